This is an optimization exercise on Yosys and OpenROAD, whose aim is small area, not a production implementation.
At most, simulation tests tie the RTL to the original design; equivalence was not proved.
Runs are listed by start time; runs that overlapped did not see each other's results, and the first one shown may already differ from the original design.
Not every run is shown, and edits may drop behaviour that the tests do not exercise.
No functional check of the RTL was part of runs 5 and 6.

$ cat design/flow/design.v
module freq(input clkin,output reg clkout,output reg tick,input rst);
	parameter cycle = 500;
	parameter size = 30;
	reg[size-1:0] cyc;
	always @(posedge clkin) begin
		if(~rst) begin
			clkout <= 1'b1;
			tick <= 1'b0;
			cyc <= cycle;
		end
		else begin
			if(cyc == 1) begin
				clkout <= ~clkout;
				tick <= ~clkout;
				cyc <= cycle;
			end
			else begin
				cyc <= cyc - 1;
				tick <= 1'b0;
			end
		end
	end
endmodule
module cyc_counter5_rl(clk,en,rst_n,out,rst);
	parameter cycle2one = 10;
	parameter size_cyc = 30;
	parameter count = 5;
	parameter size_cnt = 3;
	input clk;
	input en;      
	input rst_n;   
	input rst;
	output reg[size_cnt-1:0] out;
	reg [size_cyc-1:0] cyc;
	always @(posedge clk) begin
		if(~rst_n) begin
			out <= 0;
			cyc <= cycle2one;
		end
		else if(en) begin
			if(~rst) begin
				out <= 0;
				cyc <= cycle2one;
			end
			else begin
				if(cyc == 1) begin
					if(out == count - 1) out <= 0;
					else out <= out + 1;
					cyc <= cycle2one;
				end
				else begin
					cyc <= cyc - 1;
				end
			end
		end
	end
endmodule
module player(act,state,led_ctrl,clk,rst);
	input wire[1:0] act;
	output reg[1:0] state;
	output reg[2:0] led_ctrl;
	input clk,rst;
	parameter atk_pre_cyc = 10; 
	parameter atk_rec_cyc = 2; 
	parameter def_hld_cyc = 20;
	parameter def_rec_cyc = 1; 
	parameter freq_base_time = 1000000;
	wire clk_act;
	wire tick;
	freq #(.cycle(freq_base_time)) fq_act(.clkin(clk),.clkout(clk_act),.tick(tick),.rst(rst));
	wire [2:0] led_apt,led_art,led_drt,led_dht;
	reg [3:0] led_sel;
	reg rst_apt,rst_art,rst_drt,rst_dht;
	reg ct5;
	reg ct5_rec;
	cyc_counter5_rl #(.cycle2one(atk_pre_cyc)) ct_apt(.clk(clk),.en(tick),.rst_n(rst),.out(led_apt),.rst(rst_apt));
	cyc_counter5_rl #(.cycle2one(atk_rec_cyc)) ct_art(.clk(clk),.en(tick),.rst_n(rst),.out(led_art),.rst(rst_art));
	cyc_counter5_rl #(.cycle2one(def_rec_cyc)) ct_drt(.clk(clk),.en(tick),.rst_n(rst),.out(led_drt),.rst(rst_drt));
	cyc_counter5_rl #(.cycle2one(def_hld_cyc)) ct_dht(.clk(clk),.en(tick),.rst_n(rst),.out(led_dht),.rst(rst_dht));
	reg acting;
	parameter atk = 2'b10;
	parameter def = 2'b01;
	parameter nothing = 2'b00;
	parameter punching = 2'b11;
	always @(posedge clk) begin
		if(~rst) begin
			rst_apt <= 1'b0;
			rst_art <= 1'b0;
			rst_dht <= 1'b0;
			rst_drt <= 1'b0;
			led_ctrl <= 3'b000;
			state <= nothing;
			acting <= 1'b0;
			ct5 <= 1'b0;
			ct5_rec <= 1'b1;
			led_sel <= 4'b0000;
		end
		else if(tick) begin
			if(acting) begin
				if(ct5 && ct5_rec)begin 
					case(led_sel)
						4'b0001 : begin 
							rst_drt <= 1'b0;
							acting <= 1'b0;
								 end
						4'b0010 : begin 
							rst_dht <= 1'b0;
							rst_drt <= 1'b1;
							state <= nothing;
								 end
						4'b0100 : begin 
							rst_art <= 1'b0;
							acting <= 1'b0;
							state <= nothing;
								 end
						4'b1000 : begin 
							rst_apt <= 1'b0;
							rst_art <= 1'b1;
							state <= punching;
								 end
						default :  begin
							rst_apt <= 1'b0;
							rst_art <= 1'b0;
							rst_dht <= 1'b0;
							rst_drt <= 1'b0;
							acting <= 1'b0;
									  end
					endcase
					ct5_rec <= 1'b0;
				end
				else begin  
					if(state == def && act == nothing) begin
						state <= nothing;
						rst_dht <= 1'b0;
						rst_drt <= 1'b1;
					end
					else	acting <= acting;
					ct5_rec <= (led_apt[2] | led_art[2] |led_drt[2] | led_dht[2]) & ~ct5;
					ct5 <= led_apt[2] | led_art[2] |led_drt[2] | led_dht[2];
				end
			end
			else begin
				case(act)
				2'b00 : begin  
					state <= nothing;
					acting <= 1'b0;
					end
				2'b01,2'b11 : begin  
					state <= def; 
					rst_dht <= 1'b1;
					acting <= 1'b1;
					end
				2'b10 : 	begin  
					state <= atk;
					rst_apt <= 1'b1;
					acting <= 1'b1;
					end
				default : begin
					state <= nothing;
					acting <= 1'b0;
					end
				endcase
			end
			led_sel[0] <= rst_drt;
			led_sel[1] <= rst_dht;
			led_sel[2] <= rst_art;
			led_sel[3] <= rst_apt;
			case(led_sel)
				4'b0001 : led_ctrl <= led_drt;
				4'b0010 : led_ctrl <= led_dht;
				4'b0100 : led_ctrl <= led_art;
				4'b1000 : led_ctrl <= led_apt;
				default : led_ctrl <= 3'b0;
			endcase
		end
	end
endmodule
module ps2_keyboard_driver(clk,rst_n,ps2k_clk,ps2k_data,ps2_byte,ps2_state);
input clk;		 
input rst_n;	 
input ps2k_clk;	 
input ps2k_data;	 
output wire [7:0] ps2_byte;	 
output ps2_state;		 
reg ps2k_clk_r0,ps2k_clk_r1,ps2k_clk_r2;	 
wire neg_ps2k_clk;	 
always @ (posedge clk) begin
	if(!rst_n) begin
			ps2k_clk_r0 <= 1'b0;
			ps2k_clk_r1 <= 1'b0;
			ps2k_clk_r2 <= 1'b0;
		end
	else begin
			ps2k_clk_r0 <= ps2k_clk;
			ps2k_clk_r1 <= ps2k_clk_r0;
			ps2k_clk_r2 <= ps2k_clk_r1;
		end
end
assign neg_ps2k_clk = ~ps2k_clk_r1 & ps2k_clk_r2;	 
reg[7:0] ps2_byte_r;
reg[3:0] num;				 
reg[7:0] temp_data;			 
always @ (posedge clk) begin
	if(!rst_n) begin
			num <= 4'd0;
			temp_data <= 8'd0;
		end
	else if(neg_ps2k_clk) begin
			case (num)
				4'd0:	num <= num+1'b1;
				4'd1:	begin
							num <= num+1'b1;
							temp_data[0] <= ps2k_data;	 
						end
				4'd2:	begin
							num <= num+1'b1;
							temp_data[1] <= ps2k_data;	 
						end
				4'd3:	begin
							num <= num+1'b1;
							temp_data[2] <= ps2k_data;	 
						end
				4'd4:	begin
							num <= num+1'b1;
							temp_data[3] <= ps2k_data;	 
						end
				4'd5:	begin
							num <= num+1'b1;
							temp_data[4] <= ps2k_data;	 
						end
				4'd6:	begin
							num <= num+1'b1;
							temp_data[5] <= ps2k_data;	 
						end
				4'd7:	begin
							num <= num+1'b1;
							temp_data[6] <= ps2k_data;	 
						end
				4'd8:	begin
							num <= num+1'b1;
							temp_data[7] <= ps2k_data;	 
						end
				4'd9:	begin
							num <= num+1'b1;	 
						end
				4'd10: begin
							num <= 4'd0;
						end
				default: ;
				endcase
		end
end
reg key_f0;		 
reg ps2_state_r;	 
reg[7:0] ps2_asci;	 
always @ (posedge clk) begin
	if(!rst_n) begin
			key_f0 <= 1'b0;
			ps2_asci <= 1'b0;
			ps2_state_r <= 1'b0;
		end
	else if(num==4'd10) begin	 
			case (temp_data)
				8'h1c,8'h1b,8'h3b,8'h42,8'hf0: begin
					ps2_asci <= temp_data;	 
					ps2_state_r <= 1'b1;
				end
			default:
				ps2_state_r <= 1'b0;
			endcase
		end
	else begin
		ps2_state_r <= 1'b0;
	end
end
assign ps2_byte[7] = ps2_asci[7] & ps2_state;
assign ps2_byte[6] = ps2_asci[6] & ps2_state;
assign ps2_byte[5] = ps2_asci[5] & ps2_state;
assign ps2_byte[4] = ps2_asci[4] & ps2_state;
assign ps2_byte[3] = ps2_asci[3] & ps2_state;
assign ps2_byte[2] = ps2_asci[2] & ps2_state;
assign ps2_byte[1] = ps2_asci[1] & ps2_state;
assign ps2_byte[0] = ps2_asci[0] & ps2_state;
assign ps2_state = ps2_state_r;
endmodule
module get_act(in,out1,out2,clk,rst);
	input [7:0] in;
	output reg[1:0] out1;
	output reg[1:0] out2;
	input rst;
	input clk;
	reg [7:0] bufin1;
	reg [7:0] bufin2;
	reg access;
	parameter opt_freq = 50_000; 
	reg [20:0] num;
	reg [3:0] tmp;
	reg brk;
	always @(posedge clk) begin
		if(~rst) begin
			bufin1 <= 8'd0;
			bufin2 <= 8'd0;
			access <= 1'b0;
		end
		else begin
			bufin1 <= in;
			bufin2 <= bufin1;
			if(bufin1 == bufin2) access <= 1'b0;
			else access <= 1'b1;
		end
	end
	always @(posedge clk) begin
		if(~rst)  begin
			brk <= 0;
			tmp <= 0;
		end
		else begin
			if(access) begin
				if(brk) begin
					case (in)
					8'h1c: begin
							tmp[3] <= 1'b0;	 
							brk <= 1'b0;
						end
					8'h1b: begin
							tmp[2] <= 1'b0;	 
							brk <= 1'b0;
						end
					8'h3b: begin
							tmp[1] <= 1'b0;	 
							brk <= 1'b0;
						end
					8'h42: begin
							tmp[0] <= 1'b0;	 
							brk <= 1'b0;
						end
					8'h00: begin
							tmp <= tmp;
						end
					default: begin
							tmp <= tmp;
							brk <= 1'b1;
						end
					endcase
				end
				else begin
					case (in)
						8'h1c: tmp[3] <= 1'b1; 
						8'h1b: tmp[2] <= 1'b1; 
						8'h3b: tmp[1] <= 1'b1; 
						8'h42: tmp[0] <= 1'b1; 
						8'hf0: brk <= 1'b1;
						default:	tmp <= tmp;
					endcase
				end
			end
			else tmp <= tmp;
		end
	end
	always @(posedge clk) begin
		if(~rst)  begin
				num <= opt_freq;
				out1 <= 0;
				out2 <= 0;
			end
		else if(num == 0) begin
				out1[1] <= tmp[3];
				out1[0] <= tmp[2];
				out2[1] <= tmp[1];
				out2[0] <= tmp[0];
				num <= opt_freq;
			end
		else begin
				num <= num - 1;
		end
	end
endmodule
module fight_sys(state1,state2,clk,rst,point1_1,point1_0,point2_1,point2_0,win );
	input [1:0] state1,state2;
	input clk,rst;
	output reg[3:0] point1_1,point1_0,point2_1,point2_0;
	output reg win;
	parameter inipoint1 = 10;
	parameter inipoint2 = 10;
	reg [4:0] point1,point2;
	reg st1_buf1,st1_buf2;
	reg ph_access1;
	always @(posedge clk) begin
		if(~rst) begin
			st1_buf1 <= 1'b0;
			st1_buf2 <= 1'b0;
			ph_access1 <= 1'b0;
		end
		else begin
			st1_buf1 <= state1;
			st1_buf2 <= st1_buf1;
			if(st1_buf1 == st1_buf2) ph_access1 <= 1'b0;
			else begin
				if(state1 == 2'b11) ph_access1 <= 1'b1;
			end
		end
	end
	reg st2_buf1,st2_buf2;
	reg ph_access2;
	always @(posedge clk) begin
		if(~rst) begin
			st2_buf1 <= 1'b0;
			st2_buf2 <= 1'b0;
			ph_access2 <= 1'b0;
		end
		else begin
			st2_buf1 <= state2;
			st2_buf2 <= st2_buf1;
			if(st2_buf1 == st2_buf2) ph_access2 <= 1'b0;
			else begin
				if(state2 == 2'b11) ph_access2 <= 1'b1;
			end
		end
	end
	always @(posedge clk) begin
		if(~rst) begin
			point1 <= inipoint1;
			point2 <= inipoint2;
			win <= 0;
		end
		else if(win)win <= win;
		else if(ph_access1)begin
			case (state2)
				2'b00: begin
					if(point2 > 5'd2) begin
						point2 <= point2 - 5'd2;
						point1 <= point1 + 5'd2;
					end
					else begin
						win <= 1'b1;
						point2 <= 0;
						point1 <= 5'd20;
					end
				end
				2'b01: begin
					if(point2 > 5'd1) begin
						point2 <= point2 - 5'd1;
						point1 <= point1 + 5'd1;
					end
					else begin
						win <= 1'b1;
						point2 <= 0;
						point1 <= 5'd20;
					end
				end
				2'b10,2'b11: begin
					if(point2 > 5'd3) begin
						point2 <= point2 - 5'd3;
						point1 <= point1 + 5'd3;
					end
					else begin
						win <= 1'b1;
						point2 <= 0;
						point1 <= 5'd20;
					end
				end
				default: begin
					point1 <= point1;
					point2 <= point2;
				end
			endcase
		end
		else if(ph_access2) begin
			case (state1)
				2'b00: begin
					if(point1 > 5'd2) begin
						point1 <= point1 - 5'd2;
						point2 <= point2 + 5'd2;
					end
					else begin
						win <= 1'b1;
						point1 <= 0;
						point2 <= 5'd20;
					end
				end
				2'b10,2'b11: begin
					if(point1 > 5'd3) begin
						point1 <= point1 - 5'd3;
						point2 <= point2 + 5'd3;
					end
					else begin
						win <= 1'b1;
						point1 <= 0;
						point2 <= 5'd20;
					end
				end
				2'b01: begin
					if(point1 > 5'd1) begin
						point1 <= point1 - 5'd1;
						point2 <= point2 + 5'd1;
					end
					else begin
						win <= 1'b1;
						point1 <= 0;
						point2 <= 5'd20;
					end
				end
				default: begin
					point1 <= point1;
					point2 <= point2;
				end
			endcase
		end
		else point1 <= point1;
	end
	always @(*) begin
		if(point1 == 5'd20) begin
			point1_1 = 4'b0010;
			point1_0 = 0;
		end
		else if (point1 > 5'd10)begin
			point1_1 = 4'd1;
			point1_0 = point1[3:0] + 4'd6;
		end
		else if(point1 == 5'd10) begin
			point1_1 = 4'd1;
			point1_0 = 0;
		end
		else begin
			point1_1 = 0;
			point1_0 = point1[3:0];
		end
		if(point2 == 5'd20) begin
			point2_1 = 4'd2;
			point2_0 = 0;
		end
		else if (point2 > 5'd10)begin
			point2_1 = 4'd1;
			point2_0 = point2[3:0] + 4'd6;
		end
		else if(point2 == 5'd10) begin
			point2_1 = 4'd1;
			point2_0 = 0;
		end
		else begin
			point2_1 = 0;
			point2_0 = point2[3:0];
		end
	end
endmodule
module led_display(state,in,out,clk,rst);
	input wire[2:0] in;
	input wire[1:0] state;
	output reg[4:0] out;
	input rst;
	input clk;
	always @(posedge clk) begin
		if(~rst) out <= 5'b11111;
		else begin
			case(state)
				2'b10 : begin  
					case (in)
						3'd0: out <= 5'b00001;
						3'd1: out <= 5'b00011;
						3'd2: out <= 5'b00111;
						3'd3: out <= 5'b01111;
						3'd4: out <= 5'b11111;
						default: ;
					endcase
					end
				2'b11 : begin  
					case (in)
						3'd0: out <= 5'b10000;
						3'd1: out <= 5'b01000;
						3'd2: out <= 5'b00100;
						3'd3: out <= 5'b00010;
						3'd4: out <= 5'b00001;
						default: ;
					endcase
					end
				2'b01 : begin  
					case (in)
						3'd0: out <= 5'b11111;
						3'd1: out <= 5'b10111;
						3'd2: out <= 5'b10011;
						3'd3: out <= 5'b10001;
						3'd4: out <= 5'b00000;
						default: ;
					endcase
					end
				2'b00 : begin  
						out <= 5'b00000;
					end
				default :;
			endcase
		end
	end
endmodule
module boxing_top(
	input  wire       clk,
	input  wire       rst_n,
	input  wire       ps2k_clk,
	input  wire       ps2k_data,
	output wire [1:0] state1,
	output wire [1:0] state2,
	output wire [4:0] led1,
	output wire [4:0] led2,
	output wire [3:0] p1_tens,
	output wire [3:0] p1_ones,
	output wire [3:0] p2_tens,
	output wire [3:0] p2_ones,
	output wire       win
);
	wire [7:0] ps2_byte;
	wire       ps2_state;
	wire [1:0] act1, act2;
	wire [2:0] led_ctrl1, led_ctrl2;
	ps2_keyboard_driver u_kbd(
		.clk(clk), .rst_n(rst_n), .ps2k_clk(ps2k_clk), .ps2k_data(ps2k_data),
		.ps2_byte(ps2_byte), .ps2_state(ps2_state));
	get_act #(.opt_freq(12)) u_act(
		.in(ps2_byte), .out1(act1), .out2(act2), .clk(clk), .rst(rst_n));
	player #(.atk_pre_cyc(10), .atk_rec_cyc(2), .def_hld_cyc(20), .def_rec_cyc(1),
	         .freq_base_time(4)) u_p1(
		.act(act1), .state(state1), .led_ctrl(led_ctrl1), .clk(clk), .rst(rst_n));
	player #(.atk_pre_cyc(10), .atk_rec_cyc(2), .def_hld_cyc(20), .def_rec_cyc(1),
	         .freq_base_time(4)) u_p2(
		.act(act2), .state(state2), .led_ctrl(led_ctrl2), .clk(clk), .rst(rst_n));
	fight_sys u_fight(
		.state1(state1), .state2(state2), .clk(clk), .rst(rst_n),
		.point1_1(p1_tens), .point1_0(p1_ones), .point2_1(p2_tens), .point2_0(p2_ones),
		.win(win));
	led_display u_led1(.state(state1), .in(led_ctrl1), .out(led1), .clk(clk), .rst(rst_n));
	led_display u_led2(.state(state2), .in(led_ctrl2), .out(led2), .clk(clk), .rst(rst_n));
endmodule
$ cat design/flow/constraint.sdc
create_clock -name core_clock -period 10.0 [get_ports {clk}]
set_input_delay 2.0000 -clock core_clock [delete_from_list [all_inputs] [get_ports {clk}]]
set_output_delay 2.0000 -clock core_clock [all_outputs]
set_load 0.01 [all_outputs]
$ cat design/flow/run.sh
#!/bin/bash
# synth_recipe.tcl (not shown) runs the flow's synth.tcl, then flattens the netlist and writes it again
# the make line also repeats each setting of config.mk as NAME=value (left out here)
make -C /OpenROAD-flow-scripts/flow DESIGN_CONFIG=/design/flow/config.mk WORK_HOME=/design/flow/orfs CLKGATE_MAP_FILE= SYNTH_SCRIPT=/design/flow/synth_recipe.tcl finish
$ cat design/flow/config.mk
export PLATFORM = sky130hd
export DESIGN_NAME = boxing_top
export DESIGN_NICKNAME = boxing_top
export VERILOG_FILES = /design/flow/design.v
export SDC_FILE = /design/flow/constraint.sdc
export NUM_CORES = 4
export LEC_CHECK = 0
export CAP_MARGIN = 20
export CORE_MARGIN = 2
export CORE_UTILIZATION = 40
export SLEW_MARGIN = 20
==> results by group, run 1 <==
STA
  • Tcrit/Tclk final: 51.6%
  • Hold Violations, Final: 0
  • Fmax: 194 MHz
  • Skew final: 0.0246 ns
  • Tightest Pin Transition: 0.955 ns
  • Max-slew violation count: 0
  • TNS Setup: 0 ns
  • RSZ-0062 raised after global routing: no
  • Final setup vio count: 0
  • Final Critical Period: 5.16 ns
  • Max-slew headroom: 36.2%

Logic synthesis
  • Ranking of synthesized cells by area: dfxtp_1 42%, nor2_1 8.6%, xnor2_1 7.9%, xor2_1 4.4%, ha_1 3.2%
  • EDFF count, synth: 0
  • Synthesized area: 22000 µm²
  • Post-synth top area cell: dfxtp_1
  • Register bit count reported by yosys: 458
  • Distinct cells, synth: 82
  • Sequential-to-total area share from yosys stat: 41.7%
  • Mean post-synth cell area: 8.34 µm²
  • Most frequent cells after synthesis: 504 x nor2_1, 458 x dfxtp_1, 198 x xnor2_1
  • Top FF cell, synth: dfxtp_1
  • Yosys warns: 10
  • Synth async-reset ratio: 0%
  • Cell count after synthesis: 2637
  • Most common cell in the synthesized netlist: nor2_1
  • Yosys top cell area share: 41.7%

Floorplanning
  • I/O Pins: 35
  • Die Wd: 239 µm
  • Initial core utilization: 40.6%
  • Die Ht: 239 µm
  • Core footprint: 54100 µm²
  • Die area: 56900 µm²
  • Site row count: 85

Route
  • Antenna-violating nets left: 0
  • Wire length on met2: 20300 µm
  • DRT iter0 DRCs: 1079
  • Initial DRT Pass Iterations: 6
  • Via count: 17700
  • Top Layer Used: met4
  • Met3 wire length: 1660 µm
  • M1 wire length: 21900 µm
  • DRC viols: 0
  • Drt via density: 5.29
  • WL final: 44700 µm
  • Wire length per cell: 13.4 µm

Worst setup path
  • Crit-path max FO: 18
  • Crit-path leading delay family: buffers and inverters
  • Arrival time at the worst endpoint: 3.16 ns
  • Worst path cell trace: inv_1 -> ha_1 -> nor2b_1 -> a21oi_1 -> nor2_1 -> a21oi_1 -> nor2_1 -> clkdlybuf4s50_1
  • FF-to-FF path depth: 6
  • CP Depth: 8
  • Critical Path RT: 8.00 ns
  • Critical path's slowest cell: dfxtp_1
  • Critical path class: flip-flop to primary output
  • CP Capture Type: primary output
  • Setup crit start kind: flip-flop
  • Buf/Inv on CP: 2
  • R2R setup slack: 6.68 ns
  • Delay of the slowest cell on the worst path: 0.71 ns

Clock network
  • CTS buffer count: 49
  • Clock H-tree levels: 2
  • Clock latency on the worst-skew pair: 0.58 ns
  • Clock root cell: clkbuf_16
  • CTS hold repair buffers: 0
  • Clk buf depth: 3
  • PostCTS Resize Cnt: 0
  • Clk sinks: 458
  • CTS tree: built
  • Clock transition at path regs: 0.06 ns
  • Post-CTS Repair Setup Buffers: 0

Global routing
  • Overall Global Routing Usage: 15.7%
  • Grt total ovfl: 0
  • Global-route wire length before repair: 77700 µm
  • Vias in the first global route: 16700
  • Initial antenna violation count: 0
  • Largest net degree at the start of global routing: 55

Finish
  • Fillers: 5248
  • Final #Nets: 2674
  • Layout cells sized above 1: 5.09%
  • Ant. Diodes: 0
  • Area growth syn-to-layout: 11.1%

Placement
  • Gpl congestion: 0.847
  • IO buf count: 30
  • Hpwl dp: 30100 µm

Min path
  • Hold WC Path Type: flip-flop to flip-flop
  • Hold path cells: 1

Job
  • Maxcap violations: 0

Run status
  • Status: no timing/DRC/antenna violations
==> stage by stage <==
step                std cells  hold WS [ns]  instance area, µm²  worst slack [ns]  utilization (%)
detailed placement       3258         0.424               22800              5.02             42.1
global route             3347         0.455               24500              4.58             45.2
CTS                      3347         0.439               24400              4.84             45.1
finish                   3347         0.432               24500              4.84             45.2
global placement         3258         0.420               22800              5.09             42.1
floorplan                2640         0.412               22000              6.22                -
==> routing by layer <==
metal / up-vias / global-route usage [%]
met5: - / 0
met4: 0 / 4.85
met3: 65 / 2.38
met2: 270 / 25.8
met1: 8288 / 21.2
li1: 9095 / -
==> area by class of cell <==
class | instances | area [µm²] | area share [%]
Clock inverter | 20 | 206 | 0.844
Sequential cell | 458 | 9170 | 37.5
Tap cell | 696 | 871 | 3.56
Inverter | 79 | 298 | 1.22
Clock buffer | 69 | 1450 | 5.95
Timing Repair Buffer | 41 | 380 | 1.56
Multi-Input combinational cell | 1984 | 12100 | 49.4
==> logic make-up (layout without fill, tap and decap cells) <==
group,Yosys count,count (layout),synth area share [%]
flops,458,458,41.7
buf+inv,198,209,3.61
simple gates,1249,1249,28.0
xor+xnor,308,308,12.3
compound gates,337,337,9.79
fa+ha+maj,57,57,3.24
mux,29,29,1.44
other cells,1,4,0.0170
==> cells in the final DEF (no fill, tap or decap), types with 67 or more instances in the layout <==
| cell | count |
|---|---|
| xor2_1 | 110 |
| nand2_1 | 190 |
| nor4_1 | 86 |
| inv_1 | 74 |
| nor3_1 | 107 |
| nand3_1 | 67 |
| o21ai_0 | 79 |
| a21oi_1 | 106 |
| xnor2_1 | 198 |
| dfxtp_1 | 458 |
| nor2_1 | 504 |
==> worst paths after layout <==
path                            start                  end
setup / recovery    u_fight.point1[2]           p1_ones[2]
hold / removal      u_kbd.ps2k_clk_r0    u_kbd.ps2k_clk_r1
setup reg to reg  u_p1.ct_apt.cyc[11]  u_p1.ct_apt.cyc[25]
hold reg to reg     u_kbd.ps2k_clk_r0    u_kbd.ps2k_clk_r1
Power of run 1 is not shown: the default activity estimate is doubtful for this run.
==> run 2, diff against run 1 <==
==> design/flow/design.v (replaced) <==
module boxing_top(
	input  wire       clk,
	input  wire       rst_n,
	input  wire       ps2k_clk,
	input  wire       ps2k_data,
	output wire [1:0] state1,
	output wire [1:0] state2,
	output wire [4:0] led1,
	output wire [4:0] led2,
	output wire [3:0] p1_tens,
	output wire [3:0] p1_ones,
	output wire [3:0] p2_tens,
	output wire [3:0] p2_ones,
	output wire       win
);
	reg r0, r1, r2;
	reg [3:0] num;
	reg [7:0] sh;
	reg vs;
	wire neg = ~r1 & r2;
	wire n10 = num[3] & num[1];
	wire isA  = sh == 8'h1c;
	wire isS  = sh == 8'h1b;
	wire isJ  = sh == 8'h3b;
	wire isK  = sh == 8'h42;
	wire isF0 = sh == 8'hf0;
	wire valid = isA | isS | isJ | isK | isF0;
	always @(posedge clk) begin
		if (!rst_n) begin
			r0 <= 1'b0; r1 <= 1'b0; r2 <= 1'b0;
			num <= 4'd0;
			vs <= 1'b0;
		end else begin
			r0 <= ps2k_clk; r1 <= r0; r2 <= r1;
			if (neg) num <= n10 ? 4'd0 : num + 4'd1;
			vs <= n10 & valid;
		end
	end
	always @(posedge clk)
		if (neg && num != 4'd0 && !num[3] | (num == 4'd8))
			sh <= {ps2k_data, sh[7:1]};
	reg x1, x2, acc, brk;
	reg [3:0] tmp;
	reg [3:0] cnt;
	reg [1:0] act1, act2;
	always @(posedge clk) begin
		if (!rst_n) begin
			x1 <= 1'b0; x2 <= 1'b0; acc <= 1'b0; brk <= 1'b0;
			tmp <= 4'd0; cnt <= 4'd12; act1 <= 2'd0; act2 <= 2'd0;
		end else begin
			x1 <= vs; x2 <= vs ^ x1; acc <= x2;
			if (acc & vs) begin
				if (isA | isS | isJ | isK) brk <= 1'b0;
				else brk <= 1'b1;
				if (isA) tmp[3] <= ~brk;
				if (isS) tmp[2] <= ~brk;
				if (isJ) tmp[1] <= ~brk;
				if (isK) tmp[0] <= ~brk;
			end
			if (cnt == 4'd0) begin
				cnt <= 4'd12;
				act1 <= tmp[3:2];
				act2 <= tmp[1:0];
			end else cnt <= cnt - 4'd1;
		end
	end
	reg [2:0] ph;
	always @(posedge clk)
		if (!rst_n) ph <= 3'd0; else ph <= ph + 3'd1;
	wire tick = ph == 3'd0;
	wire [2:0] lc1, lc2;
	wire en1, en2;
	player u_p1(.clk(clk), .rst_n(rst_n), .tick(tick), .act(act1), .state(state1), .lc(lc1), .entry(en1));
	player u_p2(.clk(clk), .rst_n(rst_n), .tick(tick), .act(act2), .state(state2), .lc(lc2), .entry(en2));
	wire pa1 = (ph == 3'd3) & en1;
	wire pa2 = (ph == 3'd3) & en2;
	reg [4:0] pt;
	assign win = (pt == 5'd0) | (pt == 5'd20);
	wire [1:0] k2 = state2[1] ? 2'd3 : state2[0] ? 2'd1 : 2'd2;
	wire [1:0] k1 = state1[1] ? 2'd3 : state1[0] ? 2'd1 : 2'd2;
	wire [4:0] q2 = 5'd20 - pt;
	always @(posedge clk) begin
		if (!rst_n) pt <= 5'd10;
		else if (!win) begin
			if (pa1) pt <= (q2 > {3'd0, k2}) ? pt + {3'd0, k2} : 5'd20;
			else if (pa2) pt <= (pt > {3'd0, k1}) ? pt - {3'd0, k1} : 5'd0;
		end
	end
	bcd u_b1(.v(pt), .tens(p1_tens), .ones(p1_ones));
	bcd u_b2(.v(q2), .tens(p2_tens), .ones(p2_ones));
	ledpat u_l1(.clk(clk), .rst_n(rst_n), .state(state1), .lc(lc1), .out(led1));
	ledpat u_l2(.clk(clk), .rst_n(rst_n), .state(state2), .lc(lc2), .out(led2));
endmodule
module bcd(input wire [4:0] v, output wire [3:0] tens, output wire [3:0] ones);
	assign tens = (v >= 5'd20) ? 4'd2 : (v >= 5'd10) ? 4'd1 : 4'd0;
	assign ones = (v >= 5'd20) ? 4'd0 : (v >= 5'd10) ? v[3:0] - 4'd10 : v[3:0];
endmodule
module ledpat(input wire clk, input wire rst_n, input wire [1:0] state, input wire [2:0] lc, output reg [4:0] out);
	always @(posedge clk) begin
		if (!rst_n) out <= 5'b11111;
		else case (state)
			2'b10: out <= lc[2] ? 5'b11111 : lc[1] ? (lc[0] ? 5'b01111 : 5'b00111) : (lc[0] ? 5'b00011 : 5'b00001);
			2'b11: out <= lc[2] ? 5'b00001 : lc[1] ? (lc[0] ? 5'b00010 : 5'b00100) : (lc[0] ? 5'b01000 : 5'b10000);
			2'b01: out <= lc[2] ? 5'b00000 : lc[1] ? (lc[0] ? 5'b10001 : 5'b10011) : (lc[0] ? 5'b10111 : 5'b11111);
			default: out <= 5'b00000;
		endcase
	end
endmodule
module player(input wire clk, input wire rst_n, input wire tick, input wire [1:0] act,
	output wire [1:0] state, output reg [2:0] lc, output wire entry);
	reg [2:0] f;
	reg nw;
	reg [2:0] o;
	reg [4:0] e;
	reg trig;
	assign state = f[2:1];
	assign entry = f[2] & f[1] & nw;
	wire f_apt = f == 3'b100;
	wire f_art = f == 3'b110;
	wire f_dht = f == 3'b010;
	wire f_drt = f == 3'b001;
	wire acting = |f;
	wire [2:0] co = nw ? 3'd0 : o;
	wire [4:0] ce = nw ? 5'd0 : e;
	wire [4:0] lim = f_apt ? 5'd9 : f_art ? 5'd1 : f_dht ? 5'd19 : 5'd0;
	reg [2:0] fn;
	always @(*) begin
		fn = f;
		if (acting) begin
			if (trig) begin
				if (!nw) begin
					if (f_drt | f_art) fn = 3'b000;
					else if (f_dht) fn = 3'b001;
					else fn = 3'b110;
				end
			end else if (f_dht && act == 2'b00) fn = 3'b001;
		end else begin
			case (act)
				2'b00: fn = 3'b000;
				2'b10: fn = 3'b100;
				default: fn = 3'b010;
			endcase
		end
	end
	always @(posedge clk) begin
		if (!rst_n) begin
			f <= 0; nw <= 0; o <= 0; e <= 0; lc <= 0; trig <= 0;
		end else if (tick) begin
			if (!acting) begin o <= 0; e <= 0; end
			else if (ce == lim) begin o <= co[2] ? 3'd0 : co + 3'd1; e <= 0; end
			else begin o <= co; e <= ce + 5'd1; end
			f <= fn;
			nw <= fn != f;
			lc <= o;
			if (acting) trig <= trig ? 1'b0 : (o[2] & ~lc[2]);
		end
	end
endmodule
==> results by group, run 2 <==
Route
  • DRT iter0 DRCs: 234 (-78%)
  • Via count: 4052 (-77%)
  • WL final: 10500 µm (-76%)
  • Initial DRT Pass Iterations: 7 (+1)
  • Drt via density: 5.48 (+3.6%)
  • DRC viols: 0 (unchanged)
  • Wire length per cell: 14.2 µm (+6.5%)
  • Antenna-violating nets left: 0 (unchanged)

Clock network
  • CTS tree: built
  • PostCTS Resize Cnt: 0 (unchanged)
  • CTS hold repair buffers: 0 (unchanged)
  • Clk sinks: 82 (-82%)
  • Post-CTS Repair Setup Buffers: 0 (unchanged)
  • Clock H-tree levels: 3 (+1)
  • Clock latency on the worst-skew pair: 0.35 ns (-0.23 ns)
  • Clk buf depth: 2 (-1)
  • Clock transition at path regs: 0.07 ns (about the same)
  • Clock root cell: clkbuf_16
  • CTS buffer count: 9 (-82%)

Finish
  • Layout cells sized above 1: 6.76% (+1.7 points)
  • Fillers: 1153 (-78%)
  • Most common cell after layout, fill and taps aside: dfxtp_1
  • Final #Nets: 616 (-77%)
  • Ant. Diodes: 0 (unchanged)
  • Biggest register: sh
  • Area growth syn-to-layout: 12.0%
  • Most frequent cells in the layout: 74 x dfxtp_1, 52 x nor2_1, 45 x nand2_1, 39 x a21oi_1, 35 x inv_1
  • Max reg flops: 8

Logic synthesis
  • Mean post-synth cell area: 8.39 µm² (+0.50%)
  • Synth async-reset ratio: 0% (unchanged)
  • Cell count after synthesis: 584 (-78%)
  • Yosys top cell area share: 30.3% (-11 points)
  • Most common cell in the synthesized netlist: dfxtp_1
  • Yosys warns: 3 (-7)
  • EDFF count, synth: 8 (+8)
  • Post-synth top area cell: dfxtp_1
  • Top FF cell, synth: dfxtp_1
  • Synthesized area: 4900 µm² (-78%)
  • Register bit count reported by yosys: 82 (-82%)
  • Distinct cells, synth: 81 (-1.2%)
  • Ranking of synthesized cells by area: dfxtp_1 30%, ha_1 5.9%, edfxtp_1 4.9%, a21oi_1 4.0%, nor2_1 4.0%
  • Most frequent cells after synthesis: 74 x dfxtp_1, 52 x nor2_1, 45 x nand2_1
  • Sequential-to-total area share from yosys stat: 35.2% (-6.5 points)

Floorplanning
  • I/O Pins: 35 (unchanged)
  • Initial core utilization: 40.9% (+0.29 points)
  • Site row count: 40 (-53%)
  • Die Wd: 115 µm (-52%)
  • Die area: 13100 µm² (-77%)
  • Die Ht: 115 µm (-52%)
  • Core footprint: 12000 µm² (-78%)

Placement
  • Hpwl dp: 7410 µm (-75%)
  • Gpl congestion: 0.823 (-2.9%)
  • IO buf count: 30 (unchanged)

Worst setup path
  • CP Capture Type: primary output
  • R2R setup slack: 7.14 ns (+0.46 ns)
  • Setup crit start: pt[0]
  • Setup crit start kind: flip-flop
  • R2r startpoint: u_p1.f[2]
  • Crit-path max FO: 9 (-9)
  • Arrival time at the worst endpoint: 3.37 ns (+0.21 ns)
  • Critical Path RT: 8.00 ns (about the same)
  • FF-to-FF path depth: 9 (+3)
  • Critical path class: flip-flop to primary output
  • Worst Setup EP: p2_ones[1]
  • Crit Reg-Reg Endpoint: pt[1]

Min path
  • Hold WC Path Type: flip-flop to flip-flop

STA
  • Fmax: 186 MHz (-3.9%)
  • Tcrit/Tclk final: 53.7% (+2.1 points)
  • Min Hold Slack: 0.431 ns (-0.00126 ns)
  • Max-slew headroom: 28.7% (-7.5 points)
  • Tightest Pin Transition: 1.07 ns (+0.110 ns)
  • Hold Violations, Final: 0 (unchanged)
  • Final setup vio count: 0 (unchanged)
  • RSZ-0062 raised after global routing: no
  • Final Critical Period: 5.37 ns (+0.208 ns)
  • Skew final: 0.0129 ns (-0.0117 ns)
  • Max-slew violation count: 0 (unchanged)
  • TNS Setup: 0 ns (unchanged)

Global routing
  • Grt total ovfl: 0 (unchanged)
  • Vias in the first global route: 3717 (-78%)
  • Initial antenna violation count: 0 (unchanged)
  • Overall Global Routing Usage: 16.5% (+0.81 points)
  • Largest net degree at the start of global routing: 35 (-36%)
  • Global-route wire length before repair: 17600 µm (-77%)

Run status
  • Status: no timing/DRC/antenna violations

Job
  • Maxcap violations: 0 (unchanged)
-- run 2: cell types whose count changed in the layout (fill, tap and decap cells not counted), moves of 42 or more --
cell       delta
nor2_1      -452
dfxtp_1     -384
xnor2_1     -190
nand2_1     -145
xor2_1      -106
nor3_1       -92
nor4_1       -83
a21oi_1      -67
nand3_1      -50
o21ai_0      -45
or4_1        -45
clkbuf_16    -42
-- run 2: layout make-up --
class	count	area [µm²]	share of cell area [%]
clock inverters	7	76.3	1.39
multi-input cells	424	2820	51.3
inverters	37	139	2.53
well taps	147	184	3.35
flip-flops and latches	82	1720	31.4
repair buffers	33	323	5.89
clock buffers	9	225	4.11
-- run 2: kinds of logic (layout without fill, tap and decap cells) --
family                   count (synthesis)  after routing  synth area share (%)
AND/OR/NAND/NOR                        222            222                  24.6
AO/OA/AOI/OAI                          144            144                  20.2
flip-flops                              82             82                  35.2
buffers and inverters                   81             86                  7.59
adder cells (fa/ha/maj)                 25             25                  6.69
multiplexers                            17             17                  3.53
XOR/XNOR                                12             12                  2.15
other                                    1              4                0.0766
-- run 2: worst min path at each step --
stage          cells after the start  slack, ns  from  end
2_1_floorplan                      1       0.41    x2  acc
3_3_place_gp                       1       0.41    x2  acc
3_5_place_dp                       1       0.42    r0   r1
4_1_cts                            1       0.43    r0   r1
5_1_grt                            1       0.44    r0   r1
6_report                           1       0.43    r0   r1
-- run 2: metrics by stage --
| stage | instances | instance area, µm² | setup slack (ns) | utilization, % |
|---|---|---|---|---|
| 2_1_floorplan | 587 | 4910 | 5.66 | - |
| 3_3_place_gp | 723 | 5180 | 5.11 | 43.3 |
| 3_5_place_dp | 723 | 5180 | 5.01 | 43.3 |
| 4_1_cts | 739 | 5480 | 4.63 | 45.8 |
| 5_1_grt | 739 | 5480 | 4.39 | 45.8 |
| 6_report | 739 | 5480 | 4.63 | 45.8 |
-- run 2: worst max-delay path: stages (launching register included) --
cell,delay [ns]
dfxtp_1,0.45
inv_1,0.22
ha_1,0.36
xnor2_1,0.20
ha_1,0.35
a22o_1,0.23
a2bb2oi_1,0.18
a2bb2oi_2,0.20
mux2_2,0.35
clkdlybuf4s50_1,0.47
-- run 2: layer usage --
metal / up-vias / part of all wire (%) / track usage (%)
met1: 1906 / 47 / 21.1
met3: 11 / 3.3 / 4.29
met4: 0 / 1.5 / 5.28
met5: - / 0 / 0
li1: 2069 / - / -
met2: 66 / 49 / 27.2
Power of run 2 is not shown: the default activity estimate is doubtful for this run.
==> run 3, diff against run 2 <==
--- a/design/flow/config.mk
+++ b/design/flow/config.mk
@@ -7,5 +7,9 @@
 export LEC_CHECK = 0
+export ABC_AREA = 1
 export CAP_MARGIN = 20
 export CORE_MARGIN = 2
-export CORE_UTILIZATION = 40
+export CORE_UTILIZATION = 60
+export CTS_BUF_LIST = sky130_fd_sc_hd__clkbuf_8
+export CTS_CLUSTER_DIAMETER = 200
+export CTS_CLUSTER_SIZE = 50
 export SLEW_MARGIN = 20
==> results by group, run 3 <==
Finish
  • Fillers: 687 (-40%)
  • Max reg flops: 8 (unchanged)
  • Layout cells sized above 1: 6.23% (-0.52 points)
  • Most frequent cells in the layout: 154 x nand2_1, 87 x inv_1, 74 x dfxtp_1, 63 x a21oi_1, 58 x nand3_1
  • Post-layout util: 68.1% (+22 points)
  • Ant. Diodes: 0 (unchanged)
  • Storage cell area: 1720 µm² (unchanged)
  • Biggest register: sh
  • Final #Nets: 730 (+19%)
  • Most common cell after layout, fill and taps aside: nand2_1
  • Area growth syn-to-layout: 11.1%
  • Multi-input gate area: 2500 µm² (-11%)

Worst setup path
  • R2R setup slack: 7.64 ns (+0.50 ns)
  • Critical Path RT: 8.00 ns (about the same)
  • R2r startpoint: pt[1]
  • Critical path class: flip-flop to primary output
  • Setup crit start kind: flip-flop
  • Crit Reg-Reg Endpoint: pt[2]
  • Arrival time at the worst endpoint: 2.85 ns (-0.52 ns)
  • Setup crit start: pt[1]
  • Crit-path max FO: 6 (-3)
  • CP Capture Type: primary output
  • Worst Setup EP: p2_ones[2]
  • FF-to-FF path depth: 10 (+1)

Logic synthesis
  • Synthesized area: 4710 µm² (-3.8%)
  • Yosys top cell area share: 31.4% (+1.2 points)
  • Ranking of synthesized cells by area: dfxtp_1 31%, nand2_1 12%, inv_1 6.9%, a21oi_1 6.7%, nand3_1 6.2%
  • Mean post-synth cell area: 6.91 µm² (-18%)
  • Cell count after synthesis: 682 (+17%)
  • Sequential-to-total area share from yosys stat: 36.5% (+1.4 points)
  • Top FF cell, synth: dfxtp_1
  • Most frequent cells after synthesis: 154 x nand2_1, 87 x inv_1, 74 x dfxtp_1
  • Yosys warns: 3 (unchanged)
  • Register bit count reported by yosys: 82 (unchanged)
  • EDFF count, synth: 8 (unchanged)
  • Distinct cells, synth: 39 (-52%)
  • Post-synth top area cell: dfxtp_1
  • Synth async-reset ratio: 0% (unchanged)
  • Most common cell in the synthesized netlist: nand2_1

STA
  • Tcrit/Tclk final: 48.5% (-5.2 points)
  • Final Critical Period: 4.85 ns (-0.517 ns)
  • Final setup vio count: 0 (unchanged)
  • Skew final: 0.0132 ns (+0.000317 ns)
  • Max-slew headroom: 51.1% (+22 points)
  • Tightest Pin Transition: 0.733 ns (-0.333 ns)
  • TNS Setup: 0 ns (unchanged)
  • Hold Violations, Final: 0 (unchanged)
  • Fmax: 206 MHz (+11%)
  • RSZ-0062 raised after global routing: no
  • Max-slew violation count: 0 (unchanged)

Clock network
  • Clock H-tree levels: 3 (unchanged)
  • CTS hold repair buffers: 0 (unchanged)
  • Clock transition at path regs: 0.09 ns (+0.02 ns)
  • CTS buffer count: 9 (unchanged)
  • CTS tree: built
  • Clock latency on the worst-skew pair: 0.36 ns (about the same)
  • Clock root cell: clkbuf_8
  • PostCTS Resize Cnt: 0 (unchanged)
  • Clk buf depth: 2 (unchanged)
  • Post-CTS Repair Setup Buffers: 0 (unchanged)
  • Clk sinks: 82 (unchanged)

Global routing
  • Global routing met1 resource utilization: 30.8% (+9.7 points)
  • Initial antenna violation count: 0 (unchanged)
  • Met2 Use GR: 42.6% (+15 points)
  • GRT met3 Usage: 4.96% (+0.68 points)
  • Largest net degree at the start of global routing: 44 (+26%)
  • Overall Global Routing Usage: 24.4% (+7.9 points)
  • Vias in the first global route: 4005 (+7.7%)
  • Grt total ovfl: 0 (unchanged)
  • GR peak layer: met2
  • Global-route wire length before repair: 17200 µm (-2.6%)

Route
  • Drt via density: 5.39 (-1.7%)
  • DRC viols: 0 (unchanged)
  • DRT iter0 DRCs: 187 (-20%)
  • Initial DRT Pass Iterations: 5 (-2)
  • Antenna-violating nets left: 0 (unchanged)
  • Via count: 4356 (+7.5%)
  • WL final: 9980 µm (-5.1%)
  • Wire length per cell: 12.4 µm (-13%)

Floorplanning
  • Die area: 8580 µm² (-35%)
  • Die Wd: 92.6 µm (-19%)
  • Site row count: 32 (-20%)
  • Initial core utilization: 61.3% (+20 points)
  • Die Ht: 92.6 µm (-19%)
  • Core footprint: 7690 µm² (-36%)
  • I/O Pins: 35 (unchanged)

Min path
  • Hold_sp: cnt[0]
  • Hold WC Path Type: flip-flop to flip-flop

Run status
  • Status: no timing/DRC/antenna violations

Job
  • Maxcap violations: 0 (unchanged)

Placement
  • Gpl congestion: 0.918 (+12%)
  • IO buf count: 30 (unchanged)
  • Hpwl dp: 7190 µm (-3.0%)
## run 3: changes by cell type after synthesis, moves of 8 or more
cell | before | now
buf_2 | 15 | 7
inv_1 | 35 | 87
nor2b_1 | 20 | 0
a21oi_1 | 39 | 63
nand2b_1 | 15 | 0
nand2_1 | 45 | 154
nand3_1 | 17 | 58
mux2i_1 | 15 | 0
## run 3: worst min-delay path by stage
stage | endpoint | slack (ns) | depth (start not counted)
3_5_place_dp | acc | 0.40 | 2
2_1_floorplan | acc | 0.39 | 2
6_report | cnt[0] | 0.42 | 1
3_3_place_gp | acc | 0.40 | 2
4_1_cts | cnt[0] | 0.42 | 1
5_1_grt | cnt[0] | 0.44 | 1
## run 3: area by class of cell
class                           count  area share [%]
Timing Repair Buffer               32            6.02
Sequential cell                    82            32.9
Clock inverter                      7            1.60
Multi-Input combinational cell    479            47.7
Inverter                           97            7.00
Tap cell                          102            2.44
Clock buffer                        9            2.37
## run 3: critical path, stage by stage, from the launching register on
cell             delay [ns]
dfxtp_1                0.44
inv_1                  0.19
ha_1                   0.28
inv_1                  0.09
nand2_1                0.05
nand2_1                0.14
ha_1                   0.17
nand2_1                0.05
nand2_1                0.07
nand3_1                0.08
nand2_1                0.10
nand2_1                0.06
inv_1                  0.08
nand2_1                0.05
o21ai_0                0.07
clkdlybuf4s50_1        0.56
## run 3: cells by family after synthesis
kind of cell               share of synthesized area (%)
AOI/OAI and AO/OA                                   15.1
xor gates and xnor gates                            2.04
adders and majority gates                           6.96
buffers and inverters                               10.8
DFF                                                 36.5
other                                             0.0796
and+or+nand+nor                                     28.5
## run 3: through the flow
step | hold slack (ns) | std cells | area, µm² | worst slack, ns
2_1_floorplan | 0.390 | 685 | 4720 | 6.24
3_3_place_gp | 0.396 | 792 | 5030 | 5.67
3_5_place_dp | 0.403 | 792 | 5030 | 5.53
4_1_cts | 0.418 | 808 | 5240 | 5.13
5_1_grt | 0.440 | 808 | 5240 | 4.87
6_report | 0.419 | 808 | 5240 | 5.15
## run 3: routing by layer
layer	vias up	share of wire, %
met3	8	4.9
met2	112	46
met1	1974	48
met4	0	0.82
met5	-	0
li1	2262	-
Power of run 3 is not shown: the default activity estimate is doubtful for this run.
==> run 4, diff against run 3 <==
--- a/design/flow/design.v
+++ b/design/flow/design.v
@@ -39,5 +39,5 @@
 	always @(posedge clk)
-		if (neg && num != 4'd0 && !num[3] | (num == 4'd8))
+		if (neg && num != 4'd0 && (!num[3] || num == 4'd8))
 			sh <= {ps2k_data, sh[7:1]};
-	reg x1, x2, acc, brk;
+	reg x1, x2, acc, accd, brk;
 	reg [3:0] tmp;
@@ -47,7 +47,7 @@
 		if (!rst_n) begin
-			x1 <= 1'b0; x2 <= 1'b0; acc <= 1'b0; brk <= 1'b0;
-			tmp <= 4'd0; cnt <= 4'd12; act1 <= 2'd0; act2 <= 2'd0;
+			x1 <= 1'b0; x2 <= 1'b0; acc <= 1'b0; accd <= 1'b0; brk <= 1'b0;
+			tmp <= 4'd0; cnt <= 4'd13; act1 <= 2'd0; act2 <= 2'd0;
 		end else begin
-			x1 <= vs; x2 <= vs ^ x1; acc <= x2;
-			if (acc & vs) begin
+			x1 <= vs; x2 <= vs ^ x1; acc <= x2; accd <= acc;
+			if (accd & x1) begin
 				if (isA | isS | isJ | isK) brk <= 1'b0;
@@ -69,7 +69,12 @@
 		if (!rst_n) ph <= 3'd0; else ph <= ph + 3'd1;
-	wire tick = ph == 3'd0;
+	wire tick = ph == 3'd1;
+	reg jr;		 
+	always @(posedge clk) jr <= ~rst_n;
+	wire [1:0] sd1, sd2;
 	wire [2:0] lc1, lc2;
 	wire en1, en2;
-	player u_p1(.clk(clk), .rst_n(rst_n), .tick(tick), .act(act1), .state(state1), .lc(lc1), .entry(en1));
-	player u_p2(.clk(clk), .rst_n(rst_n), .tick(tick), .act(act2), .state(state2), .lc(lc2), .entry(en2));
+	player u_p1(.clk(clk), .rst_n(rst_n), .tick(tick), .act(act1), .state_out(state1),
+		.state(sd1), .lc(lc1), .entry(en1));
+	player u_p2(.clk(clk), .rst_n(rst_n), .tick(tick), .act(act2), .state_out(state2),
+		.state(sd2), .lc(lc2), .entry(en2));
 	wire pa1 = (ph == 3'd3) & en1;
@@ -78,4 +83,4 @@
 	assign win = (pt == 5'd0) | (pt == 5'd20);
-	wire [1:0] k2 = state2[1] ? 2'd3 : state2[0] ? 2'd1 : 2'd2;
-	wire [1:0] k1 = state1[1] ? 2'd3 : state1[0] ? 2'd1 : 2'd2;
+	wire [1:0] k2 = sd2[1] ? 2'd3 : sd2[0] ? 2'd1 : 2'd2;
+	wire [1:0] k1 = sd1[1] ? 2'd3 : sd1[0] ? 2'd1 : 2'd2;
 	wire [4:0] q2 = 5'd20 - pt;
@@ -90,4 +95,4 @@
 	bcd u_b2(.v(q2), .tens(p2_tens), .ones(p2_ones));
-	ledpat u_l1(.clk(clk), .rst_n(rst_n), .state(state1), .lc(lc1), .out(led1));
-	ledpat u_l2(.clk(clk), .rst_n(rst_n), .state(state2), .lc(lc2), .out(led2));
+	ledpat u_l1(.jr(jr), .state(sd1), .lc(lc1), .out(led1));
+	ledpat u_l2(.jr(jr), .state(sd2), .lc(lc2), .out(led2));
 endmodule
@@ -97,10 +102,10 @@
 endmodule
-module ledpat(input wire clk, input wire rst_n, input wire [1:0] state, input wire [2:0] lc, output reg [4:0] out);
-	always @(posedge clk) begin
-		if (!rst_n) out <= 5'b11111;
+module ledpat(input wire jr, input wire [1:0] state, input wire [2:0] lc, output reg [4:0] out);
+	always @(*) begin
+		if (jr) out = 5'b11111;
 		else case (state)
-			2'b10: out <= lc[2] ? 5'b11111 : lc[1] ? (lc[0] ? 5'b01111 : 5'b00111) : (lc[0] ? 5'b00011 : 5'b00001);
-			2'b11: out <= lc[2] ? 5'b00001 : lc[1] ? (lc[0] ? 5'b00010 : 5'b00100) : (lc[0] ? 5'b01000 : 5'b10000);
-			2'b01: out <= lc[2] ? 5'b00000 : lc[1] ? (lc[0] ? 5'b10001 : 5'b10011) : (lc[0] ? 5'b10111 : 5'b11111);
-			default: out <= 5'b00000;
+			2'b10: out = lc[2] ? 5'b11111 : lc[1] ? (lc[0] ? 5'b01111 : 5'b00111) : (lc[0] ? 5'b00011 : 5'b00001);
+			2'b11: out = lc[2] ? 5'b00001 : lc[1] ? (lc[0] ? 5'b00010 : 5'b00100) : (lc[0] ? 5'b01000 : 5'b10000);
+			2'b01: out = lc[2] ? 5'b00000 : lc[1] ? (lc[0] ? 5'b10001 : 5'b10011) : (lc[0] ? 5'b10111 : 5'b11111);
+			default: out = 5'b00000;
 		endcase
@@ -109,3 +114,3 @@
 module player(input wire clk, input wire rst_n, input wire tick, input wire [1:0] act,
-	output wire [1:0] state, output reg [2:0] lc, output wire entry);
+	output wire [1:0] state_out, output wire [1:0] state, output reg [2:0] lc, output wire entry);
 	reg [2:0] f;
@@ -113,3 +118,3 @@
 	reg [2:0] o;
-	reg [4:0] e;
+	reg [4:0] d;
 	reg trig;
@@ -122,5 +127,2 @@
 	wire acting = |f;
-	wire [2:0] co = nw ? 3'd0 : o;
-	wire [4:0] ce = nw ? 5'd0 : e;
-	wire [4:0] lim = f_apt ? 5'd9 : f_art ? 5'd1 : f_dht ? 5'd19 : 5'd0;
 	reg [2:0] fn;
@@ -144,12 +146,13 @@
 	end
+	wire chg = fn != f;
+	wire [4:0] lim = (fn == 3'b100) ? 5'b10111 : (fn == 3'b110) ? 5'b10000 : (fn == 3'b010) ? 5'b01111 : 5'b00001;
+	wire wrap = d == 5'b00001;
+	wire [2:0] co = nw ? 3'd0 : o;
+	assign state_out = tick ? fn[2:1] : f[2:1];
 	always @(posedge clk) begin
 		if (!rst_n) begin
-			f <= 0; nw <= 0; o <= 0; e <= 0; lc <= 0; trig <= 0;
+			f <= 3'b000;
+			trig <= 1'b0;
 		end else if (tick) begin
-			if (!acting) begin o <= 0; e <= 0; end
-			else if (ce == lim) begin o <= co[2] ? 3'd0 : co + 3'd1; e <= 0; end
-			else begin o <= co; e <= ce + 5'd1; end
 			f <= fn;
-			nw <= fn != f;
-			lc <= o;
 			if (acting) trig <= trig ? 1'b0 : (o[2] & ~lc[2]);
@@ -157,2 +160,12 @@
 	end
+	always @(posedge clk) begin
+		if (tick) begin
+			if (!acting) o <= 3'd0;
+			else if (wrap) o <= co[2] ? 3'd0 : co + 3'd1;
+			else o <= co;
+			d <= (chg | wrap) ? lim : {d[3:0], d[4] ^ d[2]};
+			nw <= chg;
+			lc <= o;
+		end
+	end
 endmodule
==> results by group, run 4 <==
Run status
  • Status: no timing/DRC/antenna violations

Route
  • Via count: 3909 (-10%)
  • WL final: 9090 µm (-8.9%)
  • Drt via density: 5.41 (+0.29%)
  • Wire length per cell: 12.6 µm (+1.8%)
  • DRT iter0 DRCs: 155 (-17%)
  • DRC viols: 0 (unchanged)
  • Initial DRT Pass Iterations: 5 (unchanged)
  • Antenna-violating nets left: 0 (unchanged)

Clock network
  • CTS tree: built
  • Clock latency on the worst-skew pair: 0.35 ns (about the same)
  • Clock H-tree levels: 3 (unchanged)
  • Clk buf depth: 2 (unchanged)
  • Post-CTS Repair Setup Buffers: 0 (unchanged)
  • PostCTS Resize Cnt: 0 (unchanged)
  • Clk sinks: 74 (-9.8%)
  • CTS buffer count: 9 (unchanged)
  • Clock transition at path regs: 0.07 ns (-0.02 ns)
  • Clock root cell: clkbuf_8
  • CTS hold repair buffers: 0 (unchanged)

Worst setup path
  • FF-to-FF path depth: 6 (-4)
  • Critical path's slowest cell: clkinv_1
  • Worst path cell trace: inv_1 -> ha_1 -> nand2_1 -> clkinv_1 -> nand3_1 -> nand2_1 -> clkdlybuf4s50_1
  • Most frequent cell on the critical path: nand2_1
  • Critical path class: flip-flop to primary output
  • Arrival time at the worst endpoint: 3.00 ns (+0.15 ns)
  • CP Capture Type: primary output
  • Crit-path max FO: 28 (+22)
  • Setup crit start kind: flip-flop
  • Delay of the slowest cell on the worst path: 0.86 ns (+0.30 ns)
  • Critical Path RT: 8.00 ns (about the same)

Global routing
  • Grt total ovfl: 0 (unchanged)
  • Largest net degree at the start of global routing: 29 (-34%)
  • Global-route wire length before repair: 15900 µm (-7.1%)
  • Initial antenna violation count: 0 (unchanged)
  • Overall Global Routing Usage: 23.8% (-0.62 points)
  • Vias in the first global route: 3682 (-8.1%)

Logic synthesis
  • Yosys top cell area share: 21.6% (-9.8 points)
  • Synth async-reset ratio: 0% (unchanged)
  • Ranking of synthesized cells by area: edfxtp_1 22%, dfxtp_1 19%, nand2_1 11%, inv_1 7.4%, ha_1 5.9%
  • Post-synth top area cell: edfxtp_1
  • Sequential-to-total area share from yosys stat: 40.6% (+4.0 points)
  • Register bit count reported by yosys: 74 (-9.8%)
  • EDFF count, synth: 32 (+24)
  • Cell count after synthesis: 586 (-14%)
  • Most common cell in the synthesized netlist: nand2_1
  • Mean post-synth cell area: 7.58 µm² (+9.7%)
  • Top FF cell, synth: dfxtp_1
  • Yosys warns: 3 (unchanged)
  • Distinct cells, synth: 44 (+13%)
  • Synthesized area: 4440 µm² (-5.7%)
  • Most frequent cells after synthesis: 126 x nand2_1, 87 x inv_1, 65 x nor2_1

Min path
  • Hold path cells: 2 (+1)
  • Hold WC Path Type: flip-flop to flip-flop

Floorplanning
  • Die area: 8110 µm² (-5.5%)
  • I/O Pins: 35 (unchanged)
  • Initial core utilization: 61.6% (+0.27 points)
  • Site row count: 31 (-3.1%)
  • Die Ht: 90.1 µm (-2.8%)
  • Die Wd: 90.1 µm (-2.8%)
  • Core footprint: 7210 µm² (-6.2%)

Placement
  • IO buf count: 30 (unchanged)
  • Hpwl dp: 6770 µm (-5.8%)
  • Gpl congestion: 0.893 (-2.7%)

Finish
  • Final #Nets: 646 (-12%)
  • Layout cells sized above 1: 7.85% (+1.6 points)
  • Fillers: 626 (-8.9%)
  • Max reg flops: 8 (unchanged)
  • Ant. Diodes: 0 (unchanged)
  • Most frequent cells in the layout: 126 x nand2_1, 88 x inv_1, 65 x nor2_1, 42 x dfxtp_1, 38 x a21oi_1
  • Most common cell after layout, fill and taps aside: nand2_1
  • Biggest register: sh
  • Area growth syn-to-layout: 12.9%

STA
  • Max-slew violation count: 0 (unchanged)
  • Hold Violations, Final: 0 (unchanged)
  • TNS Setup: 0 ns (unchanged)
  • Tcrit/Tclk final: 50.0% (+1.4 points)
  • Final setup vio count: 0 (unchanged)
  • Skew final: 0.0100 ns (-0.00317 ns)
  • Max-slew headroom: 34.6% (-17 points)
  • Fmax: 200 MHz (-2.9%)
  • RSZ-0062 raised after global routing: no
  • Tightest Pin Transition: 0.975 ns (+0.242 ns)
  • Final Critical Period: 5.00 ns (+0.145 ns)

Job
  • Maxcap violations: 0 (unchanged)
run 4: worst max-delay path: cells and delay by family (launching register included):
kind | cells | cell delay [ns]
AND/OR/NAND/NOR | 3 | 0.76
flip-flops | 1 | 0.33
buffers and inverters | 3 | 1.39
adder cells (fa/ha/maj) | 1 | 0.17
run 4: through the flow:
stage          worst slack, ns  std cells  util, %  area, µm²  hold WS (ns)
4_1_cts                   5.14        723     69.5       5020         0.429
6_report                  5.00        723     69.5       5020         0.423
5_1_grt                   4.77        723     69.5       5020         0.446
3_3_place_gp              5.63        707     66.7       4810         0.393
3_5_place_dp              5.54        707     66.7       4810         0.411
2_1_floorplan             6.17        589        -       4450         0.390
run 4: cells by family after synthesis:
group	synth area share, %
AO/OA/AOI/OAI	12.9
XOR/XNOR	1.97
adder cells (fa/ha/maj)	6.81
buffers and inverters	9.91
flip-flops	40.6
other	0.0844
AND/OR/NAND/NOR	27.7
run 4: area by class of cell:
| cell class | count | area (µm²) | share of cell area [%] |
|---|---|---|---|
| clock buffer | 12 | 165 | 3.29 |
| clock inverter | 4 | 42.5 | 0.848 |
| inverter | 99 | 372 | 7.41 |
| multi-input combinational | 405 | 2210 | 44.1 |
| sequential | 74 | 1800 | 35.9 |
| tap | 99 | 124 | 2.47 |
| timing repair buffer | 30 | 300 | 5.99 |
run 4: routing by layer:
metal / GRT usage, % / wire, µm / vias to the layer above / part of all wire [%]
met2: 41.2 / 4450 / 104 / 49
li1: - / - / 1975 / -
met4: 8.33 / 152 / 0 / 1.7
met5: 0 / 0 / - / 0
met3: 4.95 / 439 / 19 / 4.8
met1: 29.4 / 4050 / 1811 / 45
run 4: path summary, 6_finish.rpt:
check	start	end	slack, ns
setup / recovery	ph[1]	state1[0]	5.00
hold / removal	x2	acc	0.42
setup reg to reg	ph[1]	u_p1.f[1]	7.68
hold reg to reg	x2	acc	0.42
Power of run 4 is not shown: the default activity estimate is doubtful for this run.
==> run 5, diff against run 4 <==
--- a/design/flow/design.v
+++ b/design/flow/design.v
@@ -17,12 +17,13 @@
 	reg [3:0] num;
-	reg [7:0] sh;
 	reg vs;
+	localparam [2:0] CN = 3'd0, CA = 3'd1, CF = 3'd2, CK = 3'd3, CS = 3'd4, CJ = 3'd5;
+	reg [2:0] cd;
 	wire neg = ~r1 & r2;
 	wire n10 = num[3] & num[1];
-	wire isA  = sh == 8'h1c;
-	wire isS  = sh == 8'h1b;
-	wire isJ  = sh == 8'h3b;
-	wire isK  = sh == 8'h42;
-	wire isF0 = sh == 8'hf0;
-	wire valid = isA | isS | isJ | isK | isF0;
+	wire isA  = cd == CA;
+	wire isS  = cd == CS;
+	wire isJ  = cd == CJ;
+	wire isK  = cd == CK;
+	wire isF0 = cd == CF;
+	wire valid = cd != CN;
 	always @(posedge clk) begin
@@ -38,5 +39,26 @@
 	end
+	wire d = ps2k_data;
+	reg [7:0] ex;
+	always @(*) begin
+		case (cd)
+			CA: ex = 8'b00111000;
+			CF: ex = 8'b11100001;
+			CK: ex = 8'b10000100;
+			CS: ex = 8'b00110110;
+			CJ: ex = 8'b01110110;
+			default: ex = 8'b00000000;
+		endcase
+	end
+	wire hit = (d == ex[num[2:0]]) & (cd != CN);
+	reg [2:0] cn;
+	always @(*) begin
+		if (num[2:0] == 3'd1) cn = d ? CS : CA;
+		else if (num[2:0] == 3'd2 && cd == CA && d) cn = CK;
+		else if (num[2:0] == 3'd3 && cd == CA && !d) cn = CF;
+		else if (num[2:0] == 3'd6 && cd == CS && d) cn = CJ;
+		else cn = hit ? cd : CN;
+	end
 	always @(posedge clk)
 		if (neg && num != 4'd0 && (!num[3] || num == 4'd8))
-			sh <= {ps2k_data, sh[7:1]};
+			cd <= cn;
 	reg x1, x2, acc, accd, brk;
@@ -81,16 +103,28 @@
 	wire pa2 = (ph == 3'd3) & en2;
-	reg [4:0] pt;
-	assign win = (pt == 5'd0) | (pt == 5'd20);
+	reg [1:0] t1;
+	reg [3:0] o1;
+	wire z1 = o1 == 4'd0;
+	assign win = t1[1] | (~t1[0] & z1);
 	wire [1:0] k2 = sd2[1] ? 2'd3 : sd2[0] ? 2'd1 : 2'd2;
 	wire [1:0] k1 = sd1[1] ? 2'd3 : sd1[0] ? 2'd1 : 2'd2;
-	wire [4:0] q2 = 5'd20 - pt;
-	always @(posedge clk) begin
-		if (!rst_n) pt <= 5'd10;
+	wire [4:0] up = {1'b0, o1} + {3'd0, k2};
+	wire [4:0] dn = {1'b0, o1} - {3'd0, k1};
+	always @(posedge clk) begin
+		if (!rst_n) begin t1 <= 2'd1; o1 <= 4'd0; end
 		else if (!win) begin
-			if (pa1) pt <= (q2 > {3'd0, k2}) ? pt + {3'd0, k2} : 5'd20;
-			else if (pa2) pt <= (pt > {3'd0, k1}) ? pt - {3'd0, k1} : 5'd0;
-		end
-	end
-	bcd u_b1(.v(pt), .tens(p1_tens), .ones(p1_ones));
-	bcd u_b2(.v(q2), .tens(p2_tens), .ones(p2_ones));
+			if (pa1) begin
+				if (t1[0] & (up >= 5'd10)) begin t1 <= 2'd2; o1 <= 4'd0; end
+				else if (up >= 5'd10) begin t1 <= 2'd1; o1 <= up[3:0] - 4'd10; end
+				else o1 <= up[3:0];
+			end else if (pa2) begin
+				if (~t1[0] & (o1 <= {2'd0, k1})) begin t1 <= 2'd0; o1 <= 4'd0; end
+				else if (dn[4]) begin t1 <= 2'd0; o1 <= dn[3:0] + 4'd10; end
+				else o1 <= dn[3:0];
+			end
+		end
+	end
+	assign p1_tens = {2'd0, t1};
+	assign p1_ones = o1;
+	assign p2_tens = {2'd0, z1 ? ~t1[0] & ~t1[1] : 1'b0, z1 ? t1[0] : ~t1[0] & ~t1[1]};
+	assign p2_ones = z1 ? 4'd0 : 4'd10 - o1;
 	ledpat u_l1(.jr(jr), .state(sd1), .lc(lc1), .out(led1));
==> design/flow/flow/run.sh (new file) <==
#!/bin/bash
# Standard ORFS layout with two changes: the port buffers are buf_1 cells
# and clock tree synthesis adds no dummy loads.
set -euo pipefail
cat >> config.mk <<'EOC'
export BUFFER_PORTS_ARGS = -buffer_cell sky130_fd_sc_hd__buf_1
export CTS_ARGS = -sink_clustering_enable -repair_clock_nets -dont_use_dummy_load -buf_list sky130_fd_sc_hd__clkbuf_8 -sink_clustering_size 50 -sink_clustering_max_diameter 200
EOC
bash standard.sh finish > standard_flow.log 2>&1
==> design/flow/standard.sh (new file) <==
#!/bin/bash
# synth_recipe.tcl (not shown) runs the flow's synth.tcl, then flattens the netlist and writes it again
# the make line also repeats each setting of config.mk as NAME=value (left out here)
make -C /OpenROAD-flow-scripts/flow DESIGN_CONFIG=/design/flow/config.mk WORK_HOME=/design/flow/orfs CLKGATE_MAP_FILE= SYNTH_SCRIPT=/design/flow/synth_recipe.tcl "${@:-finish}"
--- a/design/flow/config.mk
+++ b/design/flow/config.mk
@@ -11,5 +11,4 @@
 export CORE_UTILIZATION = 60
-export CTS_BUF_LIST = sky130_fd_sc_hd__clkbuf_8
-export CTS_CLUSTER_DIAMETER = 200
-export CTS_CLUSTER_SIZE = 50
 export SLEW_MARGIN = 20
+export BUFFER_PORTS_ARGS = -buffer_cell sky130_fd_sc_hd__buf_1
+export CTS_ARGS = -sink_clustering_enable -repair_clock_nets -dont_use_dummy_load -buf_list sky130_fd_sc_hd__clkbuf_8 -sink_clustering_size 50 -sink_clustering_max_diameter 200
removed: design/flow/run.sh
==> results by group, run 5 <==
Run status
  • Status: no timing/DRC/antenna violations

Global routing
  • Grt total ovfl: 0 (unchanged)
  • Global-route wire length before repair: 14800 µm (-6.9%)
  • Initial antenna violation count: 0 (unchanged)
  • Largest net degree at the start of global routing: 29 (unchanged)
  • Vias in the first global route: 3467 (-5.8%)
  • Overall Global Routing Usage: 23.9% (+0.15 points)

Logic synthesis
  • Mean post-synth cell area: 7.15 µm² (-5.7%)
  • Synthesized area: 4260 µm² (-4.1%)
  • Sequential-to-total area share from yosys stat: 39.2% (-1.3 points)
  • Synth async-reset ratio: 0% (unchanged)
  • EDFF count, synth: 27 (-16%)
  • Cell count after synthesis: 596 (+1.7%)
  • Distinct cells, synth: 40 (-9.1%)
  • Post-synth top area cell: dfxtp_1
  • Register bit count reported by yosys: 70 (-5.4%)
  • Most frequent cells after synthesis: 150 x nand2_1, 90 x inv_1, 57 x nor2_1
  • Ranking of synthesized cells by area: dfxtp_1 20%, edfxtp_1 19%, nand2_1 13%, inv_1 7.9%, ha_1 5.9%
  • Yosys warns: 3 (unchanged)
  • Most common cell in the synthesized netlist: nand2_1
  • Yosys top cell area share: 20.2% (-1.4 points)
  • Top FF cell, synth: dfxtp_1

Worst setup path
  • Setup crit start: ph[0]
  • Setup crit start kind: flip-flop
  • R2R setup slack: 7.38 ns (-0.30 ns)
  • R2r startpoint: u_p2.f[1]
  • Crit-path max FO: 28 (unchanged)
  • Arrival time at the worst endpoint: 1.95 ns (-1.05 ns)
  • Critical path class: flip-flop to primary output
  • CP Capture Type: primary output
  • Critical Path RT: 8.00 ns (about the same)

Clock network
  • PostCTS Resize Cnt: 0 (unchanged)
  • Clock transition at path regs: 0.07 ns (about the same)
  • Clk buf depth: 2 (unchanged)
  • Clock latency on the worst-skew pair: 0.34 ns (about the same)
  • CTS hold repair buffers: 0 (unchanged)
  • Clock H-tree levels: 3 (unchanged)
  • CTS buffer count: 9 (unchanged)
  • CTS tree: built
  • Clock root cell: clkbuf_8
  • Post-CTS Repair Setup Buffers: 0 (unchanged)
  • Clk sinks: 70 (-5.4%)

Floorplanning
  • I/O Pins: 35 (unchanged)
  • Site row count: 30 (-3.2%)
  • Die Wd: 88.3 µm (-2.0%)
  • Initial core utilization: 62.4% (+0.81 points)
  • Die Ht: 88.3 µm (-2.0%)
  • Die area: 7800 µm² (-3.9%)
  • Core footprint: 6830 µm² (-5.3%)

STA
  • Final Critical Period: 3.95 ns (-1.05 ns)
  • Max-slew violation count: 0 (unchanged)
  • Skew final: 0.0184 ns (+0.00837 ns)
  • Post-route setup slack: 6.05 ns (+1.05 ns)
  • RSZ-0062 raised after global routing: no
  • Hold Violations, Final: 0 (unchanged)
  • Max-slew headroom: 64.3% (+30 points)
  • TNS Setup: 0 ns (unchanged)
  • Final setup vio count: 0 (unchanged)
  • Fmax: 253 MHz (+27%)
  • Tcrit/Tclk final: 39.5% (-11 points)
  • Tightest Pin Transition: 0.535 ns (-0.440 ns)

Placement
  • Hpwl dp: 6580 µm (-2.9%)
  • IO buf count: 30 (unchanged)
  • Placed Area: 4460 µm² (-7.3%)
  • Pre-CTS setup slack: 6.42 ns (+0.879 ns)
  • Gpl congestion: 0.966 (+8.2%)

Finish
  • Area growth syn-to-layout: 7.46%
  • Most common cell after layout, fill and taps aside: nand2_1
  • Fillers: 628 (+0.32%)
  • Ant. Diodes: 0 (unchanged)
  • Most frequent cells in the layout: 150 x nand2_1, 90 x inv_1, 57 x nor2_1, 44 x nand3_1
  • Storage cell area: 1670 µm² (-7.2%)
  • Design Area, Final: 4580 µm² (-8.7%)
  • Layout cells sized above 1: 5.57% (-2.3 points)
  • Largest regs: u_p1.d: 5 flops, u_p2.d: 5 flops
  • Final #Nets: 656 (+1.5%)
  • Multi-input gate area: 2170 µm² (-1.7%)
  • Post-layout util: 67.1% (-2.5 points)

Route
  • DRT iter0 DRCs: 169 (+9.0%)
  • DRC viols: 0 (unchanged)
  • Drt via density: 5.33 (-1.4%)
  • Antenna-violating nets left: 0 (unchanged)
  • Via count: 3860 (-1.3%)
  • WL final: 8710 µm (-4.2%)
  • Wire length per cell: 12.0 µm (-4.4%)
  • Initial DRT Pass Iterations: 4 (-1)

Min path
  • Hold_sp: x2
  • Hold WC Path Type: flip-flop to flip-flop

Job
  • Maxcap violations: 0 (unchanged)
==> run 5: final timing paths <==
| path | to | cells past startpoint |
|---|---|---|
| max | state2[0] | 7 |
| min | acc | 2 |
| max reg2reg | o1[0] | 13 |
| min reg2reg | acc | 2 |
==> run 5: routing by layer <==
metal / vias to the layer above / part of all wire, % / routed length, µm / global-route usage, %
li1: 1992 / - / - / -
met1: 1770 / 47 / 4090 / 31.0
met2: 86 / 48 / 4150 / 40.6
met3: 12 / 4.0 / 346 / 4.01
met4: 0 / 1.3 / 115 / 8.26
met5: - / 0 / 0 / 0
==> run 5: through the flow <==
| stage | std cells | hold WS [ns] |
|---|---|---|
| after floorplan | 599 | 0.390 |
| after global placement | 715 | 0.395 |
| after detailed placement | 715 | 0.404 |
| after CTS | 724 | 0.429 |
| after global routing | 724 | 0.452 |
| final | 724 | 0.424 |
==> run 5: logic make-up (layout without fill, tap and decap cells) <==
logic type,count (synthesis),after routing,share of synthesized area [%]
simple gates,286,286,29.2
buf+inv,108,137,10.0
compound gates,101,101,13.0
flops,70,70,39.2
fa+ha+maj,22,22,6.81
xor+xnor,8,8,1.64
other cells,1,4,0.0880
==> run 5: final cells by class <==
| type | count | area share (%) |
|---|---|---|
| Multi-Input combinational cell | 421 | 47.5 |
| Sequential cell | 70 | 36.5 |
| Inverter | 96 | 7.92 |
| Timing Repair Buffer | 32 | 2.79 |
| Clock buffer | 9 | 2.70 |
| Tap cell | 96 | 2.62 |
==> run 5: critical path, cell delays in order (launching register included) <==
cell     delay (ns)
dfxtp_1        0.36
ha_1           0.16
nand2_1        0.24
inv_1          0.12
buf_4          0.34
nand3_1        0.16
nand2_1        0.08
buf_1          0.15
Power of run 5 is not shown: the default activity estimate is doubtful for this run.
==> run 6, diff against run 5 <==
==> design/flow/flow/run.sh (replaced) <==
#!/bin/bash
# Standard ORFS layout with two changes: the port buffers are buf_1 cells
# and clock tree synthesis adds no dummy loads.
set -euo pipefail
cat >> config.mk <<'EOC'
export BUFFER_PORTS_ARGS = -buffer_cell sky130_fd_sc_hd__buf_1
export CTS_ARGS = -sink_clustering_enable -repair_clock_nets -dont_use_dummy_load -buf_list sky130_fd_sc_hd__clkbuf_4 -sink_clustering_size 16 -sink_clustering_max_diameter 100
EOC
bash standard.sh finish > standard_flow.log 2>&1
--- a/design/flow/config.mk
+++ b/design/flow/config.mk
@@ -13,2 +13,2 @@
 export BUFFER_PORTS_ARGS = -buffer_cell sky130_fd_sc_hd__buf_1
-export CTS_ARGS = -sink_clustering_enable -repair_clock_nets -dont_use_dummy_load -buf_list sky130_fd_sc_hd__clkbuf_8 -sink_clustering_size 50 -sink_clustering_max_diameter 200
+export CTS_ARGS = -sink_clustering_enable -repair_clock_nets -dont_use_dummy_load -buf_list sky130_fd_sc_hd__clkbuf_4 -sink_clustering_size 16 -sink_clustering_max_diameter 100
==> results by group, run 6 <==
Run status
  • Status: no timing/DRC/antenna violations

Worst setup path
  • R2r startpoint: u_p2.f[1]
  • Crit-path max FO: 28 (unchanged)
  • Critical path class: flip-flop to primary output
  • FF-to-FF path depth: 13 (unchanged)
  • Crit-path leading delay family: buffers and inverters
  • Buf/Inv on CP: 3 (unchanged)
  • Worst path cell trace: ha_1 -> nand2_1 -> inv_1 -> buf_4 -> nand3_1 -> nand2_1 -> buf_1
  • Critical path's slowest cell: dfxtp_1
  • Delay of the slowest cell on the worst path: 0.38 ns (+0.02 ns)
  • R2R setup slack: 7.34 ns (-0.04 ns)
  • Arrival time at the worst endpoint: 2.01 ns (+0.06 ns)
  • CP Capture Type: primary output
  • Most frequent cell on the critical path: nand2_1
  • Setup crit start kind: flip-flop
  • Setup crit start: ph[0]
  • Crit Reg-Reg Endpoint: o1[0]
  • Critical Path RT: 8.00 ns (about the same)

Finish
  • Most frequent cells in the layout: 150 x nand2_1, 90 x inv_1, 57 x nor2_1, 44 x nand3_1
  • Layout cells sized above 1: 5.57% (unchanged)
  • Fillers: 639 (+1.8%)
  • Most common cell after layout, fill and taps aside: nand2_1
  • Area growth syn-to-layout: 6.13%
  • Storage cell area: 1670 µm² (unchanged)
  • Largest regs: u_p1.d: 5 flops, u_p2.d: 5 flops
  • Ant. Diodes: 0 (unchanged)
  • Final #Nets: 656 (unchanged)
  • Multi-input gate area: 2170 µm² (unchanged)

Logic synthesis
  • Yosys top cell area share: 20.2% (unchanged)
  • Cell count after synthesis: 596 (unchanged)
  • Yosys warns: 3 (unchanged)
  • Register bit count reported by yosys: 70 (unchanged)
  • Post-synth top area cell: dfxtp_1
  • Most common cell in the synthesized netlist: nand2_1
  • Top FF cell, synth: dfxtp_1
  • Most frequent cells after synthesis: 150 x nand2_1, 90 x inv_1, 57 x nor2_1
  • Mean post-synth cell area: 7.15 µm² (unchanged)
  • Synthesized area: 4260 µm² (unchanged)
  • Synth async-reset ratio: 0% (unchanged)
  • Distinct cells, synth: 40 (unchanged)
  • EDFF count, synth: 27 (unchanged)
  • Ranking of synthesized cells by area: dfxtp_1 20%, edfxtp_1 19%, nand2_1 13%, inv_1 7.9%, ha_1 5.9%
  • Sequential-to-total area share from yosys stat: 39.2% (unchanged)

STA
  • Hold Violations, Final: 0 (unchanged)
  • Final Critical Period: 4.01 ns (+0.0614 ns)
  • Max-slew violation count: 0 (unchanged)
  • RSZ-0062 raised after global routing: no
  • TNS Setup: 0 ns (unchanged)
  • Post-route setup slack: 5.99 ns (-0.0614 ns)
  • Skew final: 0.0331 ns (+0.0147 ns)
  • Tightest Pin Transition: 0.537 ns (+0.00168 ns)
  • Fmax: 249 MHz (-1.5%)
  • Final setup vio count: 0 (unchanged)
  • Tcrit/Tclk final: 40.1% (+0.61 points)
  • Max-slew headroom: 64.2% (-0.11 points)

Floorplanning
  • Core footprint: 6830 µm² (unchanged)
  • Die Wd: 88.3 µm (unchanged)
  • Site row count: 30 (unchanged)
  • Die area: 7800 µm² (unchanged)
  • I/O Pins: 35 (unchanged)
  • Initial core utilization: 62.4% (unchanged)
  • Die Ht: 88.3 µm (unchanged)

Route
  • Wire length per cell: 12.0 µm (-0.51%)
  • DRC viols: 0 (unchanged)
  • WL final: 8660 µm (-0.51%)
  • Initial DRT Pass Iterations: 4 (unchanged)
  • DRT iter0 DRCs: 195 (+15%)
  • Via count: 3884 (+0.62%)
  • Drt via density: 5.36 (+0.62%)
  • Antenna-violating nets left: 0 (unchanged)

Global routing
  • Grt total ovfl: 0 (unchanged)
  • Largest net degree at the start of global routing: 29 (unchanged)
  • Global-route wire length before repair: 14800 µm (about the same)
  • Vias in the first global route: 3465 (-0.058%)
  • Overall Global Routing Usage: 23.9% (unchanged)
  • Initial antenna violation count: 0 (unchanged)

Clock network
  • CTS tree: built
  • Post-CTS Repair Setup Buffers: 0 (unchanged)
  • Clock latency on the worst-skew pair: 0.40 ns (+0.06 ns)
  • CTS buffer count: 9 (unchanged)
  • Clock root cell: clkbuf_4
  • CTS hold repair buffers: 0 (unchanged)
  • Clk buf depth: 2 (unchanged)
  • PostCTS Resize Cnt: 0 (unchanged)
  • Clk sinks: 70 (unchanged)
  • Clock transition at path regs: 0.10 ns (+0.03 ns)
  • Clock H-tree levels: 3 (unchanged)

Min path
  • Hold path cells: 2 (unchanged)
  • Worst Hold Path EP: accd
  • Hold WC Path Type: flip-flop to flip-flop
  • Hold_sp: acc

Placement
  • Hpwl dp: 6580 µm (unchanged)
  • Pre-CTS setup slack: 6.42 ns (unchanged)
  • IO buf count: 30 (unchanged)
  • Gpl congestion: 0.966 (unchanged)

Job
  • Maxcap violations: 0 (unchanged)
[run 6: cell counts after synthesis]
Identical to the previous run, type by type.
[run 6: how the worst max path moves through the flow]
stage	endpoint	slack (ns)	depth (start not counted)
2_1_floorplan	state1[0]	6.61	5
3_3_place_gp	state1[0]	6.52	7
3_5_place_dp	state2[0]	6.42	7
4_1_cts	state2[0]	5.97	7
5_1_grt	state1[0]	5.78	8
6_report	state2[0]	5.99	7
[run 6: cell families after synthesis]
kind of cell	share of synthesized area (%)
simple gates	29.2
fa+ha+maj	6.81
flops	39.2
xor+xnor	1.64
compound gates	13.0
buf+inv	10.0
other cells	0.0880
[run 6: area by class of cell]
type                       instances  area share (%)
timing repair buffer              32            2.82
sequential                        70            36.9
tap                               96            2.65
inverter                          96            8.02
multi-input combinational        421            48.1
clock buffer                       9            1.49
[run 6: worst reg2reg max path: cells and delay by family (launching register included)]
family                   cells  cell delay [ns]
AO/OA/AOI/OAI                2             0.37
XOR/XNOR                     1             0.24
adder cells (fa/ha/maj)      3             0.79
buffers and inverters        2             0.16
flip-flops                   1             0.52
AND/OR/NAND/NOR              5             0.47
[run 6: per-layer routing]
layer	routed length (µm)	vias up	GRT usage, %
li1	-	1990	-
met2	4110	93	40.4
met4	138	0	9.64
met3	328	14	3.26
met5	0	-	0
met1	4090	1787	31.1
[run 6: per-stage QoR]
stage / utilization, % / cells / hold WS [ns] / instance area [µm²]
6_report: 66.2 / 724 / 0.431 / 4520
5_1_grt: 66.2 / 724 / 0.458 / 4520
4_1_cts: 66.2 / 724 / 0.435 / 4520
3_5_place_dp: 65.2 / 715 / 0.404 / 4460
3_3_place_gp: 65.2 / 715 / 0.395 / 4460
2_1_floorplan: - / 599 / 0.390 / 4270
Power of run 6 is not shown: the default activity estimate is doubtful for this run.
==> run 7, diff against run 6 <==
==> design/flow/design.v (replaced) <==
module boxing_top(clk, rst_n, ps2k_clk, ps2k_data, state1, state2, led1, led2, p1_tens, p1_ones, p2_tens, p2_ones, win);
  input clk;
  wire clk;
  input rst_n;
  wire rst_n;
  input ps2k_clk;
  wire ps2k_clk;
  input ps2k_data;
  wire ps2k_data;
  output [1:0] state1;
  wire [1:0] state1;
  output [1:0] state2;
  wire [1:0] state2;
  output [4:0] led1;
  wire [4:0] led1;
  output [4:0] led2;
  wire [4:0] led2;
  output [3:0] p1_tens;
  wire [3:0] p1_tens;
  output [3:0] p1_ones;
  wire [3:0] p1_ones;
  output [3:0] p2_tens;
  wire [3:0] p2_tens;
  output [3:0] p2_ones;
  wire [3:0] p2_ones;
  output win;
  wire win;
  reg [1:0] act1;
  reg [1:0] act2;
  reg brk;
  reg [2:0] cd;
  reg [3:0] cnt;
  reg [2:0] lc1;
  reg [2:0] lc2;
  reg [3:0] num;
  reg [2:0] ph;
  reg [4:0] pt;
  reg r0;
  reg r1;
  reg r2;
  reg [2:0] rl;
  reg [1:0] sd1;
  reg [1:0] sd2;
  reg [3:0] tmp;
  reg [4:0] \u_p1.d ;
  wire [2:0] \u_p1.f ;
  reg \u_p1.nw ;
  reg [2:0] \u_p1.o ;
  reg \u_p1.trig ;
  reg [4:0] \u_p2.d ;
  wire [2:0] \u_p2.f ;
  reg \u_p2.nw ;
  reg [2:0] \u_p2.o ;
  reg \u_p2.trig ;
  reg vs;
  wire xg0;
  wire xg1;
  wire xg10;
  wire xg100;
  wire xg101;
  wire xg102;
  wire xg103;
  wire xg104;
  wire xg105;
  wire xg106;
  wire xg107;
  wire xg108;
  wire xg109;
  wire xg11;
  wire xg110;
  wire xg111;
  wire xg112;
  wire xg113;
  wire xg114;
  wire xg115;
  wire xg116;
  wire xg117;
  wire xg118;
  wire xg119;
  wire xg12;
  wire xg120;
  wire xg121;
  wire xg122;
  wire xg123;
  wire xg124;
  wire xg125;
  wire xg126;
  wire xg127;
  wire xg128;
  wire xg129;
  wire xg13;
  wire xg130;
  wire xg131;
  wire xg132;
  wire xg133;
  wire xg134;
  wire xg135;
  wire xg136;
  wire xg137;
  wire xg138;
  wire xg139;
  wire xg14;
  wire xg140;
  wire xg141;
  wire xg142;
  wire xg143;
  wire xg144;
  wire xg145;
  wire xg146;
  wire xg147;
  wire xg148;
  wire xg149;
  wire xg15;
  wire xg150;
  wire xg151;
  wire xg152;
  wire xg153;
  wire xg154;
  wire xg155;
  wire xg156;
  wire xg157;
  wire xg158;
  wire xg159;
  wire xg16;
  wire xg160;
  wire xg161;
  wire xg162;
  wire xg163;
  wire xg164;
  wire xg165;
  wire xg166;
  wire xg167;
  wire xg168;
  wire xg169;
  wire xg17;
  wire xg170;
  wire xg171;
  wire xg172;
  wire xg173;
  wire xg174;
  wire xg175;
  wire xg176;
  wire xg177;
  wire xg178;
  wire xg179;
  wire xg18;
  wire xg180;
  wire xg181;
  wire xg182;
  wire xg183;
  wire xg184;
  wire xg185;
  wire xg186;
  wire xg187;
  wire xg188;
  wire xg189;
  wire xg19;
  wire xg190;
  wire xg191;
  wire xg192;
  wire xg193;
  wire xg194;
  wire xg195;
  wire xg196;
  wire xg197;
  wire xg198;
  wire xg199;
  wire xg2;
  wire xg20;
  wire xg200;
  wire xg201;
  wire xg202;
  wire xg203;
  wire xg204;
  wire xg205;
  wire xg206;
  wire xg207;
  wire xg208;
  wire xg209;
  wire xg21;
  wire xg210;
  wire xg211;
  wire xg212;
  wire xg213;
  wire xg214;
  wire xg215;
  wire xg216;
  wire xg217;
  wire xg218;
  wire xg219;
  wire xg22;
  wire xg220;
  wire xg221;
  wire xg222;
  wire xg223;
  wire xg224;
  wire xg225;
  wire xg226;
  wire xg227;
  wire xg228;
  wire xg229;
  wire xg23;
  wire xg230;
  wire xg231;
  wire xg232;
  wire xg233;
  wire xg234;
  wire xg235;
  wire xg236;
  wire xg237;
  wire xg238;
  wire xg239;
  wire xg24;
  wire xg240;
  wire xg241;
  wire xg242;
  wire xg243;
  wire xg244;
  wire xg245;
  wire xg246;
  wire xg247;
  wire xg248;
  wire xg249;
  wire xg25;
  wire xg250;
  wire xg251;
  wire xg252;
  wire xg253;
  wire xg254;
  wire xg255;
  wire xg256;
  wire xg257;
  wire xg258;
  wire xg259;
  wire xg26;
  wire xg260;
  wire xg261;
  wire xg262;
  wire xg263;
  wire xg264;
  wire xg265;
  wire xg266;
  wire xg267;
  wire xg268;
  wire xg269;
  wire xg27;
  wire xg270;
  wire xg271;
  wire xg272;
  wire xg273;
  wire xg274;
  wire xg275;
  wire xg276;
  wire xg277;
  wire xg278;
  wire xg279;
  wire xg28;
  wire xg280;
  wire xg281;
  wire xg282;
  wire xg283;
  wire xg284;
  wire xg285;
  wire xg286;
  wire xg287;
  wire xg288;
  wire xg289;
  wire xg29;
  wire xg290;
  wire xg291;
  wire xg292;
  wire xg293;
  wire xg294;
  wire xg295;
  wire xg296;
  wire xg297;
  wire xg298;
  wire xg299;
  wire xg3;
  wire xg30;
  wire xg300;
  wire xg301;
  wire xg302;
  wire xg303;
  wire xg304;
  wire xg305;
  wire xg306;
  wire xg307;
  wire xg308;
  wire xg309;
  wire xg31;
  wire xg310;
  wire xg311;
  wire xg312;
  wire xg313;
  wire xg314;
  wire xg315;
  wire xg316;
  wire xg317;
  wire xg318;
  wire xg319;
  wire xg32;
  wire xg320;
  wire xg321;
  wire xg322;
  wire xg323;
  wire xg324;
  wire xg325;
  wire xg326;
  wire xg327;
  wire xg328;
  wire xg329;
  wire xg33;
  wire xg330;
  wire xg331;
  wire xg332;
  wire xg333;
  wire xg334;
  wire xg335;
  wire xg336;
  wire xg337;
  wire xg338;
  wire xg339;
  wire xg34;
  wire xg340;
  wire xg341;
  wire xg342;
  wire xg343;
  wire xg344;
  wire xg345;
  wire xg346;
  wire xg347;
  wire xg348;
  wire xg349;
  wire xg35;
  wire xg350;
  wire xg351;
  wire xg352;
  wire xg353;
  wire xg354;
  wire xg355;
  wire xg356;
  wire xg357;
  wire xg358;
  wire xg359;
  wire xg36;
  wire xg360;
  wire xg361;
  wire xg362;
  wire xg363;
  wire xg364;
  wire xg365;
  wire xg366;
  wire xg367;
  wire xg368;
  wire xg369;
  wire xg37;
  wire xg370;
  wire xg371;
  wire xg372;
  wire xg373;
  wire xg374;
  wire xg375;
  wire xg376;
  wire xg377;
  wire xg378;
  wire xg379;
  wire xg38;
  wire xg380;
  wire xg381;
  wire xg382;
  wire xg383;
  wire xg384;
  wire xg385;
  wire xg386;
  wire xg387;
  wire xg388;
  wire xg389;
  wire xg39;
  wire xg390;
  wire xg391;
  wire xg392;
  wire xg393;
  wire xg394;
  wire xg395;
  wire xg396;
  wire xg397;
  wire xg398;
  wire xg399;
  wire xg4;
  wire xg40;
  wire xg400;
  wire xg401;
  wire xg402;
  wire xg403;
  wire xg404;
  wire xg405;
  wire xg406;
  wire xg407;
  wire xg408;
  wire xg409;
  wire xg41;
  wire xg410;
  wire xg411;
  wire xg412;
  wire xg413;
  wire xg414;
  wire xg415;
  wire xg416;
  wire xg417;
  wire xg418;
  wire xg419;
  wire xg42;
  wire xg420;
  wire xg421;
  wire xg422;
  wire xg423;
  wire xg424;
  wire xg425;
  wire xg426;
  wire xg427;
  wire xg428;
  wire xg429;
  wire xg43;
  wire xg430;
  wire xg431;
  wire xg432;
  wire xg433;
  wire xg434;
  wire xg435;
  wire xg436;
  wire xg437;
  wire xg438;
  wire xg439;
  wire xg44;
  wire xg440;
  wire xg441;
  wire xg442;
  wire xg443;
  wire xg444;
  wire xg445;
  wire xg446;
  wire xg447;
  wire xg448;
  wire xg449;
  wire xg45;
  wire xg450;
  wire xg451;
  wire xg452;
  wire xg453;
  wire xg454;
  wire xg455;
  wire xg456;
  wire xg457;
  wire xg458;
  wire xg459;
  wire xg46;
  wire xg460;
  wire xg461;
  wire xg462;
  wire xg463;
  wire xg464;
  wire xg465;
  wire xg466;
  wire xg467;
  wire xg468;
  wire xg469;
  wire xg47;
  wire xg470;
  wire xg471;
  wire xg472;
  wire xg473;
  wire xg474;
  wire xg475;
  wire xg476;
  wire xg477;
  wire xg478;
  wire xg479;
  wire xg48;
  wire xg480;
  wire xg481;
  wire xg482;
  wire xg483;
  wire xg484;
  wire xg485;
  wire xg486;
  wire xg487;
  wire xg488;
  wire xg489;
  wire xg49;
  wire xg490;
  wire xg491;
  wire xg492;
  wire xg493;
  wire xg494;
  wire xg495;
  wire xg496;
  wire xg497;
  wire xg498;
  wire xg499;
  wire xg5;
  wire xg50;
  wire xg500;
  wire xg501;
  wire xg502;
  wire xg503;
  wire xg504;
  wire xg505;
  wire xg506;
  wire xg507;
  wire xg508;
  wire xg509;
  wire xg51;
  wire xg510;
  wire xg511;
  wire xg512;
  wire xg513;
  wire xg514;
  wire xg515;
  wire xg516;
  wire xg517;
  wire xg518;
  wire xg519;
  wire xg52;
  wire xg520;
  wire xg521;
  wire xg522;
  wire xg523;
  wire xg524;
  wire xg525;
  wire xg526;
  wire xg527;
  wire xg528;
  wire xg529;
  wire xg53;
  wire xg530;
  wire xg531;
  wire xg532;
  wire xg533;
  wire xg534;
  wire xg535;
  wire xg536;
  wire xg537;
  wire xg538;
  wire xg539;
  wire xg54;
  wire xg55;
  wire xg56;
  wire xg57;
  wire xg58;
  wire xg59;
  wire xg6;
  wire xg60;
  wire xg61;
  wire xg62;
  wire xg63;
  wire xg64;
  wire xg65;
  wire xg66;
  wire xg67;
  wire xg68;
  wire xg69;
  wire xg7;
  wire xg70;
  wire xg71;
  wire xg72;
  wire xg73;
  wire xg74;
  wire xg75;
  wire xg76;
  wire xg77;
  wire xg78;
  wire xg79;
  wire xg8;
  wire xg80;
  wire xg81;
  wire xg82;
  wire xg83;
  wire xg84;
  wire xg85;
  wire xg86;
  wire xg87;
  wire xg88;
  wire xg89;
  wire xg9;
  wire xg90;
  wire xg91;
  wire xg92;
  wire xg93;
  wire xg94;
  wire xg95;
  wire xg96;
  wire xg97;
  wire xg98;
  wire xg99;
  assign xg519 = 4'h1 >> { xg147, xg248 };
  assign xg518 = 4'h2 >> { xg247, xg288 };
  assign xg517 = 4'h1 >> { xg518, xg144 };
  assign xg516 = 4'h4 >> { xg517, xg519 };
  assign xg515 = 4'h8 >> { xg516, xg533 };
  assign xg514 = 4'h1 >> { xg515, xg520 };
  assign xg513 = 4'h4 >> { xg514, xg523 };
  assign xg398 = 4'hd >> { xg513, rst_n };
  assign xg512 = 4'h8 >> { xg169, xg183 };
  assign xg511 = 4'h8 >> { xg512, brk };
  assign xg510 = 4'h1 >> { xg512, tmp[3] };
  assign xg509 = 4'h2 >> { xg510, rst_n };
  assign xg397 = 4'h4 >> { xg509, xg511 };
  assign xg508 = 4'h1 >> { xg185, cd[0] };
  assign xg507 = 4'h1 >> { xg182, xg209 };
  assign xg506 = 4'h1 >> { xg507, xg206 };
  assign xg505 = 4'h2 >> { xg506, xg185 };
  assign xg504 = 4'h4 >> { xg222, ps2k_data };
  assign xg503 = 4'h2 >> { xg504, xg505 };
  assign xg396 = 4'h1 >> { xg503, xg508 };
  assign xg502 = 4'h4 >> { xg161, cd[0] };
  assign xg501 = 4'h8 >> { xg502, brk };
  assign xg443 = 4'h1 >> { xg502, tmp[2] };
  assign xg444 = 4'h2 >> { xg443, rst_n };
  assign xg395 = 4'h4 >> { xg444, xg501 };
  assign xg445 = 4'h2 >> { xg505, cd[2] };
  assign xg446 = 4'h8 >> { xg503, xg222 };
  assign xg394 = 4'he >> { xg446, xg445 };
  assign xg447 = 4'h8 >> { xg161, cd[0] };
  assign xg448 = 4'h8 >> { xg447, brk };
  assign xg449 = 4'h1 >> { xg447, tmp[1] };
  assign xg450 = 4'h2 >> { xg449, rst_n };
  assign xg393 = 4'h4 >> { xg450, xg448 };
  assign xg451 = 4'h1 >> { xg178, cnt[0] };
  assign xg392 = 4'hd >> { xg451, rst_n };
  assign xg452 = 4'h4 >> { xg248, pt[1] };
  assign xg453 = 4'h2 >> { xg452, xg149 };
  assign xg454 = 4'h1 >> { xg453, xg355 };
  assign xg455 = 4'h8 >> { xg454, xg533 };
  assign xg456 = 4'h1 >> { xg455, pt[0] };
  assign xg457 = 4'h8 >> { xg530, sd1[1] };
  assign xg458 = 4'h1 >> { xg457, pt[0] };
  assign xg459 = 4'h2 >> { xg458, xg455 };
  assign xg460 = 4'h8 >> { xg131, xg308 };
  assign xg461 = 4'h2 >> { xg460, rst_n };
  assign xg462 = 4'h4 >> { xg461, xg459 };
  assign xg391 = 4'h4 >> { xg462, xg456 };
  assign xg463 = 4'h1 >> { ph[0], ph[1] };
  assign xg464 = 4'h2 >> { xg153, rst_n };
  assign xg390 = 4'h4 >> { xg464, xg463 };
  assign xg389 = 4'h4 >> { rst_n, ph[0] };
  assign xg465 = 4'h4 >> { rl[2], rl[0] };
  assign xg466 = 4'h4 >> { xg157, xg159 };
  assign xg388 = 4'h4 >> { xg466, xg465 };
  assign xg467 = 4'h2 >> { xg361, rst_n };
  assign xg387 = 4'hb >> { xg467, xg179 };
  assign xg468 = 4'h8 >> { xg187, num[1] };
  assign xg469 = 4'h2 >> { xg468, rst_n };
  assign xg470 = 4'h8 >> { num[1], num[3] };
  assign xg471 = 4'h2 >> { xg470, xg187 };
  assign xg472 = 4'h1 >> { xg471, num[0] };
  assign xg473 = 4'h8 >> { xg187, num[0] };
  assign xg474 = 4'h2 >> { xg473, rst_n };
  assign xg384 = 4'h4 >> { xg474, xg472 };
  assign xg475 = 4'h1 >> { xg384, xg469 };
  assign xg476 = 4'h4 >> { rst_n, num[3] };
  assign xg477 = 4'h8 >> { xg476, xg475 };
  assign xg478 = 4'h1 >> { xg477, num[2] };
  assign xg479 = 4'h8 >> { xg475, num[2] };
  assign xg386 = 4'h1 >> { xg479, xg478 };
  assign xg480 = 4'h1 >> { xg473, num[1] };
  assign xg385 = 4'h1 >> { xg480, xg475 };
  assign xg481 = 4'h1 >> { xg82, \u_p1.o [2] };
  assign xg383 = 4'h2 >> { xg481, xg78 };
  assign xg482 = 4'h4 >> { xg109, \u_p1.f [0] };
  assign xg483 = 4'h1 >> { xg482, xg316 };
  assign xg484 = 4'h1 >> { xg483, xg324 };
  assign xg485 = 4'h8 >> { xg99, \u_p1.d [3] };
  assign xg486 = 4'h2 >> { xg357, \u_p1.d [4] };
  assign xg487 = 4'h1 >> { xg486, xg485 };
  assign xg382 = 4'hb >> { xg487, xg484 };
  assign xg488 = 4'h2 >> { xg357, lc1[2] };
  assign xg489 = 4'h8 >> { xg357, \u_p1.o [2] };
  assign xg381 = 4'he >> { xg489, xg488 };
  assign xg490 = 4'h2 >> { xg357, \u_p1.nw  };
  assign xg380 = 4'he >> { xg490, xg316 };
  assign xg379 = 4'h8 >> { state1[1], rst_n };
  assign xg491 = 4'h2 >> { xg120, \u_p1.trig  };
  assign xg492 = 4'h4 >> { \u_p1.o [2], \u_p1.trig  };
  assign xg493 = 4'h4 >> { xg492, lc1[2] };
  assign xg494 = 4'h8 >> { xg493, xg120 };
  assign xg495 = 4'h1 >> { xg494, xg491 };
  assign xg378 = 4'h2 >> { xg495, rst_n };
  assign xg496 = 4'h1 >> { cd[0], cd[1] };
  assign xg497 = 4'h4 >> { xg496, cd[2] };
  assign xg498 = 4'h8 >> { xg470, rst_n };
  assign xg377 = 4'h4 >> { xg498, xg497 };
  assign xg499 = 4'h8 >> { xg469, num[3] };
  assign xg500 = 4'h8 >> { xg477, num[2] };
  assign xg376 = 4'he >> { xg500, xg499 };
  always @(posedge clk)
    sd2[1] <= xg407;
  always @(posedge clk)
    rl[0] <= xg388;
  always @(posedge clk)
    \u_p2.nw  <= xg408;
  always @(posedge clk)
    lc2[2] <= xg409;
  always @(posedge clk)
    \u_p2.d [4] <= xg410;
  always @(posedge clk)
    \u_p2.o [2] <= xg411;
  always @(posedge clk)
    \u_p1.nw  <= xg380;
  always @(posedge clk)
    \u_p2.o [1] <= xg412;
  always @(posedge clk)
    ph[0] <= xg389;
  always @(posedge clk)
    \u_p2.d [0] <= xg413;
  always @(posedge clk)
    \u_p2.d [1] <= xg414;
  always @(posedge clk)
    \u_p2.d [2] <= xg415;
  always @(posedge clk)
    \u_p2.d [3] <= xg416;
  always @(posedge clk)
    lc2[0] <= xg417;
  always @(posedge clk)
    lc2[1] <= xg418;
  reg xg1115;
  always @(posedge clk)
    xg1115 <= xg419;
  assign \u_p2.f [0] = xg1115;
  always @(posedge clk)
    ph[1] <= xg390;
  assign xg372 = 4'h2 >> { sd2[0], sd2[1] };
  always @(posedge clk)
    sd2[0] <= xg420;
  always @(posedge clk)
    pt[0] <= xg391;
  always @(posedge clk)
    \u_p1.o [0] <= xg421;
  always @(posedge clk)
    lc1[2] <= xg381;
  always @(posedge clk)
    \u_p1.o [1] <= xg422;
  always @(posedge clk)
    cnt[0] <= xg392;
  always @(posedge clk)
    \u_p1.d [0] <= xg423;
  always @(posedge clk)
    \u_p1.d [1] <= xg424;
  always @(posedge clk)
    \u_p1.d [2] <= xg425;
  always @(posedge clk)
    \u_p1.d [3] <= xg426;
  always @(posedge clk)
    lc1[0] <= xg427;
  assign xg373 = 4'h4 >> { xg374, lc2[1] };
  always @(posedge clk)
    lc1[1] <= xg428;
  reg xg1131;
  always @(posedge clk)
    xg1131 <= xg429;
  assign \u_p1.f [0] = xg1131;
  always @(posedge clk)
    tmp[1] <= xg393;
  always @(posedge clk)
    sd1[0] <= xg430;
  always @(posedge clk)
    \u_p1.d [4] <= xg382;
  always @(posedge clk)
    pt[4] <= xg431;
  always @(posedge clk)
    cd[2] <= xg394;
  always @(posedge clk)
    ph[2] <= xg432;
  always @(posedge clk)
    rl[1] <= xg433;
  assign xg375 = 4'h2 >> { lc2[2], sd2[0] };
  always @(posedge clk)
    tmp[2] <= xg395;
  always @(posedge clk)
    brk <= xg434;
  always @(posedge clk)
    \u_p1.o [2] <= xg383;
  always @(posedge clk)
    tmp[0] <= xg435;
  always @(posedge clk)
    cd[0] <= xg396;
  always @(posedge clk)
    cnt[3] <= xg436;
  always @(posedge clk)
    act1[1] <= xg437;
  always @(posedge clk)
    tmp[3] <= xg397;
  always @(posedge clk)
    act2[1] <= xg438;
  always @(posedge clk)
    \u_p1.trig  <= xg378;
  always @(posedge clk)
    cd[1] <= xg439;
  always @(posedge clk)
    pt[1] <= xg398;
  always @(posedge clk)
    r0 <= xg440;
  assign xg374 = 4'h1 >> { lc2[0], lc2[2] };
  always @(posedge clk)
    r1 <= xg441;
  always @(posedge clk)
    r2 <= xg442;
  always @(posedge clk)
    num[0] <= xg384;
  always @(posedge clk)
    rl[2] <= xg399;
  always @(posedge clk)
    pt[2] <= xg400;
  always @(posedge clk)
    num[3] <= xg376;
  always @(posedge clk)
    pt[3] <= xg401;
  always @(posedge clk)
    num[1] <= xg385;
  always @(posedge clk)
    act2[0] <= xg402;
  always @(posedge clk)
    sd1[1] <= xg379;
  assign xg371 = 4'h4 >> { xg372, xg373 };
  assign xg370 = 4'h1 >> { xg371, xg375 };
  always @(posedge clk)
    act1[0] <= xg403;
  always @(posedge clk)
    num[2] <= xg386;
  always @(posedge clk)
    cnt[1] <= xg404;
  always @(posedge clk)
    \u_p2.o [0] <= xg405;
  always @(posedge clk)
    vs <= xg377;
  always @(posedge clk)
    \u_p2.trig  <= xg406;
  always @(posedge clk)
    cnt[2] <= xg387;
  assign xg369 = 4'h4 >> { lc2[1], sd2[1] };
  assign xg368 = 4'h8 >> { xg369, lc2[0] };
  assign xg367 = 4'h8 >> lc2[1:0];
  assign xg366 = 4'h8 >> { sd2[0], sd2[1] };
  assign xg365 = 4'h4 >> { xg366, xg367 };
  assign xg364 = 4'h1 >> { xg365, xg368 };
  assign xg363 = 4'h4 >> { xg364, xg370 };
  assign xg362 = 4'h1 >> cnt[1:0];
  assign xg361 = 4'h2 >> { xg362, cnt[2] };
  assign xg360 = 4'h4 >> { cnt[3], cnt[1] };
  assign xg359 = 4'h8 >> { xg360, xg361 };
  assign led2[1] = 4'he >> { xg359, xg363 };
  assign xg358 = 4'h2 >> { ph[2], ph[0] };
  assign xg357 = 4'h4 >> { xg358, ph[1] };
  assign xg356 = 4'h4 >> { sd2[0], \u_p2.f [0] };
  assign xg355 = 4'h1 >> { sd2[0], sd2[1] };
  assign xg354 = 4'h4 >> { xg355, \u_p2.f [0] };
  assign xg353 = 4'h1 >> { xg354, \u_p2.nw  };
  assign xg352 = 4'h8 >> { xg353, \u_p2.trig  };
  assign xg351 = 4'h1 >> act2;
  assign xg350 = 4'h2 >> { xg351, xg354 };
  assign xg349 = 4'h1 >> { sd2[1], \u_p2.trig  };
  assign xg348 = 4'h8 >> { xg349, xg356 };
  assign xg347 = 4'h8 >> { xg348, xg351 };
  assign xg346 = 4'h1 >> { xg347, xg350 };
  assign xg345 = 4'h4 >> { xg346, xg352 };
  assign xg344 = 4'h2 >> { xg345, xg356 };
  assign xg343 = 4'h8 >> { xg344, xg357 };
  assign xg342 = 4'h2 >> { \u_p2.nw , \u_p2.trig  };
  assign xg341 = 4'h8 >> { xg342, xg357 };
  assign xg340 = 4'h8 >> { xg341, sd2[1] };
  assign xg339 = 4'h4 >> { xg357, sd2[1] };
  assign xg338 = 4'h2 >> { \u_p2.f [0], act2[0] };
  assign xg337 = 4'h8 >> { xg338, xg339 };
  assign xg336 = 4'h1 >> { xg337, sd2[0] };
  assign xg335 = 4'h4 >> { xg336, xg340 };
  assign state2[0] = 4'h1 >> { xg335, xg343 };
  assign xg334 = 4'h1 >> { act1[1], \u_p1.trig  };
  assign xg333 = 4'h2 >> { xg334, sd1[0] };
  assign xg332 = 4'h1 >> { \u_p1.f [0], act1[0] };
  assign xg331 = 4'h4 >> { xg332, xg333 };
  assign xg330 = 4'h8 >> { xg331, act1[1] };
  assign xg329 = 4'h2 >> { \u_p1.nw , \u_p1.trig  };
  assign xg328 = 4'h8 >> { xg329, sd1[0] };
  assign xg327 = 4'h2 >> { xg328, sd1[1] };
  assign xg326 = 4'h8 >> { xg328, \u_p1.f [0] };
  assign xg325 = 4'h1 >> { xg326, xg327 };
  assign xg324 = 4'h4 >> { xg325, xg330 };
  assign xg323 = 4'h8 >> { xg324, xg331 };
  assign xg322 = 4'h1 >> { \u_p1.f [0], sd1[1] };
  assign xg321 = 4'h4 >> { xg322, sd1[0] };
  assign xg320 = 4'h1 >> { xg321, xg329 };
  assign xg319 = 4'h2 >> { xg320, xg323 };
  assign xg318 = 4'h4 >> { xg320, xg323 };
  assign xg317 = 4'h1 >> { xg318, xg319 };
  assign xg316 = 4'h8 >> { xg317, xg357 };
  assign xg315 = 4'h2 >> { sd1[0], sd1[1] };
  assign xg314 = 4'h8 >> { xg321, act1[0] };
  assign xg313 = 4'h1 >> { xg314, xg315 };
  assign xg312 = 4'h2 >> { xg313, xg316 };
  assign xg311 = 4'h8 >> { xg316, xg325 };
  assign xg310 = 4'h2 >> { xg311, sd1[0] };
  assign state1[0] = 4'he >> { xg310, xg312 };
  assign xg309 = 4'h4 >> pt[4:3];
  assign xg308 = 4'h4 >> { xg309, pt[2] };
  assign p1_tens[1] = 4'h2 >> { xg308, pt[4] };
  assign xg307 = 4'h1 >> pt[2:1];
  assign xg306 = 4'h8 >> { xg307, xg309 };
  assign xg305 = 4'h2 >> pt[4:3];
  assign xg304 = 4'h4 >> { xg305, pt[1] };
  assign xg303 = 4'h2 >> { pt[4], pt[2] };
  assign xg302 = 4'h4 >> { xg303, xg304 };
  assign p1_ones[2] = 4'he >> { xg302, xg306 };
  assign p1_ones[0] = 4'h2 >> { p1_tens[1], pt[0] };
  assign xg301 = 4'h4 >> { xg375, lc2[1] };
  assign xg300 = 4'h2 >> { xg374, sd2[0] };
  assign xg299 = 4'h2 >> { xg300, lc2[1] };
  assign xg298 = 4'h1 >> { xg299, xg301 };
  assign xg297 = 4'h8 >> { lc2[0], sd2[1] };
  assign xg296 = 4'h4 >> { xg297, xg298 };
  assign xg295 = 4'h8 >> { xg372, lc2[2] };
  assign xg294 = 4'h1 >> { xg295, xg359 };
  assign xg293 = 4'h4 >> { xg375, sd2[1] };
  assign xg292 = 4'h8 >> { xg293, xg373 };
  assign xg291 = 4'h2 >> { xg292, xg294 };
  assign led2[3] = 4'hb >> { xg291, xg296 };
  assign xg290 = 4'h8 >> { xg315, lc1[2] };
  assign xg289 = 4'h1 >> { xg290, xg359 };
  assign xg288 = 4'h4 >> { sd1[0], sd1[1] };
  assign xg287 = 4'h4 >> { xg288, lc1[2] };
  assign xg286 = 4'h4 >> { xg287, lc1[1] };
  assign xg285 = 4'h1 >> { lc1[0], lc1[2] };
  assign xg284 = 4'h2 >> { xg285, sd1[0] };
  assign xg283 = 4'h2 >> { xg284, sd1[1] };
  assign xg282 = 4'h8 >> { xg283, lc1[1] };
  assign xg281 = 4'h1 >> { xg282, xg286 };
  assign led1[2] = 4'h7 >> { xg281, xg289 };
  assign xg280 = 4'h4 >> { lc1[0], sd1[1] };
  assign xg279 = 4'h2 >> { lc1[2], sd1[0] };
  assign xg278 = 4'h4 >> { xg279, lc1[1] };
  assign xg277 = 4'h4 >> { xg278, xg280 };
  assign xg276 = 4'h4 >> { xg277, xg283 };
  assign xg275 = 4'h8 >> { lc1[0], lc1[1] };
  assign xg274 = 4'h8 >> { xg275, xg315 };
  assign xg273 = 4'h2 >> { xg274, xg289 };
  assign led1[3] = 4'hb >> { xg273, xg276 };
  assign xg272 = 4'h2 >> { xg375, sd2[1] };
  assign xg271 = 4'h2 >> { xg293, xg294 };
  assign led2[0] = 4'hb >> { xg271, xg272 };
  assign xg270 = 4'h4 >> { xg285, lc1[1] };
  assign xg269 = 4'h2 >> { xg270, xg315 };
  assign xg268 = 4'h1 >> { xg269, xg279 };
  assign xg267 = 4'h4 >> { xg275, sd1[1] };
  assign xg266 = 4'h8 >> { sd1[0], sd1[1] };
  assign xg265 = 4'h4 >> { xg266, xg275 };
  assign xg264 = 4'h1 >> { xg265, xg267 };
  assign xg263 = 4'h4 >> { xg264, xg268 };
  assign led1[1] = 4'he >> { xg263, xg359 };
  assign xg262 = 4'h2 >> { xg279, sd1[1] };
  assign xg261 = 4'h2 >> { xg287, xg289 };
  assign led1[0] = 4'hb >> { xg261, xg262 };
  assign xg260 = 4'h1 >> { xg293, xg299 };
  assign xg259 = 4'h1 >> { xg260, xg369 };
  assign led2[2] = 4'hd >> { xg259, xg294 };
  assign xg258 = 4'h1 >> pt[1:0];
  assign xg257 = 4'h4 >> { xg258, pt[3] };
  assign xg256 = 4'h2 >> { xg257, p1_tens[1] };
  assign win = 4'h4 >> { xg257, p1_ones[2] };
  assign xg255 = 4'h4 >> { win, pt[2] };
  assign p2_tens[1] = 4'he >> { xg255, xg256 };
  assign xg254 = 4'h8 >> pt[1:0];
  assign xg253 = 4'h1 >> { xg254, pt[2] };
  assign xg252 = 4'h2 >> { xg253, pt[3] };
  assign xg251 = 4'h1 >> { xg252, pt[4] };
  assign p2_tens[0] = 4'h4 >> { xg251, p2_tens[1] };
  assign xg250 = 4'h8 >> { xg270, sd1[0] };
  assign led1[4] = 4'hd >> { xg250, xg261 };
  assign xg249 = 4'h1 >> pt[4:3];
  assign xg248 = 4'h4 >> { xg249, pt[2] };
  assign xg247 = 4'h1 >> { xg254, xg258 };
  assign xg246 = 4'h8 >> { xg247, xg248 };
  assign xg245 = 4'h8 >> { xg249, pt[1] };
  assign xg244 = 4'h4 >> { xg305, xg307 };
  assign p1_tens[0] = 4'he >> { xg244, xg308 };
  assign xg243 = 4'h4 >> { p1_tens[0], pt[1] };
  assign p1_ones[1] = 4'he >> { xg243, xg245 };
  assign xg242 = 4'h8 >> { p1_ones[1], pt[0] };
  assign xg241 = 4'h1 >> { xg242, p1_ones[2] };
  assign xg240 = 4'h1 >> { xg253, pt[4] };
  assign xg239 = 4'h8 >> { xg240, xg241 };
  assign p2_ones[3] = 4'he >> { xg239, xg246 };
  assign xg238 = 4'h8 >> { xg242, p1_ones[2] };
  assign p2_ones[2] = 4'h1 >> { xg238, xg241 };
  assign xg237 = 4'h2 >> { xg324, xg357 };
  assign xg236 = 4'h2 >> { xg357, sd1[1] };
  assign state1[1] = 4'he >> { xg236, xg237 };
  assign xg235 = 4'h2 >> { xg247, p2_tens[0] };
  assign xg234 = 4'h4 >> { xg247, p2_tens[1] };
  assign xg233 = 4'h4 >> { xg234, p2_tens[0] };
  assign p2_ones[1] = 4'he >> { xg233, xg235 };
  assign xg232 = 4'h4 >> { xg301, lc2[0] };
  assign led2[4] = 4'hd >> { xg232, xg271 };
  assign xg231 = 4'h1 >> { xg304, xg308 };
  assign p1_ones[3] = 4'h1 >> { xg231, xg243 };
  assign xg230 = 4'h2 >> { xg357, sd2[1] };
  assign xg229 = 4'h1 >> { \u_p2.f [0], act2[0] };
  assign xg228 = 4'h1 >> { xg229, sd2[0] };
  assign xg227 = 4'h1 >> { xg228, xg345 };
  assign xg226 = 4'h1 >> { xg227, sd2[1] };
  assign xg225 = 4'h1 >> { xg226, xg344 };
  assign xg224 = 4'h8 >> { xg225, xg357 };
  assign state2[1] = 4'he >> { xg224, xg230 };
  assign xg442 = 4'h8 >> { r1, rst_n };
  assign xg441 = 4'h8 >> { r0, rst_n };
  assign xg440 = 4'h8 >> { ps2k_clk, rst_n };
  assign xg223 = 4'h1 >> num[2:1];
  assign xg222 = 4'h8 >> { xg223, num[0] };
  assign xg221 = 4'h4 >> { xg222, num[3] };
  assign xg220 = 4'h4 >> { cd[0], num[0] };
  assign xg219 = 4'h8 >> { xg220, cd[2] };
  assign xg218 = 4'h2 >> { xg219, num[1] };
  assign xg217 = 4'h1 >> { xg218, cd[1] };
  assign xg216 = 4'h2 >> { xg217, num[2] };
  assign xg215 = 4'h1 >> { cd[0], num[1] };
  assign xg214 = 4'h2 >> { cd[1], num[0] };
  assign xg213 = 4'h1 >> { xg214, xg215 };
  assign xg212 = 4'h1 >> { xg213, cd[2] };
  assign xg211 = 4'h4 >> cd[2:1];
  assign xg210 = 4'h4 >> num[1:0];
  assign xg209 = 4'h8 >> { xg210, xg211 };
  assign xg208 = 4'h1 >> { xg209, num[2] };
  assign xg207 = 4'h4 >> { xg208, xg212 };
  assign xg206 = 4'h1 >> { xg207, xg216 };
  assign xg205 = 4'h2 >> num[2:1];
  assign xg204 = 4'h8 >> { xg205, xg220 };
  assign xg203 = 4'h2 >> { cd[0], num[0] };
  assign xg202 = 4'h1 >> { xg203, num[1] };
  assign xg201 = 4'h2 >> { xg220, num[2] };
  assign xg200 = 4'h4 >> { xg201, xg202 };
  assign xg199 = 4'h1 >> { xg200, xg204 };
  assign xg198 = 4'h2 >> cd[2:1];
  assign xg197 = 4'h4 >> { xg198, xg199 };
  assign xg196 = 4'h1 >> { xg197, xg206 };
  assign xg195 = 4'h4 >> { xg196, ps2k_data };
  assign xg194 = 4'h2 >> { num[0], num[3] };
  assign xg193 = 4'h2 >> { xg194, xg223 };
  assign xg192 = 4'h2 >> { xg196, ps2k_data };
  assign xg191 = 4'h1 >> { xg192, xg193 };
  assign xg190 = 4'h4 >> { xg191, xg195 };
  assign xg189 = 4'h1 >> { xg190, xg221 };
  assign xg188 = 4'h2 >> { xg223, num[3] };
  assign xg187 = 4'h2 >> { r1, r2 };
  assign xg186 = 4'h4 >> { xg187, xg188 };
  assign xg185 = 4'h4 >> { xg186, xg189 };
  assign xg184 = 4'h2 >> { cd[2], cd[0] };
  assign xg183 = 4'h4 >> { xg184, cd[1] };
  assign xg182 = 4'h8 >> { xg183, xg205 };
  assign xg181 = 4'h2 >> { xg182, xg185 };
  assign xg180 = 4'h1 >> { xg185, cd[1] };
  assign xg439 = 4'h1 >> { xg180, xg181 };
  assign xg179 = 4'h4 >> { xg362, cnt[2] };
  assign xg178 = 4'h4 >> { xg179, cnt[3] };
  assign xg177 = 4'h4 >> { xg178, tmp[1] };
  assign xg176 = 4'h1 >> { xg178, act2[1] };
  assign xg175 = 4'h2 >> { xg176, rst_n };
  assign xg438 = 4'h4 >> { xg175, xg177 };
  assign xg174 = 4'h4 >> { xg178, tmp[3] };
  assign xg173 = 4'h1 >> { xg178, act1[1] };
  assign xg172 = 4'h2 >> { xg173, rst_n };
  assign xg437 = 4'h4 >> { xg172, xg174 };
  assign xg171 = 4'h2 >> { xg178, rst_n };
  assign xg170 = 4'h2 >> { xg179, cnt[3] };
  assign xg436 = 4'hd >> { xg170, xg171 };
  assign xg169 = 4'h8 >> rl[1:0];
  assign xg168 = 4'h8 >> { xg169, xg184 };
  assign xg167 = 4'h8 >> { xg168, cd[1] };
  assign xg166 = 4'h8 >> { xg167, brk };
  assign xg165 = 4'h1 >> { xg167, tmp[0] };
  assign xg164 = 4'h2 >> { xg165, rst_n };
  assign xg435 = 4'h4 >> { xg164, xg166 };
  assign xg163 = 4'h2 >> { xg168, rst_n };
  assign xg162 = 4'h1 >> { xg169, brk };
  assign xg161 = 4'h8 >> { xg169, xg211 };
  assign xg160 = 4'h1 >> { xg161, xg162 };
  assign xg434 = 4'h8 >> { xg160, xg163 };
  assign xg159 = 4'h2 >> { rl[2], rl[0] };
  assign xg158 = 4'h8 >> { xg159, rl[1] };
  assign xg157 = 4'h8 >> { rst_n, vs };
  assign xg156 = 4'h1 >> { xg159, rl[1] };
  assign xg155 = 4'h2 >> { xg156, xg157 };
  assign xg433 = 4'h4 >> { xg155, xg158 };
  assign xg154 = 4'h8 >> { xg358, ph[1] };
  assign xg153 = 4'h8 >> { ph[0], ph[1] };
  assign xg152 = 4'h2 >> { xg153, ph[2] };
  assign xg151 = 4'h1 >> { xg152, xg154 };
  assign xg432 = 4'h2 >> { xg151, rst_n };
  assign xg150 = 4'h8 >> { xg247, sd1[1] };
  assign xg149 = 4'h1 >> { sd1[0], sd1[1] };
  assign xg148 = 4'h4 >> { xg149, pt[1] };
  assign xg147 = 4'h1 >> { xg148, xg150 };
  assign xg146 = 4'h4 >> { xg147, xg258 };
  assign xg145 = 4'h8 >> { xg266, \u_p1.nw  };
  assign xg144 = 4'h8 >> { xg145, xg154 };
  assign xg143 = 4'h1 >> { xg144, xg146 };
  assign xg142 = 4'h8 >> { xg366, \u_p2.nw  };
  assign xg141 = 4'h8 >> { xg142, xg154 };
  assign xg140 = 4'h4 >> { xg141, pt[2] };
  assign xg139 = 4'h8 >> { xg140, xg143 };
  assign xg138 = 4'h8 >> { xg139, xg309 };
  assign xg137 = 4'h2 >> { xg138, rst_n };
  assign xg136 = 4'h8 >> { sd2[1], pt[0] };
  assign xg135 = 4'h1 >> { xg136, pt[1] };
  assign xg134 = 4'h1 >> { sd2[1], pt[0] };
  assign xg133 = 4'h8 >> { xg134, sd2[0] };
  assign xg132 = 4'h1 >> { xg133, xg135 };
  assign xg131 = 4'h8 >> { xg132, xg144 };
  assign xg130 = 4'h8 >> { xg131, pt[2] };
  assign xg129 = 4'h8 >> { xg130, pt[3] };
  assign xg128 = 4'h1 >> { xg129, pt[4] };
  assign xg127 = 4'h8 >> { xg129, pt[4] };
  assign xg126 = 4'h1 >> { xg127, xg128 };
  assign xg431 = 4'h8 >> { xg126, xg137 };
  assign xg430 = 4'h8 >> { state1[0], rst_n };
  assign xg125 = 4'h2 >> { xg322, xg357 };
  assign xg124 = 4'h2 >> { xg125, xg329 };
  assign xg123 = 4'h2 >> { xg329, \u_p1.f [0] };
  assign xg122 = 4'h1 >> { xg123, xg124 };
  assign xg121 = 4'h4 >> { xg122, xg323 };
  assign xg120 = 4'h2 >> { xg321, xg357 };
  assign xg119 = 4'h1 >> { xg120, \u_p1.f [0] };
  assign xg118 = 4'h2 >> { xg119, rst_n };
  assign xg429 = 4'h4 >> { xg118, xg121 };
  assign xg117 = 4'h2 >> { xg357, lc1[1] };
  assign xg116 = 4'h8 >> { xg357, \u_p1.o [1] };
  assign xg428 = 4'he >> { xg116, xg117 };
  assign xg115 = 4'h2 >> { xg357, lc1[0] };
  assign xg114 = 4'h8 >> { xg357, \u_p1.o [0] };
  assign xg427 = 4'he >> { xg114, xg115 };
  assign xg113 = 4'h1 >> { \u_p1.d [4], \u_p1.d [2] };
  assign xg112 = 4'h1 >> { \u_p1.d [3], \u_p1.d [1] };
  assign xg111 = 4'h8 >> { xg112, xg113 };
  assign xg110 = 4'h8 >> { xg111, \u_p1.d [0] };
  assign xg109 = 4'h8 >> { xg110, xg357 };
  assign xg108 = 4'h4 >> { xg266, \u_p1.f [0] };
  assign xg107 = 4'h2 >> { xg108, xg109 };
  assign xg106 = 4'h4 >> { xg107, xg317 };
  assign xg105 = 4'h1 >> { xg106, xg311 };
  assign xg104 = 4'h1 >> { xg328, \u_p1.f [0] };
  assign xg103 = 4'h4 >> { xg104, xg323 };
  assign xg102 = 4'h4 >> { xg103, xg105 };
  assign xg101 = 4'h8 >> { xg102, xg324 };
  assign xg100 = 4'h2 >> { xg357, \u_p1.d [3] };
  assign xg99 = 4'h2 >> { xg317, xg357 };
  assign xg98 = 4'h8 >> { xg99, \u_p1.d [2] };
  assign xg97 = 4'h1 >> { xg98, xg100 };
  assign xg426 = 4'hb >> { xg97, xg101 };
  assign xg96 = 4'h2 >> { xg357, \u_p1.d [2] };
  assign xg95 = 4'h8 >> { xg99, \u_p1.d [1] };
  assign xg94 = 4'h1 >> { xg95, xg96 };
  assign xg425 = 4'hb >> { xg94, xg102 };
  assign xg93 = 4'h2 >> { xg111, \u_p1.d [0] };
  assign xg92 = 4'h8 >> { xg93, xg99 };
  assign xg91 = 4'h2 >> { xg357, \u_p1.d [1] };
  assign xg90 = 4'h1 >> { xg91, xg92 };
  assign xg424 = 4'hb >> { xg90, xg102 };
  assign xg89 = 4'h8 >> { \u_p1.d [4], \u_p1.d [2] };
  assign xg88 = 4'h1 >> { xg89, xg113 };
  assign xg87 = 4'h8 >> { xg88, xg99 };
  assign xg86 = 4'h2 >> { xg357, \u_p1.d [0] };
  assign xg85 = 4'h1 >> { xg86, xg87 };
  assign xg423 = 4'h7 >> { xg85, xg105 };
  assign xg84 = 4'h8 >> { xg109, \u_p1.o [0] };
  assign xg83 = 4'h1 >> { xg84, \u_p1.o [1] };
  assign xg82 = 4'h8 >> { xg84, \u_p1.o [1] };
  assign xg81 = 4'h1 >> { xg321, \u_p1.nw  };
  assign xg80 = 4'h2 >> { xg81, xg357 };
  assign xg79 = 4'h8 >> { xg109, \u_p1.o [2] };
  assign xg78 = 4'h1 >> { xg79, xg80 };
  assign xg77 = 4'h4 >> { xg78, xg82 };
  assign xg422 = 4'h4 >> { xg77, xg83 };
  assign xg76 = 4'h1 >> { \u_p1.o [2], \u_p1.o [0] };
  assign xg75 = 4'h1 >> { xg76, \u_p1.nw  };
  assign xg74 = 4'h2 >> { xg75, xg120 };
  assign xg73 = 4'h8 >> { xg74, xg110 };
  assign xg72 = 4'h2 >> { xg109, \u_p1.o [0] };
  assign xg71 = 4'h4 >> { xg72, xg80 };
  assign xg421 = 4'he >> { xg71, xg73 };
  assign xg420 = 4'h8 >> { state2[0], rst_n };
  assign xg70 = 4'h2 >> { xg341, \u_p2.f [0] };
  assign xg69 = 4'h8 >> { xg339, xg344 };
  assign xg68 = 4'h1 >> { xg69, xg70 };
  assign xg419 = 4'h2 >> { xg68, rst_n };
  assign xg67 = 4'h2 >> { xg357, lc2[1] };
  assign xg66 = 4'h8 >> { xg357, \u_p2.o [1] };
  assign xg418 = 4'he >> { xg66, xg67 };
  assign xg65 = 4'h8 >> { xg357, \u_p2.o [0] };
  assign xg64 = 4'h2 >> { xg357, lc2[0] };
  assign xg417 = 4'he >> { xg64, xg65 };
  assign xg63 = 4'h4 >> { \u_p2.d [0], \u_p2.d [1] };
  assign xg62 = 4'h4 >> { xg63, \u_p2.d [3] };
  assign xg61 = 4'h1 >> { \u_p2.d [4], \u_p2.d [2] };
  assign xg60 = 4'h8 >> { xg61, xg62 };
  assign xg59 = 4'h4 >> { xg60, \u_p2.f [0] };
  assign xg58 = 4'h2 >> { xg59, xg345 };
  assign xg57 = 4'h2 >> { xg58, xg357 };
  assign xg56 = 4'h8 >> { xg57, state2[0] };
  assign xg55 = 4'h4 >> { xg56, xg225 };
  assign xg54 = 4'h2 >> { xg357, \u_p2.d [3] };
  assign xg53 = 4'h8 >> { xg345, xg357 };
  assign xg52 = 4'h8 >> { xg53, \u_p2.d [2] };
  assign xg51 = 4'h1 >> { xg52, xg54 };
  assign xg416 = 4'hb >> { xg51, xg55 };
  assign xg50 = 4'h8 >> { xg57, xg225 };
  assign xg49 = 4'h8 >> { xg50, xg335 };
  assign xg48 = 4'h1 >> { xg49, xg55 };
  assign xg47 = 4'h8 >> { xg53, \u_p2.d [1] };
  assign xg46 = 4'h2 >> { xg357, \u_p2.d [2] };
  assign xg45 = 4'h1 >> { xg46, xg47 };
  assign xg415 = 4'h7 >> { xg45, xg48 };
  assign xg44 = 4'h2 >> { xg60, \u_p2.d [0] };
  assign xg43 = 4'h8 >> { xg44, xg53 };
  assign xg42 = 4'h2 >> { xg357, \u_p2.d [1] };
  assign xg41 = 4'h1 >> { xg42, xg43 };
  assign xg414 = 4'h7 >> { xg41, xg48 };
  assign xg40 = 4'h8 >> { xg50, state2[0] };
  assign xg39 = 4'h1 >> { xg357, \u_p2.d [0] };
  assign xg38 = 4'h8 >> { \u_p2.d [4], \u_p2.d [2] };
  assign xg37 = 4'h4 >> { xg61, xg62 };
  assign xg36 = 4'h1 >> { xg37, xg38 };
  assign xg35 = 4'h2 >> { xg36, xg53 };
  assign xg34 = 4'h1 >> { xg35, xg39 };
  assign xg413 = 4'h4 >> { xg34, xg40 };
  assign xg33 = 4'h2 >> { xg60, xg353 };
  assign xg32 = 4'h2 >> { xg33, xg357 };
  assign xg31 = 4'h2 >> { xg32, \u_p2.o [1] };
  assign xg30 = 4'h8 >> { \u_p2.o [0], \u_p2.o [1] };
  assign xg29 = 4'h8 >> { xg60, xg65 };
  assign xg28 = 4'h1 >> { xg29, \u_p2.o [1] };
  assign xg27 = 4'h4 >> { xg353, \u_p2.o [2] };
  assign xg26 = 4'h4 >> { xg27, xg28 };
  assign xg25 = 4'h4 >> { xg26, xg30 };
  assign xg412 = 4'he >> { xg25, xg31 };
  assign xg24 = 4'h2 >> { xg32, \u_p2.o [2] };
  assign xg23 = 4'h2 >> { xg412, xg26 };
  assign xg411 = 4'he >> { xg23, xg24 };
  assign xg22 = 4'h8 >> { xg53, \u_p2.d [3] };
  assign xg21 = 4'h2 >> { xg357, \u_p2.d [4] };
  assign xg20 = 4'h1 >> { xg21, xg22 };
  assign xg410 = 4'hb >> { xg20, xg50 };
  assign xg19 = 4'h2 >> { xg357, lc2[2] };
  assign xg18 = 4'h8 >> { xg357, \u_p2.o [2] };
  assign xg409 = 4'he >> { xg18, xg19 };
  assign xg17 = 4'h1 >> { xg357, \u_p2.nw  };
  assign xg408 = 4'h1 >> { xg17, xg53 };
  assign xg407 = 4'h8 >> { state2[1], rst_n };
  assign xg16 = 4'h2 >> { xg354, xg357 };
  assign xg15 = 4'h2 >> { xg16, \u_p2.trig  };
  assign xg14 = 4'h1 >> { lc2[2], \u_p2.trig  };
  assign xg13 = 4'h8 >> { xg14, \u_p2.o [2] };
  assign xg12 = 4'h8 >> { xg13, xg16 };
  assign xg11 = 4'h1 >> { xg12, xg15 };
  assign xg406 = 4'h2 >> { xg11, rst_n };
  assign xg10 = 4'h2 >> { xg32, \u_p2.o [0] };
  assign xg9 = 4'h1 >> { \u_p2.o [2], \u_p2.o [0] };
  assign xg8 = 4'h1 >> { xg9, \u_p2.nw  };
  assign xg7 = 4'h2 >> { xg8, xg60 };
  assign xg6 = 4'h8 >> { xg7, xg16 };
  assign xg405 = 4'he >> { xg6, xg10 };
  assign xg5 = 4'h8 >> cnt[1:0];
  assign xg4 = 4'h1 >> { xg5, xg362 };
  assign xg404 = 4'h2 >> { xg4, xg171 };
  assign xg3 = 4'h4 >> { xg178, tmp[2] };
  assign xg2 = 4'h1 >> { xg178, act1[0] };
  assign xg1 = 4'h2 >> { xg2, rst_n };
  assign xg403 = 4'h4 >> { xg1, xg3 };
  assign xg0 = 4'h4 >> { xg178, tmp[0] };
  assign xg539 = 4'h1 >> { xg178, act2[0] };
  assign xg538 = 4'h2 >> { xg539, rst_n };
  assign xg402 = 4'h4 >> { xg538, xg0 };
  assign xg537 = 4'h1 >> { xg130, pt[3] };
  assign xg536 = 4'h1 >> { xg537, xg129 };
  assign xg535 = 4'h4 >> { xg536, xg139 };
  assign xg401 = 4'hd >> { xg535, xg137 };
  assign xg534 = 4'h1 >> { xg141, xg144 };
  assign xg533 = 4'h1 >> { xg534, win };
  assign xg532 = 4'h1 >> { xg131, xg143 };
  assign xg531 = 4'h2 >> { xg532, xg533 };
  assign xg530 = 4'h2 >> { xg144, xg248 };
  assign xg529 = 4'h1 >> { xg530, pt[2] };
  assign xg528 = 4'h2 >> { xg529, xg531 };
  assign xg527 = 4'h1 >> { xg531, pt[2] };
  assign xg526 = 4'h2 >> { xg527, rst_n };
  assign xg400 = 4'h4 >> { xg526, xg528 };
  assign xg525 = 4'h1 >> { xg169, rl[2] };
  assign xg399 = 4'h2 >> { xg525, xg157 };
  assign xg524 = 4'h4 >> { xg533, xg133 };
  assign xg523 = 4'h1 >> { xg524, pt[1] };
  assign xg522 = 4'h2 >> { xg308, sd2[1] };
  assign xg521 = 4'h4 >> { xg522, xg247 };
  assign xg520 = 4'h2 >> { xg521, xg131 };
  assign \u_p2.f [2:1] = sd2;
  assign \u_p1.f [2:1] = sd1;
  assign p2_ones[0] = p1_ones[0];
  assign p2_tens[3:2] = 2'h0;
  assign p1_tens[3:2] = 2'h0;
endmodule
==> results by group, run 7 <==
Logic synthesis
  • Register bit count reported by yosys: 67 (-4.3%)
  • Yosys warns: 1 (-2)
  • Most frequent cells after synthesis: 109 x nand2_1, 74 x inv_1, 67 x dfxtp_1
  • Synth async-reset ratio: 0% (unchanged)
  • Most common cell in the synthesized netlist: nand2_1
  • Synth Area in Compound Gates: 19.2% (+6.2 points)
  • Synth Area in Simple Gates: 29.0% (-0.20 points)
  • Top FF cell, synth: dfxtp_1
  • Yosys top cell area share: 36.2% (+16 points)
  • Area share of fa/ha/maj cells after synthesis: 2.03% (-4.8 points)
  • Cell count after synthesis: 536 (-10%)
  • Main combinational cell family by area after synthesis: simple AND/OR/NAND/NOR gates
  • XOR/XNOR share of the synthesized area: 1.59% (-0.055 points)
  • Sequential-to-total area share from yosys stat: 36.2% (-3.0 points)
  • Distinct cells, synth: 48 (+20%)
  • Synthesized area: 3700 µm² (-13%)
  • Ranking of synthesized cells by area: dfxtp_1 36%, nand2_1 11%, inv_1 7.5%, o21ai_0 6.9%, nor2_1 4.4%
  • Post-synth top area cell: dfxtp_1
  • EDFF count, synth: 0 (-100%)
  • Mean post-synth cell area: 6.91 µm² (-3.4%)
  • Mux cell area share after synthesis: 0% (unchanged)

Floorplanning
  • I/O Pins: 35 (unchanged)
  • Core footprint: 5960 µm² (-13%)
  • Die Wd: 82.6 µm (-6.5%)
  • Die Ht: 82.6 µm (-6.5%)
  • Initial core utilization: 62.2% (-0.24 points)
  • Die area: 6810 µm² (-13%)
  • Site row count: 28 (-6.7%)

Placement
  • Hpwl dp: 6030 µm (-8.3%)
  • Pre-CTS setup slack: 6.00 ns (-0.417 ns)
  • IO buf count: 30 (unchanged)
  • Post-Place Cells: 630 (-12%)
  • Gpl congestion: 0.880 (-8.9%)

Finish
  • Finished Layout Cells: 639 (-12%)
  • Area growth syn-to-layout: 5.31%
  • Largest regs: pt: 5 flops, u_p1.d: 5 flops, u_p2.d: 5 flops
  • Ant. Diodes: 0 (unchanged)
  • Layout cells sized above 1: 9.22% (+3.6 points)
  • Final #Nets: 576 (-12%)
  • Most common cell after layout, fill and taps aside: nand2_1
  • Most frequent cells in the layout: 109 x nand2_1, 74 x inv_1, 67 x dfxtp_1, 51 x o21ai_0, 43 x nor2_1

Clock network
  • Clock latency on the worst-skew pair: 0.42 ns (+0.02 ns)
  • PostCTS Resize Cnt: 0 (unchanged)
  • Clk buf depth: 2 (unchanged)
  • Clock root cell: clkbuf_4
  • CTS buffer count: 9 (unchanged)
  • Clock transition at path regs: 0.10 ns (about the same)
  • Clock H-tree levels: 3 (unchanged)
  • CTS hold repair buffers: 0 (unchanged)
  • Clk sinks: 67 (-4.3%)
  • CTS tree: built
  • Post-CTS Repair Setup Buffers: 0 (unchanged)

STA
  • Final setup vio count: 0 (unchanged)
  • Final Critical Period: 4.45 ns (+0.444 ns)
  • Max-slew headroom: 36.6% (-28 points)
  • Tightest Pin Transition: 0.951 ns (+0.414 ns)
  • Tcrit/Tclk final: 44.5% (+4.4 points)
  • Skew final: 0.0238 ns (-0.00925 ns)
  • Max-slew violation count: 0 (unchanged)
  • Fmax: 225 MHz (-10%)
  • Hold Violations, Final: 0 (unchanged)
  • RSZ-0062 raised after global routing: no
  • Post-route setup slack: 5.55 ns (-0.444 ns)
  • TNS Setup: 0 ns (unchanged)

Worst setup path
  • Setup crit start kind: flip-flop
  • Critical Path RT: 8.00 ns (about the same)
  • Critical path class: flip-flop to primary output
  • Crit-path max FO: 22 (-21%)
  • Arrival time at the worst endpoint: 2.45 ns (+0.44 ns)
  • CP Capture Type: primary output

Global routing
  • Largest net degree at the start of global routing: 25 (-14%)
  • Grt total ovfl: 0 (unchanged)
  • Global-route wire length before repair: 13300 µm (-10%)
  • Initial antenna violation count: 0 (unchanged)
  • Overall Global Routing Usage: 25.5% (+1.6 points)
  • Vias in the first global route: 3007 (-13%)

Run status
  • Status: no timing/DRC/antenna violations

Route
  • Wire length per cell: 12.6 µm (+5.6%)
  • DRC viols: 0 (unchanged)
  • Via count: 3500 (-9.9%)
  • Antenna-violating nets left: 0 (unchanged)
  • DRT iter0 DRCs: 234 (+20%)
  • WL final: 8070 µm (-6.8%)
  • Drt via density: 5.48 (+2.1%)
  • Initial DRT Pass Iterations: 5 (+1)

Job
  • Maxcap violations: 0 (unchanged)

Min path
  • Hold WC Path Type: flip-flop to flip-flop
-- run 7: changes by cell type after synthesis, sizes merged, moves of 6 or more --
| cell | before | now |
|---|---|---|
| nand2 | 156 | 118 |
| edfxtp | 27 | 0 |
| dfxtp | 43 | 67 |
| o21ai | 44 | 60 |
| a21oi | 41 | 27 |
| ha | 20 | 6 |
| nor2 | 62 | 49 |
| nand3 | 46 | 34 |
| nand4 | 7 | 13 |
-- run 7: layer usage --
layer	share of wire, %	wire length (µm)	vias to the layer above	global-route usage, %
met2	44	3520	113	40.3
met1	50	4010	1555	34.3
met3	5.6	449	8	5.33
met4	1.1	89	0	9.34
met5	0	0	-	0
li1	-	-	1824	-
-- run 7: logic make-up (layout without fill, tap and decap cells) --
| group | after synthesis | in the layout |
|---|---|---|
| adders and majority gates | 6 | 6 |
| and+or+nand+nor | 232 | 232 |
| buffers and inverters | 105 | 130 |
| other | 1 | 4 |
| DFF | 67 | 67 |
| xor gates and xnor gates | 5 | 5 |
| AOI/OAI and AO/OA | 120 | 120 |
-- run 7: area by class of cell --
| class | count | area, µm² |
|---|---|---|
| Clock buffer | 9 | 67.6 |
| Fill cell | 554 | 2060 |
| Tap cell | 75 | 93.8 |
| Timing Repair Buffer | 30 | 113 |
| Sequential cell | 67 | 1340 |
| Inverter | 91 | 349 |
| Multi-Input combinational cell | 367 | 1930 |
-- run 7: critical path, stage by stage, from the launching register on --
cell,delay (ns)
dfxtp_1,0.38
nand2_1,0.08
nor2_2,0.66
nand3_1,0.25
o211ai_1,0.32
o21ai_2,0.11
inv_2,0.09
buf_1,0.15
-- run 7: final timing paths --
path               from        end  slack, ns  cells past startpoint
setup / recovery  ph[0]  state2[0]       5.55                      7
hold / removal       r0         r1       0.43                      2
setup reg to reg  ph[0]  u_p1.d[2]       7.56                     10
hold reg to reg      r0         r1       0.43                      2
-- run 7: through the flow --
step,hold slack (ns),util [%],cell area [µm²]
CTS,0.440,65.5,3900
finish,0.435,65.5,3900
global placement,0.404,64.3,3830
global route,0.459,65.5,3900
detailed placement,0.416,64.3,3830
floorplan,0.390,-,3710
Power of run 7 is not shown: the default activity estimate is doubtful for this run.
==> run 8, diff against run 7 <==
==> design/flow/flow/run.sh (replaced) <==
#!/bin/bash
# Standard ORFS layout with two changes: the port buffers are buf_1 cells
# and clock tree synthesis adds no dummy loads.
set -euo pipefail
cat >> config.mk <<'EOC'
export BUFFER_PORTS_ARGS = -buffer_cell sky130_fd_sc_hd__buf_1
export CTS_ARGS = -sink_clustering_enable -repair_clock_nets -dont_use_dummy_load -buf_list sky130_fd_sc_hd__clkbuf_8 -sink_clustering_size 35 -sink_clustering_max_diameter 500
EOC
bash standard.sh finish > standard_flow.log 2>&1
--- a/design/flow/config.mk
+++ b/design/flow/config.mk
@@ -13,2 +13,2 @@
 export BUFFER_PORTS_ARGS = -buffer_cell sky130_fd_sc_hd__buf_1
-export CTS_ARGS = -sink_clustering_enable -repair_clock_nets -dont_use_dummy_load -buf_list sky130_fd_sc_hd__clkbuf_4 -sink_clustering_size 16 -sink_clustering_max_diameter 100
+export CTS_ARGS = -sink_clustering_enable -repair_clock_nets -dont_use_dummy_load -buf_list sky130_fd_sc_hd__clkbuf_8 -sink_clustering_size 35 -sink_clustering_max_diameter 500
==> results by group, run 8 <==
Finish
  • Most frequent cells in the layout: 109 x nand2_1, 74 x inv_1, 67 x dfxtp_1, 51 x o21ai_0, 43 x nor2_1
  • Layout cells sized above 1: 9.22% (unchanged)
  • Final #Nets: 576 (unchanged)
  • Ant. Diodes: 0 (unchanged)
  • Area growth syn-to-layout: 6.83%
  • Largest regs: pt: 5 flops, u_p1.d: 5 flops, u_p2.d: 5 flops
  • Most common cell after layout, fill and taps aside: nand2_1

Clock network
  • Clock transition at path regs: 0.07 ns (-0.03 ns)
  • CTS buffer count: 9 (unchanged)
  • Post-CTS Repair Setup Buffers: 0 (unchanged)
  • Clock H-tree levels: 3 (unchanged)
  • Clock latency on the worst-skew pair: 0.35 ns (-0.07 ns)
  • CTS tree: built
  • CTS hold repair buffers: 0 (unchanged)
  • Clock root cell: clkbuf_8
  • Clk buf depth: 2 (unchanged)
  • PostCTS Resize Cnt: 0 (unchanged)
  • Clk sinks: 67 (unchanged)

Global routing
  • Initial antenna violation count: 0 (unchanged)
  • Vias in the first global route: 3046 (+1.3%)
  • Largest net degree at the start of global routing: 25 (unchanged)
  • Overall Global Routing Usage: 25.6% (+0.092 points)
  • Global-route wire length before repair: 13400 µm (+0.52%)
  • Grt total ovfl: 0 (unchanged)

STA
  • Max-slew violation count: 0 (unchanged)
  • Hold Violations, Final: 0 (unchanged)
  • Max-slew headroom: 37.4% (+0.83 points)
  • TNS Setup: 0 ns (unchanged)
  • Tightest Pin Transition: 0.939 ns (-0.0125 ns)
  • Fmax: 228 MHz (+1.7%)
  • Final Critical Period: 4.38 ns (-0.0742 ns)
  • RSZ-0062 raised after global routing: no
  • Tcrit/Tclk final: 43.8% (-0.74 points)
  • Skew final: 0.0163 ns (-0.00757 ns)
  • Final setup vio count: 0 (unchanged)

Worst setup path
  • R2r startpoint: ph[0]
  • Critical Path RT: 8.00 ns (about the same)
  • Crit-path max FO: 22 (unchanged)
  • CP Capture Type: primary output
  • Crit Reg-Reg Endpoint: u_p1.d[1]
  • Arrival time at the worst endpoint: 2.38 ns (-0.07 ns)
  • Critical path class: flip-flop to primary output
  • FF-to-FF path depth: 10 (unchanged)
  • R2R setup slack: 7.57 ns (about the same)
  • Setup crit start kind: flip-flop

Route
  • Drt via density: 5.46 (-0.37%)
  • DRC viols: 0 (unchanged)
  • Antenna-violating nets left: 0 (unchanged)
  • WL final: 8100 µm (+0.37%)
  • Wire length per cell: 12.7 µm (+0.37%)
  • Initial DRT Pass Iterations: 5 (unchanged)
  • DRT iter0 DRCs: 249 (+6.4%)
  • Via count: 3487 (-0.37%)

Logic synthesis
  • Yosys warns: 1 (unchanged)
  • Most frequent cells after synthesis: 109 x nand2_1, 74 x inv_1, 67 x dfxtp_1
  • Top FF cell, synth: dfxtp_1
  • Distinct cells, synth: 48 (unchanged)
  • Post-synth top area cell: dfxtp_1
  • Cell count after synthesis: 536 (unchanged)
  • Register bit count reported by yosys: 67 (unchanged)
  • Synthesized area: 3700 µm² (unchanged)
  • Ranking of synthesized cells by area: dfxtp_1 36%, nand2_1 11%, inv_1 7.5%, o21ai_0 6.9%, nor2_1 4.4%
  • Mean post-synth cell area: 6.91 µm² (unchanged)
  • Synth async-reset ratio: 0% (unchanged)
  • Sequential-to-total area share from yosys stat: 36.2% (unchanged)
  • Yosys top cell area share: 36.2% (unchanged)
  • Most common cell in the synthesized netlist: nand2_1
  • EDFF count, synth: 0 (unchanged)

Placement
  • IO buf count: 30 (unchanged)
  • Hpwl dp: 6030 µm (unchanged)
  • Gpl congestion: 0.880 (unchanged)

Min path
  • Worst Hold Path EP: r1
  • Hold_sp: r0
  • Hold WC Path Type: flip-flop to flip-flop
  • Hold path cells: 2 (unchanged)

Floorplanning
  • Initial core utilization: 62.2% (unchanged)
  • Die Wd: 82.6 µm (unchanged)
  • Core footprint: 5960 µm² (unchanged)
  • Die Ht: 82.6 µm (unchanged)
  • Site row count: 28 (unchanged)
  • Die area: 6810 µm² (unchanged)
  • I/O Pins: 35 (unchanged)

Job
  • Maxcap violations: 0 (unchanged)

Run status
  • Status: no timing/DRC/antenna violations
[run 8: final cells by class]
type | count | area (µm²)
Multi-Input combinational cell | 367 | 1930
Clock buffer | 9 | 124
Timing Repair Buffer | 30 | 113
Fill cell | 549 | 2000
Inverter | 91 | 349
Sequential cell | 67 | 1340
Tap cell | 75 | 93.8
[run 8: worst max-delay path by stage]
stage / startpoint / endpoint / cells after the start
finish: ph[0] / state2[0] / 7
global route: ph[0] / state2[0] / 7
CTS: ph[0] / state2[0] / 7
detailed placement: ph[0] / state2[0] / 7
global placement: ph[0] / state2[0] / 6
floorplan: pt[3] / p2_ones[3] / 8
[run 8: stage by stage]
| stage | hold slack (ns) | setup WS [ns] | area, µm² | cells | utilization [%] |
|---|---|---|---|---|---|
| final | 0.426 | 5.62 | 3960 | 639 | 66.4 |
| after global placement | 0.404 | 6.11 | 3830 | 630 | 64.3 |
| after global routing | 0.451 | 5.45 | 3960 | 639 | 66.4 |
| after floorplan | 0.390 | 6.37 | 3710 | 539 | - |
| after detailed placement | 0.416 | 6.00 | 3830 | 630 | 64.3 |
| after CTS | 0.431 | 5.64 | 3960 | 639 | 66.4 |
[run 8: critical path, cell delays in order (launching register included)]
cell      delay [ns]
dfxtp_1         0.37
nand2_1         0.08
nor2_2          0.65
nand3_1         0.25
o211ai_1        0.32
o21ai_2         0.12
inv_2           0.09
buf_1           0.15
[run 8: logic make-up (layout without fill, tap and decap cells)]
| kind of cell | Yosys count | in the layout | share of synthesized area, % |
|---|---|---|---|
| buf+inv | 105 | 130 | 11.8 |
| flops | 67 | 67 | 36.2 |
| fa+ha+maj | 6 | 6 | 2.03 |
| compound gates | 120 | 120 | 19.2 |
| other cells | 1 | 4 | 0.101 |
| simple gates | 232 | 232 | 29.0 |
| xor+xnor | 5 | 5 | 1.59 |
[run 8: per-layer routing]
layer  wire [µm]  global-route usage (%)  part of all wire, %  up-vias
li1            -                       -                    -     1820
met1        4010                    34.4                   49     1562
met2        3570                    40.4                   44       92
met3         395                    4.46                  4.9       13
met4         131                    11.0                  1.6        0
met5           0                       0                    0        -
Power of run 8 is not shown: the default activity estimate is doubtful for this run.
==> run 9, diff against run 8 <==
==> design/flow/flow/run.sh (replaced) <==
#!/bin/bash
# Standard ORFS layout with two changes: the port buffers are buf_1 cells
# and clock tree synthesis adds no dummy loads.
set -euo pipefail
cat >> config.mk <<'EOC'
export BUFFER_PORTS_ARGS = -buffer_cell sky130_fd_sc_hd__buf_1
export CTS_ARGS = -sink_clustering_enable -repair_clock_nets -dont_use_dummy_load -buf_list sky130_fd_sc_hd__clkbuf_16 -sink_clustering_size 70 -sink_clustering_max_diameter 500
EOC
bash standard.sh finish > standard_flow.log 2>&1
--- a/design/flow/config.mk
+++ b/design/flow/config.mk
@@ -13,2 +13,2 @@
 export BUFFER_PORTS_ARGS = -buffer_cell sky130_fd_sc_hd__buf_1
-export CTS_ARGS = -sink_clustering_enable -repair_clock_nets -dont_use_dummy_load -buf_list sky130_fd_sc_hd__clkbuf_8 -sink_clustering_size 35 -sink_clustering_max_diameter 500
+export CTS_ARGS = -sink_clustering_enable -repair_clock_nets -dont_use_dummy_load -buf_list sky130_fd_sc_hd__clkbuf_16 -sink_clustering_size 70 -sink_clustering_max_diameter 500
==> results by group, run 9 <==
Clock network
  • CTS tree: built
  • Clock latency on the worst-skew pair: 0.32 ns (-0.03 ns)
  • Clock root cell: clkbuf_16
  • CTS buffer count: 9 (unchanged)
  • PostCTS Resize Cnt: 0 (unchanged)
  • Post-CTS Repair Setup Buffers: 0 (unchanged)
  • Clock H-tree levels: 3 (unchanged)
  • CTS hold repair buffers: 0 (unchanged)
  • Clock transition at path regs: 0.05 ns (-0.02 ns)
  • Clk buf depth: 2 (unchanged)
  • Clk sinks: 67 (unchanged)

Worst setup path
  • Crit Reg-Reg Endpoint: u_p1.d[1]
  • R2r startpoint: ph[0]
  • Critical Path RT: 8.00 ns (about the same)
  • Crit-path max FO: 22 (unchanged)
  • Worst Setup EP: state2[0]
  • CP Capture Type: primary output
  • Critical path class: flip-flop to primary output
  • Arrival time at the worst endpoint: 2.36 ns (-0.02 ns)
  • FF-to-FF path depth: 10 (unchanged)
  • Setup crit start: ph[0]
  • R2R setup slack: 7.56 ns (about the same)
  • Setup crit start kind: flip-flop

Logic synthesis
  • Most frequent cells after synthesis: 109 x nand2_1, 74 x inv_1, 67 x dfxtp_1
  • Ranking of synthesized cells by area: dfxtp_1 36%, nand2_1 11%, inv_1 7.5%, o21ai_0 6.9%, nor2_1 4.4%
  • Yosys top cell area share: 36.2% (unchanged)
  • Sequential-to-total area share from yosys stat: 36.2% (unchanged)
  • Yosys warns: 1 (unchanged)
  • Most common cell in the synthesized netlist: nand2_1
  • Register bit count reported by yosys: 67 (unchanged)
  • Cell count after synthesis: 536 (unchanged)
  • Top FF cell, synth: dfxtp_1
  • Synthesized area: 3700 µm² (unchanged)
  • Post-synth top area cell: dfxtp_1
  • Mean post-synth cell area: 6.91 µm² (unchanged)
  • EDFF count, synth: 0 (unchanged)
  • Synth async-reset ratio: 0% (unchanged)
  • Distinct cells, synth: 48 (unchanged)

Route
  • Wire length per cell: 12.5 µm (-1.1%)
  • DRC viols: 0 (unchanged)
  • Via count: 3480 (-0.20%)
  • Drt via density: 5.45 (-0.20%)
  • WL final: 8010 µm (-1.1%)
  • Antenna-violating nets left: 0 (unchanged)
  • Initial DRT Pass Iterations: 5 (unchanged)
  • DRT iter0 DRCs: 251 (+0.80%)

Finish
  • Area growth syn-to-layout: 9.56%
  • Layout cells sized above 1: 9.22% (unchanged)
  • Most common cell after layout, fill and taps aside: nand2_1
  • Most frequent cells in the layout: 109 x nand2_1, 74 x inv_1, 67 x dfxtp_1, 51 x o21ai_0, 43 x nor2_1
  • Final #Nets: 576 (unchanged)
  • Largest regs: pt: 5 flops, u_p1.d: 5 flops, u_p2.d: 5 flops
  • Ant. Diodes: 0 (unchanged)

Placement
  • Hpwl dp: 6030 µm (unchanged)
  • IO buf count: 30 (unchanged)
  • Gpl congestion: 0.880 (unchanged)
  • Pre-CTS setup slack: 6.00 ns (unchanged)

Floorplanning
  • Site row count: 28 (unchanged)
  • Initial core utilization: 62.2% (unchanged)
  • Core footprint: 5960 µm² (unchanged)
  • I/O Pins: 35 (unchanged)
  • Die Wd: 82.6 µm (unchanged)
  • Die area: 6810 µm² (unchanged)
  • Die Ht: 82.6 µm (unchanged)

STA
  • Final Critical Period: 4.36 ns (-0.0220 ns)
  • Max-slew violation count: 0 (unchanged)
  • Tcrit/Tclk final: 43.6% (-0.22 points)
  • Fmax: 230 MHz (+0.51%)
  • Skew final: 0.0119 ns (-0.00440 ns)
  • Tightest Pin Transition: 0.938 ns (-0.000896 ns)
  • Max-slew headroom: 37.5% (+0.060 points)
  • Post-route setup slack: 5.64 ns (+0.0220 ns)
  • Hold Violations, Final: 0 (unchanged)
  • TNS Setup: 0 ns (unchanged)
  • RSZ-0062 raised after global routing: no
  • Final setup vio count: 0 (unchanged)

Run status
  • Status: no timing/DRC/antenna violations

Job
  • Maxcap violations: 0 (unchanged)

Min path
  • Hold path cells: 2 (unchanged)
  • Hold WC Path Type: flip-flop to flip-flop

Global routing
  • Grt total ovfl: 0 (unchanged)
  • Vias in the first global route: 3003 (-1.4%)
  • Largest net degree at the start of global routing: 25 (unchanged)
  • Initial antenna violation count: 0 (unchanged)
  • Global-route wire length before repair: 13300 µm (-0.52%)
  • Overall Global Routing Usage: 25.3% (-0.30 points)
==> run 9: cell counts after synthesis <==
No cell type changed its count.
==> run 9: worst min path at each step <==
stage	endpoint	start	slack, ns
3_3_place_gp	r1	r0	0.40
6_report	r1	r0	0.43
5_1_grt	r1	r0	0.45
4_1_cts	r2	r1	0.43
2_1_floorplan	r1	r0	0.39
3_5_place_dp	r1	r0	0.42
==> run 9: cell families after synthesis <==
kind of cell    count (synthesis)  synth area share, %
simple gates                  232                 29.0
compound gates                120                 19.2
buf+inv                       105                 11.8
flops                          67                 36.2
fa+ha+maj                       6                 2.03
xor+xnor                        5                 1.59
other cells                     1                0.101
==> run 9: routing by layer <==
| layer | vias up | track usage, % | part of all wire, % |
|---|---|---|---|
| li1 | 1825 | - | - |
| met1 | 1548 | 34.7 | 50 |
| met2 | 100 | 40.1 | 44 |
| met3 | 7 | 4.57 | 5.3 |
| met4 | 0 | 8.52 | 1.0 |
| met5 | - | 0 | 0 |
==> run 9: metrics by stage <==
| stage | cell area, µm² | hold WS (ns) | utilization, % | std cells |
|---|---|---|---|---|
| after floorplan | 3710 | 0.390 | - | 539 |
| after detailed placement | 3830 | 0.416 | 64.3 | 630 |
| after CTS | 4060 | 0.433 | 68.1 | 639 |
| after global routing | 4060 | 0.452 | 68.1 | 639 |
| after global placement | 3830 | 0.404 | 64.3 | 630 |
| final | 4060 | 0.426 | 68.1 | 639 |
==> run 9: final cells by class <==
cell class	instances	area [µm²]
multi-input cells	367	1930
fillers	542	1900
flip-flops and latches	67	1340
inverters	91	349
clock buffers	9	225
repair buffers	30	113
well taps	75	93.8
==> run 9: worst max-delay path: stages, from the launching register on <==
cell and delay [ns]:
dfxtp_1 0.37, nand2_1 0.08, nor2_2 0.67, nand3_1 0.25, o211ai_1 0.31, o21ai_2 0.11
inv_2 0.09, buf_1 0.15
Power of run 9 is not shown: the default activity estimate is doubtful for this run.
==> run 10, diff against run 9 <==
==> design/flow/flow/run.sh (replaced) <==
#!/bin/bash
# Standard ORFS layout with two changes: the port buffers are buf_1 cells
# and clock tree synthesis adds no dummy loads.
set -euo pipefail
cat >> config.mk <<'EOC'
export BUFFER_PORTS_ARGS = -buffer_cell sky130_fd_sc_hd__buf_1
export RECOVER_POWER = 100
export CTS_ARGS = -sink_clustering_enable -repair_clock_nets -dont_use_dummy_load -buf_list sky130_fd_sc_hd__clkbuf_4 -sink_clustering_size 16 -sink_clustering_max_diameter 100
EOC
bash standard.sh finish > standard_flow.log 2>&1
--- a/design/flow/config.mk
+++ b/design/flow/config.mk
@@ -13,2 +13,3 @@
 export BUFFER_PORTS_ARGS = -buffer_cell sky130_fd_sc_hd__buf_1
-export CTS_ARGS = -sink_clustering_enable -repair_clock_nets -dont_use_dummy_load -buf_list sky130_fd_sc_hd__clkbuf_16 -sink_clustering_size 70 -sink_clustering_max_diameter 500
+export RECOVER_POWER = 100
+export CTS_ARGS = -sink_clustering_enable -repair_clock_nets -dont_use_dummy_load -buf_list sky130_fd_sc_hd__clkbuf_4 -sink_clustering_size 16 -sink_clustering_max_diameter 100
==> results by group, run 10 <==
Finish
  • Design Area, Final: 3880 µm² (-4.4%)
  • Largest regs: pt: 5 flops, u_p1.d: 5 flops, u_p2.d: 5 flops
  • Most common cell after layout, fill and taps aside: nand2_1
  • Final #Nets: 576 (unchanged)
  • Post-layout util: 65.1% (-3.0 points)
  • Layout cells sized above 1: 7.45% (-1.8 points)
  • Area growth syn-to-layout: 4.77%
  • Ant. Diodes: 0 (unchanged)
  • Most frequent cells in the layout: 111 x nand2_1, 76 x inv_1, 67 x dfxtp_1, 55 x o21ai_0, 44 x nor2_1

Worst setup path
  • Critical Path RT: 8.00 ns (about the same)
  • R2r startpoint: ph[0]
  • Critical path's slowest cell: nor2_1
  • CP Capture Type: primary output
  • Delay of the slowest cell on the worst path: 0.99 ns (+0.32 ns)
  • Critical path class: flip-flop to primary output
  • Worst Setup EP: state2[0]
  • Crit Reg-Reg Endpoint: u_p2.d[3]
  • Setup crit start: ph[0]
  • Setup crit start kind: flip-flop
  • FF-to-FF path depth: 7 (-3)
  • Worst path cell trace: nand2_1 -> nor2_1 -> inv_1 -> o21ai_0 -> clkinv_1 -> buf_1
  • Crit-path max FO: 24 (+9.1%)
  • Arrival time at the worst endpoint: 3.36 ns (+1.00 ns)
  • R2R setup slack: 6.81 ns (-0.75 ns)

Route
  • DRC viols: 0 (unchanged)
  • Drt via density: 5.49 (+0.80%)
  • DRT iter0 DRCs: 244 (-2.8%)
  • Wire length per cell: 12.7 µm (+0.90%)
  • Antenna-violating nets left: 0 (unchanged)
  • Initial DRT Pass Iterations: 5 (unchanged)
  • Via count: 3508 (+0.80%)
  • WL final: 8090 µm (+0.90%)

Job
  • Maxcap violations: 0 (unchanged)

Floorplanning
  • Site row count: 28 (unchanged)
  • Die Wd: 82.6 µm (unchanged)
  • I/O Pins: 35 (unchanged)
  • Initial core utilization: 62.2% (unchanged)
  • Die Ht: 82.6 µm (unchanged)
  • Core footprint: 5960 µm² (unchanged)
  • Die area: 6810 µm² (unchanged)

STA
  • Final Critical Period: 5.36 ns (+1.00 ns)
  • Fmax: 187 MHz (-19%)
  • Tightest Pin Transition: 1.32 ns (+0.386 ns)
  • Final setup vio count: 0 (unchanged)
  • RSZ-0062 raised after global routing: no
  • Max-slew violation count: 0 (unchanged)
  • Skew final: 0.0289 ns (+0.0170 ns)
  • TNS Setup: 0 ns (unchanged)
  • Tcrit/Tclk final: 53.6% (+10 points)
  • Max-slew headroom: 11.5% (-26 points)
  • Hold Violations, Final: 0 (unchanged)

Clock network
  • Clock root cell: clkbuf_4
  • CTS tree: built
  • CTS hold repair buffers: 0 (unchanged)
  • Clock H-tree levels: 3 (unchanged)
  • Clk sinks: 67 (unchanged)
  • CTS buffer count: 9 (unchanged)
  • Clk buf depth: 2 (unchanged)
  • Clock transition at path regs: 0.10 ns (+0.05 ns)
  • Post-CTS Repair Setup Buffers: 0 (unchanged)
  • PostCTS Resize Cnt: 0 (unchanged)
  • Clock latency on the worst-skew pair: 0.42 ns (+0.10 ns)

Global routing
  • Initial antenna violation count: 0 (unchanged)
  • Overall Global Routing Usage: 25.5% (+0.21 points)
  • Vias in the first global route: 3007 (+0.13%)
  • Largest net degree at the start of global routing: 25 (unchanged)
  • Grt total ovfl: 0 (unchanged)
  • Global-route wire length before repair: 13300 µm (unchanged)

Logic synthesis
  • Distinct cells, synth: 48 (unchanged)
  • Synth async-reset ratio: 0% (unchanged)
  • Mean post-synth cell area: 6.91 µm² (unchanged)
  • Post-synth top area cell: dfxtp_1
  • Synthesized area: 3700 µm² (unchanged)
  • Most frequent cells after synthesis: 109 x nand2_1, 74 x inv_1, 67 x dfxtp_1
  • Sequential-to-total area share from yosys stat: 36.2% (unchanged)
  • Most common cell in the synthesized netlist: nand2_1
  • EDFF count, synth: 0 (unchanged)
  • Yosys warns: 1 (unchanged)
  • Top FF cell, synth: dfxtp_1
  • Ranking of synthesized cells by area: dfxtp_1 36%, nand2_1 11%, inv_1 7.5%, o21ai_0 6.9%, nor2_1 4.4%
  • Cell count after synthesis: 536 (unchanged)
  • Register bit count reported by yosys: 67 (unchanged)
  • Yosys top cell area share: 36.2% (unchanged)

Placement
  • Placed Area: 3830 µm² (unchanged)
  • Hpwl dp: 6030 µm (unchanged)
  • Gpl congestion: 0.880 (unchanged)
  • IO buf count: 30 (unchanged)

Run status
  • Status: no timing/DRC/antenna violations

Min path
  • Hold WC Path Type: flip-flop to flip-flop
[run 10: cell counts after synthesis]
Identical to the previous run, type by type.
[run 10: metal layers]
layer  vias to the layer above  track usage, %  part of all wire [%]
met5                         -               0                     0
met4                         0            9.34                   1.4
met3                        11            5.33                   5.4
met2                       108            40.3                    44
met1                      1560            34.3                    50
li1                       1829               -                     -
[run 10: layout make-up]
cell class | instances | area, µm²
Timing Repair Buffer | 30 | 113
Inverter | 91 | 349
Sequential cell | 67 | 1340
Multi-Input combinational cell | 367 | 1910
Tap cell | 75 | 93.8
Clock buffer | 9 | 67.6
Fill cell | 561 | 2080
[run 10: cell families after synthesis]
kind of cell | after synthesis | share of synthesized area (%)
other cells | 1 | 0.101
fa+ha+maj | 6 | 2.03
flops | 67 | 36.2
buf+inv | 105 | 11.8
simple gates | 232 | 29.0
xor+xnor | 5 | 1.59
compound gates | 120 | 19.2
[run 10: metrics by stage]
stage | hold WS, ns | setup slack [ns] | cells
after floorplan | 0.390 | 6.37 | 539
after global placement | 0.404 | 6.11 | 630
after detailed placement | 0.416 | 6.00 | 630
after CTS | 0.440 | 5.57 | 639
after global routing | 0.459 | 4.27 | 639
final | 0.437 | 4.64 | 639
[run 10: how the worst min path moves through the flow]
| stage | from | endpoint | slack (ns) | depth (start not counted) |
|---|---|---|---|---|
| 2_1_floorplan | r0 | r1 | 0.39 | 2 |
| 3_3_place_gp | r0 | r1 | 0.40 | 2 |
| 3_5_place_dp | r0 | r1 | 0.42 | 2 |
| 4_1_cts | r0 | r1 | 0.44 | 2 |
| 5_1_grt | r0 | r1 | 0.46 | 2 |
| 6_report | r0 | r1 | 0.44 | 2 |
[run 10: critical path, delay by kind of cell, from the launching register on]
| family | cells | cell delay (ns) |
|---|---|---|
| AO/OA/AOI/OAI | 1 | 0.46 |
| buffers and inverters | 3 | 1.06 |
| flip-flops | 1 | 0.38 |
| AND/OR/NAND/NOR | 2 | 1.07 |
Power of run 10 is not shown: the default activity estimate is doubtful for this run.
==> run 11, diff against run 10 <==
==> design/flow/design.v (replaced) <==
module boxing_top(clk, rst_n, ps2k_clk, ps2k_data, state1, state2, led1, led2, p1_tens, p1_ones, p2_tens, p2_ones, win);
  input clk;
  wire clk;
  input rst_n;
  wire rst_n;
  input ps2k_clk;
  wire ps2k_clk;
  input ps2k_data;
  wire ps2k_data;
  output [1:0] state1;
  wire [1:0] state1;
  output [1:0] state2;
  wire [1:0] state2;
  output [4:0] led1;
  wire [4:0] led1;
  output [4:0] led2;
  wire [4:0] led2;
  output [3:0] p1_tens;
  wire [3:0] p1_tens;
  output [3:0] p1_ones;
  wire [3:0] p1_ones;
  output [3:0] p2_tens;
  wire [3:0] p2_tens;
  output [3:0] p2_ones;
  wire [3:0] p2_ones;
  output win;
  wire win;
  reg [1:0] act1;
  reg [1:0] act2;
  reg brk;
  reg [2:0] cd;
  reg [3:0] cnt;
  reg [2:0] lc1;
  reg [2:0] lc2;
  reg [3:0] num;
  reg [2:0] ph;
  reg [4:0] pt;
  reg r0;
  reg r1;
  reg r2;
  reg [2:0] rl;
  reg [1:0] sd1;
  reg [1:0] sd2;
  reg [3:0] tmp;
  reg [4:0] \u_p1.d ;
  wire [2:0] \u_p1.f ;
  reg \u_p1.nw ;
  reg [2:0] \u_p1.o ;
  reg \u_p1.trig ;
  reg [4:0] \u_p2.d ;
  wire [2:0] \u_p2.f ;
  reg \u_p2.nw ;
  reg [2:0] \u_p2.o ;
  reg \u_p2.trig ;
  reg vs;
  wire xg0;
  wire xg1;
  wire xg10;
  wire xg100;
  wire xg101;
  wire xg102;
  wire xg103;
  wire xg104;
  wire xg105;
  wire xg106;
  wire xg107;
  wire xg108;
  wire xg109;
  wire xg11;
  wire xg110;
  wire xg111;
  wire xg112;
  wire xg113;
  wire xg114;
  wire xg115;
  wire xg116;
  wire xg117;
  wire xg118;
  wire xg119;
  wire xg12;
  wire xg120;
  wire xg121;
  wire xg122;
  wire xg123;
  wire xg124;
  wire xg125;
  wire xg126;
  wire xg127;
  wire xg128;
  wire xg129;
  wire xg13;
  wire xg130;
  wire xg131;
  wire xg132;
  wire xg133;
  wire xg134;
  wire xg135;
  wire xg136;
  wire xg137;
  wire xg138;
  wire xg139;
  wire xg14;
  wire xg140;
  wire xg141;
  wire xg142;
  wire xg143;
  wire xg144;
  wire xg145;
  wire xg146;
  wire xg147;
  wire xg148;
  wire xg149;
  wire xg15;
  wire xg150;
  wire xg151;
  wire xg152;
  wire xg153;
  wire xg154;
  wire xg155;
  wire xg156;
  wire xg157;
  wire xg158;
  wire xg159;
  wire xg16;
  wire xg160;
  wire xg161;
  wire xg162;
  wire xg163;
  wire xg164;
  wire xg165;
  wire xg166;
  wire xg167;
  wire xg168;
  wire xg169;
  wire xg17;
  wire xg170;
  wire xg171;
  wire xg172;
  wire xg173;
  wire xg174;
  wire xg175;
  wire xg176;
  wire xg177;
  wire xg178;
  wire xg179;
  wire xg18;
  wire xg180;
  wire xg181;
  wire xg182;
  wire xg183;
  wire xg184;
  wire xg185;
  wire xg186;
  wire xg187;
  wire xg188;
  wire xg189;
  wire xg19;
  wire xg190;
  wire xg191;
  wire xg192;
  wire xg193;
  wire xg194;
  wire xg195;
  wire xg196;
  wire xg197;
  wire xg198;
  wire xg199;
  wire xg2;
  wire xg20;
  wire xg200;
  wire xg201;
  wire xg202;
  wire xg203;
  wire xg204;
  wire xg205;
  wire xg206;
  wire xg207;
  wire xg208;
  wire xg209;
  wire xg21;
  wire xg210;
  wire xg211;
  wire xg212;
  wire xg213;
  wire xg214;
  wire xg215;
  wire xg216;
  wire xg217;
  wire xg218;
  wire xg219;
  wire xg22;
  wire xg220;
  wire xg221;
  wire xg222;
  wire xg223;
  wire xg224;
  wire xg225;
  wire xg226;
  wire xg227;
  wire xg228;
  wire xg229;
  wire xg23;
  wire xg230;
  wire xg231;
  wire xg232;
  wire xg233;
  wire xg234;
  wire xg235;
  wire xg236;
  wire xg237;
  wire xg238;
  wire xg239;
  wire xg24;
  wire xg240;
  wire xg241;
  wire xg242;
  wire xg243;
  wire xg244;
  wire xg245;
  wire xg246;
  wire xg247;
  wire xg248;
  wire xg249;
  wire xg25;
  wire xg250;
  wire xg251;
  wire xg252;
  wire xg253;
  wire xg254;
  wire xg255;
  wire xg256;
  wire xg257;
  wire xg258;
  wire xg259;
  wire xg26;
  wire xg260;
  wire xg261;
  wire xg262;
  wire xg263;
  wire xg264;
  wire xg265;
  wire xg266;
  wire xg267;
  wire xg268;
  wire xg269;
  wire xg27;
  wire xg270;
  wire xg271;
  wire xg272;
  wire xg273;
  wire xg274;
  wire xg275;
  wire xg276;
  wire xg277;
  wire xg278;
  wire xg279;
  wire xg28;
  wire xg280;
  wire xg281;
  wire xg282;
  wire xg283;
  wire xg284;
  wire xg285;
  wire xg286;
  wire xg287;
  wire xg288;
  wire xg289;
  wire xg29;
  wire xg290;
  wire xg291;
  wire xg292;
  wire xg293;
  wire xg294;
  wire xg295;
  wire xg296;
  wire xg297;
  wire xg298;
  wire xg299;
  wire xg3;
  wire xg30;
  wire xg300;
  wire xg301;
  wire xg302;
  wire xg303;
  wire xg304;
  wire xg305;
  wire xg306;
  wire xg307;
  wire xg308;
  wire xg309;
  wire xg31;
  wire xg310;
  wire xg311;
  wire xg312;
  wire xg313;
  wire xg314;
  wire xg315;
  wire xg316;
  wire xg317;
  wire xg318;
  wire xg319;
  wire xg32;
  wire xg320;
  wire xg321;
  wire xg322;
  wire xg323;
  wire xg324;
  wire xg325;
  wire xg326;
  wire xg327;
  wire xg328;
  wire xg329;
  wire xg33;
  wire xg330;
  wire xg331;
  wire xg332;
  wire xg333;
  wire xg334;
  wire xg335;
  wire xg336;
  wire xg337;
  wire xg338;
  wire xg339;
  wire xg34;
  wire xg340;
  wire xg341;
  wire xg342;
  wire xg343;
  wire xg344;
  wire xg345;
  wire xg346;
  wire xg347;
  wire xg348;
  wire xg349;
  wire xg35;
  wire xg350;
  wire xg351;
  wire xg352;
  wire xg353;
  wire xg354;
  wire xg355;
  wire xg356;
  wire xg357;
  wire xg358;
  wire xg359;
  wire xg36;
  wire xg360;
  wire xg361;
  wire xg362;
  wire xg363;
  wire xg364;
  wire xg365;
  wire xg366;
  wire xg367;
  wire xg368;
  wire xg369;
  wire xg37;
  wire xg370;
  wire xg371;
  wire xg372;
  wire xg373;
  wire xg374;
  wire xg375;
  wire xg376;
  wire xg377;
  wire xg378;
  wire xg379;
  wire xg38;
  wire xg380;
  wire xg381;
  wire xg382;
  wire xg383;
  wire xg384;
  wire xg385;
  wire xg386;
  wire xg387;
  wire xg388;
  wire xg389;
  wire xg39;
  wire xg390;
  wire xg391;
  wire xg392;
  wire xg393;
  wire xg394;
  wire xg395;
  wire xg396;
  wire xg397;
  wire xg398;
  wire xg399;
  wire xg4;
  wire xg40;
  wire xg400;
  wire xg401;
  wire xg402;
  wire xg403;
  wire xg404;
  wire xg405;
  wire xg406;
  wire xg407;
  wire xg408;
  wire xg409;
  wire xg41;
  wire xg410;
  wire xg411;
  wire xg412;
  wire xg413;
  wire xg414;
  wire xg415;
  wire xg416;
  wire xg417;
  wire xg418;
  wire xg419;
  wire xg42;
  wire xg420;
  wire xg421;
  wire xg422;
  wire xg423;
  wire xg424;
  wire xg425;
  wire xg426;
  wire xg427;
  wire xg428;
  wire xg429;
  wire xg43;
  wire xg430;
  wire xg431;
  wire xg432;
  wire xg433;
  wire xg434;
  wire xg435;
  wire xg436;
  wire xg437;
  wire xg438;
  wire xg439;
  wire xg44;
  wire xg440;
  wire xg441;
  wire xg442;
  wire xg443;
  wire xg444;
  wire xg445;
  wire xg446;
  wire xg447;
  wire xg448;
  wire xg449;
  wire xg45;
  wire xg450;
  wire xg451;
  wire xg452;
  wire xg453;
  wire xg454;
  wire xg455;
  wire xg456;
  wire xg457;
  wire xg458;
  wire xg459;
  wire xg46;
  wire xg460;
  wire xg461;
  wire xg462;
  wire xg463;
  wire xg464;
  wire xg465;
  wire xg466;
  wire xg467;
  wire xg468;
  wire xg469;
  wire xg47;
  wire xg470;
  wire xg471;
  wire xg472;
  wire xg473;
  wire xg474;
  wire xg475;
  wire xg476;
  wire xg477;
  wire xg478;
  wire xg479;
  wire xg48;
  wire xg480;
  wire xg481;
  wire xg482;
  wire xg483;
  wire xg484;
  wire xg485;
  wire xg486;
  wire xg487;
  wire xg488;
  wire xg489;
  wire xg49;
  wire xg490;
  wire xg491;
  wire xg492;
  wire xg493;
  wire xg494;
  wire xg495;
  wire xg496;
  wire xg497;
  wire xg498;
  wire xg499;
  wire xg5;
  wire xg50;
  wire xg500;
  wire xg501;
  wire xg502;
  wire xg503;
  wire xg504;
  wire xg505;
  wire xg506;
  wire xg507;
  wire xg508;
  wire xg509;
  wire xg51;
  wire xg510;
  wire xg511;
  wire xg512;
  wire xg513;
  wire xg514;
  wire xg515;
  wire xg516;
  wire xg517;
  wire xg518;
  wire xg519;
  wire xg52;
  wire xg520;
  wire xg521;
  wire xg522;
  wire xg523;
  wire xg524;
  wire xg525;
  wire xg526;
  wire xg527;
  wire xg528;
  wire xg529;
  wire xg53;
  wire xg530;
  wire xg54;
  wire xg55;
  wire xg56;
  wire xg57;
  wire xg58;
  wire xg59;
  wire xg6;
  wire xg60;
  wire xg61;
  wire xg62;
  wire xg63;
  wire xg64;
  wire xg65;
  wire xg66;
  wire xg67;
  wire xg68;
  wire xg69;
  wire xg7;
  wire xg70;
  wire xg71;
  wire xg72;
  wire xg73;
  wire xg74;
  wire xg75;
  wire xg76;
  wire xg77;
  wire xg78;
  wire xg79;
  wire xg8;
  wire xg80;
  wire xg81;
  wire xg82;
  wire xg83;
  wire xg84;
  wire xg85;
  wire xg86;
  wire xg87;
  wire xg88;
  wire xg89;
  wire xg9;
  wire xg90;
  wire xg91;
  wire xg92;
  wire xg93;
  wire xg94;
  wire xg95;
  wire xg96;
  wire xg97;
  wire xg98;
  wire xg99;
  assign xg494 = 4'h8 >> { xg495, xg196 };
  assign xg493 = 4'h4 >> { xg494, xg496 };
  assign xg492 = 4'h2 >> { xg493, xg184 };
  assign xg491 = 4'h1 >> { xg492, xg497 };
  assign xg387 = 4'h4 >> { xg491, xg498 };
  assign xg490 = 4'h4 >> { xg159, cd[0] };
  assign xg489 = 4'h8 >> { xg490, xg166 };
  assign xg488 = 4'h8 >> { rst_n, tmp[2] };
  assign xg487 = 4'h4 >> { xg488, xg490 };
  assign xg386 = 4'he >> { xg487, xg489 };
  assign xg486 = 4'h2 >> { xg186, xg215 };
  assign xg485 = 4'h2 >> { xg486, cd[2] };
  assign xg484 = 4'h4 >> { xg486, cd[2] };
  assign xg483 = 4'h1 >> { xg484, xg485 };
  assign xg385 = 4'h1 >> { xg483, xg492 };
  assign xg434 = 4'h8 >> { xg159, cd[0] };
  assign xg435 = 4'h8 >> { xg434, xg166 };
  assign xg436 = 4'h8 >> { rst_n, tmp[1] };
  assign xg437 = 4'h4 >> { xg436, xg434 };
  assign xg384 = 4'he >> { xg437, xg435 };
  assign xg383 = 4'h1 >> { xg3, xg174 };
  assign xg438 = 4'h1 >> { xg137, xg146 };
  assign xg439 = 4'h1 >> { xg329, xg348 };
  assign xg440 = 4'h4 >> { xg439, xg438 };
  assign xg441 = 4'h2 >> { xg440, pt[0] };
  assign xg442 = 4'h4 >> { xg440, pt[0] };
  assign xg443 = 4'h1 >> { xg442, xg441 };
  assign xg444 = 4'h2 >> { xg443, xg521 };
  assign xg382 = 4'h8 >> { xg444, xg513 };
  assign xg445 = 4'h2 >> { ph[0], ph[1] };
  assign xg446 = 4'h1 >> { xg445, xg338 };
  assign xg381 = 4'h2 >> { xg446, rst_n };
  assign xg380 = 4'h4 >> { rst_n, ph[0] };
  assign xg447 = 4'h4 >> { rl[2], rl[0] };
  assign xg448 = 4'h4 >> { xg155, xg157 };
  assign xg379 = 4'h4 >> { xg448, xg447 };
  assign xg449 = 4'h2 >> { xg352, rst_n };
  assign xg378 = 4'hb >> { xg449, xg178 };
  assign xg450 = 4'h8 >> { xg217, num[1] };
  assign xg451 = 4'h2 >> { xg450, rst_n };
  assign xg452 = 4'h8 >> { xg451, num[2] };
  assign xg453 = 4'h4 >> { xg450, num[2] };
  assign xg454 = 4'h2 >> { xg453, num[0] };
  assign xg455 = 4'h4 >> { rst_n, num[3] };
  assign xg456 = 4'h4 >> { xg455, xg214 };
  assign xg457 = 4'h4 >> { xg456, xg454 };
  assign xg377 = 4'he >> { xg457, xg452 };
  assign xg458 = 4'h8 >> { num[1], num[3] };
  assign xg459 = 4'h2 >> { xg458, xg217 };
  assign xg460 = 4'h1 >> { xg459, num[0] };
  assign xg461 = 4'h2 >> { xg216, rst_n };
  assign xg375 = 4'h4 >> { xg461, xg460 };
  assign xg462 = 4'h1 >> { xg375, xg451 };
  assign xg463 = 4'h1 >> { xg216, num[1] };
  assign xg376 = 4'h1 >> { xg463, xg462 };
  assign xg464 = 4'h2 >> { xg83, \u_p1.o [2] };
  assign xg465 = 4'h8 >> { xg85, \u_p1.o [1] };
  assign xg466 = 4'h1 >> { xg465, xg464 };
  assign xg374 = 4'h1 >> { xg466, xg79 };
  assign xg467 = 4'h2 >> { xg337, \u_p1.d [4] };
  assign xg468 = 4'h8 >> { xg108, \u_p1.d [3] };
  assign xg469 = 4'h1 >> { xg468, xg467 };
  assign xg373 = 4'hb >> { xg469, xg102 };
  assign xg470 = 4'h2 >> { xg337, lc1[2] };
  assign xg471 = 4'h8 >> { xg337, \u_p1.o [2] };
  assign xg372 = 4'he >> { xg471, xg470 };
  assign xg472 = 4'h2 >> { xg337, \u_p1.nw  };
  assign xg371 = 4'he >> { xg472, xg316 };
  assign xg370 = 4'h8 >> { state1[1], rst_n };
  assign xg473 = 4'h2 >> { xg77, \u_p1.trig  };
  assign xg474 = 4'h4 >> { \u_p1.o [2], \u_p1.trig  };
  assign xg475 = 4'h4 >> { xg474, lc1[2] };
  assign xg476 = 4'h8 >> { xg475, xg77 };
  assign xg477 = 4'h1 >> { xg476, xg473 };
  assign xg369 = 4'h2 >> { xg477, rst_n };
  assign xg478 = 4'h4 >> { xg204, cd[1] };
  assign xg479 = 4'h8 >> { xg458, rst_n };
  assign xg368 = 4'h4 >> { xg479, xg478 };
  assign xg480 = 4'h8 >> { xg451, num[3] };
  assign xg481 = 4'h8 >> { xg455, num[2] };
  assign xg482 = 4'h4 >> { xg481, xg377 };
  assign xg367 = 4'he >> { xg482, xg480 };
  always @(posedge clk)
    sd2[1] <= xg398;
  always @(posedge clk)
    rl[0] <= xg379;
  always @(posedge clk)
    \u_p2.nw  <= xg399;
  always @(posedge clk)
    lc2[2] <= xg400;
  always @(posedge clk)
    \u_p2.d [4] <= xg401;
  always @(posedge clk)
    \u_p2.o [2] <= xg402;
  always @(posedge clk)
    \u_p1.nw  <= xg371;
  always @(posedge clk)
    \u_p2.o [1] <= xg403;
  always @(posedge clk)
    ph[0] <= xg380;
  always @(posedge clk)
    \u_p2.d [0] <= xg404;
  always @(posedge clk)
    \u_p2.d [1] <= xg405;
  always @(posedge clk)
    \u_p2.d [2] <= xg406;
  always @(posedge clk)
    \u_p2.d [3] <= xg407;
  always @(posedge clk)
    lc2[0] <= xg408;
  always @(posedge clk)
    lc2[1] <= xg409;
  reg xg1097;
  always @(posedge clk)
    xg1097 <= xg410;
  assign \u_p2.f [0] = xg1097;
  always @(posedge clk)
    ph[1] <= xg381;
  assign xg363 = 4'h2 >> { lc2[2], sd2[0] };
  always @(posedge clk)
    sd2[0] <= xg411;
  always @(posedge clk)
    pt[0] <= xg382;
  always @(posedge clk)
    \u_p1.o [0] <= xg412;
  always @(posedge clk)
    lc1[2] <= xg372;
  always @(posedge clk)
    \u_p1.o [1] <= xg413;
  always @(posedge clk)
    cnt[0] <= xg383;
  always @(posedge clk)
    \u_p1.d [0] <= xg414;
  always @(posedge clk)
    \u_p1.d [1] <= xg415;
  always @(posedge clk)
    \u_p1.d [2] <= xg416;
  always @(posedge clk)
    \u_p1.d [3] <= xg417;
  always @(posedge clk)
    lc1[0] <= xg418;
  assign xg364 = 4'h2 >> { sd2[0], sd2[1] };
  always @(posedge clk)
    lc1[1] <= xg419;
  reg xg1113;
  always @(posedge clk)
    xg1113 <= xg420;
  assign \u_p1.f [0] = xg1113;
  always @(posedge clk)
    tmp[1] <= xg384;
  always @(posedge clk)
    sd1[0] <= xg421;
  always @(posedge clk)
    \u_p1.d [4] <= xg373;
  always @(posedge clk)
    pt[4] <= xg422;
  always @(posedge clk)
    cd[2] <= xg385;
  always @(posedge clk)
    ph[2] <= xg423;
  always @(posedge clk)
    rl[1] <= xg424;
  assign xg366 = 4'h8 >> lc2[1:0];
  always @(posedge clk)
    tmp[2] <= xg386;
  always @(posedge clk)
    brk <= xg425;
  always @(posedge clk)
    \u_p1.o [2] <= xg374;
  always @(posedge clk)
    tmp[0] <= xg426;
  always @(posedge clk)
    cd[0] <= xg387;
  always @(posedge clk)
    cnt[3] <= xg427;
  always @(posedge clk)
    act1[1] <= xg428;
  always @(posedge clk)
    tmp[3] <= xg388;
  always @(posedge clk)
    act2[1] <= xg429;
  always @(posedge clk)
    \u_p1.trig  <= xg369;
  always @(posedge clk)
    cd[1] <= xg430;
  always @(posedge clk)
    pt[1] <= xg389;
  always @(posedge clk)
    r0 <= xg431;
  assign xg365 = 4'h4 >> { xg366, sd2[1] };
  always @(posedge clk)
    r1 <= xg432;
  always @(posedge clk)
    r2 <= xg433;
  always @(posedge clk)
    num[0] <= xg375;
  always @(posedge clk)
    rl[2] <= xg390;
  always @(posedge clk)
    pt[2] <= xg391;
  always @(posedge clk)
    num[3] <= xg367;
  always @(posedge clk)
    pt[3] <= xg392;
  always @(posedge clk)
    num[1] <= xg376;
  always @(posedge clk)
    act2[0] <= xg393;
  always @(posedge clk)
    sd1[1] <= xg370;
  assign xg362 = 4'h1 >> { xg363, xg364 };
  assign xg361 = 4'h1 >> { xg362, xg365 };
  always @(posedge clk)
    act1[0] <= xg394;
  always @(posedge clk)
    num[2] <= xg377;
  always @(posedge clk)
    cnt[1] <= xg395;
  always @(posedge clk)
    \u_p2.o [0] <= xg396;
  always @(posedge clk)
    vs <= xg368;
  always @(posedge clk)
    \u_p2.trig  <= xg397;
  always @(posedge clk)
    cnt[2] <= xg378;
  assign xg360 = 4'h8 >> { sd2[0], sd2[1] };
  assign xg359 = 4'h4 >> { xg360, xg366 };
  assign xg358 = 4'h1 >> { lc2[0], lc2[2] };
  assign xg357 = 4'h1 >> { lc2[1], sd2[0] };
  assign xg356 = 4'h8 >> { xg357, xg358 };
  assign xg355 = 4'h1 >> { xg356, xg359 };
  assign xg354 = 4'h8 >> { xg355, xg361 };
  assign xg353 = 4'h1 >> cnt[1:0];
  assign xg352 = 4'h2 >> { xg353, cnt[2] };
  assign xg351 = 4'h4 >> { cnt[3], cnt[1] };
  assign xg350 = 4'h8 >> { xg351, xg352 };
  assign led2[1] = 4'he >> { xg350, xg354 };
  assign xg349 = 4'h1 >> act2;
  assign xg348 = 4'h1 >> { sd2[0], sd2[1] };
  assign xg347 = 4'h4 >> { xg348, \u_p2.f [0] };
  assign xg346 = 4'h8 >> { xg347, xg349 };
  assign xg345 = 4'h2 >> { \u_p2.nw , \u_p2.trig  };
  assign xg344 = 4'h4 >> { xg349, \u_p2.trig  };
  assign xg343 = 4'h2 >> { xg344, sd2[0] };
  assign xg342 = 4'h1 >> { \u_p2.f [0], sd2[1] };
  assign xg341 = 4'h4 >> { xg342, xg343 };
  assign xg340 = 4'h1 >> { xg341, xg345 };
  assign xg339 = 4'h1 >> { xg340, xg346 };
  assign xg338 = 4'h4 >> { ph[0], ph[1] };
  assign xg337 = 4'h4 >> { xg338, ph[2] };
  assign xg336 = 4'h8 >> { xg337, xg339 };
  assign xg335 = 4'h2 >> { \u_p2.f [0], act2[0] };
  assign xg334 = 4'h1 >> { xg335, sd2[1] };
  assign xg333 = 4'h2 >> { xg334, xg336 };
  assign xg332 = 4'h1 >> { xg333, sd2[0] };
  assign xg331 = 4'h4 >> { sd2[0], \u_p2.f [0] };
  assign xg330 = 4'h8 >> { xg331, xg336 };
  assign state2[0] = 4'h1 >> { xg330, xg332 };
  assign xg329 = 4'h1 >> { sd1[0], sd1[1] };
  assign xg328 = 4'h8 >> { xg329, \u_p1.f [0] };
  assign xg327 = 4'h4 >> { sd1[0], \u_p1.f [0] };
  assign xg326 = 4'h4 >> { xg329, \u_p1.f [0] };
  assign xg325 = 4'h1 >> { xg326, \u_p1.nw  };
  assign xg324 = 4'h8 >> { xg325, \u_p1.trig  };
  assign xg323 = 4'h1 >> act1;
  assign xg322 = 4'h1 >> { sd1[1], \u_p1.trig  };
  assign xg321 = 4'h8 >> { xg322, xg327 };
  assign xg320 = 4'h8 >> { xg321, xg323 };
  assign xg319 = 4'h2 >> { xg323, xg326 };
  assign xg318 = 4'h1 >> { xg319, xg320 };
  assign xg317 = 4'h4 >> { xg318, xg324 };
  assign xg316 = 4'h2 >> { xg317, xg337 };
  assign xg315 = 4'h8 >> { xg316, xg327 };
  assign xg314 = 4'h1 >> { xg315, xg328 };
  assign xg313 = 4'h1 >> { act1[0], sd1[1] };
  assign xg312 = 4'h2 >> { xg313, xg316 };
  assign xg311 = 4'h1 >> { xg312, sd1[0] };
  assign state1[0] = 4'h2 >> { xg311, xg314 };
  assign xg310 = 4'h1 >> pt[3:2];
  assign p1_tens[1] = 4'h2 >> { xg310, pt[4] };
  assign xg309 = 4'h8 >> { xg310, pt[4] };
  assign xg308 = 4'h4 >> { xg309, pt[1] };
  assign xg307 = 4'h2 >> pt[4:3];
  assign xg306 = 4'h8 >> { xg307, pt[2] };
  assign xg305 = 4'h1 >> { xg306, xg309 };
  assign xg304 = 4'h1 >> { xg305, pt[1] };
  assign xg303 = 4'h2 >> { pt[4], pt[2] };
  assign xg302 = 4'h4 >> { xg303, xg304 };
  assign p1_ones[2] = 4'he >> { xg302, xg308 };
  assign p1_ones[0] = 4'h2 >> { p1_tens[1], pt[0] };
  assign xg301 = 4'h2 >> { xg358, sd2[0] };
  assign xg300 = 4'h1 >> { lc2[1], lc2[2] };
  assign xg299 = 4'h2 >> { xg300, sd2[1] };
  assign xg298 = 4'h4 >> { xg299, xg301 };
  assign xg297 = 4'h4 >> { xg298, xg358 };
  assign xg296 = 4'h1 >> lc2[1:0];
  assign xg295 = 4'h4 >> { xg363, sd2[1] };
  assign xg294 = 4'h8 >> { xg295, xg296 };
  assign xg293 = 4'h8 >> { xg360, lc2[0] };
  assign xg292 = 4'h8 >> { xg293, xg300 };
  assign xg291 = 4'h1 >> { xg292, xg350 };
  assign xg290 = 4'h4 >> { xg291, xg294 };
  assign led2[3] = 4'hb >> { xg290, xg297 };
  assign xg289 = 4'h4 >> { sd1[0], sd1[1] };
  assign xg288 = 4'h4 >> { xg289, lc1[2] };
  assign xg287 = 4'h1 >> { xg288, xg350 };
  assign xg286 = 4'h2 >> { sd1[0], sd1[1] };
  assign xg285 = 4'h8 >> { xg286, lc1[2] };
  assign xg284 = 4'h2 >> { xg285, xg287 };
  assign xg283 = 4'h1 >> { xg284, lc1[1] };
  assign xg282 = 4'h1 >> { lc1[0], lc1[2] };
  assign xg281 = 4'h2 >> { xg282, sd1[0] };
  assign xg280 = 4'h8 >> { lc1[1], sd1[1] };
  assign xg279 = 4'h4 >> { xg280, xg281 };
  assign xg278 = 4'h1 >> { xg279, xg350 };
  assign led1[2] = 4'hb >> { xg278, xg283 };
  assign xg277 = 4'h1 >> { lc1[1], lc1[2] };
  assign xg276 = 4'h1 >> { xg277, xg282 };
  assign xg275 = 4'h8 >> { xg276, xg286 };
  assign xg274 = 4'h1 >> { xg275, xg350 };
  assign xg273 = 4'h4 >> { xg277, lc1[0] };
  assign xg272 = 4'h8 >> { xg273, xg289 };
  assign xg271 = 4'h8 >> { sd1[0], sd1[1] };
  assign xg270 = 4'h8 >> { xg277, lc1[0] };
  assign xg269 = 4'h8 >> { xg270, xg271 };
  assign xg268 = 4'h1 >> { xg269, xg272 };
  assign led1[3] = 4'h7 >> { xg268, xg274 };
  assign xg267 = 4'h2 >> { xg363, sd2[1] };
  assign xg266 = 4'h1 >> { xg295, xg350 };
  assign led2[0] = 4'hb >> { xg266, xg267 };
  assign xg265 = 4'h1 >> { xg273, sd1[0] };
  assign xg264 = 4'h4 >> { xg276, lc1[2] };
  assign xg263 = 4'h1 >> { xg264, xg265 };
  assign xg262 = 4'h2 >> { xg263, sd1[1] };
  assign xg261 = 4'h2 >> { xg276, xg289 };
  assign xg260 = 4'h1 >> { xg261, xg350 };
  assign led1[1] = 4'hb >> { xg260, xg262 };
  assign xg259 = 4'h2 >> { lc1[2], sd1[0] };
  assign xg258 = 4'h2 >> { xg259, sd1[1] };
  assign led1[0] = 4'hd >> { xg258, xg287 };
  assign xg257 = 4'h4 >> { xg295, lc2[1] };
  assign xg256 = 4'h1 >> { xg298, xg350 };
  assign led2[2] = 4'hb >> { xg256, xg257 };
  assign xg255 = 4'h1 >> pt[1:0];
  assign xg254 = 4'h4 >> { xg310, pt[4] };
  assign xg253 = 4'h8 >> { xg254, xg255 };
  assign xg252 = 4'h4 >> { xg255, pt[3] };
  assign xg251 = 4'h2 >> { xg252, p1_tens[1] };
  assign p2_tens[1] = 4'he >> { xg251, xg253 };
  assign xg250 = 4'h8 >> pt[1:0];
  assign xg249 = 4'h1 >> { xg250, pt[2] };
  assign xg248 = 4'h2 >> { xg249, xg307 };
  assign xg247 = 4'h1 >> { xg248, pt[4] };
  assign p2_tens[0] = 4'h4 >> { xg247, p2_tens[1] };
  assign xg246 = 4'h8 >> { xg273, sd1[0] };
  assign led1[4] = 4'hd >> { xg246, xg284 };
  assign xg245 = 4'h1 >> { xg250, xg255 };
  assign xg244 = 4'h8 >> { xg245, xg254 };
  assign xg243 = 4'h2 >> { pt[4], pt[1] };
  assign xg242 = 4'h4 >> { xg243, pt[3] };
  assign p1_ones[1] = 4'he >> { xg242, xg304 };
  assign xg241 = 4'h8 >> { p1_ones[1], pt[0] };
  assign xg240 = 4'h1 >> { xg241, p1_ones[2] };
  assign xg239 = 4'h8 >> { xg240, xg248 };
  assign p2_ones[3] = 4'he >> { xg239, xg244 };
  assign xg238 = 4'h8 >> { xg241, p1_ones[2] };
  assign p2_ones[2] = 4'h1 >> { xg238, xg240 };
  assign xg237 = 4'h2 >> { sd1[0], act1[0] };
  assign xg236 = 4'h2 >> { xg237, xg316 };
  assign xg235 = 4'h1 >> { xg236, sd1[1] };
  assign state1[1] = 4'h2 >> { xg235, xg314 };
  assign xg234 = 4'h4 >> { xg245, xg305 };
  assign xg233 = 4'h2 >> { xg245, p2_tens[0] };
  assign p2_ones[1] = 4'he >> { xg233, xg234 };
  assign xg232 = 4'h8 >> { xg364, lc2[2] };
  assign xg231 = 4'h8 >> { xg296, xg363 };
  assign xg230 = 4'h1 >> { xg231, xg232 };
  assign led2[4] = 4'h7 >> { xg230, xg266 };
  assign xg229 = 4'h8 >> { xg243, pt[3] };
  assign p1_tens[0] = 4'hd >> { xg229, xg305 };
  assign xg228 = 4'h8 >> { xg309, pt[1] };
  assign xg227 = 4'h2 >> { p1_tens[0], xg307 };
  assign p1_ones[3] = 4'he >> { xg227, xg228 };
  assign xg226 = 4'h2 >> { xg337, sd2[1] };
  assign xg225 = 4'h1 >> { \u_p2.f [0], act2[0] };
  assign xg224 = 4'h1 >> { xg225, sd2[0] };
  assign xg223 = 4'h2 >> { xg224, xg339 };
  assign xg222 = 4'h1 >> { xg223, sd2[1] };
  assign xg221 = 4'h2 >> { xg330, xg337 };
  assign xg220 = 4'h4 >> { xg221, xg222 };
  assign state2[1] = 4'he >> { xg220, xg226 };
  assign win = 4'h4 >> { xg252, p1_ones[2] };
  assign xg433 = 4'h8 >> { r1, rst_n };
  assign xg432 = 4'h8 >> { r0, rst_n };
  assign xg431 = 4'h8 >> { ps2k_clk, rst_n };
  assign xg219 = 4'h1 >> { num[1], num[3] };
  assign xg218 = 4'h4 >> { xg219, num[2] };
  assign xg217 = 4'h2 >> { r1, r2 };
  assign xg216 = 4'h8 >> { xg217, num[0] };
  assign xg215 = 4'h8 >> { xg216, xg218 };
  assign xg214 = 4'h1 >> { num[2], num[0] };
  assign xg213 = 4'h4 >> { xg214, num[1] };
  assign xg212 = 4'h2 >> { xg213, num[3] };
  assign xg211 = 4'h4 >> { cd[0], num[0] };
  assign xg210 = 4'h8 >> { xg211, num[2] };
  assign xg209 = 4'h1 >> { xg211, num[2] };
  assign xg208 = 4'h8 >> { cd[1], num[1] };
  assign xg207 = 4'h4 >> { xg208, cd[2] };
  assign xg206 = 4'h4 >> { xg207, xg209 };
  assign xg205 = 4'h4 >> { xg206, xg210 };
  assign xg204 = 4'h1 >> { cd[2], cd[0] };
  assign xg203 = 4'h8 >> { xg204, num[0] };
  assign xg202 = 4'h1 >> { cd[1], num[1] };
  assign xg201 = 4'h1 >> { xg202, xg203 };
  assign xg200 = 4'h2 >> { xg201, num[2] };
  assign xg199 = 4'h1 >> { xg208, cd[2] };
  assign xg198 = 4'h8 >> { xg199, xg209 };
  assign xg197 = 4'h1 >> { xg211, xg214 };
  assign xg196 = 4'h2 >> { cd[1], num[1] };
  assign xg195 = 4'h2 >> { cd[2], cd[0] };
  assign xg194 = 4'h2 >> { xg195, xg196 };
  assign xg193 = 4'h4 >> { xg194, xg197 };
  assign xg192 = 4'h1 >> { xg193, xg198 };
  assign xg191 = 4'h4 >> { xg192, xg200 };
  assign xg190 = 4'h4 >> { xg191, xg205 };
  assign xg189 = 4'h1 >> { xg190, ps2k_data };
  assign xg188 = 4'h8 >> { xg190, ps2k_data };
  assign xg187 = 4'h1 >> { xg188, xg189 };
  assign xg186 = 4'h1 >> { xg187, xg212 };
  assign xg185 = 4'h4 >> { xg217, xg218 };
  assign xg184 = 4'h8 >> { xg185, xg186 };
  assign xg183 = 4'h1 >> { xg184, xg215 };
  assign xg182 = 4'h8 >> { xg183, cd[1] };
  assign xg181 = 4'h4 >> { xg196, num[2] };
  assign xg180 = 4'h8 >> { xg181, xg195 };
  assign xg179 = 4'h4 >> { xg180, xg183 };
  assign xg430 = 4'he >> { xg179, xg182 };
  assign xg178 = 4'h4 >> { xg353, cnt[2] };
  assign xg177 = 4'h4 >> { xg178, cnt[3] };
  assign xg176 = 4'h2 >> { xg177, rst_n };
  assign xg175 = 4'h8 >> { xg176, act2[1] };
  assign xg174 = 4'h8 >> { xg177, rst_n };
  assign xg173 = 4'h8 >> { xg174, tmp[1] };
  assign xg429 = 4'he >> { xg173, xg175 };
  assign xg172 = 4'h8 >> { xg176, act1[1] };
  assign xg171 = 4'h8 >> { xg174, tmp[3] };
  assign xg428 = 4'he >> { xg171, xg172 };
  assign xg170 = 4'h2 >> { xg178, cnt[3] };
  assign xg427 = 4'hd >> { xg170, xg176 };
  assign xg169 = 4'h8 >> rl[1:0];
  assign xg168 = 4'h8 >> { xg169, xg195 };
  assign xg167 = 4'h8 >> { xg168, cd[1] };
  assign xg166 = 4'h4 >> { rst_n, brk };
  assign xg165 = 4'h8 >> { xg166, xg167 };
  assign xg164 = 4'h8 >> { rst_n, tmp[0] };
  assign xg163 = 4'h4 >> { xg164, xg167 };
  assign xg426 = 4'he >> { xg163, xg165 };
  assign xg162 = 4'h2 >> { xg168, rst_n };
  assign xg161 = 4'h1 >> { xg169, brk };
  assign xg160 = 4'h4 >> cd[2:1];
  assign xg159 = 4'h8 >> { xg160, xg169 };
  assign xg158 = 4'h1 >> { xg159, xg161 };
  assign xg425 = 4'h8 >> { xg158, xg162 };
  assign xg157 = 4'h2 >> { rl[2], rl[0] };
  assign xg156 = 4'h8 >> { xg157, rl[1] };
  assign xg155 = 4'h8 >> { rst_n, vs };
  assign xg154 = 4'h1 >> { xg157, rl[1] };
  assign xg153 = 4'h2 >> { xg154, xg155 };
  assign xg424 = 4'h4 >> { xg153, xg156 };
  assign xg152 = 4'h8 >> { ph[0], ph[1] };
  assign xg151 = 4'h2 >> { xg152, ph[2] };
  assign xg150 = 4'h4 >> { xg152, ph[2] };
  assign xg149 = 4'h1 >> { xg150, xg151 };
  assign xg423 = 4'h2 >> { xg149, rst_n };
  assign xg148 = 4'h8 >> { xg289, pt[0] };
  assign xg147 = 4'h8 >> { xg360, \u_p2.nw  };
  assign xg146 = 4'h8 >> { xg147, xg150 };
  assign xg145 = 4'h4 >> { xg146, xg148 };
  assign xg144 = 4'h8 >> { xg271, \u_p1.nw  };
  assign xg143 = 4'h4 >> { pt[1], sd1[1] };
  assign xg142 = 4'h1 >> { xg143, xg144 };
  assign xg141 = 4'h4 >> { xg142, xg250 };
  assign xg140 = 4'h8 >> { xg141, xg145 };
  assign xg139 = 4'h8 >> { xg140, xg309 };
  assign xg138 = 4'h2 >> { xg139, rst_n };
  assign xg137 = 4'h8 >> { xg144, xg150 };
  assign xg136 = 4'h1 >> { sd2[0], pt[0] };
  assign xg135 = 4'h1 >> { xg136, sd2[1] };
  assign xg134 = 4'h8 >> { xg135, xg245 };
  assign xg133 = 4'h2 >> { xg134, xg137 };
  assign xg132 = 4'h4 >> { xg133, xg255 };
  assign xg131 = 4'h8 >> { xg132, pt[2] };
  assign xg130 = 4'h8 >> { xg131, pt[3] };
  assign xg129 = 4'h2 >> { xg130, pt[4] };
  assign xg128 = 4'h4 >> { xg130, pt[4] };
  assign xg127 = 4'h1 >> { xg128, xg129 };
  assign xg422 = 4'h2 >> { xg127, xg138 };
  assign xg421 = 4'h8 >> { state1[0], rst_n };
  assign xg126 = 4'h2 >> { xg316, \u_p1.f [0] };
  assign xg125 = 4'h4 >> { xg315, sd1[1] };
  assign xg124 = 4'h1 >> { xg125, xg126 };
  assign xg420 = 4'h2 >> { xg124, rst_n };
  assign xg123 = 4'h2 >> { xg337, lc1[1] };
  assign xg122 = 4'h8 >> { xg337, \u_p1.o [1] };
  assign xg419 = 4'he >> { xg122, xg123 };
  assign xg121 = 4'h8 >> { xg337, \u_p1.o [0] };
  assign xg120 = 4'h2 >> { xg337, lc1[0] };
  assign xg418 = 4'he >> { xg120, xg121 };
  assign xg119 = 4'h4 >> { \u_p1.d [0], \u_p1.d [1] };
  assign xg118 = 4'h4 >> { xg119, \u_p1.d [3] };
  assign xg117 = 4'h1 >> { \u_p1.d [4], \u_p1.d [2] };
  assign xg116 = 4'h8 >> { xg117, xg118 };
  assign xg115 = 4'h1 >> { xg329, \u_p1.f [0] };
  assign xg114 = 4'h8 >> { xg115, xg116 };
  assign xg113 = 4'h8 >> { xg114, xg317 };
  assign xg112 = 4'h1 >> { xg113, xg319 };
  assign xg111 = 4'h2 >> { xg112, xg337 };
  assign xg110 = 4'h4 >> { xg111, state1[1] };
  assign xg109 = 4'h2 >> { xg337, \u_p1.d [3] };
  assign xg108 = 4'h8 >> { xg317, xg337 };
  assign xg107 = 4'h8 >> { xg108, \u_p1.d [2] };
  assign xg106 = 4'h1 >> { xg107, xg109 };
  assign xg417 = 4'hb >> { xg106, xg110 };
  assign xg105 = 4'h1 >> { xg337, \u_p1.d [2] };
  assign xg104 = 4'h8 >> { xg112, xg337 };
  assign xg103 = 4'h1 >> { xg111, xg316 };
  assign xg102 = 4'h2 >> { xg103, state1[1] };
  assign xg101 = 4'h8 >> { xg102, sd1[0] };
  assign xg100 = 4'h1 >> { xg101, xg104 };
  assign xg99 = 4'h8 >> { xg317, \u_p1.d [1] };
  assign xg98 = 4'h1 >> { xg99, xg100 };
  assign xg416 = 4'h1 >> { xg98, xg105 };
  assign xg97 = 4'h1 >> { xg337, \u_p1.d [1] };
  assign xg96 = 4'h2 >> { xg116, \u_p1.d [0] };
  assign xg95 = 4'h8 >> { xg96, xg317 };
  assign xg94 = 4'h1 >> { xg95, xg100 };
  assign xg415 = 4'h1 >> { xg94, xg97 };
  assign xg93 = 4'h4 >> { xg102, xg311 };
  assign xg92 = 4'h1 >> { xg337, \u_p1.d [0] };
  assign xg91 = 4'h8 >> { \u_p1.d [4], \u_p1.d [2] };
  assign xg90 = 4'h4 >> { xg117, xg118 };
  assign xg89 = 4'h1 >> { xg90, xg91 };
  assign xg88 = 4'h2 >> { xg89, xg108 };
  assign xg87 = 4'h1 >> { xg88, xg92 };
  assign xg414 = 4'h4 >> { xg87, xg93 };
  assign xg86 = 4'h4 >> { xg121, \u_p1.o [2] };
  assign xg85 = 4'h8 >> { xg86, xg116 };
  assign xg84 = 4'h1 >> { xg85, \u_p1.o [1] };
  assign xg83 = 4'h8 >> { xg116, xg337 };
  assign xg82 = 4'h1 >> { \u_p1.o [2], \u_p1.o [0] };
  assign xg81 = 4'h2 >> { xg82, \u_p1.o [1] };
  assign xg80 = 4'h8 >> { xg81, xg83 };
  assign xg79 = 4'h2 >> { xg325, xg337 };
  assign xg78 = 4'h1 >> { xg79, xg80 };
  assign xg413 = 4'h4 >> { xg78, xg84 };
  assign xg77 = 4'h2 >> { xg326, xg337 };
  assign xg76 = 4'h1 >> { xg82, \u_p1.nw  };
  assign xg75 = 4'h2 >> { xg76, xg116 };
  assign xg74 = 4'h8 >> { xg75, xg77 };
  assign xg73 = 4'h2 >> { xg83, \u_p1.o [0] };
  assign xg72 = 4'h4 >> { xg73, xg79 };
  assign xg412 = 4'he >> { xg72, xg74 };
  assign xg411 = 4'h8 >> { state2[0], rst_n };
  assign xg71 = 4'h2 >> { xg336, \u_p2.f [0] };
  assign xg70 = 4'h4 >> { xg330, sd2[1] };
  assign xg69 = 4'h1 >> { xg70, xg71 };
  assign xg410 = 4'h2 >> { xg69, rst_n };
  assign xg68 = 4'h2 >> { xg337, lc2[1] };
  assign xg67 = 4'h8 >> { xg337, \u_p2.o [1] };
  assign xg409 = 4'he >> { xg67, xg68 };
  assign xg66 = 4'h2 >> { xg337, lc2[0] };
  assign xg65 = 4'h8 >> { xg337, \u_p2.o [0] };
  assign xg408 = 4'he >> { xg65, xg66 };
  assign xg64 = 4'h4 >> { \u_p2.d [0], \u_p2.d [1] };
  assign xg63 = 4'h4 >> { xg64, \u_p2.d [3] };
  assign xg62 = 4'h1 >> { \u_p2.d [4], \u_p2.d [2] };
  assign xg61 = 4'h8 >> { xg62, xg63 };
  assign xg60 = 4'h4 >> { xg61, \u_p2.f [0] };
  assign xg59 = 4'h8 >> { xg60, xg340 };
  assign xg58 = 4'h4 >> { xg347, xg349 };
  assign xg57 = 4'h2 >> { xg58, xg337 };
  assign xg56 = 4'h4 >> { xg57, xg59 };
  assign xg55 = 4'h1 >> { xg56, xg220 };
  assign xg54 = 4'h2 >> { xg339, \u_p2.d [2] };
  assign xg53 = 4'h1 >> { xg54, xg55 };
  assign xg52 = 4'h1 >> { xg337, \u_p2.d [3] };
  assign xg407 = 4'h1 >> { xg52, xg53 };
  assign xg51 = 4'h1 >> { xg337, \u_p2.d [2] };
  assign xg50 = 4'h1 >> { xg60, xg339 };
  assign xg49 = 4'h2 >> { xg50, xg220 };
  assign xg48 = 4'h4 >> { xg49, xg332 };
  assign xg47 = 4'h1 >> { xg48, xg56 };
  assign xg46 = 4'h2 >> { xg339, \u_p2.d [1] };
  assign xg45 = 4'h1 >> { xg46, xg47 };
  assign xg406 = 4'h1 >> { xg45, xg51 };
  assign xg44 = 4'h1 >> { xg337, \u_p2.d [1] };
  assign xg43 = 4'h2 >> { xg61, \u_p2.d [0] };
  assign xg42 = 4'h4 >> { xg43, xg339 };
  assign xg41 = 4'h1 >> { xg42, xg47 };
  assign xg405 = 4'h1 >> { xg41, xg44 };
  assign xg40 = 4'h8 >> { \u_p2.d [4], \u_p2.d [2] };
  assign xg39 = 4'h4 >> { xg62, xg63 };
  assign xg38 = 4'h1 >> { xg39, xg40 };
  assign xg37 = 4'h4 >> { xg337, xg339 };
  assign xg36 = 4'h4 >> { xg37, xg38 };
  assign xg35 = 4'h1 >> { xg337, \u_p2.d [0] };
  assign xg34 = 4'h1 >> { xg35, xg36 };
  assign xg404 = 4'h4 >> { xg34, xg48 };
  assign xg33 = 4'h1 >> { \u_p2.o [2], \u_p2.o [0] };
  assign xg32 = 4'h1 >> { xg347, \u_p2.nw  };
  assign xg31 = 4'h4 >> { xg32, xg61 };
  assign xg30 = 4'h4 >> { xg337, \u_p2.o [2] };
  assign xg29 = 4'h4 >> { xg30, xg31 };
  assign xg28 = 4'h4 >> { xg29, \u_p2.o [1] };
  assign xg27 = 4'h1 >> { xg28, xg33 };
  assign xg26 = 4'h4 >> { xg33, \u_p2.o [1] };
  assign xg25 = 4'h2 >> { xg26, xg32 };
  assign xg24 = 4'h4 >> { xg25, xg27 };
  assign xg23 = 4'h2 >> { xg31, xg337 };
  assign xg22 = 4'h2 >> { xg23, \u_p2.o [1] };
  assign xg403 = 4'he >> { xg22, xg24 };
  assign xg21 = 4'h2 >> { xg23, \u_p2.o [2] };
  assign xg20 = 4'h8 >> { xg29, xg32 };
  assign xg19 = 4'h8 >> { xg20, xg27 };
  assign xg402 = 4'he >> { xg19, xg21 };
  assign xg18 = 4'h2 >> { xg337, \u_p2.d [4] };
  assign xg17 = 4'h8 >> { xg37, \u_p2.d [3] };
  assign xg16 = 4'h1 >> { xg17, xg18 };
  assign xg401 = 4'hb >> { xg16, xg49 };
  assign xg15 = 4'h1 >> { xg337, lc2[2] };
  assign xg400 = 4'h1 >> { xg15, xg30 };
  assign xg14 = 4'h1 >> { xg337, \u_p2.nw  };
  assign xg399 = 4'h1 >> { xg14, xg37 };
  assign xg398 = 4'h8 >> { state2[1], rst_n };
  assign xg13 = 4'h4 >> { xg337, xg347 };
  assign xg12 = 4'h2 >> { xg13, \u_p2.trig  };
  assign xg11 = 4'h1 >> { lc2[2], \u_p2.trig  };
  assign xg10 = 4'h8 >> { xg11, \u_p2.o [2] };
  assign xg9 = 4'h8 >> { xg10, xg13 };
  assign xg8 = 4'h1 >> { xg9, xg12 };
  assign xg397 = 4'h2 >> { xg8, rst_n };
  assign xg7 = 4'h2 >> { xg23, \u_p2.o [0] };
  assign xg6 = 4'h1 >> { xg33, \u_p2.nw  };
  assign xg5 = 4'h2 >> { xg6, xg61 };
  assign xg4 = 4'h8 >> { xg5, xg13 };
  assign xg396 = 4'he >> { xg4, xg7 };
  assign xg3 = 4'h8 >> { rst_n, cnt[0] };
  assign xg2 = 4'h8 >> { xg3, cnt[1] };
  assign xg1 = 4'h8 >> { xg176, xg353 };
  assign xg395 = 4'he >> { xg1, xg2 };
  assign xg0 = 4'h8 >> { xg176, act1[0] };
  assign xg530 = 4'h8 >> { xg174, tmp[2] };
  assign xg394 = 4'he >> { xg530, xg0 };
  assign xg529 = 4'h8 >> { xg174, tmp[0] };
  assign xg528 = 4'h8 >> { xg176, act2[0] };
  assign xg393 = 4'he >> { xg528, xg529 };
  assign xg527 = 4'h1 >> { xg131, pt[3] };
  assign xg526 = 4'h4 >> { xg140, pt[2] };
  assign xg525 = 4'h1 >> { xg526, xg130 };
  assign xg524 = 4'h4 >> { xg525, xg527 };
  assign xg392 = 4'hd >> { xg524, xg138 };
  assign xg523 = 4'h8 >> { xg142, xg254 };
  assign xg522 = 4'h8 >> { xg523, xg146 };
  assign xg521 = 4'h2 >> { xg522, rst_n };
  assign xg520 = 4'h1 >> { xg132, xg140 };
  assign xg519 = 4'h1 >> { xg520, win };
  assign xg518 = 4'h2 >> { xg519, pt[2] };
  assign xg517 = 4'h4 >> { xg519, pt[2] };
  assign xg516 = 4'h1 >> { xg517, xg518 };
  assign xg391 = 4'h2 >> { xg516, xg521 };
  assign xg515 = 4'h1 >> { xg169, rl[2] };
  assign xg390 = 4'h2 >> { xg515, xg155 };
  assign xg514 = 4'h8 >> { xg133, xg228 };
  assign xg513 = 4'h1 >> { xg514, win };
  assign xg512 = 4'h1 >> { xg135, xg245 };
  assign xg511 = 4'h2 >> { xg512, xg133 };
  assign xg510 = 4'h8 >> { xg255, sd1[1] };
  assign xg509 = 4'h1 >> { xg510, xg254 };
  assign xg508 = 4'h8 >> { xg509, xg140 };
  assign xg507 = 4'h2 >> { xg145, pt[1] };
  assign xg506 = 4'h1 >> { xg507, xg137 };
  assign xg505 = 4'h4 >> { xg506, xg508 };
  assign xg504 = 4'h1 >> { xg505, xg511 };
  assign xg503 = 4'h8 >> { xg504, xg513 };
  assign xg389 = 4'hd >> { xg503, rst_n };
  assign xg502 = 4'h4 >> { xg168, cd[1] };
  assign xg501 = 4'h8 >> { xg502, xg166 };
  assign xg500 = 4'h8 >> { rst_n, tmp[3] };
  assign xg499 = 4'h4 >> { xg500, xg502 };
  assign xg388 = 4'he >> { xg499, xg501 };
  assign xg498 = 4'h4 >> { xg183, cd[0] };
  assign xg497 = 4'h8 >> { xg215, ps2k_data };
  assign xg496 = 4'h2 >> { cd[2], num[2] };
  assign xg495 = 4'h4 >> { ps2k_data, num[0] };
  assign \u_p2.f [2:1] = sd2;
  assign \u_p1.f [2:1] = sd1;
  assign p2_ones[0] = p1_ones[0];
  assign p2_tens[3:2] = 2'h0;
  assign p1_tens[3:2] = 2'h0;
endmodule
--- a/design/flow/flow/run.sh
+++ b/design/flow/flow/run.sh
@@ -1,4 +1,7 @@
 #!/bin/bash
-# Standard ORFS layout with two changes: the port buffers are buf_1 cells
-# and clock tree synthesis adds no dummy loads.
+# Standard ORFS layout (standard.sh) with three settings changed: the
+# port buffers are buf_1 cells, clock tree synthesis uses clkbuf_4 and adds no
+# dummy loads, and global routing's repair recovers power on paths with slack
+# (downsizing cells). The whole flow's output goes to standard_flow.log; ORFS
+# keeps each step's log under orfs/logs.
 set -euo pipefail
==> results by group, run 11 <==
Floorplanning
  • Initial core utilization: 61.5% (-0.66 points)
  • Die Ht: 81.7 µm (-1.1%)
  • Die Wd: 81.7 µm (-1.1%)
  • Core footprint: 5890 µm² (-1.2%)
  • I/O Pins: 35 (unchanged)
  • Die area: 6670 µm² (-2.1%)
  • Site row count: 28 (unchanged)

Logic synthesis
  • Ranking of synthesized cells by area: dfxtp_1 37%, nand2_1 12%, inv_1 8.4%, nor2_1 6.5%, o21ai_0 6.4%
  • Sequential-to-total area share from yosys stat: 37.1% (+0.83 points)
  • Register bit count reported by yosys: 67 (unchanged)
  • Post-synth top area cell: dfxtp_1
  • Top FF cell, synth: dfxtp_1
  • Most frequent cells after synthesis: 111 x nand2_1, 81 x inv_1, 67 x dfxtp_1
  • Cell count after synthesis: 543 (+1.3%)
  • Distinct cells, synth: 42 (-13%)
  • Most common cell in the synthesized netlist: nand2_1
  • EDFF count, synth: 0 (unchanged)
  • Yosys warns: 1 (unchanged)
  • Mean post-synth cell area: 6.67 µm² (-3.5%)
  • Synthesized area: 3620 µm² (-2.2%)
  • Yosys top cell area share: 37.1% (+0.83 points)
  • Synth async-reset ratio: 0% (unchanged)

Finish
  • Largest regs: pt: 5 flops, u_p1.d: 5 flops, u_p2.d: 5 flops
  • Ant. Diodes: 0 (unchanged)
  • Layout cells sized above 1: 4.38% (-3.1 points)
  • Finished Layout Cells: 646 (+1.1%)
  • Most frequent cells in the layout: 113 x nand2_1, 82 x inv_1, 67 x dfxtp_1, 66 x nor2_1, 52 x o21ai_0
  • Final #Nets: 583 (+1.2%)
  • Most common cell after layout, fill and taps aside: nand2_1
  • Area growth syn-to-layout: 4.67% (about the same)

Worst setup path
  • Crit-path max FO: 25 (+4.2%)
  • Worst path cell trace: ha_1 -> nand2_1 -> inv_1 -> nand3_1 -> o21ai_0 -> inv_1 -> nor2_1 -> buf_1
  • CP Capture Type: primary output
  • Buf/Inv on CP: 3 (unchanged)
  • Most frequent cell on the critical path: inv_1
  • Arrival time at the worst endpoint: 2.85 ns (-0.51 ns)
  • Critical path class: flip-flop to primary output
  • Critical Path RT: 8.00 ns (about the same)
  • Delay of the slowest cell on the worst path: 0.67 ns (-0.32 ns)
  • Setup crit start kind: flip-flop
  • Critical path's slowest cell: inv_1
  • Crit-path leading delay family: buffers and inverters

Placement
  • IO buf count: 30 (unchanged)
  • Gpl congestion: 0.853 (-3.1%)
  • Hpwl dp: 5960 µm (-1.1%)
  • Post-Place Cells: 637 (+1.1%)

Global routing
  • Initial antenna violation count: 0 (unchanged)
  • Global-route wire length before repair: 13100 µm (-1.8%)
  • Vias in the first global route: 3146 (+4.6%)
  • Grt total ovfl: 0 (unchanged)
  • Overall Global Routing Usage: 25.0% (-0.49 points)
  • Largest net degree at the start of global routing: 26 (+4.0%)

Run status
  • Status: no timing/DRC/antenna violations

Route
  • Antenna-violating nets left: 0 (unchanged)
  • DRC viols: 0 (unchanged)
  • DRT iter0 DRCs: 191 (-22%)
  • Via count: 3511 (+0.086%)
  • Initial DRT Pass Iterations: 4 (-1)
  • Drt via density: 5.43 (-1.0%)
  • Wire length per cell: 12.2 µm (-3.4%)
  • WL final: 7890 µm (-2.4%)

Clock network
  • CTS hold repair buffers: 0 (unchanged)
  • Clk sinks: 67 (unchanged)
  • Clock transition at path regs: 0.12 ns (+0.02 ns)
  • Post-CTS Repair Setup Buffers: 0 (unchanged)
  • CTS tree: built
  • Clk buf depth: 2 (unchanged)
  • Clock latency on the worst-skew pair: 0.40 ns (-0.02 ns)
  • Clock root cell: clkbuf_4
  • Clock H-tree levels: 3 (unchanged)
  • CTS buffer count: 9 (unchanged)
  • PostCTS Resize Cnt: 0 (unchanged)

STA
  • Final setup vio count: 0 (unchanged)
  • Fmax: 206 MHz (+10%)
  • Max-slew headroom: 45.0% (+34 points)
  • RSZ-0062 raised after global routing: no
  • Skew final: 0.0292 ns (+0.000339 ns)
  • Hold Violations, Final: 0 (unchanged)
  • Max-slew violation count: 0 (unchanged)
  • TNS Setup: 0 ns (unchanged)
  • Tightest Pin Transition: 0.825 ns (-0.498 ns)
  • Final Critical Period: 4.85 ns (-0.509 ns)
  • Tcrit/Tclk final: 48.5% (-5.1 points)

Min path
  • Hold WC Path Type: flip-flop to flip-flop

Job
  • Maxcap violations: 0 (unchanged)
## run 11: cell types whose count changed after synthesis, moves of 6 or more
| cell | before | now |
|---|---|---|
| inv_1 | 74 | 81 |
| inv_2 | 15 | 3 |
| nand3_1 | 30 | 40 |
| nand4_1 | 13 | 5 |
| nor2_1 | 43 | 63 |
| o21ai_1 | 5 | 11 |
## run 11: area by class of cell
cell class | instances | area, µm²
repair buffers | 30 | 113
clock buffers | 9 | 67.6
inverters | 86 | 323
multi-input cells | 379 | 1850
well taps | 75 | 93.8
flip-flops and latches | 67 | 1340
fillers | 588 | 2100
## run 11: cells by family after synthesis
| kind of cell | after synthesis | synth area share, % |
|---|---|---|
| DFF | 67 | 37.1 |
| buffers and inverters | 100 | 11.2 |
| other | 1 | 0.104 |
| adders and majority gates | 6 | 2.07 |
| xor gates and xnor gates | 3 | 0.726 |
| and+or+nand+nor | 256 | 31.7 |
| AOI/OAI and AO/OA | 110 | 17.1 |
## run 11: layer usage
metal	up-vias	part of all wire, %	global-route usage [%]
met1	1614	49	30.5
met3	10	3.2	5.38
met5	-	0	0
met2	63	46	43.2
met4	0	1.3	9.33
li1	1824	-	-
## run 11: worst paths after layout
path / start / to / depth (start not counted) / slack, ns
max: ph[0] / state2[0] / 8 / 5.15
min: r1 / r2 / 2 / 0.44
max reg2reg: ph[0] / u_p1.d[0] / 10 / 7.28
min reg2reg: r1 / r2 / 2 / 0.44
## run 11: worst reg2reg max path: stages (launching register included)
cell	delay (ns)
dfxtp_1	0.37
ha_1	0.16
nand2_1	0.36
inv_1	0.68
nand2_1	0.28
nand2_2	0.11
nand2_1	0.07
nor2_1	0.22
nand2_1	0.13
o21ai_0	0.18
inv_1	0.06
## run 11: stage by stage
step	utilization (%)	worst slack [ns]	area, µm²	hold slack [ns]
finish	64.4	5.15	3790	0.437
detailed placement	63.8	5.66	3750	0.418
CTS	64.9	5.21	3820	0.438
floorplan	-	6.47	3630	0.390
global route	64.4	4.91	3790	0.460
global placement	63.8	5.77	3750	0.393
Power of run 11 is not shown: the default activity estimate is doubtful for this run.
==> run 12, diff against run 11 <==
==> design/flow/design.v (replaced) <==
module boxing_top(clk, rst_n, ps2k_clk, ps2k_data, state1, state2, led1, led2, p1_tens, p1_ones, p2_tens, p2_ones, win);
  input clk;
  wire clk;
  input rst_n;
  wire rst_n;
  input ps2k_clk;
  wire ps2k_clk;
  input ps2k_data;
  wire ps2k_data;
  output [1:0] state1;
  wire [1:0] state1;
  output [1:0] state2;
  wire [1:0] state2;
  output [4:0] led1;
  wire [4:0] led1;
  output [4:0] led2;
  wire [4:0] led2;
  output [3:0] p1_tens;
  wire [3:0] p1_tens;
  output [3:0] p1_ones;
  wire [3:0] p1_ones;
  output [3:0] p2_tens;
  wire [3:0] p2_tens;
  output [3:0] p2_ones;
  wire [3:0] p2_ones;
  output win;
  wire win;
  reg [1:0] act1;
  reg [1:0] act2;
  reg brk;
  reg [2:0] cd;
  reg [3:0] cnt;
  reg e1;
  reg e2;
  reg [2:0] lc1;
  reg [2:0] lc2;
  reg [3:0] num;
  reg [2:0] ph;
  reg [4:0] pt;
  reg r0;
  reg r1;
  reg r2;
  reg [1:0] sd1;
  reg [1:0] sd2;
  reg [3:0] tmp;
  reg [4:0] \u_p1.d ;
  wire [2:0] \u_p1.f ;
  reg \u_p1.nw ;
  reg [2:0] \u_p1.o ;
  reg \u_p1.trig ;
  reg [4:0] \u_p2.d ;
  wire [2:0] \u_p2.f ;
  reg \u_p2.nw ;
  reg [2:0] \u_p2.o ;
  reg \u_p2.trig ;
  wire xg0;
  wire xg1;
  wire xg10;
  wire xg100;
  wire xg101;
  wire xg102;
  wire xg103;
  wire xg104;
  wire xg105;
  wire xg106;
  wire xg107;
  wire xg108;
  wire xg109;
  wire xg11;
  wire xg110;
  wire xg111;
  wire xg112;
  wire xg113;
  wire xg114;
  wire xg115;
  wire xg116;
  wire xg117;
  wire xg118;
  wire xg119;
  wire xg12;
  wire xg120;
  wire xg121;
  wire xg122;
  wire xg123;
  wire xg124;
  wire xg125;
  wire xg126;
  wire xg127;
  wire xg128;
  wire xg129;
  wire xg13;
  wire xg130;
  wire xg131;
  wire xg132;
  wire xg133;
  wire xg134;
  wire xg135;
  wire xg136;
  wire xg137;
  wire xg138;
  wire xg139;
  wire xg14;
  wire xg140;
  wire xg141;
  wire xg142;
  wire xg143;
  wire xg144;
  wire xg145;
  wire xg146;
  wire xg147;
  wire xg148;
  wire xg149;
  wire xg15;
  wire xg150;
  wire xg151;
  wire xg152;
  wire xg153;
  wire xg154;
  wire xg155;
  wire xg156;
  wire xg157;
  wire xg158;
  wire xg159;
  wire xg16;
  wire xg160;
  wire xg161;
  wire xg162;
  wire xg163;
  wire xg164;
  wire xg165;
  wire xg166;
  wire xg167;
  wire xg168;
  wire xg169;
  wire xg17;
  wire xg170;
  wire xg171;
  wire xg172;
  wire xg173;
  wire xg174;
  wire xg175;
  wire xg176;
  wire xg177;
  wire xg178;
  wire xg179;
  wire xg18;
  wire xg180;
  wire xg181;
  wire xg182;
  wire xg183;
  wire xg184;
  wire xg185;
  wire xg186;
  wire xg187;
  wire xg188;
  wire xg189;
  wire xg19;
  wire xg190;
  wire xg191;
  wire xg192;
  wire xg193;
  wire xg194;
  wire xg195;
  wire xg196;
  wire xg197;
  wire xg198;
  wire xg199;
  wire xg2;
  wire xg20;
  wire xg200;
  wire xg201;
  wire xg202;
  wire xg203;
  wire xg204;
  wire xg205;
  wire xg206;
  wire xg207;
  wire xg208;
  wire xg209;
  wire xg21;
  wire xg210;
  wire xg211;
  wire xg212;
  wire xg213;
  wire xg214;
  wire xg215;
  wire xg216;
  wire xg217;
  wire xg218;
  wire xg219;
  wire xg22;
  wire xg220;
  wire xg221;
  wire xg222;
  wire xg223;
  wire xg224;
  wire xg225;
  wire xg226;
  wire xg227;
  wire xg228;
  wire xg229;
  wire xg23;
  wire xg230;
  wire xg231;
  wire xg232;
  wire xg233;
  wire xg234;
  wire xg235;
  wire xg236;
  wire xg237;
  wire xg238;
  wire xg239;
  wire xg24;
  wire xg240;
  wire xg241;
  wire xg242;
  wire xg243;
  wire xg244;
  wire xg245;
  wire xg246;
  wire xg247;
  wire xg248;
  wire xg249;
  wire xg25;
  wire xg250;
  wire xg251;
  wire xg252;
  wire xg253;
  wire xg254;
  wire xg255;
  wire xg256;
  wire xg257;
  wire xg258;
  wire xg259;
  wire xg26;
  wire xg260;
  wire xg261;
  wire xg262;
  wire xg263;
  wire xg264;
  wire xg265;
  wire xg266;
  wire xg267;
  wire xg268;
  wire xg269;
  wire xg27;
  wire xg270;
  wire xg271;
  wire xg272;
  wire xg273;
  wire xg274;
  wire xg275;
  wire xg276;
  wire xg277;
  wire xg278;
  wire xg279;
  wire xg28;
  wire xg280;
  wire xg281;
  wire xg282;
  wire xg283;
  wire xg284;
  wire xg285;
  wire xg286;
  wire xg287;
  wire xg288;
  wire xg289;
  wire xg29;
  wire xg290;
  wire xg291;
  wire xg292;
  wire xg293;
  wire xg294;
  wire xg295;
  wire xg296;
  wire xg297;
  wire xg298;
  wire xg299;
  wire xg3;
  wire xg30;
  wire xg300;
  wire xg301;
  wire xg302;
  wire xg303;
  wire xg304;
  wire xg305;
  wire xg306;
  wire xg307;
  wire xg308;
  wire xg309;
  wire xg31;
  wire xg310;
  wire xg311;
  wire xg312;
  wire xg313;
  wire xg314;
  wire xg315;
  wire xg316;
  wire xg317;
  wire xg318;
  wire xg319;
  wire xg32;
  wire xg320;
  wire xg321;
  wire xg322;
  wire xg323;
  wire xg324;
  wire xg325;
  wire xg326;
  wire xg327;
  wire xg328;
  wire xg329;
  wire xg33;
  wire xg330;
  wire xg331;
  wire xg332;
  wire xg333;
  wire xg334;
  wire xg335;
  wire xg336;
  wire xg337;
  wire xg338;
  wire xg339;
  wire xg34;
  wire xg340;
  wire xg341;
  wire xg342;
  wire xg343;
  wire xg344;
  wire xg345;
  wire xg346;
  wire xg347;
  wire xg348;
  wire xg349;
  wire xg35;
  wire xg350;
  wire xg351;
  wire xg352;
  wire xg353;
  wire xg354;
  wire xg355;
  wire xg356;
  wire xg357;
  wire xg358;
  wire xg359;
  wire xg36;
  wire xg360;
  wire xg361;
  wire xg362;
  wire xg363;
  wire xg364;
  wire xg365;
  wire xg366;
  wire xg367;
  wire xg368;
  wire xg369;
  wire xg37;
  wire xg370;
  wire xg371;
  wire xg372;
  wire xg373;
  wire xg374;
  wire xg375;
  wire xg376;
  wire xg377;
  wire xg378;
  wire xg379;
  wire xg38;
  wire xg380;
  wire xg381;
  wire xg382;
  wire xg383;
  wire xg384;
  wire xg385;
  wire xg386;
  wire xg387;
  wire xg388;
  wire xg389;
  wire xg39;
  wire xg390;
  wire xg391;
  wire xg392;
  wire xg393;
  wire xg394;
  wire xg395;
  wire xg396;
  wire xg397;
  wire xg398;
  wire xg399;
  wire xg4;
  wire xg40;
  wire xg400;
  wire xg401;
  wire xg402;
  wire xg403;
  wire xg404;
  wire xg405;
  wire xg406;
  wire xg407;
  wire xg408;
  wire xg409;
  wire xg41;
  wire xg410;
  wire xg411;
  wire xg412;
  wire xg413;
  wire xg414;
  wire xg415;
  wire xg416;
  wire xg417;
  wire xg418;
  wire xg419;
  wire xg42;
  wire xg420;
  wire xg421;
  wire xg422;
  wire xg423;
  wire xg424;
  wire xg425;
  wire xg426;
  wire xg427;
  wire xg428;
  wire xg429;
  wire xg43;
  wire xg430;
  wire xg431;
  wire xg432;
  wire xg433;
  wire xg434;
  wire xg435;
  wire xg436;
  wire xg437;
  wire xg438;
  wire xg439;
  wire xg44;
  wire xg440;
  wire xg441;
  wire xg442;
  wire xg443;
  wire xg444;
  wire xg445;
  wire xg446;
  wire xg447;
  wire xg448;
  wire xg449;
  wire xg45;
  wire xg450;
  wire xg451;
  wire xg452;
  wire xg453;
  wire xg454;
  wire xg455;
  wire xg456;
  wire xg457;
  wire xg458;
  wire xg459;
  wire xg46;
  wire xg460;
  wire xg461;
  wire xg462;
  wire xg463;
  wire xg464;
  wire xg465;
  wire xg466;
  wire xg467;
  wire xg468;
  wire xg469;
  wire xg47;
  wire xg470;
  wire xg471;
  wire xg472;
  wire xg473;
  wire xg474;
  wire xg475;
  wire xg476;
  wire xg477;
  wire xg478;
  wire xg479;
  wire xg48;
  wire xg480;
  wire xg481;
  wire xg482;
  wire xg483;
  wire xg484;
  wire xg485;
  wire xg486;
  wire xg487;
  wire xg488;
  wire xg489;
  wire xg49;
  wire xg490;
  wire xg491;
  wire xg492;
  wire xg493;
  wire xg494;
  wire xg495;
  wire xg496;
  wire xg497;
  wire xg498;
  wire xg499;
  wire xg5;
  wire xg50;
  wire xg500;
  wire xg501;
  wire xg502;
  wire xg503;
  wire xg504;
  wire xg505;
  wire xg506;
  wire xg507;
  wire xg508;
  wire xg509;
  wire xg51;
  wire xg510;
  wire xg511;
  wire xg512;
  wire xg513;
  wire xg514;
  wire xg515;
  wire xg516;
  wire xg517;
  wire xg518;
  wire xg519;
  wire xg52;
  wire xg520;
  wire xg521;
  wire xg522;
  wire xg523;
  wire xg524;
  wire xg525;
  wire xg526;
  wire xg527;
  wire xg528;
  wire xg529;
  wire xg53;
  wire xg530;
  wire xg531;
  wire xg532;
  wire xg533;
  wire xg534;
  wire xg535;
  wire xg536;
  wire xg537;
  wire xg538;
  wire xg54;
  wire xg55;
  wire xg56;
  wire xg57;
  wire xg58;
  wire xg59;
  wire xg6;
  wire xg60;
  wire xg61;
  wire xg62;
  wire xg63;
  wire xg64;
  wire xg65;
  wire xg66;
  wire xg67;
  wire xg68;
  wire xg69;
  wire xg7;
  wire xg70;
  wire xg71;
  wire xg72;
  wire xg73;
  wire xg74;
  wire xg75;
  wire xg76;
  wire xg77;
  wire xg78;
  wire xg79;
  wire xg8;
  wire xg80;
  wire xg81;
  wire xg82;
  wire xg83;
  wire xg84;
  wire xg85;
  wire xg86;
  wire xg87;
  wire xg88;
  wire xg89;
  wire xg9;
  wire xg90;
  wire xg91;
  wire xg92;
  wire xg93;
  wire xg94;
  wire xg95;
  wire xg96;
  wire xg97;
  wire xg98;
  wire xg99;
  assign xg516 = 4'h8 >> { xg517, xg215 };
  assign xg515 = 4'h8 >> { rst_n, tmp[2] };
  assign xg514 = 4'h4 >> { xg515, xg517 };
  assign xg404 = 4'he >> { xg514, xg516 };
  assign xg513 = 4'h1 >> { xg38, pt[2] };
  assign xg403 = 4'h1 >> { xg513, xg40 };
  assign xg512 = 4'h8 >> { xg210, cd[0] };
  assign xg511 = 4'h8 >> { xg512, xg215 };
  assign xg510 = 4'h8 >> { rst_n, tmp[1] };
  assign xg509 = 4'h4 >> { xg510, xg512 };
  assign xg402 = 4'he >> { xg509, xg511 };
  assign xg508 = 4'h2 >> { xg254, sd2[1] };
  assign xg507 = 4'h8 >> { xg508, xg332 };
  assign xg506 = 4'h2 >> { xg507, xg194 };
  assign xg505 = 4'h2 >> { xg331, sd1[1] };
  assign xg504 = 4'h1 >> { xg505, xg286 };
  assign xg503 = 4'h8 >> { xg504, xg189 };
  assign xg502 = 4'h1 >> { xg503, xg197 };
  assign xg501 = 4'h2 >> { xg502, xg46 };
  assign xg500 = 4'h4 >> { xg501, xg506 };
  assign xg499 = 4'h8 >> { xg46, xg200 };
  assign xg498 = 4'h2 >> { xg499, pt[1] };
  assign xg497 = 4'h2 >> { xg498, rst_n };
  assign xg401 = 4'hb >> { xg497, xg500 };
  assign xg496 = 4'h8 >> { rst_n, cnt[0] };
  assign xg400 = 4'h1 >> { xg496, xg221 };
  assign xg495 = 4'h2 >> { xg508, xg197 };
  assign xg444 = 4'h8 >> { sd2[1], sd1[1] };
  assign xg445 = 4'h8 >> { xg444, xg43 };
  assign xg446 = 4'h1 >> { xg445, xg495 };
  assign xg447 = 4'h1 >> { xg254, sd2[0] };
  assign xg448 = 4'h4 >> { xg447, xg446 };
  assign xg449 = 4'h4 >> { xg286, pt[1] };
  assign xg450 = 4'h2 >> { xg449, xg352 };
  assign xg451 = 4'h2 >> { xg450, xg46 };
  assign xg452 = 4'h8 >> { xg451, pt[0] };
  assign xg453 = 4'h4 >> { xg452, xg448 };
  assign xg454 = 4'h8 >> { xg451, xg446 };
  assign xg455 = 4'h1 >> { xg454, pt[0] };
  assign xg456 = 4'h2 >> { xg455, rst_n };
  assign xg399 = 4'h4 >> { xg456, xg453 };
  assign xg457 = 4'h1 >> { ph[0], ph[1] };
  assign xg458 = 4'h2 >> { xg206, rst_n };
  assign xg398 = 4'h4 >> { xg458, xg457 };
  assign xg397 = 4'h4 >> { rst_n, ph[0] };
  assign xg459 = 4'h2 >> { xg315, rst_n };
  assign xg396 = 4'hb >> { xg459, xg225 };
  assign xg460 = 4'h8 >> { xg496, cnt[1] };
  assign xg461 = 4'h8 >> { xg223, xg316 };
  assign xg395 = 4'he >> { xg461, xg460 };
  assign xg462 = 4'h1 >> { xg172, num[2] };
  assign xg463 = 4'h8 >> { xg173, num[2] };
  assign xg464 = 4'h4 >> { xg463, xg174 };
  assign xg465 = 4'h2 >> { xg29, rst_n };
  assign xg466 = 4'h4 >> { xg465, xg464 };
  assign xg394 = 4'h4 >> { xg466, xg462 };
  assign xg467 = 4'h8 >> { xg465, num[1] };
  assign xg468 = 4'h8 >> { num[2], num[3] };
  assign xg469 = 4'h2 >> { xg468, rst_n };
  assign xg470 = 4'h8 >> { xg469, xg0 };
  assign xg471 = 4'h1 >> { xg470, xg467 };
  assign xg393 = 4'h1 >> { xg471, xg172 };
  assign xg472 = 4'h2 >> { xg127, \u_p1.o [2] };
  assign xg473 = 4'h8 >> { xg132, \u_p1.o [1] };
  assign xg474 = 4'h8 >> { xg473, xg134 };
  assign xg392 = 4'he >> { xg474, xg472 };
  assign xg475 = 4'h2 >> { xg268, \u_p1.d [3] };
  assign xg476 = 4'h2 >> { xg377, \u_p1.d [4] };
  assign xg477 = 4'h1 >> { xg476, xg475 };
  assign xg391 = 4'hb >> { xg477, xg152 };
  assign xg478 = 4'h1 >> { xg377, lc1[2] };
  assign xg390 = 4'h1 >> { xg478, xg137 };
  assign xg479 = 4'h1 >> { xg377, \u_p1.nw  };
  assign xg389 = 4'h2 >> { xg479, xg268 };
  assign xg388 = 4'h8 >> { state1[1], rst_n };
  assign xg480 = 4'h2 >> { xg273, \u_p1.trig  };
  assign xg481 = 4'h4 >> { \u_p1.o [2], \u_p1.trig  };
  assign xg482 = 4'h4 >> { xg481, lc1[2] };
  assign xg483 = 4'h8 >> { xg482, xg273 };
  assign xg484 = 4'h1 >> { xg483, xg480 };
  assign xg387 = 4'h2 >> { xg484, rst_n };
  assign xg386 = 4'h8 >> { e1, rst_n };
  assign xg485 = 4'h1 >> { cd[0], cd[1] };
  assign xg486 = 4'h4 >> { xg485, cd[2] };
  assign xg487 = 4'h8 >> { rst_n, num[3] };
  assign xg488 = 4'h4 >> { xg13, num[0] };
  assign xg489 = 4'h8 >> { xg488, xg487 };
  assign xg385 = 4'h4 >> { xg489, xg486 };
  assign xg490 = 4'h4 >> { xg487, xg31 };
  assign xg491 = 4'h4 >> { xg490, xg463 };
  assign xg492 = 4'h8 >> { xg470, xg463 };
  assign xg384 = 4'he >> { xg492, xg491 };
  assign xg383 = 4'h8 >> { rst_n, r1 };
  assign xg382 = 4'h8 >> { r0, rst_n };
  assign xg381 = 4'h8 >> { ps2k_clk, rst_n };
  assign xg493 = 4'h8 >> { xg223, act2[1] };
  assign xg494 = 4'h8 >> { xg221, tmp[1] };
  assign xg379 = 4'he >> { xg494, xg493 };
  always @(posedge clk)
    sd2[0] <= xg426;
  always @(posedge clk)
    num[3] <= xg384;
  always @(posedge clk)
    \u_p1.o [0] <= xg427;
  always @(posedge clk)
    cnt[1] <= xg395;
  always @(posedge clk)
    \u_p1.o [1] <= xg428;
  always @(posedge clk)
    cnt[2] <= xg396;
  always @(posedge clk)
    \u_p1.d [0] <= xg429;
  always @(posedge clk)
    \u_p1.d [1] <= xg430;
  assign xg375 = 4'h8 >> { xg376, sd2[0] };
  always @(posedge clk)
    \u_p1.d [2] <= xg431;
  always @(posedge clk)
    \u_p1.d [3] <= xg432;
  always @(posedge clk)
    lc1[0] <= xg433;
  always @(posedge clk)
    lc1[1] <= xg434;
  reg xg1111;
  always @(posedge clk)
    xg1111 <= xg435;
  assign \u_p1.f [0] = xg1111;
  always @(posedge clk)
    ph[0] <= xg397;
  always @(posedge clk)
    sd1[0] <= xg436;
  always @(posedge clk)
    ph[1] <= xg398;
  always @(posedge clk)
    num[0] <= xg437;
  always @(posedge clk)
    pt[0] <= xg399;
  always @(posedge clk)
    pt[4] <= xg438;
  assign xg376 = 4'h2 >> { \u_p2.nw , \u_p2.trig  };
  always @(posedge clk)
    cd[1] <= xg380;
  always @(posedge clk)
    ph[2] <= xg439;
  always @(posedge clk)
    brk <= xg440;
  always @(posedge clk)
    cnt[0] <= xg400;
  always @(posedge clk)
    tmp[0] <= xg441;
  always @(posedge clk)
    pt[1] <= xg401;
  always @(posedge clk)
    cnt[3] <= xg442;
  always @(posedge clk)
    act1[1] <= xg443;
  always @(posedge clk)
    e1 <= xg385;
  always @(posedge clk)
    tmp[1] <= xg402;
  assign xg378 = 4'h2 >> { ph[2], ph[0] };
  always @(posedge clk)
    e2 <= xg386;
  always @(posedge clk)
    pt[2] <= xg403;
  always @(posedge clk)
    \u_p1.trig  <= xg387;
  always @(posedge clk)
    tmp[2] <= xg404;
  always @(posedge clk)
    act2[1] <= xg379;
  always @(posedge clk)
    cd[2] <= xg405;
  always @(posedge clk)
    tmp[3] <= xg406;
  always @(posedge clk)
    sd1[1] <= xg388;
  assign xg377 = 4'h4 >> { xg378, ph[1] };
  always @(posedge clk)
    cd[0] <= xg407;
  always @(posedge clk)
    pt[3] <= xg408;
  always @(posedge clk)
    r0 <= xg381;
  always @(posedge clk)
    act2[0] <= xg409;
  always @(posedge clk)
    \u_p1.nw  <= xg389;
  always @(posedge clk)
    act1[0] <= xg410;
  always @(posedge clk)
    lc1[2] <= xg390;
  always @(posedge clk)
    \u_p2.o [0] <= xg411;
  always @(posedge clk)
    \u_p1.d [4] <= xg391;
  always @(posedge clk)
    \u_p2.o [1] <= xg412;
  always @(posedge clk)
    \u_p1.o [2] <= xg392;
  always @(posedge clk)
    \u_p2.d [0] <= xg413;
  always @(posedge clk)
    \u_p2.d [1] <= xg414;
  always @(posedge clk)
    \u_p2.trig  <= xg415;
  always @(posedge clk)
    r1 <= xg382;
  always @(posedge clk)
    sd2[1] <= xg416;
  always @(posedge clk)
    num[1] <= xg393;
  always @(posedge clk)
    \u_p2.nw  <= xg417;
  assign xg374 = 4'h4 >> { sd2[0], sd2[1] };
  always @(posedge clk)
    lc2[2] <= xg418;
  always @(posedge clk)
    \u_p2.d [4] <= xg419;
  assign xg373 = 4'h1 >> { act2[0], act2[1] };
  always @(posedge clk)
    \u_p2.o [2] <= xg420;
  always @(posedge clk)
    r2 <= xg383;
  always @(posedge clk)
    \u_p2.d [2] <= xg421;
  always @(posedge clk)
    \u_p2.d [3] <= xg422;
  always @(posedge clk)
    lc2[0] <= xg423;
  always @(posedge clk)
    lc2[1] <= xg424;
  reg xg1167;
  always @(posedge clk)
    xg1167 <= xg425;
  assign \u_p2.f [0] = xg1167;
  always @(posedge clk)
    num[2] <= xg394;
  assign xg372 = 4'h4 >> { xg373, \u_p2.trig  };
  assign xg371 = 4'h8 >> { xg372, xg374 };
  assign xg370 = 4'h1 >> { xg371, xg375 };
  assign xg369 = 4'h1 >> { xg370, \u_p2.f [0] };
  assign xg368 = 4'h1 >> { \u_p2.f [0], sd2[1] };
  assign xg367 = 4'h8 >> { xg368, act2[0] };
  assign xg366 = 4'h1 >> { xg367, sd2[0] };
  assign xg365 = 4'h1 >> { xg366, xg369 };
  assign xg364 = 4'h2 >> { sd2[0], sd2[1] };
  assign xg363 = 4'h8 >> { xg364, xg376 };
  assign xg362 = 4'h1 >> { xg363, xg365 };
  assign xg361 = 4'h2 >> { xg362, xg377 };
  assign xg360 = 4'h2 >> { xg377, sd2[0] };
  assign state2[0] = 4'he >> { xg360, xg361 };
  assign xg359 = 4'h4 >> { xg377, \u_p1.f [0] };
  assign xg358 = 4'h2 >> { \u_p1.nw , \u_p1.trig  };
  assign xg357 = 4'h1 >> { sd1[1], \u_p1.trig  };
  assign xg356 = 4'h1 >> act1;
  assign xg355 = 4'h8 >> { xg356, xg357 };
  assign xg354 = 4'h1 >> { xg355, xg358 };
  assign xg353 = 4'h2 >> { xg354, sd1[0] };
  assign xg352 = 4'h1 >> { sd1[0], sd1[1] };
  assign xg351 = 4'h4 >> { xg352, act1[0] };
  assign xg350 = 4'h1 >> { xg351, xg353 };
  assign xg349 = 4'h2 >> { xg350, xg359 };
  assign xg348 = 4'h4 >> { xg352, xg359 };
  assign xg347 = 4'h8 >> { xg358, xg377 };
  assign xg346 = 4'h2 >> { sd1[0], sd1[1] };
  assign xg345 = 4'h4 >> { xg346, xg347 };
  assign xg344 = 4'h1 >> { xg345, xg348 };
  assign state1[0] = 4'h4 >> { xg344, xg349 };
  assign xg343 = 4'h1 >> pt[3:2];
  assign p1_tens[1] = 4'h2 >> { xg343, pt[4] };
  assign xg342 = 4'h2 >> { pt[4], pt[2] };
  assign xg341 = 4'h8 >> pt[3:2];
  assign xg340 = 4'h1 >> { xg341, pt[4] };
  assign xg339 = 4'h1 >> { xg340, p1_tens[1] };
  assign xg338 = 4'h4 >> { xg339, pt[1] };
  assign xg337 = 4'h1 >> { xg338, xg342 };
  assign xg336 = 4'h1 >> pt[1:0];
  assign xg335 = 4'h4 >> { xg336, pt[3] };
  assign win = 4'h8 >> { xg335, xg337 };
  assign xg334 = 4'h4 >> { win, p1_tens[1] };
  assign xg333 = 4'h2 >> { win, p1_tens[1] };
  assign p2_tens[1] = 4'he >> { xg333, xg334 };
  assign xg332 = 4'h8 >> pt[1:0];
  assign xg331 = 4'h1 >> { xg332, xg336 };
  assign xg330 = 4'h4 >> { xg331, xg339 };
  assign xg329 = 4'h1 >> { xg332, pt[2] };
  assign xg328 = 4'h2 >> { xg329, pt[3] };
  assign xg327 = 4'h1 >> { xg328, pt[4] };
  assign p2_tens[0] = 4'h4 >> { xg327, win };
  assign xg326 = 4'h1 >> { p2_tens[0], xg331 };
  assign p2_ones[1] = 4'h1 >> { xg326, xg330 };
  assign xg325 = 4'h1 >> { lc1[1], lc1[2] };
  assign xg324 = 4'h2 >> { xg325, xg346 };
  assign xg323 = 4'h4 >> { sd1[0], sd1[1] };
  assign xg322 = 4'h4 >> { xg323, lc1[2] };
  assign xg321 = 4'h4 >> { xg322, lc1[1] };
  assign xg320 = 4'h1 >> { xg321, xg324 };
  assign xg319 = 4'h2 >> { lc1[2], sd1[1] };
  assign xg318 = 4'h2 >> { lc1[0], lc1[1] };
  assign xg317 = 4'h8 >> { xg318, xg319 };
  assign xg316 = 4'h1 >> { cnt[0], cnt[1] };
  assign xg315 = 4'h2 >> { xg316, cnt[2] };
  assign xg314 = 4'h4 >> { cnt[3], cnt[1] };
  assign xg313 = 4'h8 >> { xg314, xg315 };
  assign xg312 = 4'h1 >> { xg313, xg317 };
  assign led1[2] = 4'h7 >> { xg312, xg320 };
  assign xg311 = 4'h8 >> { lc1[0], lc1[1] };
  assign xg310 = 4'h8 >> { xg311, xg319 };
  assign xg309 = 4'h1 >> { xg310, xg313 };
  assign xg308 = 4'h2 >> { xg311, xg322 };
  assign xg307 = 4'h4 >> { xg325, lc1[0] };
  assign xg306 = 4'h2 >> { xg307, xg346 };
  assign xg305 = 4'h1 >> { xg306, xg308 };
  assign led1[1] = 4'h7 >> { xg305, xg309 };
  assign xg304 = 4'h1 >> { xg313, xg346 };
  assign xg303 = 4'h8 >> { lc1[2], sd1[1] };
  assign xg302 = 4'h1 >> { xg303, xg322 };
  assign led1[0] = 4'h7 >> { xg302, xg304 };
  assign xg301 = 4'h4 >> { pt[3], pt[1] };
  assign p1_ones[2] = 4'h1 >> { xg301, xg337 };
  assign xg300 = 4'h2 >> { pt[4], pt[1] };
  assign xg299 = 4'h4 >> { xg300, pt[3] };
  assign p1_ones[1] = 4'he >> { xg299, xg338 };
  assign xg298 = 4'h8 >> { p1_ones[1], pt[0] };
  assign xg297 = 4'h8 >> { xg298, p1_ones[2] };
  assign xg296 = 4'h1 >> { xg298, p1_ones[2] };
  assign p2_ones[2] = 4'h1 >> { xg296, xg297 };
  assign p1_ones[0] = 4'h2 >> { p1_tens[1], pt[0] };
  assign xg295 = 4'h8 >> { xg300, pt[3] };
  assign p1_tens[0] = 4'he >> { xg295, xg339 };
  assign xg294 = 4'h2 >> { lc2[2], sd2[0] };
  assign xg293 = 4'h2 >> { xg294, sd2[1] };
  assign xg292 = 4'h4 >> { xg294, sd2[1] };
  assign xg291 = 4'h1 >> { xg292, xg313 };
  assign led2[0] = 4'hb >> { xg291, xg293 };
  assign xg290 = 4'h1 >> { xg313, lc1[2] };
  assign xg289 = 4'h1 >> { xg290, xg304 };
  assign xg288 = 4'h8 >> { xg307, sd1[0] };
  assign xg287 = 4'h1 >> { xg288, xg322 };
  assign led1[4] = 4'hb >> { xg287, xg289 };
  assign xg286 = 4'h4 >> { xg343, pt[4] };
  assign xg285 = 4'h8 >> { xg286, xg331 };
  assign xg284 = 4'h4 >> { xg328, pt[4] };
  assign xg283 = 4'h8 >> { xg284, xg296 };
  assign p2_ones[3] = 4'he >> { xg283, xg285 };
  assign xg282 = 4'h1 >> { xg288, xg311 };
  assign xg281 = 4'h1 >> { xg282, xg320 };
  assign xg280 = 4'h8 >> { sd1[0], sd1[1] };
  assign xg279 = 4'h8 >> { xg325, lc1[0] };
  assign xg278 = 4'h8 >> { xg279, xg280 };
  assign xg277 = 4'h1 >> { xg278, xg289 };
  assign led1[3] = 4'hb >> { xg277, xg281 };
  assign xg276 = 4'h2 >> { xg349, sd1[1] };
  assign xg275 = 4'h1 >> { \u_p1.f [0], sd1[1] };
  assign xg274 = 4'h4 >> { xg275, sd1[0] };
  assign xg273 = 4'h2 >> { xg274, xg377 };
  assign xg272 = 4'h1 >> { xg273, act1[1] };
  assign xg271 = 4'h8 >> { xg272, xg349 };
  assign xg270 = 4'h4 >> { xg273, xg358 };
  assign xg269 = 4'h4 >> { xg270, xg349 };
  assign xg268 = 4'h1 >> { xg269, xg271 };
  assign xg267 = 4'h1 >> { xg349, sd1[0] };
  assign xg266 = 4'h2 >> { xg275, xg347 };
  assign xg265 = 4'h2 >> { xg353, xg359 };
  assign xg264 = 4'h1 >> { xg265, xg266 };
  assign xg263 = 4'h1 >> { xg264, sd1[1] };
  assign xg262 = 4'h4 >> { xg263, xg267 };
  assign xg261 = 4'h8 >> { xg262, xg268 };
  assign state1[1] = 4'he >> { xg261, xg276 };
  assign xg260 = 4'h8 >> { xg364, lc2[2] };
  assign xg259 = 4'h1 >> { lc2[1], lc2[2] };
  assign xg258 = 4'h4 >> { xg259, lc2[0] };
  assign xg257 = 4'h8 >> { sd2[0], sd2[1] };
  assign xg256 = 4'h8 >> { xg257, xg258 };
  assign xg255 = 4'h1 >> { xg256, xg260 };
  assign led2[4] = 4'h7 >> { xg255, xg291 };
  assign xg254 = 4'h8 >> { xg337, xg339 };
  assign xg253 = 4'h8 >> { xg301, xg340 };
  assign p1_ones[3] = 4'he >> { xg253, xg254 };
  assign xg252 = 4'h2 >> { xg377, sd2[1] };
  assign xg251 = 4'h2 >> { act2[0], act2[1] };
  assign xg250 = 4'h1 >> { sd2[0], \u_p2.f [0] };
  assign xg249 = 4'h8 >> { xg250, xg251 };
  assign xg248 = 4'h1 >> { xg249, xg375 };
  assign xg247 = 4'h2 >> { xg248, xg369 };
  assign xg246 = 4'h4 >> { xg248, sd2[1] };
  assign xg245 = 4'h1 >> { xg246, xg247 };
  assign xg244 = 4'h8 >> { xg245, xg377 };
  assign state2[1] = 4'he >> { xg244, xg252 };
  assign xg243 = 4'h1 >> { lc2[0], lc2[2] };
  assign xg242 = 4'h2 >> { xg258, xg364 };
  assign xg241 = 4'h1 >> { xg242, xg294 };
  assign xg240 = 4'h8 >> { lc2[0], lc2[1] };
  assign xg239 = 4'h4 >> { xg240, sd2[1] };
  assign xg238 = 4'h1 >> { xg239, xg241 };
  assign xg237 = 4'h8 >> { xg257, lc2[0] };
  assign xg236 = 4'h4 >> { xg374, lc2[0] };
  assign xg235 = 4'h1 >> { xg236, xg237 };
  assign xg234 = 4'h4 >> { xg235, xg259 };
  assign xg233 = 4'h8 >> { xg234, xg238 };
  assign xg232 = 4'h4 >> { xg233, xg243 };
  assign xg231 = 4'h2 >> { xg235, xg259 };
  assign xg230 = 4'h1 >> { xg231, xg313 };
  assign led2[3] = 4'hb >> { xg230, xg232 };
  assign xg229 = 4'h8 >> { xg259, xg374 };
  assign xg228 = 4'h1 >> { xg229, xg313 };
  assign led2[2] = 4'hb >> { xg228, xg233 };
  assign xg227 = 4'h2 >> { xg240, xg257 };
  assign xg226 = 4'h2 >> { xg227, xg238 };
  assign led2[1] = 4'he >> { xg226, xg313 };
  assign xg225 = 4'h4 >> { xg316, cnt[2] };
  assign xg224 = 4'h4 >> { xg225, cnt[3] };
  assign xg223 = 4'h2 >> { xg224, rst_n };
  assign xg222 = 4'h8 >> { xg223, act1[1] };
  assign xg221 = 4'h8 >> { xg224, rst_n };
  assign xg220 = 4'h8 >> { xg221, tmp[3] };
  assign xg443 = 4'he >> { xg220, xg222 };
  assign xg219 = 4'h2 >> { xg225, cnt[3] };
  assign xg442 = 4'hd >> { xg219, xg223 };
  assign xg218 = 4'h2 >> { cd[2], cd[0] };
  assign xg217 = 4'h8 >> { xg218, e2 };
  assign xg216 = 4'h8 >> { xg217, cd[1] };
  assign xg215 = 4'h4 >> { rst_n, brk };
  assign xg214 = 4'h8 >> { xg215, xg216 };
  assign xg213 = 4'h8 >> { rst_n, tmp[0] };
  assign xg212 = 4'h4 >> { xg213, xg216 };
  assign xg441 = 4'he >> { xg212, xg214 };
  assign xg211 = 4'h2 >> { cd[1], e2 };
  assign xg210 = 4'h8 >> { xg211, cd[2] };
  assign xg209 = 4'h1 >> { e2, brk };
  assign xg208 = 4'h2 >> { xg209, rst_n };
  assign xg207 = 4'h4 >> { xg208, xg217 };
  assign xg440 = 4'h4 >> { xg207, xg210 };
  assign xg206 = 4'h8 >> { ph[0], ph[1] };
  assign xg205 = 4'h2 >> { xg206, ph[2] };
  assign xg204 = 4'h8 >> { xg378, ph[1] };
  assign xg203 = 4'h1 >> { xg204, xg205 };
  assign xg439 = 4'h2 >> { xg203, rst_n };
  assign xg202 = 4'h8 >> { xg323, pt[0] };
  assign xg201 = 4'h4 >> { xg374, pt[0] };
  assign xg200 = 4'h1 >> { xg201, xg202 };
  assign xg199 = 4'h8 >> { xg280, \u_p1.nw  };
  assign xg198 = 4'h8 >> { xg199, xg204 };
  assign xg197 = 4'h8 >> { xg198, xg200 };
  assign xg196 = 4'h8 >> { sd2[1], pt[0] };
  assign xg195 = 4'h1 >> { xg196, pt[1] };
  assign xg194 = 4'h2 >> { xg195, xg197 };
  assign xg193 = 4'h8 >> { xg194, xg341 };
  assign xg192 = 4'h2 >> { pt[0], sd1[1] };
  assign xg191 = 4'h2 >> { xg192, pt[1] };
  assign xg190 = 4'h1 >> { xg191, xg202 };
  assign xg189 = 4'h4 >> { xg190, xg198 };
  assign xg188 = 4'h8 >> { xg257, \u_p2.nw  };
  assign xg187 = 4'h8 >> { xg188, xg204 };
  assign xg186 = 4'h8 >> { xg187, xg343 };
  assign xg185 = 4'h8 >> { xg186, xg189 };
  assign xg184 = 4'h1 >> { xg185, xg193 };
  assign xg183 = 4'h2 >> { xg184, pt[4] };
  assign xg182 = 4'h1 >> { xg193, pt[4] };
  assign xg181 = 4'h2 >> { xg182, rst_n };
  assign xg438 = 4'h4 >> { xg181, xg183 };
  assign xg180 = 4'h2 >> { r1, r2 };
  assign xg179 = 4'h1 >> num[2:1];
  assign xg178 = 4'h2 >> { xg179, num[3] };
  assign xg177 = 4'h1 >> { xg178, num[0] };
  assign xg176 = 4'h4 >> { xg177, xg180 };
  assign xg175 = 4'h2 >> { xg177, xg180 };
  assign xg174 = 4'h1 >> { xg180, num[3] };
  assign xg173 = 4'h8 >> { num[0], num[1] };
  assign xg172 = 4'h4 >> { xg173, xg174 };
  assign xg171 = 4'h2 >> { xg172, rst_n };
  assign xg170 = 4'h4 >> { xg171, xg175 };
  assign xg437 = 4'h4 >> { xg170, xg176 };
  assign xg436 = 4'h8 >> { state1[0], rst_n };
  assign xg169 = 4'h1 >> { xg377, \u_p1.f [0] };
  assign xg168 = 4'h2 >> { xg169, rst_n };
  assign xg435 = 4'h8 >> { xg168, xg264 };
  assign xg167 = 4'h2 >> { xg377, lc1[1] };
  assign xg166 = 4'h8 >> { xg377, \u_p1.o [1] };
  assign xg434 = 4'he >> { xg166, xg167 };
  assign xg165 = 4'h2 >> { xg377, lc1[0] };
  assign xg164 = 4'h8 >> { xg377, \u_p1.o [0] };
  assign xg433 = 4'he >> { xg164, xg165 };
  assign xg163 = 4'h1 >> { \u_p1.d [4], \u_p1.d [2] };
  assign xg162 = 4'h4 >> { \u_p1.d [0], \u_p1.d [1] };
  assign xg161 = 4'h4 >> { xg162, \u_p1.d [3] };
  assign xg160 = 4'h8 >> { xg161, xg163 };
  assign xg159 = 4'h1 >> { xg160, xg268 };
  assign xg158 = 4'h1 >> { xg159, xg264 };
  assign xg157 = 4'h4 >> { xg275, xg351 };
  assign xg156 = 4'h8 >> { xg157, xg158 };
  assign xg155 = 4'h2 >> { xg268, \u_p1.d [2] };
  assign xg154 = 4'h2 >> { xg377, \u_p1.d [3] };
  assign xg153 = 4'h1 >> { xg154, xg155 };
  assign xg432 = 4'hb >> { xg153, xg156 };
  assign xg152 = 4'h8 >> { xg158, state1[1] };
  assign xg151 = 4'h4 >> { xg152, state1[0] };
  assign xg150 = 4'h1 >> { xg151, xg156 };
  assign xg149 = 4'h2 >> { xg268, \u_p1.d [1] };
  assign xg148 = 4'h2 >> { xg377, \u_p1.d [2] };
  assign xg147 = 4'h1 >> { xg148, xg149 };
  assign xg431 = 4'h7 >> { xg147, xg150 };
  assign xg146 = 4'h8 >> { xg159, \u_p1.d [0] };
  assign xg145 = 4'h2 >> { xg377, \u_p1.d [1] };
  assign xg144 = 4'h1 >> { xg145, xg146 };
  assign xg430 = 4'h7 >> { xg144, xg150 };
  assign xg143 = 4'h8 >> { xg152, state1[0] };
  assign xg142 = 4'h1 >> { xg377, \u_p1.d [0] };
  assign xg141 = 4'h8 >> { \u_p1.d [4], \u_p1.d [2] };
  assign xg140 = 4'h1 >> { xg141, xg163 };
  assign xg139 = 4'h2 >> { xg140, xg159 };
  assign xg138 = 4'h1 >> { xg139, xg142 };
  assign xg429 = 4'h4 >> { xg138, xg143 };
  assign xg137 = 4'h4 >> { xg377, \u_p1.o [2] };
  assign xg136 = 4'h1 >> { \u_p1.o [2], \u_p1.o [0] };
  assign xg135 = 4'h2 >> { xg136, xg160 };
  assign xg134 = 4'h8 >> { xg135, xg137 };
  assign xg133 = 4'h1 >> { xg134, \u_p1.o [1] };
  assign xg132 = 4'h1 >> { xg274, \u_p1.nw  };
  assign xg131 = 4'h8 >> { xg135, \u_p1.o [1] };
  assign xg130 = 4'h2 >> { xg131, xg132 };
  assign xg129 = 4'h2 >> { xg130, xg377 };
  assign xg428 = 4'h1 >> { xg129, xg133 };
  assign xg128 = 4'h4 >> { xg132, xg160 };
  assign xg127 = 4'h2 >> { xg128, xg377 };
  assign xg126 = 4'h2 >> { xg127, \u_p1.o [0] };
  assign xg125 = 4'h1 >> { xg136, \u_p1.nw  };
  assign xg124 = 4'h2 >> { xg125, xg273 };
  assign xg123 = 4'h8 >> { xg124, xg160 };
  assign xg427 = 4'he >> { xg123, xg126 };
  assign xg426 = 4'h8 >> { state2[0], rst_n };
  assign xg122 = 4'h2 >> { xg370, xg377 };
  assign xg121 = 4'h1 >> { xg122, \u_p2.f [0] };
  assign xg120 = 4'h4 >> { xg368, sd2[0] };
  assign xg119 = 4'h4 >> { xg120, xg373 };
  assign xg118 = 4'h2 >> { xg368, xg376 };
  assign xg117 = 4'h1 >> { xg118, xg119 };
  assign xg116 = 4'h2 >> { xg117, xg377 };
  assign xg115 = 4'h2 >> { xg116, rst_n };
  assign xg425 = 4'h4 >> { xg115, xg121 };
  assign xg114 = 4'h2 >> { xg377, lc2[1] };
  assign xg113 = 4'h8 >> { xg377, \u_p2.o [1] };
  assign xg424 = 4'he >> { xg113, xg114 };
  assign xg112 = 4'h2 >> { xg377, lc2[0] };
  assign xg111 = 4'h8 >> { xg377, \u_p2.o [0] };
  assign xg423 = 4'he >> { xg111, xg112 };
  assign xg110 = 4'h1 >> { \u_p2.d [4], \u_p2.d [2] };
  assign xg109 = 4'h1 >> { \u_p2.d [3], \u_p2.d [1] };
  assign xg108 = 4'h8 >> { xg109, xg110 };
  assign xg107 = 4'h8 >> { xg108, \u_p2.d [0] };
  assign xg106 = 4'h4 >> { xg377, \u_p2.f [0] };
  assign xg105 = 4'h8 >> { xg106, xg107 };
  assign xg104 = 4'h1 >> { xg105, xg116 };
  assign xg103 = 4'h1 >> { xg104, xg362 };
  assign xg102 = 4'h4 >> { xg103, xg245 };
  assign xg101 = 4'h8 >> { xg117, xg377 };
  assign xg100 = 4'h4 >> { xg101, xg369 };
  assign xg99 = 4'h8 >> { xg100, \u_p2.d [2] };
  assign xg98 = 4'h2 >> { xg377, \u_p2.d [3] };
  assign xg97 = 4'h1 >> { xg98, xg99 };
  assign xg422 = 4'hb >> { xg97, xg102 };
  assign xg96 = 4'h2 >> { xg104, xg245 };
  assign xg95 = 4'h8 >> { xg96, xg362 };
  assign xg94 = 4'h1 >> { xg95, xg102 };
  assign xg93 = 4'h8 >> { xg100, \u_p2.d [1] };
  assign xg92 = 4'h2 >> { xg377, \u_p2.d [2] };
  assign xg91 = 4'h1 >> { xg92, xg93 };
  assign xg421 = 4'h7 >> { xg91, xg94 };
  assign xg90 = 4'h2 >> { xg120, xg377 };
  assign xg89 = 4'h8 >> { xg90, xg107 };
  assign xg88 = 4'h1 >> { xg120, \u_p2.nw  };
  assign xg87 = 4'h2 >> { xg88, xg377 };
  assign xg86 = 4'h2 >> { xg87, \u_p2.o [2] };
  assign xg85 = 4'h4 >> { xg86, xg89 };
  assign xg84 = 4'h2 >> { xg87, \u_p2.o [1] };
  assign xg83 = 4'h4 >> { xg89, \u_p2.o [2] };
  assign xg82 = 4'h8 >> { xg83, \u_p2.o [0] };
  assign xg81 = 4'h8 >> { xg82, xg84 };
  assign xg420 = 4'he >> { xg81, xg85 };
  assign xg80 = 4'h8 >> { xg100, \u_p2.d [3] };
  assign xg79 = 4'h2 >> { xg377, \u_p2.d [4] };
  assign xg78 = 4'h1 >> { xg79, xg80 };
  assign xg419 = 4'hb >> { xg78, xg96 };
  assign xg77 = 4'h2 >> { xg377, lc2[2] };
  assign xg76 = 4'h8 >> { xg377, \u_p2.o [2] };
  assign xg418 = 4'he >> { xg76, xg77 };
  assign xg75 = 4'h1 >> { xg377, \u_p2.nw  };
  assign xg417 = 4'h1 >> { xg75, xg100 };
  assign xg416 = 4'h8 >> { state2[1], rst_n };
  assign xg74 = 4'h2 >> { xg90, \u_p2.trig  };
  assign xg73 = 4'h4 >> { \u_p2.o [2], \u_p2.trig  };
  assign xg72 = 4'h4 >> { xg73, lc2[2] };
  assign xg71 = 4'h8 >> { xg72, xg90 };
  assign xg70 = 4'h1 >> { xg71, xg74 };
  assign xg415 = 4'h2 >> { xg70, rst_n };
  assign xg69 = 4'h2 >> { xg377, \u_p2.d [1] };
  assign xg68 = 4'h8 >> { xg100, \u_p2.d [0] };
  assign xg67 = 4'h1 >> { xg68, xg69 };
  assign xg66 = 4'h1 >> { xg67, xg108 };
  assign xg414 = 4'hd >> { xg66, xg94 };
  assign xg65 = 4'h4 >> { xg96, xg362 };
  assign xg64 = 4'h1 >> { xg377, \u_p2.d [0] };
  assign xg63 = 4'h8 >> { \u_p2.d [4], \u_p2.d [2] };
  assign xg62 = 4'h1 >> { xg63, xg110 };
  assign xg61 = 4'h1 >> { xg62, xg107 };
  assign xg60 = 4'h8 >> { xg61, xg100 };
  assign xg59 = 4'h1 >> { xg60, xg64 };
  assign xg413 = 4'h4 >> { xg59, xg65 };
  assign xg58 = 4'h2 >> { xg87, \u_p2.o [0] };
  assign xg57 = 4'h1 >> { xg58, xg86 };
  assign xg56 = 4'h2 >> { xg57, xg89 };
  assign xg55 = 4'h2 >> { xg56, xg84 };
  assign xg54 = 4'h4 >> { xg83, \u_p2.o [1] };
  assign xg53 = 4'h8 >> { xg54, xg58 };
  assign xg412 = 4'he >> { xg53, xg55 };
  assign xg52 = 4'h1 >> { xg58, xg89 };
  assign xg411 = 4'h1 >> { xg52, xg56 };
  assign xg51 = 4'h8 >> { xg223, act1[0] };
  assign xg50 = 4'h8 >> { xg221, tmp[2] };
  assign xg410 = 4'he >> { xg50, xg51 };
  assign xg49 = 4'h8 >> { xg223, act2[0] };
  assign xg48 = 4'h8 >> { xg221, tmp[0] };
  assign xg409 = 4'he >> { xg48, xg49 };
  assign xg47 = 4'h1 >> { xg187, xg198 };
  assign xg46 = 4'h1 >> { xg47, win };
  assign xg45 = 4'h1 >> { xg189, xg194 };
  assign xg44 = 4'h2 >> { xg45, xg46 };
  assign xg43 = 4'h2 >> { xg198, xg286 };
  assign xg42 = 4'h2 >> { xg43, rst_n };
  assign xg41 = 4'h4 >> { xg42, xg44 };
  assign xg40 = 4'h2 >> { xg41, pt[2] };
  assign xg39 = 4'h1 >> { xg40, xg189 };
  assign xg38 = 4'h8 >> { xg42, xg44 };
  assign xg37 = 4'h4 >> { xg38, pt[2] };
  assign xg36 = 4'h2 >> { xg37, xg189 };
  assign xg35 = 4'h1 >> { xg36, xg39 };
  assign xg34 = 4'h2 >> { xg35, pt[3] };
  assign xg33 = 4'h4 >> { xg35, pt[3] };
  assign xg32 = 4'h2 >> { xg33, rst_n };
  assign xg408 = 4'hb >> { xg32, xg34 };
  assign xg31 = 4'h2 >> { xg179, xg180 };
  assign xg30 = 4'h4 >> { xg31, num[3] };
  assign xg29 = 4'h8 >> { xg180, num[3] };
  assign xg28 = 4'h8 >> { xg29, xg177 };
  assign xg27 = 4'h1 >> { xg28, xg30 };
  assign xg26 = 4'h8 >> { cd[1], num[1] };
  assign xg25 = 4'h1 >> { xg26, num[2] };
  assign xg24 = 4'h2 >> { cd[0], num[2] };
  assign xg23 = 4'h8 >> { xg24, num[0] };
  assign xg22 = 4'h1 >> { xg23, xg25 };
  assign xg21 = 4'h4 >> { cd[0], num[0] };
  assign xg20 = 4'h1 >> { xg21, cd[2] };
  assign xg19 = 4'h4 >> { xg20, xg22 };
  assign xg18 = 4'h8 >> { xg21, num[2] };
  assign xg17 = 4'h1 >> { xg21, num[2] };
  assign xg16 = 4'h4 >> { xg26, cd[2] };
  assign xg15 = 4'h4 >> { xg16, xg17 };
  assign xg14 = 4'h4 >> { xg15, xg18 };
  assign xg13 = 4'h4 >> num[2:1];
  assign xg12 = 4'h4 >> { xg13, cd[1] };
  assign xg11 = 4'h2 >> { cd[1], num[1] };
  assign xg10 = 4'h4 >> { xg11, num[0] };
  assign xg9 = 4'h1 >> { xg24, xg218 };
  assign xg8 = 4'h8 >> { xg9, xg10 };
  assign xg7 = 4'h1 >> { xg8, xg12 };
  assign xg6 = 4'h4 >> { xg7, xg14 };
  assign xg5 = 4'h4 >> { xg6, xg19 };
  assign xg4 = 4'h1 >> { xg5, ps2k_data };
  assign xg3 = 4'h8 >> { xg5, ps2k_data };
  assign xg2 = 4'h1 >> { xg3, xg4 };
  assign xg1 = 4'h1 >> { xg2, xg27 };
  assign xg0 = 4'h8 >> { xg180, num[0] };
  assign xg538 = 4'h4 >> { xg179, num[3] };
  assign xg537 = 4'h8 >> { xg538, xg0 };
  assign xg536 = 4'h1 >> { xg537, xg1 };
  assign xg535 = 4'h8 >> { xg536, cd[2] };
  assign xg534 = 4'h8 >> { xg10, cd[2] };
  assign xg533 = 4'h1 >> { xg534, xg537 };
  assign xg532 = 4'h2 >> { xg533, ps2k_data };
  assign xg405 = 4'he >> { xg532, xg535 };
  assign xg531 = 4'h8 >> { xg536, cd[1] };
  assign xg530 = 4'h4 >> { xg218, num[2] };
  assign xg529 = 4'h8 >> { xg530, xg11 };
  assign xg528 = 4'h4 >> { xg529, xg536 };
  assign xg380 = 4'he >> { xg528, xg531 };
  assign xg527 = 4'h1 >> { xg380, xg405 };
  assign xg526 = 4'h4 >> { xg1, num[0] };
  assign xg525 = 4'h4 >> { xg526, xg527 };
  assign xg524 = 4'h8 >> { xg536, cd[0] };
  assign xg523 = 4'h8 >> { xg527, xg537 };
  assign xg522 = 4'h1 >> { xg523, xg524 };
  assign xg407 = 4'hb >> { xg522, xg525 };
  assign xg521 = 4'h8 >> { xg211, xg218 };
  assign xg520 = 4'h8 >> { xg521, xg215 };
  assign xg519 = 4'h8 >> { rst_n, tmp[3] };
  assign xg518 = 4'h4 >> { xg519, xg521 };
  assign xg406 = 4'he >> { xg518, xg520 };
  assign xg517 = 4'h4 >> { xg210, cd[0] };
  assign \u_p2.f [2:1] = sd2;
  assign \u_p1.f [2:1] = sd1;
  assign p2_ones[0] = p1_ones[0];
  assign p2_tens[3:2] = 2'h0;
  assign p1_tens[3:2] = 2'h0;
endmodule
==> results by group, run 12 <==
Worst setup path
  • Crit-path leading delay family: buffers and inverters
  • Arrival time at the worst endpoint: 2.98 ns (+0.13 ns)
  • Worst path cell trace: inv_1 -> nor3_1 -> clkbuf_1 -> inv_1 -> o21ai_0 -> nand3_1 -> inv_1 -> buf_1
  • Critical path class: flip-flop to primary output
  • CP Depth: 8 (unchanged)
  • Critical Path RT: 8.00 ns (about the same)
  • Crit-path max FO: 21 (-16%)
  • FF-to-FF path depth: 10 (unchanged)
  • Crit Reg-Reg Endpoint: u_p2.o[1]
  • Setup crit start: ph[0]
  • Buf/Inv on CP: 5 (+2)
  • R2R setup slack: 6.92 ns (-0.36 ns)
  • Critical path's slowest cell: clkbuf_1
  • R2r startpoint: ph[0]
  • Delay of the slowest cell on the worst path: 0.73 ns (+0.06 ns)
  • Setup crit start kind: flip-flop
  • Most frequent cell on the critical path: inv_1
  • CP Capture Type: primary output

Floorplanning
  • Site row count: 28 (unchanged)
  • Die Wd: 82.8 µm (+1.4%)
  • I/O Pins: 35 (unchanged)
  • Core footprint: 5960 µm² (+1.2%)
  • Die Ht: 82.8 µm (+1.4%)
  • Die area: 6850 µm² (+2.7%)
  • Initial core utilization: 62.5% (+1.0 points)

Logic synthesis
  • Distinct cells, synth: 49 (+17%)
  • Register bit count reported by yosys: 65 (-3.0%)
  • EDFF count, synth: 0 (unchanged)
  • Sequential-to-total area share from yosys stat: 34.9% (-2.1 points)
  • Top FF cell, synth: dfxtp_1
  • Post-synth top area cell: dfxtp_1
  • Cell count after synthesis: 547 (+0.74%)
  • Yosys top cell area share: 34.9% (-2.1 points)
  • Most frequent cells after synthesis: 114 x nand2_1, 93 x inv_1, 65 x dfxtp_1
  • Most common cell in the synthesized netlist: nand2_1
  • Ranking of synthesized cells by area: dfxtp_1 35%, nand2_1 11%, inv_1 9.4%, nand3_1 5.8%, o21ai_0 5.6%
  • Synthesized area: 3720 µm² (+2.9%)
  • Synth async-reset ratio: 0% (unchanged)
  • Yosys warns: 1 (unchanged)
  • Mean post-synth cell area: 6.81 µm² (+2.1%)

Min path
  • Hold WC Path Type: flip-flop to flip-flop
  • Worst Hold Path EP: r1
  • Hold_sp: r0
  • Hold path cells: 2 (unchanged)

Global routing
  • Initial antenna violation count: 0 (unchanged)
  • Overall Global Routing Usage: 26.1% (+1.1 points)
  • Global-route wire length before repair: 13700 µm (+5.0%)
  • Vias in the first global route: 3100 (-1.5%)
  • Largest net degree at the start of global routing: 29 (+12%)
  • Grt total ovfl: 0 (unchanged)

Placement
  • Gpl congestion: 0.890 (+4.3%)
  • Pre-CTS setup slack: 6.36 ns (+0.696 ns)
  • IO buf count: 30 (unchanged)
  • Hpwl dp: 6140 µm (+3.1%)

STA
  • Post-route setup slack: 5.02 ns (-0.130 ns)
  • Final setup vio count: 0 (unchanged)
  • TNS Setup: 0 ns (unchanged)
  • Tcrit/Tclk final: 49.8% (+1.3 points)
  • Tightest Pin Transition: 1.18 ns (+0.358 ns)
  • Max-slew violation count: 0 (unchanged)
  • Skew final: 0.0226 ns (-0.00666 ns)
  • Max-slew headroom: 21.1% (-24 points)
  • Hold Violations, Final: 0 (unchanged)
  • Final Critical Period: 4.98 ns (+0.130 ns)
  • RSZ-0062 raised after global routing: no
  • Fmax: 201 MHz (-2.6%)

Finish
  • Most frequent cells in the layout: 115 x nand2_1, 96 x inv_1, 65 x dfxtp_1, 50 x nor2_1
  • Final #Nets: 586 (+0.51%)
  • Post-layout util: 64.5% (+0.083 points)
  • Ant. Diodes: 0 (unchanged)
  • Layout cells sized above 1: 5.57% (+1.2 points)
  • Largest regs: pt: 5 flops, u_p1.d: 5 flops, u_p2.d: 5 flops
  • Most common cell after layout, fill and taps aside: nand2_1
  • Area growth syn-to-layout: 3.09%

Route
  • WL final: 8230 µm (+4.2%)
  • Via count: 3564 (+1.5%)
  • Drt via density: 5.48 (+0.88%)
  • Initial DRT Pass Iterations: 5 (+1)
  • Wire length per cell: 12.7 µm (+3.6%)
  • DRC viols: 0 (unchanged)
  • DRT iter0 DRCs: 135 (-29%)
  • Antenna-violating nets left: 0 (unchanged)

Clock network
  • CTS tree: built
  • Post-CTS Repair Setup Buffers: 0 (unchanged)
  • Clk sinks: 65 (-3.0%)
  • CTS buffer count: 9 (unchanged)
  • Clk buf depth: 2 (unchanged)
  • Clock H-tree levels: 3 (unchanged)
  • Clock root cell: clkbuf_4
  • Clock latency on the worst-skew pair: 0.40 ns (about the same)
  • CTS hold repair buffers: 0 (unchanged)
  • Clock transition at path regs: 0.08 ns (-0.04 ns)
  • PostCTS Resize Cnt: 0 (unchanged)

Job
  • Maxcap violations: 0 (unchanged)

Run status
  • Status: no timing/DRC/antenna violations
[run 12: cell types whose count changed after synthesis, moves of 4 or more]
| cell | delta |
|---|---|
| o32ai_1 | +4 |
| o211ai_1 | -6 |
| nor2_1 | -17 |
| a21oi_1 | -4 |
| o22ai_1 | +7 |
| nor3_1 | -7 |
| o21ai_1 | -10 |
| a211oi_1 | +4 |
| o21ai_0 | -4 |
| inv_1 | +12 |
[run 12: cells by family after synthesis]
family | after synthesis | synth area share, %
other | 1 | 0.101
AO/OA/AOI/OAI | 112 | 18.7
buffers and inverters | 116 | 12.8
XOR/XNOR | 1 | 0.235
flip-flops | 65 | 34.9
adder cells (fa/ha/maj) | 5 | 1.68
AND/OR/NAND/NOR | 247 | 31.5
[run 12: worst register-to-register path: cells and delay by family, from the launching register on]
family,cells,cell delay (ns)
buffers and inverters,5,1.54
AO/OA/AOI/OAI,3,0.77
flip-flops,1,0.38
AND/OR/NAND/NOR,2,0.29
[run 12: area by class of cell]
cell class,count,area [µm²]
inverter,100,375
tap,75,93.8
fill,556,2120
clock buffer,9,67.6
sequential,65,1300
timing repair buffer,32,120
multi-input combinational,369,1880
[run 12: per-layer routing]
metal	vias to the layer above	GRT usage [%]	share of wire [%]
li1	1834	-	-
met3	16	6.93	6.4
met2	128	44.6	47
met4	0	6.72	1.5
met1	1586	32.6	46
met5	-	0	0
[run 12: worst max path at each step]
stage / end / slack, ns
6_report: state1[0] / 5.02
5_1_grt: state1[0] / 4.74
4_1_cts: led2[3] / 5.92
3_5_place_dp: led2[3] / 6.36
3_3_place_gp: state1[1] / 6.38
2_1_floorplan: p2_ones[3] / 6.40
[run 12: per-stage QoR]
| step | area, µm² | hold WS, ns | cells |
|---|---|---|---|
| 2_1_floorplan | 3730 | 0.390 | 550 |
| 4_1_cts | 3920 | 0.435 | 650 |
| 5_1_grt | 3840 | 0.454 | 650 |
| 3_3_place_gp | 3850 | 0.392 | 641 |
| 6_report | 3840 | 0.429 | 650 |
| 3_5_place_dp | 3850 | 0.414 | 641 |
Power of run 12 is not shown: the default activity estimate is doubtful for this run.

==> what the ideal ports hide <==
Ports are ideal in the flow. The routed layouts listed here were re-timed in OpenROAD. Step 1 assumes that a clkbuf_16 drives the clock port and a buf_2 every other input. Step 2 also shifts input and output timing later by t, the mid clock arrival at the registers, as if the neighbouring blocks saw the same clock. a / b / c = no drivers / after step 1 / after step 2; a / b = the first two.
| run | t (ns) | setup slack, ns | worst setup path at the end |
|---|---|---|---|
| run 1 | 0.629 | 4.836 / 4.777 / 5.028 | input to register |
| run 2 | 0.380 | 4.628 / 4.591 / 4.970 | register to output |
| run 3 | 0.382 | 5.145 / 5.112 / 5.494 | register to output |
| run 4 | 0.373 | 5.000 / 4.970 / 5.343 | register to output |
| run 5 | 0.362 | 6.052 / 6.023 / 6.385 | register to output |
| run 6 | 0.407 | 5.990 / 5.963 / 6.370 | register to output |
| run 7 | 0.434 | 5.547 / 5.519 / 5.953 | register to output |
| run 8 | 0.371 | 5.621 / 5.591 / 5.962 | register to output |
| run 9 | 0.350 | 5.643 / 5.611 / 5.961 | register to output |
| run 10 | 0.434 | 4.639 / 4.611 / 5.046 | register to output |
| run 11 | 0.412 | 5.149 / 5.119 / 5.531 | register to output |
| run 12 | 0.419 | 5.018 / 4.991 / 5.410 | register to output |
After both steps every run listed still meets setup and hold.
